Source: an optimization exercise on an open RTL-to-GDS flow (aim: small area). Production flows keep margins and buffers that such runs may drop. RTL that was checked went through simulation tests only; none was proved equivalent to the original. The runs stand in the order in which they began. Some may have run side by side, so a run need not build on the results above it, and the first need not be the original design. Not every run is shown, and edits may drop behaviour that the tests do not exercise. No functional check of the RTL was part of runs 6 to 8. In runs 6 to 15 the design's own scripts or RTL, not TritonCTS, make the clock network. No driver is modelled on the clock port, so clock power and skew are understated where the tree is cut down; a real chip needs a root buffer or a tree. No activity file was given, so power comes from the tool's default toggle rates.

## design/flow/design.v

```verilog
`timescale 1ns / 1ps
module digital_clock(
    input clk,
    input reset,
    input direction,
    input shift_enable,
    input min_test_enable,
    input hr_test_enable,
    output [7:0] dig,
    output [7:0] ssd
    );
    localparam [3:0] DIV_S_MAX    = 4'd10;   
    localparam [2:0] DIV_R_MAX    = 3'd4;    
    localparam [4:0] DIV_SEC_MAX  = 5'd24;   
    localparam [4:0] DIV_MIN_MAX  = 5'd6;    
    localparam [4:0] DIV_HR_MAX   = 5'd1;    
    reg [3:0] div_s;
    reg [2:0] div_r;
    reg [4:0] div_sec;
    reg clk_s;  
    reg clk_r;  
    reg clk_sec;  
    reg clk_sec_next;
    always @(*) begin
        if (min_test_enable == 1'b1) begin
            clk_sec_next = div_sec[2];
        end
        else if (hr_test_enable == 1'b1) begin
            clk_sec_next = div_sec[0];
        end
        else begin
            clk_sec_next = div_sec[4];
        end
    end
    wire tick_s = div_s[3] & ~clk_s;
    wire tick_r = div_r[2] & ~clk_r;
    wire tick_sec = clk_sec_next & ~clk_sec;
    always @(posedge clk) begin
        if (reset == 1'b1) begin
            div_s <= 4'd0;
            div_r <= 3'd0;
            div_sec <= 5'd0;
            clk_s <= 1'b0;
            clk_r <= 1'b0;
            clk_sec <= 1'b0;
        end
        else begin
            if (div_s < DIV_S_MAX) begin
                div_s <= div_s + 1;
            end
            else begin
                div_s <= 4'd0;
            end
            clk_s <= div_s[3];
            if (div_r < DIV_R_MAX) begin
                div_r <= div_r + 1;
            end
            else begin
                div_r <= 3'd0;
            end
            clk_r <= div_r[2];
            if (min_test_enable == 1'b1) begin
                if (div_sec < DIV_MIN_MAX) begin
                    div_sec <= div_sec + 1;
                end
                else begin
                    div_sec <= 5'd0;
                end
            end
            else if (hr_test_enable == 1'b1) begin
                if (div_sec < DIV_HR_MAX) begin
                    div_sec <= div_sec + 1;
                end
                else begin
                    div_sec <= 5'd0;
                end
            end
            else begin
                if (div_sec < DIV_SEC_MAX) begin
                    div_sec <= div_sec + 1;
                end
                else begin
                    div_sec <= 5'd0;
                end
            end
            clk_sec <= clk_sec_next;
        end
    end
    reg [3:0] current_time[0:19];
    always @(posedge clk) begin
        if (reset == 1'b1) begin
            current_time[0] <= 4'd2;   
            current_time[1] <= 4'd0;
            current_time[2] <= 4'd2;
            current_time[3] <= 4'd4;
            current_time[4] <= 4'd10;  
            current_time[5] <= 4'd0;   
            current_time[6] <= 4'd4;
            current_time[7] <= 4'd10;  
            current_time[8] <= 4'd2;   
            current_time[9] <= 4'd5;
            current_time[10] <= 4'd10;  
            current_time[11] <= 4'd0;   
            current_time[12] <= 4'd0;
            current_time[13] <= 4'd10;  
            current_time[14] <= 4'd0;   
            current_time[15] <= 4'd0;
            current_time[16] <= 4'd10;  
            current_time[17] <= 4'd0;   
            current_time[18] <= 4'd0;
            current_time[19] <= 4'd11;  
        end
        else if (tick_sec) begin
        if (current_time[17] == 4'd5 && current_time[18] == 4'd9) begin
            current_time[17] <= 4'd0;
            current_time[18] <= 4'd0;
            if (current_time[14] == 4'd5 && current_time[15] == 4'd9) begin
                current_time[14] <= 4'd0;
                current_time[15] <= 4'd0;
                if (current_time[11] == 4'd2 && current_time[12] == 4'd3) begin
                    current_time[11] <= 4'd0;
                    current_time[12] <= 4'd0;
                    if (current_time[8] == 4'd3 && current_time[9] == 4'd0) begin
                        current_time[8] <= 4'd0;
                        current_time[9] <= 4'd0;
                        current_time[6] <= current_time[6] + 1;
                    end
                    else if (current_time[8] != 4'd3 && current_time[9] == 4'd9) begin
                        current_time[8] <= current_time[8] + 1;
                        current_time[9] <= 4'd0;
                    end
                    else begin
                        current_time[9] <= current_time[9] + 1;
                    end
                end
                else if (current_time[11] != 4'd2 && current_time[12] == 4'd9) begin
                    current_time[11] <= current_time[11] + 1;
                    current_time[12] <= 4'd0;
                end
                else begin
                    current_time[12] <= current_time[12] + 1;
                end
            end
            else if (current_time[14] != 4'd5 && current_time[15] == 4'd9) begin
                current_time[14] <= current_time[14] + 1;
                current_time[15] <= 4'd0;
            end
            else begin
                current_time[15] <= current_time[15] + 1;
            end
        end
        else if (current_time[17] != 4'd5 && current_time[18] == 4'd9) begin
                current_time[17] <= current_time[17] + 1;
                current_time[18] <= 4'd0;
        end
        else begin
            current_time[18] <= current_time[18] + 1;
        end
        end
    end
    reg [4:0] address[0:19];
    integer k;
    always @(posedge clk) begin
        if (reset == 1'b1) begin
            for (k = 0; k < 20; k = k + 1) begin
                address[k] <= k[4:0];
            end
        end
        else if (tick_s) begin
        if(direction == 1'b0 && shift_enable == 1'b1) begin
            address[0] <= address[19];
            address[1] <= address[0];
            address[2] <= address[1];
            address[3] <= address[2];
            address[4] <= address[3];
            address[5] <= address[4];
            address[6] <= address[5];
            address[7] <= address[6];
            address[8] <= address[7];
            address[9] <= address[8];
            address[10] <= address[9];
            address[11] <= address[10];
            address[12] <= address[11];
            address[13] <= address[12];
            address[14] <= address[13];
            address[15] <= address[14];
            address[16] <= address[15];
            address[17] <= address[16];
            address[18] <= address[17];
            address[19] <= address[18];
        end
        else if (direction == 1'b1 && shift_enable == 1'b1) begin
            address[0] <= address[1];
            address[1] <= address[2];
            address[2] <= address[3];
            address[3] <= address[4];
            address[4] <= address[5];
            address[5] <= address[6];
            address[6] <= address[7];
            address[7] <= address[8];
            address[8] <= address[9];
            address[9] <= address[10];
            address[10] <= address[11];
            address[11] <= address[12];
            address[12] <= address[13];
            address[13] <= address[14];
            address[14] <= address[15];
            address[15] <= address[16];
            address[16] <= address[17];
            address[17] <= address[18];
            address[18] <= address[19];
            address[19] <= address[0];
        end
        end
    end
    function [7:0] ssd_lut;
        input [3:0] bcd;
        begin
            case (bcd)
                4'd0: ssd_lut = 8'b0000001_1;
                4'd1: ssd_lut = 8'b1001111_1;
                4'd2: ssd_lut = 8'b0010010_1;
                4'd3: ssd_lut = 8'b0000110_1;
                4'd4: ssd_lut = 8'b1001100_1;
                4'd5: ssd_lut = 8'b0100100_1;
                4'd6: ssd_lut = 8'b0100000_1;
                4'd7: ssd_lut = 8'b0001111_1;
                4'd8: ssd_lut = 8'b0000000_1;
                4'd9: ssd_lut = 8'b0000100_1;
                4'd10: ssd_lut = 8'b1111110_1;
                default: ssd_lut = 8'b1111111_1;
            endcase
        end
    endfunction
    function [3:0] time_at;
        input [4:0] a;
        begin
            if (a < 5'd20) begin
                time_at = current_time[a];
            end
            else begin
                time_at = 4'd0;
            end
        end
    endfunction
    reg [7:0] memory[0:7];
    always @(*) begin
        memory[0] = ssd_lut(time_at(address[0]));
        memory[1] = ssd_lut(time_at(address[1]));
        memory[2] = ssd_lut(time_at(address[2]));
        memory[3] = ssd_lut(time_at(address[3]));
        memory[4] = ssd_lut(time_at(address[4]));
        memory[5] = ssd_lut(time_at(address[5]));
        memory[6] = ssd_lut(time_at(address[6]));
        memory[7] = ssd_lut(time_at(address[7]));
    end
    reg [2:0] position;
    always @(posedge clk) begin
        if (reset == 1'b1) begin
            position <= 3'b000;
        end
        else if (tick_r) begin
        if (position == 3'b111) begin  
            position <= 3'b000;
        end 
        else begin
            position <= position + 1;
        end
        end
    end
    reg [7:0] ssd_current;
    reg [7:0] dig_r;
    always @(*) begin
        case(position)
            3'b000: begin
                dig_r = 8'b0111_1111;
                ssd_current = memory[0];
            end
            3'b001: begin
                dig_r = 8'b1011_1111;
                ssd_current = memory[1];
            end
            3'b010: begin
                dig_r = 8'b1101_1111;
                ssd_current = memory[2];
            end
            3'b011: begin
                dig_r = 8'b1110_1111;
                ssd_current = memory[3];
            end
            3'b100: begin
                dig_r = 8'b1111_0111;
                ssd_current = memory[4];
            end
            3'b101: begin
                dig_r = 8'b1111_1011;
                ssd_current = memory[5];
            end
            3'b110: begin
                dig_r = 8'b1111_1101;
                ssd_current = memory[6];
            end
            3'b111: begin
                dig_r = 8'b1111_1110;
                ssd_current = memory[7];
            end
            default: begin
                dig_r = 8'b0111_1111;
                ssd_current = 8'b1111111_1;
            end
        endcase
    end
    assign dig = dig_r;
    assign ssd = ssd_current;
endmodule
```

## design/flow/run.sh

```bash
#!/bin/bash
# synth_recipe.tcl (not shown) runs the flow's synth.tcl, then flattens the netlist and writes it again
# the make line also repeats each setting of config.mk as NAME=value (left out here)
make -C /OpenROAD-flow-scripts/flow DESIGN_CONFIG=/design/flow/config.mk WORK_HOME=/design/flow/orfs CLKGATE_MAP_FILE= SYNTH_SCRIPT=/design/flow/synth_recipe.tcl finish
```

## design/flow/config.mk

```make
export PLATFORM = sky130hd
export DESIGN_NAME = digital_clock
export DESIGN_NICKNAME = digital_clock
export VERILOG_FILES = /design/flow/design.v
export SDC_FILE = /design/flow/constraint.sdc
export NUM_CORES = 4
export LEC_CHECK = 0
export CAP_MARGIN = 20
export CORE_MARGIN = 2
export CORE_UTILIZATION = 40
export SLEW_MARGIN = 20
```

## design/flow/constraint.sdc

```tcl
create_clock -name core_clock -period 10.0 [get_ports {clk}]
set_input_delay 2.0000 -clock core_clock [delete_from_list [all_inputs] [get_ports {clk}]]
set_output_delay 2.0000 -clock core_clock [all_outputs]
set_load 0.01 [all_outputs]
```

==> metrics.cfg, run 1 <==
[status]
outcome=complete, no violations

[timing]
setup_slack_ps=3356
setup_viol=0
worst_slew_pin_slew_ps=1053
skew_ps=26.53
min_period_ps=6644
slew-limit-headroom_pct=29.81
hold_violations=0
period_share_pct=66.44
fin_tns_setup_ps=0
slew_viol_final=0
rsz0062_at_grt=false
max_freq_mhz=150.5
timing.hold.ws_ps=429.3

[yosys]
syn_nets=1775
netlist_area_um2=13020
yosys.area.top_type=dfxtp_1
synthFlopType=dfxtp_1
async_flop_share_pct=0
ys.warnings.count=4
synth_edf_count=0
synth.avg_cell_area_um2=7.683
ys_types=97
syn_inst=1695
synth.area.top_cells=dfxtp_1 (24%), ha_1 (7.1%), a21oi_1 (4.7%)
ys_seq_area_share_pct=23.67
synth-seq-cells=154
synth_top_cell_area_share_pct=23.67

[setup_path]
worst-path-max-fanout=21
crit_start=address[7][2]
r2r_setup_slack_ps=6870
cp_top_family=compound AO/OA/AOI/OAI gates
critPathCaptureType=output pin
crit_top_cell=inv_1
critPathKind=reg2out
cp-start-kind=flop
worstPathRequired_ps=8000
path_cells=inv_1 -> and3_1 -> nor3b_1 -> o41ai_2 -> inv_1 -> ha_1 -> a221oi_1 -> nor4_1 -> a41oi_1 -> clkdlybuf4s50_1
critPathSlowestCell=o41ai_2
r2r_start=current_time[18][0]
arrival_ps=4640
cp_num_buf_inv=3
slowest_delay_ps=940

[global_routing]
grt.total_usage_pct=25.73
grt_overflow=0
antenna_found_initial=0
grt_pass1_vias=11602
grt_max_degree=98
grt_pass1_wl_um=67630

[die]
io_pins=22
dieHeight_um=184.4
core_region_area_um2=32290
die-area_um2=34020
initial_utilization_pct=40.33
die_w_um=184.4
fp-row-count=66

[place]
gp_congestion=0.9469
placed_area_um2=13080
dp_cells=1987
dp_slack_ps=3851
post-dp-hpwl_um=28530
io_buffers=20

[cts]
tritoncts=done
holdBufCountCts=0
clk-insertion-delay-late_ps=450
cts.repair.resized=0
clockRootBuffer=clkbuf_16
post_cts_buffers=0
cts.sinks=154
cts_htree_levels=4
clock_path_buffers=2
cts_buffers=17
clkTransAtPathRegs_ps=70

[detailed_routing]
drtIter0Drc=1478
vias=12824
firstDrtPassIters=6
wirelength_um=44010
drc=0
vias_per_cell=6.361
wire_per_inst_um=21.83
ant_nets=0

[pwr]
p_per_area_nw_per_um2=94.40
irDropWorstVdd_mv=0.1100
power_leakage_nw=4.718
total_power_mw=1.285

[cells_and_area]
instances_no_fill=2016
syn_to_final_growth_pct=4.506
num-nets-final=1644
design_area_um2=13610
final_core_util_pct=42.15
antenna_cells=0
drive_gt1_share_pct=6.798

[worst_hold_path]
hp-class=reg2reg
min_from=div_r[0]

[job]
drv_cap=0

power by group:
group / leakage, nW / switching (mW) / internal, mW
sequential: 1.24 / 0.0100 / 0.618
clock: 0.248 / 0.274 / 0.313
combinational: 3.23 / 0.0458 / 0.0239
total: 4.72 / 0.330 / 0.955
Yosys cell counts, drive strengths merged (9+ instances only):
library cell / number
nand2: 139
a21oi: 123
a31oi: 28
and3b: 11
a211oi: 11
o211ai: 14
a32oi: 10
nand4: 20
a2111oi: 11
xnor2: 15
a221oi: 14
o21ai: 63
a22oi: 19
nand3b: 20
and2: 18
o22ai: 47
nor3: 34
mux2: 21
nor2: 148
mux2i: 50
xor2: 13
nand2b: 24
clkbuf: 112
and3: 20
nor2b: 48
nor3b: 22
ha: 74
dfxtp: 154
o221ai: 70
inv: 55
a211o: 47
a22o: 9
nand3: 36
buf: 68
sequential cells by signal, indices dropped and copies added (netlist names):
| register | count |
|---|---|
| current_time | 36 |
| div_s | 4 |
| clk_sec | 1 |
| address | 100 |
| clk_s | 1 |
| div_r | 3 |
| div_sec | 5 |
| position | 3 |
| clk_r | 1 |
cell families (layout without fill, tap and decap cells):
logic type	count (synthesis)	count (layout)	share of synthesized area, %
AND/OR/NAND/NOR	593	593	24.14
AO/OA/AOI/OAI	538	538	29.68
buffers and inverters	235	114	7.648
flip-flops	154	154	23.67
adder cells (fa/ha/maj)	74	74	7.110
multiplexers	72	72	5.832
XOR/XNOR	28	28	1.883
other	1	1	0.02880
layer usage:
metal / track usage [%] / vias to the layer above / share of wire, %
met1: 34.34 / 6121 / 43
met3: 5.533 / 129 / 8.9
met4: 11.58 / 0 / 4.7
met2: 39.68 / 540 / 44
met5: 0 / - / 0
li1: - / 6034 / -
path summary, 6_finish.rpt:
kind / endpoint / cells past startpoint
setup / recovery: ssd[3] / 10
hold / removal: div_r[0] / 1
hold reg to reg: div_r[0] / 1
setup reg to reg: current_time[8][1] / 8
cell type report:
class | instances | area [µm²]
Multi-Input combinational cell | 1306 | 8989
Timing Repair Buffer | 30 | 270.3
Fill cell | 3212 | 18680
Sequential cell | 154 | 3083
Clock buffer | 18 | 429.2
Inverter | 55 | 206.4
Clock inverter | 11 | 78.83
Tap cell | 442 | 553.0
placed cells by master (no fill, tap or decap), drive strengths merged, types with 8 or more instances in the layout:
| cell type | netlist | final |
|---|---|---|
| dfxtp | 154 | 154 |
| nor2 | 148 | 148 |
| nand2 | 139 | 139 |
| a21oi | 123 | 123 |
| ha | 74 | 74 |
| o221ai | 70 | 70 |
| o21ai | 63 | 63 |
| inv | 55 | 56 |
| mux2i | 50 | 50 |
| nor2b | 48 | 48 |
| o22ai | 47 | 47 |
| a211o | 47 | 47 |
| nand3 | 36 | 36 |
| nor3 | 34 | 34 |
| a31oi | 28 | 28 |
| nand2b | 24 | 24 |
| nor3b | 22 | 22 |
| mux2 | 21 | 21 |
| nand3b | 20 | 20 |
| and3 | 20 | 20 |
| nand4 | 20 | 20 |
| a22oi | 19 | 19 |
| clkdlybuf4s50 | 0 | 18 |
| clkbuf | 112 | 18 |
| and2 | 18 | 18 |
| xnor2 | 15 | 15 |
| o211ai | 14 | 14 |
| a221oi | 14 | 14 |
| xor2 | 13 | 13 |
| buf | 68 | 12 |
| and3b | 11 | 11 |
| a211oi | 11 | 11 |
| a2111oi | 11 | 11 |
| a32oi | 10 | 10 |
| a22o | 9 | 9 |
| or3 | 8 | 8 |
| nor4 | 8 | 8 |
| or2 | 8 | 8 |
| clkinv | 0 | 8 |
==> run 2: changes to the inputs <==
==> design/flow/design.v (replaced) <==
`timescale 1ns / 1ps
module digital_clock(
    input clk,
    input reset,
    input direction,
    input shift_enable,
    input min_test_enable,
    input hr_test_enable,
    output [7:0] dig,
    output [7:0] ssd
    );
    reg [3:0] div_s;
    wire tick_s = div_s[3] & ~div_s[1] & ~div_s[0];
    reg [2:0] div_r;
    wire tick_r = div_r[2];
    reg [4:0] div_sec;
    reg clk_sec;
    wire sec_bit = min_test_enable ? div_sec[2] : hr_test_enable ? div_sec[0] : div_sec[4];
    wire sec_wrap = min_test_enable ? (div_sec[4] | div_sec[3] | (div_sec[2] & div_sec[1])) :
                    hr_test_enable ? (|div_sec) : (div_sec[4] & div_sec[3]);
    wire tick_sec = sec_bit & ~clk_sec;
    always @(posedge clk) begin
        if (reset) begin
            div_s <= 4'd0;
            div_r <= 3'd0;
            div_sec <= 5'd0;
            clk_sec <= 1'b0;
        end
        else begin
            div_s <= (div_s[3] & div_s[1]) ? 4'd0 : div_s + 4'd1;
            div_r <= div_r[2] ? 3'd0 : div_r + 3'd1;
            div_sec <= sec_wrap ? 5'd0 : div_sec + 5'd1;
            clk_sec <= sec_bit;
        end
    end
    reg [3:0] s0, m0, h0, d0, mo;
    reg [2:0] s1, m1;
    reg [1:0] h1, d1;
    wire s0_9 = s0[3] & s0[0];
    wire s1_5 = s1[2] & s1[0];
    wire m0_9 = m0[3] & m0[0];
    wire m1_5 = m1[2] & m1[0];
    wire h0_9 = h0[3] & h0[0];
    wire h_23 = h1[1] & h0[1] & h0[0];
    wire d0_9 = d0[3] & d0[0];
    wire d_30 = d1[1] & d1[0];
    wire c_s0 = tick_sec & s0_9;
    wire c_s1 = c_s0 & s1_5;
    wire c_m0 = c_s1 & m0_9;
    wire c_m1 = c_m0 & m1_5;
    wire c_h  = c_m1 & (h_23 | h0_9);
    always @(posedge clk) begin
        if (reset) begin
            s0 <= 4'd0; s1 <= 3'd0;
            m0 <= 4'd0; m1 <= 3'd0;
            h0 <= 4'd0; h1 <= 2'd0;
            d0 <= 4'd5; d1 <= 2'd2;
            mo <= 4'd4;
        end
        else begin
            if (tick_sec) s0 <= s0_9 ? 4'd0 : s0 + 4'd1;
            if (c_s0) s1 <= s1_5 ? 3'd0 : s1 + 3'd1;
            if (c_s1) m0 <= m0_9 ? 4'd0 : m0 + 4'd1;
            if (c_m0) m1 <= m1_5 ? 3'd0 : m1 + 3'd1;
            if (c_m1) h0 <= (h0_9 | h_23) ? 4'd0 : h0 + 4'd1;
            if (c_h)  h1 <= h_23 ? 2'd0 : h1 + 2'd1;
            if (c_m1 & h_23) begin
                if (d_30) begin
                    d1 <= 2'd0;
                    d0 <= 4'd0;
                    mo <= mo + 4'd1;
                end
                else if (d0_9) begin
                    d1 <= d1 + 2'd1;
                    d0 <= 4'd0;
                end
                else begin
                    d0 <= d0 + 4'd1;
                end
            end
        end
    end
    reg [4:0] off;
    reg [2:0] pos;
    always @(posedge clk) begin
        if (reset) begin
            off <= 5'd0;
            pos <= 3'd0;
        end
        else begin
            if (tick_s & shift_enable) begin
                if (direction)
                    off <= (off == 5'd19) ? 5'd0 : off + 5'd1;
                else
                    off <= (off == 5'd0) ? 5'd19 : off - 5'd1;
            end
            if (tick_r) pos <= pos + 3'd1;
        end
    end
    wire [4:0] idx = off + {2'b00, pos};
    reg [3:0] code;
    always @(*) begin
        case (idx)
            5'd0, 5'd20: code = 4'd2;
            5'd1, 5'd21: code = 4'd0;
            5'd2, 5'd22: code = 4'd2;
            5'd3, 5'd23: code = 4'd4;
            5'd4, 5'd24: code = 4'd10;
            5'd5, 5'd25: code = 4'd0;
            5'd6, 5'd26: code = mo;
            5'd7:  code = 4'd10;
            5'd8:  code = {2'b00, d1};
            5'd9:  code = d0;
            5'd10: code = 4'd10;
            5'd11: code = {2'b00, h1};
            5'd12: code = h0;
            5'd13: code = 4'd10;
            5'd14: code = {1'b0, m1};
            5'd15: code = m0;
            5'd16: code = 4'd10;
            5'd17: code = {1'b0, s1};
            5'd18: code = s0;
            default: code = 4'd11;
        endcase
    end
    reg [7:0] seg;
    always @(*) begin
        case (code)
            4'd0: seg = 8'b0000001_1;
            4'd1: seg = 8'b1001111_1;
            4'd2: seg = 8'b0010010_1;
            4'd3: seg = 8'b0000110_1;
            4'd4: seg = 8'b1001100_1;
            4'd5: seg = 8'b0100100_1;
            4'd6: seg = 8'b0100000_1;
            4'd7: seg = 8'b0001111_1;
            4'd8: seg = 8'b0000000_1;
            4'd9: seg = 8'b0000100_1;
            4'd10: seg = 8'b1111110_1;
            default: seg = 8'b1111111_1;
        endcase
    end
    assign ssd = seg;
    assign dig = ~(8'b1000_0000 >> pos);
endmodule
==> metrics.cfg, run 2 <==
[die]
die-area_um2=9269  ; -73%
core_region_area_um2=8217  ; -75%
fp-row-count=33  ; -50%
io_pins=22  ; unchanged
dieHeight_um=96.28  ; -48%
initial_utilization_pct=41.45  ; +1.1 points
die_w_um=96.28  ; -48%

[timing]
min_period_ps=6171  ; -472.9 ps
skew_ps=13.28  ; -13.25 ps
worst_slew_pin_slew_ps=948.2  ; -104.7 ps
setup_slack_ps=3829  ; +472.9 ps
timing.hold.ws_ps=435.6  ; +6.305 ps
fin_tns_setup_ps=0  ; unchanged
slew-limit-headroom_pct=36.58  ; +6.8 points
period_share_pct=61.71  ; -4.7 points
slew_viol_final=0  ; unchanged
setup_viol=0  ; unchanged
hold_violations=0  ; unchanged
rsz0062_at_grt=false
max_freq_mhz=162.0  ; +7.7%

[status]
outcome=complete, no violations

[detailed_routing]
ant_nets=0  ; unchanged
firstDrtPassIters=4  ; -2
vias_per_cell=5.494  ; -14%
drc=0  ; unchanged
wirelength_um=7206  ; -84%
wire_per_inst_um=13.86  ; -37%
drtIter0Drc=201  ; -86%
vias=2857  ; -78%

[yosys]
yosys.area.top_type=dfxtp_1
synth.area.top_cells=dfxtp_1 (30%), ha_1 (9.6%), nand2_1 (4.4%)
yosysMostFrequentCell=dfxtp_1
ys.warnings.count=1  ; -3
syn_nets=438  ; -75%
syn_inst=405  ; -76%
ys_seq_area_share_pct=29.98  ; +6.3 points
async_flop_share_pct=0  ; unchanged
synth-seq-cells=51  ; -67%
synthFlopType=dfxtp_1
synth_edf_count=0  ; unchanged
netlist_area_um2=3406  ; -74%
synth_common_cells=dfxtp_1 (51), nand2_1 (40), nor2_1 (32), a21oi_1 (27), ha_1 (26)
synth.avg_cell_area_um2=8.409  ; +9.5%
ys_types=74  ; -24%
synth_top_cell_area_share_pct=29.98  ; +6.3 points

[setup_path]
critPathSlowestCell=xor2_1
r2r_setup_slack_ps=7690  ; +820 ps
slowest_delay_ps=780  ; -160 ps
cp_top_family=simple AND/OR/NAND/NOR gates
arrival_ps=4170  ; -470 ps
cp_num_buf_inv=1  ; -2
cp-start-kind=flop
worstPathRequired_ps=8000  ; about the same
critPathKind=reg2out
worst-path-max-fanout=12  ; -43%
path_cells=ha_1 -> fa_1 -> xor2_1 -> nor4_2 -> or2_2 -> a2111oi_4 -> nand4b_1 -> nand3_1 -> clkdlybuf4s50_1
critPathCaptureType=output pin

[cts]
clk-insertion-delay-late_ps=320  ; -130 ps
clock_path_buffers=2  ; unchanged
clockRootBuffer=clkbuf_8
holdBufCountCts=0  ; unchanged
cts_buffers=5  ; -12
cts.repair.resized=0  ; unchanged
tritoncts=done
post_cts_buffers=0  ; unchanged
cts.sinks=51  ; -67%
cts_htree_levels=2  ; -2
clkTransAtPathRegs_ps=110  ; +40 ps

[global_routing]
grt_pass1_wl_um=12340  ; -82%
antenna_found_initial=0  ; unchanged
grt_overflow=0  ; unchanged
grt.total_usage_pct=16.60  ; -9.1 points
grt_max_degree=50  ; -49%
grt_pass1_vias=2596  ; -78%

[cells_and_area]
drive_gt1_share_pct=7.711  ; +0.91 points
mostFrequentLayoutCells=dfxtp_1 (51), nand2_1 (40), nor2_1 (32), a21oi_1 (27), ha_1 (26)
design_area_um2=3731  ; -73%
num-nets-final=447  ; -73%
antenna_cells=0  ; unchanged
layout_commonest_cell=dfxtp_1
syn_to_final_growth_pct=9.552
reg_top3=div_sec (5), off (5)

[place]
gp_congestion=0.8760  ; -7.5%
dp_slack_ps=4215  ; +363.9 ps
io_buffers=20  ; unchanged
placed_area_um2=3637  ; -72%
post-dp-hpwl_um=5282  ; -81%

[pwr]
clock_power_share_pct=34.3  ; -11 points
p_per_area_nw_per_um2=100.8  ; +6.8%
irDropWorstVdd_mv=0.05606  ; -49%
pwr-share-seq_pct=56.3  ; +7.4 points
p_int_uw=275.3  ; -71%
netSwitchingPower_uw=100.8  ; -69%
switching_share_pct=26.80  ; +1.1 points
p_comb_share_pct=9.4  ; +4.0 points
power_leakage_nw=1.346  ; -71%

[job]
drv_cap=0  ; unchanged

[worst_hold_path]
hp-class=reg2reg

[run 2: logic make-up after synthesis]
group / synth area share [%]
DFF: 29.98
AOI/OAI and AO/OA: 22.85
buffers and inverters: 4.813
other: 0.1101
muxes: 3.013
and+or+nand+nor: 23.73
adders and majority gates: 10.14
xor gates and xnor gates: 5.364
[run 2: through the flow]
| step | power (mW) | instances | util (%) |
|---|---|---|---|
| 2_1_floorplan | 0.2401 | 405 | - |
| 3_3_place_gp | 0.2514 | 512 | 44.27 |
| 3_5_place_dp | 0.2521 | 512 | 44.27 |
| 4_1_cts | 0.3806 | 520 | 45.41 |
| 5_1_grt | 0.3943 | 520 | 45.41 |
| 6_report | 0.3761 | 520 | 45.41 |
[run 2: per-layer routing]
metal	wire length (µm)	GRT usage [%]	vias up	part of all wire, %
met2	3292	27.26	49	46
met4	145	4.881	0	2.0
met5	0	0	-	0
li1	-	-	1478	-
met3	232	2.662	12	3.2
met1	3536	22.33	1318	49
[run 2: power groups by stage]
stage	Combinational, mW	Sequential, mW	Clock (mW)
2_1_floorplan	0.0252	0.215	0
3_3_place_gp	0.0351	0.216	0
3_5_place_dp	0.0357	0.216	0
4_1_cts	0.0358	0.212	0.133
5_1_grt	0.0401	0.213	0.142
6_report	0.0355	0.212	0.129
[run 2: cell type report]
class                      count  area (µm²)
sequential                    51        1021
timing repair buffer          21       207.7
clock inverter                 3       25.02
fill                         818        4486
clock buffer                   5       68.82
inverter                      15       56.30
tap                          105       131.4
multi-input combinational    320        2221
[run 2: path summary, 6_finish.rpt]
kind              start       end  cells after the start
min reg2reg    div_r[0]  div_r[0]                      1
max reg2reg  div_sec[4]     mo[3]                      7
min            div_r[0]  div_r[0]                      1
max              off[0]    ssd[7]                      9
[run 2: worst reg2reg max path: cells and delay by family (launching register included)]
family | cells | cell delay [ps]
mux | 1 | 120
flops | 1 | 430
simple gates | 4 | 1040
compound gates | 2 | 670
==> run 3: changes to the inputs <==
==> design/flow/flow/run.sh (new file) <==
#!/bin/bash
# Own layout flow: the standard ORFS flow, with
#  - synthesis mapped by an area-oriented ABC script (flow/synth.tcl, flow/area.abc); the
#    registers come from the same dfflibmap step as the standard synthesis,
#  - the smallest buffer for the port buffers,
#  - clock tree synthesis without dummy loads.
set -euo pipefail
W=$(pwd)
export MY_ABC_SCRIPT=$W/flow/area.abc
bash standard.sh \
  SYNTH_SCRIPT=$W/flow/synth.tcl \
  BUFFER_PORTS_ARGS="-buffer_cell sky130_fd_sc_hd__buf_1" \
  CTS_ARGS="-sink_clustering_enable -repair_clock_nets -dont_use_dummy_load -buf_list \"sky130_fd_sc_hd__clkbuf_4 sky130_fd_sc_hd__clkbuf_8\"" \
  finish > $W/flow_make.log 2>&1
==> design/flow/flow/area.abc (new file) <==
strash
&get -n
&deepsyn -I 5 -T 20
&put
dch -f
amap
topo
==> design/flow/flow/synth.tcl (new file) <==
proc synth {args} { yosys synth -nofsm -noshare {*}$args }
proc extract_fa {args} { }
proc abc {args} {
  set out {}
  set skip 0
  foreach a $args {
    if {$skip} { set skip 0; continue }
    if {$a eq "-script" || $a eq "-D" || $a eq "-constr"} { set skip 1; continue }
    lappend out $a
  }
  yosys abc -script $::env(MY_ABC_SCRIPT) {*}$out
}
source $::env(SCRIPTS_DIR)/synth.tcl
# left out here: clear keep_hierarchy, flatten, clean up, hide names made inside functions, write 1_2_yosys.v
==> design/flow/standard.sh (new file) <==
#!/bin/bash
# synth_recipe.tcl (not shown) runs the flow's synth.tcl, then flattens the netlist and writes it again
# the make line also repeats each setting of config.mk as NAME=value (left out here)
make -C /OpenROAD-flow-scripts/flow DESIGN_CONFIG=/design/flow/config.mk WORK_HOME=/design/flow/orfs CLKGATE_MAP_FILE= SYNTH_SCRIPT=/design/flow/synth_recipe.tcl "${@:-finish}"
removed: design/flow/run.sh
==> metrics.cfg, run 3 <==
[yosys]
syn_nets=341  ; -22%
yosys.area.top_type=dfxtp_1
yosys.area_share.xor_xnor_pct=0  ; -5.4 points
synth_top_family_by_area=simple AND/OR/NAND/NOR gates
yosys.area_share.adder_pct=0  ; -10 points
yosysMostFrequentCell=nor2_1
ys_types=34  ; -54%
ys_seq_area_share_pct=42.28  ; +12 points
synth_compound_area_share_pct=23.83  ; +0.98 points
synth.area.top_cells=dfxtp_1 (42%), nor2_1 (12%), clkinv_1 (7.3%)
synthFlopType=dfxtp_1
synth_edf_count=0  ; unchanged
ys.warnings.count=1  ; unchanged
synth.area.mux_share_pct=0  ; -3.0 points
synth-seq-cells=51  ; unchanged
synth.avg_cell_area_um2=7.208  ; -14%
syn_inst=335  ; -17%
netlist_area_um2=2415  ; -29%
synth_common_cells=nor2_1 (76), dfxtp_1 (51), clkinv_1 (47), nand2_1 (24), o21ai_0 (23)
synthSimpleGateAreaFrac_pct=26.11  ; +2.4 points
synth_top_cell_area_share_pct=42.28  ; +12 points
async_flop_share_pct=0  ; unchanged

[place]
io_buffers=20  ; unchanged
post-dp-hpwl_um=4226  ; -20%
gp_congestion=0.8705  ; -0.63%

[status]
stop_error=[ERROR STA-0564] clock_tree_synthesis positional arguments not supported.
outcome=did not finish
lastStage=4_1_cts

[die]
dieHeight_um=81.70  ; -15%
fp-row-count=28  ; -15%
io_pins=22  ; unchanged
die_w_um=81.70  ; -15%
initial_utilization_pct=41.03  ; -0.42 points

-- run 3: cells by family after synthesis --
kind of cell / Yosys count
DFF: 51
and+or+nand+nor: 147
AOI/OAI and AO/OA: 88
buffers and inverters: 48
other: 1
-- run 3: how the worst max path moves through the flow --
stage                       from     end  slack (ps)  cells after the start
after floorplan           pos[1]  ssd[4]        3950                     21
after global placement    pos[1]  ssd[4]        3590                     22
after detailed placement  pos[1]  ssd[4]        3380                     22
-- run 3: through the flow --
step	util (%)	power [mW]	area (µm²)	instances	setup slack, ps
detailed placement	43.90	0.3034	2584	430	3384
global placement	43.90	0.3022	2584	430	3594
floorplan	-	0.2827	2415	335	3951
-- run 3: power groups by stage --
stage	Sequential, mW	Clock (mW)	Combinational, mW
after floorplan	0.227	0	0.0557
after global placement	0.229	0	0.0733
after detailed placement	0.229	0	0.0743
==> run 4: changes to the inputs <==
--- a/design/flow/flow/run.sh
+++ b/design/flow/flow/run.sh
@@ -12,3 +12,3 @@
   BUFFER_PORTS_ARGS="-buffer_cell sky130_fd_sc_hd__buf_1" \
-  CTS_ARGS="-sink_clustering_enable -repair_clock_nets -dont_use_dummy_load -buf_list \"sky130_fd_sc_hd__clkbuf_4 sky130_fd_sc_hd__clkbuf_8\"" \
+  CTS_ARGS="-sink_clustering_enable -repair_clock_nets -dont_use_dummy_load -buf_list {sky130_fd_sc_hd__clkbuf_4 sky130_fd_sc_hd__clkbuf_8}" \
   finish > $W/flow_make.log 2>&1
==> metrics.cfg, run 4 <==
[yosys]
yosys.area.top_type=dfxtp_1
synth.avg_cell_area_um2=7.208  ; unchanged
synth_top_cell_area_share_pct=42.28  ; unchanged
yosysMostFrequentCell=nor2_1
synth-seq-cells=51  ; unchanged
synth_compound_area_share_pct=23.83  ; unchanged
synth_top_family_by_area=simple AND/OR/NAND/NOR gates
synthFlopType=dfxtp_1
synth.area.mux_share_pct=0  ; unchanged
yosys.area_share.adder_pct=0  ; unchanged
synth_common_cells=nor2_1 (76), dfxtp_1 (51), clkinv_1 (47), nand2_1 (24), o21ai_0 (23)
syn_inst=335  ; unchanged
async_flop_share_pct=0  ; unchanged
ys.warnings.count=1  ; unchanged
yosys.area_share.xor_xnor_pct=0  ; unchanged
synthSimpleGateAreaFrac_pct=26.11  ; unchanged
ys_types=34  ; unchanged
synth_edf_count=0  ; unchanged
syn_nets=341  ; unchanged
ys_seq_area_share_pct=42.28  ; unchanged
synth.area.top_cells=dfxtp_1 (42%), nor2_1 (12%), clkinv_1 (7.3%)
netlist_area_um2=2415  ; unchanged

[worst_hold_path]
holdPathStages=1
hp-class=reg2reg

[setup_path]
critPathCaptureType=output pin
r2r_setup_slack_ps=6650
worst-path-max-fanout=9
worstPathRequired_ps=8000
reg2reg_depth=21
path_cells=clkinv_1 -> o22ai_1 -> nor3_1 -> a21oi_1 -> o21ai_0 -> nor2b_1 -> nor2_1 -> nor2_1 -> o21ai_0 -> o21ai_0 -> nor2_1 -> clkinv_1 -> a32o_1 -> o21a_1 -> nor3_1 -> clkinv_1 -> a2111oi_0 -> nor2_1 -> a21oi_1 -> nor2_1 -> or2_0 -> buf_1
critPathSlowestCell=a2111oi_0
critPathKind=reg2out
cp_num_buf_inv=4
cp_top_family=compound AO/OA/AOI/OAI gates
crit_top_cell=nor2_1
slowest_delay_ps=740
cp-start-kind=flop
crit_cells=22
arrival_ps=5050

[pwr]
p_per_area_nw_per_um2=152.4
power_leakage_nw=0.8553
switching_share_pct=29.00
irDropWorstVdd_mv=0.06789
p_comb_share_pct=18.3
clock_power_share_pct=26.2
pwr-share-seq_pct=55.5
p_int_uw=287.1
netSwitchingPower_uw=117.2

[cts]
clk-insertion-delay-late_ps=300
clockRootBuffer=clkbuf_8
cts_htree_levels=2
tritoncts=done
holdBufCountCts=0
clock_path_buffers=2
cts_buffers=5
post_cts_buffers=0
clkTransAtPathRegs_ps=80
cts.sinks=51
cts.repair.resized=0

[detailed_routing]
firstDrtPassIters=6
wirelength_um=5370
vias_per_cell=5.294
drc=0
drtIter0Drc=156
ant_nets=0
vias=2303
wire_per_inst_um=12.34

[place]
gp_congestion=0.8705  ; unchanged
post-dp-hpwl_um=4226  ; unchanged
placed_area_um2=2584  ; unchanged
io_buffers=20  ; unchanged

[global_routing]
grt.total_usage_pct=17.82
grt_pass1_wl_um=9190
grt_pass1_vias=2081
grt_max_degree=23
grt_overflow=0
antenna_found_initial=0

[timing]
period_share_pct=70.53
fin_tns_setup_ps=0
min_period_ps=7053
hold_violations=0
worst_slew_pin_slew_ps=932.1
setup_viol=0
slew_viol_final=0
max_freq_mhz=141.8
slew-limit-headroom_pct=36.26
skew_ps=12.02
rsz0062_at_grt=false

[job]
drv_cap=0

[die]
io_pins=22  ; unchanged
die-area_um2=6675
core_region_area_um2=5886
dieHeight_um=81.70  ; unchanged
die_w_um=81.70  ; unchanged
initial_utilization_pct=41.03  ; unchanged
fp-row-count=28  ; unchanged

[cells_and_area]
reg_top3=div_sec (5), off (5)
num-nets-final=368
mostFrequentLayoutCells=nor2_1 (76), dfxtp_1 (51), clkinv_1 (47), nand2_1 (24), o21ai_0 (23)
antenna_cells=0
design_area_um2=2653
layout_commonest_cell=nor2_1
drive_gt1_share_pct=1.667
syn_to_final_growth_pct=9.844

[status]
outcome=complete, no violations

==> run 4: path summary, 6_finish.rpt <==
path,startpoint,to
setup reg to reg,div_sec[4],mo[3]
setup / recovery,pos[1],ssd[4]
hold reg to reg,div_s[0],div_s[0]
hold / removal,div_s[0],div_s[0]
==> run 4: power groups by stage <==
| stage | logic (mW) | registers [mW] | clock network [mW] |
|---|---|---|---|
| global route | 0.0859 | 0.226 | 0.117 |
| CTS | 0.0745 | 0.224 | 0.110 |
| global placement | 0.0733 | 0.229 | 0 |
| finish | 0.0742 | 0.224 | 0.106 |
| floorplan | 0.0557 | 0.227 | 0 |
| detailed placement | 0.0743 | 0.229 | 0 |
==> run 4: cell type report <==
| class | instances | area [µm²] |
|---|---|---|
| well taps | 75 | 93.84 |
| repair buffers | 21 | 82.58 |
| fillers | 622 | 3233 |
| flip-flops and latches | 51 | 1021 |
| inverters | 47 | 176.4 |
| multi-input cells | 236 | 1210 |
| clock buffers | 5 | 68.82 |
==> run 4: cells by family (layout without fill, tap and decap cells) <==
family	count (synthesis)	in the layout
buffers and inverters	48	73
DFF	51	51
other	1	1
and+or+nand+nor	147	147
AOI/OAI and AO/OA	88	88
==> run 4: metal layers <==
metal,vias to the layer above,part of all wire (%),global-route usage [%]
met1,1040,49,23.66
met5,-,0,0
li1,1228,-,-
met2,31,47,29.43
met4,0,0.97,5.000
met3,4,3.7,3.626
==> run 4: metrics by stage <==
stage          total power, mW  cells  hold WS [ps]  worst slack [ps]  utilization (%)
6_report                0.4043    435         437.1              2947            45.07
2_1_floorplan           0.2827    335         403.8              3951                -
4_1_cts                 0.4092    435         439.2              3035            45.07
5_1_grt                 0.4288    435         454.5              2299            45.07
3_3_place_gp            0.3022    430         421.5              3594            43.90
3_5_place_dp            0.3034    430         425.5              3384            43.90
==> run 5: changes to the inputs <==
--- a/design/flow/flow/run.sh
+++ b/design/flow/flow/run.sh
@@ -12,3 +12,3 @@
   BUFFER_PORTS_ARGS="-buffer_cell sky130_fd_sc_hd__buf_1" \
-  CTS_ARGS="-sink_clustering_enable -repair_clock_nets -dont_use_dummy_load -buf_list {sky130_fd_sc_hd__clkbuf_4 sky130_fd_sc_hd__clkbuf_8}" \
+  CTS_ARGS="-sink_clustering_enable -repair_clock_nets -dont_use_dummy_load -sink_clustering_size 30 -sink_clustering_max_diameter 300 -buf_list {sky130_fd_sc_hd__clkbuf_4 sky130_fd_sc_hd__clkbuf_8 sky130_fd_sc_hd__clkbuf_16}" \
   finish > $W/flow_make.log 2>&1
==> metrics.cfg, run 5 <==
[yosys]
yosysMostFrequentCell=nor2_1
synth-seq-cells=51  ; unchanged
netlist_area_um2=2415  ; unchanged
ys_seq_area_share_pct=42.28  ; unchanged
synth.area.top_cells=dfxtp_1 (42%), nor2_1 (12%), clkinv_1 (7.3%)
synth_edf_count=0  ; unchanged
synth_common_cells=nor2_1 (76), dfxtp_1 (51), clkinv_1 (47), nand2_1 (24), o21ai_0 (23)
synth.avg_cell_area_um2=7.208  ; unchanged
ys.warnings.count=1  ; unchanged
yosys.area.top_type=dfxtp_1
async_flop_share_pct=0  ; unchanged
synthFlopType=dfxtp_1
syn_nets=341  ; unchanged
ys_types=34  ; unchanged
syn_inst=335  ; unchanged
synth_top_cell_area_share_pct=42.28  ; unchanged

[cts]
cts_htree_levels=2  ; unchanged
clk-insertion-delay-late_ps=300  ; about the same
clockRootBuffer=clkbuf_8
tritoncts=done
holdBufCountCts=0  ; unchanged
cts.sinks=51  ; unchanged
clkTransAtPathRegs_ps=80  ; about the same
cts.repair.resized=0  ; unchanged
clock_path_buffers=2  ; unchanged
cts_buffers=5  ; unchanged
post_cts_buffers=0  ; unchanged

[cells_and_area]
mostFrequentLayoutCells=nor2_1 (76), dfxtp_1 (51), clkinv_1 (47), nand2_1 (24), o21ai_0 (23)
drive_gt1_share_pct=1.667  ; unchanged
instances_no_fill=435  ; unchanged
num-nets-final=368  ; unchanged
syn_to_final_growth_pct=9.844  ; unchanged
antenna_cells=0  ; unchanged
reg_top3=div_sec (5), off (5)
layout_commonest_cell=nor2_1

[setup_path]
reg2reg_depth=21  ; unchanged
r2r-end=mo[3]
worstPathRequired_ps=8000  ; about the same
critPathKind=reg2out
r2r_setup_slack_ps=6650  ; about the same
arrival_ps=5050  ; about the same
crit_start=pos[1]
r2r_start=div_sec[4]
worst-path-max-fanout=9  ; unchanged
endpoint=ssd[4]
cp-start-kind=flop
critPathCaptureType=output pin

[timing]
worst_slew_pin_slew_ps=932.1  ; unchanged
setup_viol=0  ; unchanged
max_freq_mhz=141.8  ; unchanged
rsz0062_at_grt=false
slew-limit-headroom_pct=36.26  ; unchanged
skew_ps=12.02  ; unchanged
min_period_ps=7053  ; unchanged
slew_viol_final=0  ; unchanged
hold_violations=0  ; unchanged
fin_tns_setup_ps=0  ; unchanged
period_share_pct=70.53  ; unchanged
timing.hold.ws_ps=437.1  ; unchanged

[place]
dp_cells=430  ; unchanged
post-dp-hpwl_um=4226  ; unchanged
io_buffers=20  ; unchanged
gp_congestion=0.8705  ; unchanged

[die]
initial_utilization_pct=41.03  ; unchanged
fp-row-count=28  ; unchanged
die_w_um=81.70  ; unchanged
die-area_um2=6675  ; unchanged
core_region_area_um2=5886  ; unchanged
io_pins=22  ; unchanged
dieHeight_um=81.70  ; unchanged

[pwr]
irDropWorstVdd_mv=0.06789  ; unchanged
p_per_area_nw_per_um2=152.4  ; unchanged
power_leakage_nw=0.8553  ; unchanged

[global_routing]
grt_pass1_wl_um=9190  ; unchanged
grt_overflow=0  ; unchanged
use_met1_pct=23.66  ; unchanged
grt_use_met2_pct=29.43  ; unchanged
grt_busiest_layer=met2
grt.total_usage_pct=17.82  ; unchanged
antenna_found_initial=0  ; unchanged
grt_pass1_vias=2081  ; unchanged
gr-usage-met3_pct=3.626  ; unchanged
grt_max_degree=23  ; unchanged

[detailed_routing]
wirelength_um=5370  ; unchanged
firstDrtPassIters=6  ; unchanged
vias=2303  ; unchanged
ant_nets=0  ; unchanged
drc=0  ; unchanged
wire_per_inst_um=12.34  ; unchanged
drtIter0Drc=156  ; unchanged
vias_per_cell=5.294  ; unchanged

[job]
drv_cap=0  ; unchanged

[worst_hold_path]
hp-class=reg2reg
holdPathStages=1  ; unchanged

[status]
outcome=complete, no violations

## run 5: cell counts after synthesis
Identical to the previous run, type by type.
## run 5: how the worst min path moves through the flow
stage | start | endpoint | slack [ps]
final | div_s[0] | div_s[0] | 440
after global routing | div_s[0] | div_s[0] | 450
after CTS | div_s[0] | div_s[0] | 440
after detailed placement | div_s[0] | div_s[0] | 430
after global placement | div_s[0] | div_s[0] | 420
after floorplan | div_s[0] | div_s[0] | 400
## run 5: cell families (layout without fill, tap and decap cells)
kind of cell	count (synthesis)	count (layout)	synth area share (%)
and+or+nand+nor	147	147	26.11
AOI/OAI and AO/OA	88	88	23.84
DFF	51	51	42.28
buffers and inverters	48	73	7.617
other	1	1	0.1553
## run 5: layout make-up
class                           count  area (µm²)
Clock buffer                        5       68.82
Multi-Input combinational cell    236        1210
Inverter                           47       176.4
Tap cell                           75       93.84
Timing Repair Buffer               21       82.58
Fill cell                         622        3233
Sequential cell                    51        1021
## run 5: power by group
group          leakage (nW)  switching [mW]  internal [mW]  total [mW]
clock network        0.0359          0.0606         0.0452       0.106
registers             0.414         0.00852          0.216       0.224
logic                 0.405          0.0481         0.0261      0.0742
total                 0.855           0.117          0.287       0.404
## run 5: stage by stage
| step | util [%] | total power [mW] | instance area, µm² | worst slack, ps |
|---|---|---|---|---|
| CTS | 45.07 | 0.4092 | 2653 | 3035 |
| finish | 45.07 | 0.4043 | 2653 | 2947 |
| detailed placement | 43.90 | 0.3034 | 2584 | 3384 |
| global placement | 43.90 | 0.3022 | 2584 | 3594 |
| global route | 45.07 | 0.4288 | 2653 | 2299 |
| floorplan | - | 0.2827 | 2415 | 3951 |
## run 5: worst max-delay path: stages (launching register included)
cell and delay, ps:
dfxtp_1 470, clkinv_1 200, o22ai_1 370, nor3_1 110, a21oi_1 200, o21ai_0 130
nor2b_1 160, nor2_1 120, nor2_1 70, o21ai_0 70, o21ai_0 130, nor2_1 200
clkinv_1 140, a32o_1 290, o21a_1 100, nor3_1 430, clkinv_1 130, a2111oi_0 740
nor2_1 140, a21oi_1 200, nor2_1 70, or2_0 190, buf_1 120
## run 5: metal layers
metal | wire length (µm) | vias up
li1 | - | 1228
met1 | 2613 | 1040
met2 | 2507 | 31
met3 | 198 | 4
met4 | 52 | 0
met5 | 0 | -
==> run 6: changes to the inputs <==
--- a/design/flow/design.v
+++ b/design/flow/design.v
@@ -12,5 +12,15 @@
     reg [3:0] div_s;
-    wire tick_s = div_s[3] & ~div_s[1] & ~div_s[0];
+    wire tick_s = div_s[3] & div_s[1];
+    wire div_s_in = div_s[3] ? div_s[2] : ~div_s[2] & ~(div_s[1] & div_s[0]);
     reg [2:0] div_r;
     wire tick_r = div_r[2];
+    always @(posedge clk) begin
+        if (reset) begin
+            div_s <= 4'd0;
+            div_r <= 3'd0;
+        end else begin
+            div_s <= {div_s[2:0], div_s_in};
+            div_r <= {div_r[1] & ~div_r[0], div_r[0], ~div_r[2] & ~div_r[1]};
+        end
+    end
     reg [4:0] div_sec;
@@ -23,10 +33,5 @@
         if (reset) begin
-            div_s <= 4'd0;
-            div_r <= 3'd0;
             div_sec <= 5'd0;
             clk_sec <= 1'b0;
-        end
-        else begin
-            div_s <= (div_s[3] & div_s[1]) ? 4'd0 : div_s + 4'd1;
-            div_r <= div_r[2] ? 3'd0 : div_r + 3'd1;
+        end else begin
             div_sec <= sec_wrap ? 5'd0 : div_sec + 5'd1;
@@ -86,3 +91,3 @@
         if (reset) begin
-            off <= 5'd0;
+            off <= 5'd1;
             pos <= 3'd0;
@@ -92,3 +97,3 @@
                 if (direction)
-                    off <= (off == 5'd19) ? 5'd0 : off + 5'd1;
+                    off <= (off[4] & off[1] & off[0]) ? 5'd0 : off + 5'd1;
                 else
@@ -99,46 +104,54 @@
     end
-    wire [4:0] idx = off + {2'b00, pos};
-    reg [3:0] code;
+    wire [4:0] t = off + {2'b00, pos};
+    reg [3:0] c;
     always @(*) begin
-        case (idx)
-            5'd0, 5'd20: code = 4'd2;
-            5'd1, 5'd21: code = 4'd0;
-            5'd2, 5'd22: code = 4'd2;
-            5'd3, 5'd23: code = 4'd4;
-            5'd4, 5'd24: code = 4'd10;
-            5'd5, 5'd25: code = 4'd0;
-            5'd6, 5'd26: code = mo;
-            5'd7:  code = 4'd10;
-            5'd8:  code = {2'b00, d1};
-            5'd9:  code = d0;
-            5'd10: code = 4'd10;
-            5'd11: code = {2'b00, h1};
-            5'd12: code = h0;
-            5'd13: code = 4'd10;
-            5'd14: code = {1'b0, m1};
-            5'd15: code = m0;
-            5'd16: code = 4'd10;
-            5'd17: code = {1'b0, s1};
-            5'd18: code = s0;
-            default: code = 4'd11;
+        case (t)
+            5'd0: c = 4'd11;
+            5'd1: c = 4'd2;
+            5'd2: c = 4'd0;
+            5'd3: c = 4'd2;
+            5'd4: c = 4'd4;
+            5'd5: c = 4'd10;
+            5'd6: c = 4'd0;
+            5'd7: c = mo;
+            5'd8: c = 4'd10;
+            5'd9: c = {2'b00, d1};
+            5'd10: c = d0;
+            5'd11: c = 4'd10;
+            5'd12: c = {2'b00, h1};
+            5'd13: c = h0;
+            5'd14: c = 4'd10;
+            5'd15: c = {1'b0, m1};
+            5'd16: c = m0;
+            5'd17: c = 4'd10;
+            5'd18: c = {1'b0, s1};
+            5'd19: c = s0;
+            5'd20: c = 4'd11;
+            5'd21: c = 4'd2;
+            5'd22: c = 4'd0;
+            5'd23: c = 4'd2;
+            5'd24: c = 4'd4;
+            5'd25: c = 4'd10;
+            5'd26: c = 4'd0;
+            default: c = 4'bxxxx;
         endcase
     end
-    reg [7:0] seg;
+    reg [6:0] seg;
     always @(*) begin
-        case (code)
-            4'd0: seg = 8'b0000001_1;
-            4'd1: seg = 8'b1001111_1;
-            4'd2: seg = 8'b0010010_1;
-            4'd3: seg = 8'b0000110_1;
-            4'd4: seg = 8'b1001100_1;
-            4'd5: seg = 8'b0100100_1;
-            4'd6: seg = 8'b0100000_1;
-            4'd7: seg = 8'b0001111_1;
-            4'd8: seg = 8'b0000000_1;
-            4'd9: seg = 8'b0000100_1;
-            4'd10: seg = 8'b1111110_1;
-            default: seg = 8'b1111111_1;
+        case (c)
+            4'd0: seg = 7'b0000001;
+            4'd1: seg = 7'b1001111;
+            4'd2: seg = 7'b0010010;
+            4'd3: seg = 7'b0000110;
+            4'd4: seg = 7'b1001100;
+            4'd5: seg = 7'b0100100;
+            4'd6: seg = 7'b0100000;
+            4'd7: seg = 7'b0001111;
+            4'd8: seg = 7'b0000000;
+            4'd9: seg = 7'b0000100;
+            4'd10: seg = 7'b1111110;
+            default: seg = 7'b1111111;
         endcase
     end
-    assign ssd = seg;
+    assign ssd = {seg, 1'b1};
     assign dig = ~(8'b1000_0000 >> pos);
==> design/flow/flow/run.sh (replaced) <==
#!/bin/bash
# Own layout flow: the standard ORFS flow (standard.sh), with
#  - synthesis mapped by an area-oriented ABC script (flow/synth.tcl, flow/area.abc); the
#    registers come from the same dfflibmap step as the standard synthesis,
#  - the smallest buffer for the port buffers,
#  - one clock buffer driving all register clock pins in place of a clock tree (flow/cts_hook.tcl).
# The make output goes to flow_make.log; ORFS keeps each step's log under orfs/logs/.
set -euo pipefail
W=$(pwd)
export MY_ABC_SCRIPT=$W/flow/area.abc
export MY_CLK_BUF=sky130_fd_sc_hd__buf_8
export MY_CLK_GROUPS=3
export MY_CLK_PORT=clk
bash standard.sh \
  SYNTH_SCRIPT=$W/flow/synth.tcl \
  BUFFER_PORTS_ARGS="-buffer_cell sky130_fd_sc_hd__buf_1" \
  PRE_CTS_TCL=$W/flow/cts_hook.tcl \
  finish > $W/flow_make.log 2>&1
==> design/flow/flow/area.abc (replaced) <==
strash
 &get -n
 &deepsyn -J 100
 &put
 dch -f
 amap
 topo
==> design/flow/flow/cts_hook.tcl (new file) <==
# Sourced by ORFS's cts.tcl before clock_tree_synthesis (PRE_CTS_TCL). The design has few
# registers, so in place of a buffer tree the register clock pins are split by position into
# MY_CLK_GROUPS groups (k-means on their locations), and each group gets one clock buffer of type
# MY_CLK_BUF at its centre. The clock port drives only those buffers, so every register gets its
# clock through exactly one buffer.
proc clock_tree_synthesis {args} {
  set db [ord::get_db]
  set block [ord::get_db_block]
  set master [$db findMaster $::env(MY_CLK_BUF)]
  set clknet [$block findNet $::env(MY_CLK_PORT)]
  set k $::env(MY_CLK_GROUPS)
  set pins {}
  foreach it [$clknet getITerms] {
    set loc [[$it getInst] getLocation]
    lappend pins [list $it [lindex $loc 0] [lindex $loc 1]]
  }
  set n [llength $pins]
  # k-means, started from pins spread through the list sorted by x
  set sorted [lsort -integer -index 1 $pins]
  set cent {}
  for {set g 0} {$g < $k} {incr g} {
    set p [lindex $sorted [expr {int(($g + 0.5) * $n / $k)}]]
    lappend cent [list [lindex $p 1] [lindex $p 2]]
  }
  for {set iter 0} {$iter < 50} {incr iter} {
    set assign {}
    foreach p $pins {
      set best 0
      set bd -1
      for {set g 0} {$g < $k} {incr g} {
        set dx [expr {[lindex $p 1] - [lindex $cent $g 0]}]
        set dy [expr {[lindex $p 2] - [lindex $cent $g 1]}]
        set d [expr {abs($dx) + abs($dy)}]
        if {$bd < 0 || $d < $bd} { set bd $d; set best $g }
      }
      lappend assign $best
    }
    set newc {}
    for {set g 0} {$g < $k} {incr g} {
      set sx 0; set sy 0; set c 0
      foreach p $pins a $assign {
        if {$a == $g} { incr sx [lindex $p 1]; incr sy [lindex $p 2]; incr c }
      }
      if {$c > 0} {
        lappend newc [list [expr {$sx / $c}] [expr {$sy / $c}]]
      } else {
        lappend newc [lindex $cent $g]
      }
    }
    if {$newc eq $cent} break
    set cent $newc
  }
  for {set g 0} {$g < $k} {incr g} {
    set inst [odb::dbInst_create $block $master clkbuf_$g]
    set net [odb::dbNet_create $block clknet_$g]
    $net setSigType CLOCK
    set c 0
    foreach p $pins a $assign {
      if {$a == $g} {
        set it [lindex $p 0]
        $it disconnect
        $it connect $net
        incr c
      }
    }
    [$inst findITerm A] connect $clknet
    [$inst findITerm X] connect $net
    $inst setLocation [lindex $cent $g 0] [lindex $cent $g 1]
    $inst setPlacementStatus PLACED
    puts "clock_tree_synthesis (own flow): group $g, $c clock pins on $::env(MY_CLK_BUF)"
  }
  set_propagated_clock [all_clocks]
}
==> metrics.cfg, run 6 <==
[pwr]
power_leakage_nw=0.8498  ; -0.65%
p_per_area_nw_per_um2=139.3  ; -8.6%
irDropWorstVdd_mv=0.09428  ; +39%

[setup_path]
r2r-end=mo[3]
r2r_setup_slack_ps=5860  ; -790 ps
worst-path-max-fanout=7  ; -2
reg2reg_depth=21  ; unchanged
cp-start-kind=flop
critPathSlowestCell=dfxtp_1
slowest_delay_ps=430  ; -310 ps
crit_top_cell=nor2_1
arrival_ps=4840  ; -210 ps
critPathCaptureType=output pin
critPathKind=reg2out
worstPathRequired_ps=8000  ; about the same
r2r_start=div_sec[0]

[status]
outcome=complete, no violations

[detailed_routing]
wire_per_inst_um=12.20  ; -1.2%
drtIter0Drc=172  ; +10%
vias=2390  ; +3.8%
ant_nets=0  ; unchanged
wirelength_um=5550  ; +3.4%
vias_per_cell=5.253  ; -0.78%
drc=0  ; unchanged
firstDrtPassIters=4  ; -2

[die]
die-area_um2=6875  ; +3.0%
dieHeight_um=82.92  ; +1.5%
die_w_um=82.92  ; +1.5%
io_pins=22  ; unchanged
core_region_area_um2=5956  ; +1.2%
fp-row-count=28  ; unchanged
initial_utilization_pct=41.83  ; +0.80 points

[yosys]
synth-seq-cells=51  ; unchanged
ys_types=33  ; -2.9%
synth_top_family_by_area=simple AND/OR/NAND/NOR gates
synthSimpleGateAreaFrac_pct=28.98  ; +2.9 points
yosys.area_share.adder_pct=0  ; unchanged
ys.warnings.count=1  ; unchanged
yosys.area_share.xor_xnor_pct=0  ; unchanged
syn_inst=357  ; +6.6%
netlist_area_um2=2491  ; +3.2%
synth_common_cells=nor2_1 (80), clkinv_1 (57), dfxtp_1 (51), nand2_1 (32), nor3_1 (25)
synth_edf_count=0  ; unchanged
ys_seq_area_share_pct=40.98  ; -1.3 points
yosysMostFrequentCell=nor2_1
synthFlopType=dfxtp_1
synth.avg_cell_area_um2=6.978  ; -3.2%
yosys.area.top_type=dfxtp_1
synth.area.mux_share_pct=0  ; unchanged
async_flop_share_pct=0  ; unchanged
synth_top_cell_area_share_pct=40.98  ; -1.3 points
synth.area.top_cells=dfxtp_1 (41%), nor2_1 (12%), clkinv_1 (8.6%)
synth_compound_area_share_pct=20.99  ; -2.8 points
syn_nets=363  ; +6.5%

[timing]
setup_viol=0  ; unchanged
worst_slew_pin_slew_ps=547.4  ; -384.7 ps
slew-limit-headroom_pct=63.51  ; +27 points
slew_viol_final=0  ; unchanged
period_share_pct=68.36  ; -2.2 points
hold_violations=0  ; unchanged
skew_ps=30.29  ; +18.27 ps
min_period_ps=6836  ; -216.8 ps
rsz0062_at_grt=false
max_freq_mhz=146.3  ; +3.2%
fin_tns_setup_ps=0  ; unchanged

[place]
post-dp-hpwl_um=4299  ; +1.7%
dp_cells=452  ; +5.1%
gp_congestion=0.9035  ; +3.8%
io_buffers=20  ; unchanged

[global_routing]
gr-usage-met3_pct=1.590  ; -2.0 points
grt_pass1_wl_um=9639  ; +4.9%
grt_use_met2_pct=25.15  ; -4.3 points
grt_busiest_layer=met2
grt_overflow=0  ; unchanged
use_met1_pct=23.47  ; -0.19 points
grt_max_degree=23  ; unchanged
grt_pass1_vias=2087  ; +0.29%
grt.total_usage_pct=15.65  ; -2.2 points
antenna_found_initial=0  ; unchanged

[cells_and_area]
drive_gt1_share_pct=1.053  ; -0.61 points
syn_to_final_growth_pct=8.588
reg_top3=div_sec (5), off (5)
instances_no_fill=455  ; +4.6%
layout_commonest_cell=nor2_1
n_fill_cell=624  ; +0.32%
mostFrequentLayoutCells=nor2_1 (80), clkinv_1 (57), dfxtp_1 (51), nand2_1 (32), nor3_1 (25)
antenna_cells=0  ; unchanged
multiInputGateArea_um2=1249  ; +3.2%
seqCellArea_um2=1021  ; unchanged
num-nets-final=388  ; +5.4%

[worst_hold_path]
min_from=div_r[1]
holdPathStages=1  ; unchanged
hp-class=reg2reg
holdPathEnd=div_r[0]

[cts]
holdBufCountCts=0  ; unchanged
post_cts_buffers=0  ; unchanged
clkTransAtPathRegs_ps=120  ; +40 ps
cts.repair.resized=0  ; unchanged
clk-insertion-delay-late_ps=140  ; -160 ps

[job]
drv_cap=0  ; unchanged

run 6: cell types whose count changed in the layout (fill, tap and decap cells not counted), moves of 4 or more:
cell / change
o22ai_1: -8
clkbuf_8: -5
nand2_1: +8
or3_1: +4
clkinv_1: +10
nor2_1: +4
o221ai_1: +4
a22oi_1: -4
nor3_1: +5
a211oi_1: +5
run 6: through the flow:
stage                     power (mW)  utilization, %  hold WS [ps]  setup slack [ps]  instance area [µm²]
after detailed placement      0.2948           44.66         411.8              3419                 2660
after global routing          0.3989           45.42         461.6              2534                 2705
after floorplan               0.2723               -         382.9              3942                 2491
final                         0.3768           45.42         423.9              3164                 2705
after global placement        0.2948           44.66         393.4              3489                 2660
after CTS                     0.3812           45.42         425.5              3195                 2705
run 6: layer usage:
| layer | wire (µm) | share of wire [%] |
|---|---|---|
| met4 | 61 | 1.1 |
| met2 | 2388 | 43 |
| met5 | 0 | 0 |
| met3 | 243 | 4.4 |
| met1 | 2857 | 51 |
run 6: logic make-up (layout without fill, tap and decap cells):
kind of cell,after synthesis,in the layout
simple gates,168,168
flops,51,51
buf+inv,58,81
other cells,1,1
compound gates,79,79
run 6: layout make-up:
cell class | count | share of cell area, %
Multi-Input combinational cell | 248 | 46.16
Sequential cell | 51 | 37.74
Tap cell | 75 | 3.469
Inverter | 57 | 7.909
Timing Repair Buffer | 21 | 3.053
Buffer | 3 | 1.665
run 6: critical path: cells and delay by family (launching register included):
kind | cells | cell delay (ps)
AOI/OAI and AO/OA | 9 | 1840
buffers and inverters | 5 | 770
DFF | 1 | 430
and+or+nand+nor | 11 | 1660
run 6: power by group:
part           internal, mW  total, mW  switching [mW]  leakage [nW]
sequential            0.209      0.214         0.00521         0.414
combinational        0.0250     0.0771          0.0521         0.413
clock                0.0343     0.0858          0.0515        0.0223
run 6: worst max-delay path by stage:
stage                start  endpoint  cells past startpoint
global route        pos[0]    ssd[2]                     25
floorplan           pos[1]    ssd[2]                     21
finish              pos[0]    ssd[2]                     25
detailed placement  pos[0]    ssd[2]                     25
CTS                 pos[0]    ssd[2]                     25
global placement    pos[0]    ssd[2]                     25
==> run 7: changes to the inputs <==
--- a/design/flow/flow/run.sh
+++ b/design/flow/flow/run.sh
@@ -10,4 +10,4 @@
 export MY_ABC_SCRIPT=$W/flow/area.abc
-export MY_CLK_BUF=sky130_fd_sc_hd__buf_8
-export MY_CLK_GROUPS=3
+export MY_CLK_BUF=sky130_fd_sc_hd__clkbuf_16
+export MY_CLK_GROUPS=2
 export MY_CLK_PORT=clk
==> metrics.cfg, run 7 <==
[status]
outcome=complete, no violations

[setup_path]
cp-start-kind=flop
critPathSlowestCell=dfxtp_1
worstPathRequired_ps=8000  ; about the same
arrival_ps=4890  ; +50 ps
worst-path-max-fanout=7  ; unchanged
reg2reg_depth=21  ; unchanged
r2r_setup_slack_ps=5880  ; +20 ps
critPathKind=reg2out
slowest_delay_ps=430  ; about the same
r2r_start=div_sec[0]
crit_top_cell=nor2_1
cp_num_buf_inv=5  ; unchanged
critPathCaptureType=output pin
r2r-end=mo[3]
cp_top_family=compound AO/OA/AOI/OAI gates

[global_routing]
grt_pass1_wl_um=9563  ; -0.79%
grt_max_degree=30  ; +30%
grt_pass1_vias=2065  ; -1.1%
antenna_found_initial=0  ; unchanged
grt_overflow=0  ; unchanged
grt.total_usage_pct=15.57  ; -0.083 points

[yosys]
syn_nets=363  ; unchanged
yosysMostFrequentCell=nor2_1
synth-seq-cells=51  ; unchanged
async_flop_share_pct=0  ; unchanged
netlist_area_um2=2491  ; unchanged
ys.warnings.count=1  ; unchanged
yosys.area.top_type=dfxtp_1
ys_types=33  ; unchanged
ys_seq_area_share_pct=40.98  ; unchanged
synthFlopType=dfxtp_1
synth_common_cells=nor2_1 (80), clkinv_1 (57), dfxtp_1 (51), nand2_1 (32), nor3_1 (25)
synth.area.top_cells=dfxtp_1 (41%), nor2_1 (12%), clkinv_1 (8.6%)
syn_inst=357  ; unchanged
synth_top_cell_area_share_pct=40.98  ; unchanged
synth_edf_count=0  ; unchanged
synth.avg_cell_area_um2=6.978  ; unchanged

[pwr]
irDropWorstVdd_mv=0.1048  ; +11%
p_per_area_nw_per_um2=140.6  ; +0.91%
switching_share_pct=28.98  ; +0.094 points
netSwitchingPower_uw=110.4  ; +1.4%
p_int_uw=270.6  ; +0.97%
pwr-share-seq_pct=56.1  ; -0.7 points
clock_power_share_pct=23.6  ; +0.8 points
p_comb_share_pct=20.3  ; -0.2 points
power_leakage_nw=0.8522  ; +0.28%

[detailed_routing]
ant_nets=0  ; unchanged
drc=0  ; unchanged
vias_per_cell=5.308  ; +1.1%
wirelength_um=5515  ; -0.63%
vias=2410  ; +0.84%
wire_per_inst_um=12.15  ; -0.41%
firstDrtPassIters=4  ; unchanged
drtIter0Drc=190  ; +10%

[worst_hold_path]
holdPathStages=1  ; unchanged
holdPathEnd=div_r[0]
hp-class=reg2reg
min_from=div_r[1]

[cells_and_area]
instances_no_fill=454  ; -0.22%
syn_to_final_growth_pct=8.790
num-nets-final=387  ; -0.26%
layout_commonest_cell=nor2_1
mostFrequentLayoutCells=nor2_1 (80), clkinv_1 (57), dfxtp_1 (51), nand2_1 (32), nor3_1 (25)
design_area_um2=2710  ; +0.19%
antenna_cells=0  ; unchanged
reg_top3=div_sec (5), off (5)
drive_gt1_share_pct=0.7916  ; -0.26 points
n_fill_cell=623  ; -0.16%

[timing]
timing.hold.ws_ps=423.4  ; -0.5200 ps
fin_tns_setup_ps=0  ; unchanged
min_period_ps=6895  ; +58.52 ps
hold_violations=0  ; unchanged
rsz0062_at_grt=false
period_share_pct=68.95  ; +0.59 points
max_freq_mhz=145.0  ; -0.85%
slew-limit-headroom_pct=65.12  ; +1.6 points
setup_viol=0  ; unchanged
slew_viol_final=0  ; unchanged
skew_ps=17.71  ; -12.58 ps
worst_slew_pin_slew_ps=510.0  ; -37.34 ps

[die]
initial_utilization_pct=41.83  ; unchanged
core_region_area_um2=5956  ; unchanged
fp-row-count=28  ; unchanged
dieHeight_um=82.92  ; unchanged
io_pins=22  ; unchanged
die_w_um=82.92  ; unchanged
die-area_um2=6875  ; unchanged

[place]
placed_area_um2=2660  ; unchanged
post-dp-hpwl_um=4299  ; unchanged
gp_congestion=0.9035  ; unchanged
io_buffers=20  ; unchanged
dp_cells=452  ; unchanged

[cts]
cts.repair.resized=0  ; unchanged
holdBufCountCts=0  ; unchanged
clkTransAtPathRegs_ps=110  ; about the same
clk-insertion-delay-late_ps=170  ; +30 ps
post_cts_buffers=0  ; unchanged

[job]
drv_cap=0  ; unchanged

[run 7: cell counts after synthesis]
No cell type changed its count.
[run 7: routing by layer]
metal | wire length (µm) | track usage, % | vias to the layer above
li1 | - | - | 1291
met1 | 2857 | 23.71 | 1062
met2 | 2370 | 25.00 | 49
met3 | 227 | 1.193 | 8
met4 | 59 | 1.192 | 0
met5 | 0 | 0 | -
[run 7: stage by stage]
step                      power, mW  utilization (%)  worst slack [ps]
after floorplan              0.2723                -              3942
after global placement       0.2948            44.66              3489
after detailed placement     0.2948            44.66              3419
after CTS                    0.3847            45.50              3175
after global routing         0.4027            45.50              2517
final                        0.3809            45.50              3105
[run 7: worst register-to-register path, cell delays in order, from the launching register on]
cell and delay, ps:
dfxtp_1 370, clkinv_1 100, a31oi_1 130, o21ai_0 130, nor2_1 210, nand2_1 180
nor2_1 160, nand2_1 110, nor2_1 240, nand2_1 170, nor2_1 150, nand2_1 100
nor2_1 120, and2_0 220, nand2_1 100, nor2_1 190, clkinv_1 140, nor3_1 210
clkinv_1 180, nor3_1 370, nand2_1 140, a221oi_1 280
[run 7: layout make-up]
| class | count | area, µm² | area share [%] |
|---|---|---|---|
| Tap cell | 75 | 93.84 | 3.463 |
| Timing Repair Buffer | 21 | 82.58 | 3.047 |
| Inverter | 57 | 214.0 | 7.895 |
| Buffer | 2 | 50.05 | 1.847 |
| Multi-Input combinational cell | 248 | 1249 | 46.08 |
| Sequential cell | 51 | 1021 | 37.67 |
[run 7: kinds of logic (layout without fill, tap and decap cells)]
logic type / Yosys count / count (layout) / synth area share [%]
compound gates: 79 / 79 / 21.00
buf+inv: 58 / 80 / 8.890
flops: 51 / 51 / 40.98
other cells: 1 / 1 / 0.1505
simple gates: 168 / 168 / 28.98
[run 7: power groups by stage]
stage          logic, mW  registers (mW)  clock network (mW)
2_1_floorplan     0.0552           0.217                   0
3_3_place_gp      0.0765           0.218                   0
3_5_place_dp      0.0765           0.218                   0
4_1_cts           0.0769           0.214              0.0941
5_1_grt           0.0879           0.215               0.100
6_report          0.0773           0.214              0.0899
[run 7: how the worst max path moves through the flow]
stage | from | cells past startpoint | end
3_5_place_dp | pos[0] | 25 | ssd[2]
3_3_place_gp | pos[0] | 25 | ssd[2]
4_1_cts | pos[0] | 25 | ssd[2]
6_report | pos[0] | 25 | ssd[2]
5_1_grt | pos[0] | 25 | ssd[2]
2_1_floorplan | pos[1] | 21 | ssd[2]
==> run 8: changes to the inputs <==
--- a/design/flow/flow/run.sh
+++ b/design/flow/flow/run.sh
@@ -10,3 +10,3 @@
 export MY_ABC_SCRIPT=$W/flow/area.abc
-export MY_CLK_BUF=sky130_fd_sc_hd__clkbuf_16
+export MY_CLK_BUF=sky130_fd_sc_hd__buf_12
 export MY_CLK_GROUPS=2
==> metrics.cfg, run 8 <==
[yosys]
synthFlopType=dfxtp_1
synth.area.top_cells=dfxtp_1 (41%), nor2_1 (12%), clkinv_1 (8.6%)
yosys.area.top_type=dfxtp_1
syn_inst=357  ; unchanged
synth.avg_cell_area_um2=6.978  ; unchanged
ys_seq_area_share_pct=40.98  ; unchanged
synth_edf_count=0  ; unchanged
yosysMostFrequentCell=nor2_1
ys_types=33  ; unchanged
ys.warnings.count=1  ; unchanged
synth-seq-cells=51  ; unchanged
netlist_area_um2=2491  ; unchanged
synth_top_cell_area_share_pct=40.98  ; unchanged
synth_common_cells=nor2_1 (80), clkinv_1 (57), dfxtp_1 (51), nand2_1 (32), nor3_1 (25)
async_flop_share_pct=0  ; unchanged
syn_nets=363  ; unchanged

[detailed_routing]
vias=2404  ; -0.25%
firstDrtPassIters=5  ; +1
drc=0  ; unchanged
wire_per_inst_um=12.16  ; +0.13%
ant_nets=0  ; unchanged
vias_per_cell=5.295  ; -0.25%
drtIter0Drc=170  ; -11%
wirelength_um=5522  ; +0.13%

[timing]
skew_ps=16.18  ; -1.536 ps
period_share_pct=68.27  ; -0.68 points
fin_tns_setup_ps=0  ; unchanged
max_freq_mhz=146.5  ; +0.99%
setup_viol=0  ; unchanged
hold_violations=0  ; unchanged
min_period_ps=6827  ; -67.75 ps
slew-limit-headroom_pct=63.47  ; -1.6 points
rsz0062_at_grt=false
slew_viol_final=0  ; unchanged
worst_slew_pin_slew_ps=547.9  ; +37.90 ps

[cells_and_area]
multiInputGateArea_um2=1249  ; unchanged
syn_to_final_growth_pct=8.388
design_area_um2=2700  ; -0.37%
instances_no_fill=454  ; unchanged
layout_commonest_cell=nor2_1
reg_top3=div_sec (5), off (5)
n_fill_cell=625  ; +0.32%
antenna_cells=0  ; unchanged
mostFrequentLayoutCells=nor2_1 (80), clkinv_1 (57), dfxtp_1 (51), nand2_1 (32), nor3_1 (25)
drive_gt1_share_pct=0.7916  ; unchanged
seqCellArea_um2=1021  ; unchanged
num-nets-final=387  ; unchanged

[cts]
cts.repair.resized=0  ; unchanged
clkTransAtPathRegs_ps=110  ; about the same
holdBufCountCts=0  ; unchanged
post_cts_buffers=0  ; unchanged
clk-insertion-delay-late_ps=140  ; -30 ps

[global_routing]
grt_pass1_wl_um=9563  ; unchanged
grt.total_usage_pct=15.57  ; unchanged
antenna_found_initial=0  ; unchanged
grt_max_degree=30  ; unchanged
grt_pass1_vias=2065  ; unchanged
grt_overflow=0  ; unchanged

[place]
dp_cells=452  ; unchanged
post-dp-hpwl_um=4299  ; unchanged
io_buffers=20  ; unchanged
gp_congestion=0.9035  ; unchanged
placed_area_um2=2660  ; unchanged

[pwr]
p_per_area_nw_per_um2=139.2  ; -0.97%
power_leakage_nw=0.8463  ; -0.69%
irDropWorstVdd_mv=0.1036  ; -1.2%

[setup_path]
arrival_ps=4830  ; -60 ps
worstPathRequired_ps=8000  ; about the same
critPathCaptureType=output pin
critPathKind=reg2out
worst-path-max-fanout=7  ; unchanged
cp-start-kind=flop

[die]
initial_utilization_pct=41.83  ; unchanged
core_region_area_um2=5956  ; unchanged
fp-row-count=28  ; unchanged
io_pins=22  ; unchanged
die_w_um=82.92  ; unchanged
dieHeight_um=82.92  ; unchanged
die-area_um2=6875  ; unchanged

[status]
outcome=complete, no violations

[job]
drv_cap=0  ; unchanged

[worst_hold_path]
hp-class=reg2reg

==> run 8: cell counts after synthesis <==
No cell type changed its count.
==> run 8: path summary, 6_finish.rpt <==
path | startpoint | end | slack (ps) | depth (start not counted)
min | div_r[1] | div_r[0] | 420 | 1
max reg2reg | div_sec[0] | mo[3] | 5890 | 21
max | pos[0] | ssd[2] | 3170 | 25
min reg2reg | div_r[1] | div_r[0] | 420 | 1
==> run 8: per-stage QoR <==
| stage | utilization (%) | hold slack (ps) | setup slack, ps | power (mW) |
|---|---|---|---|---|
| final | 45.34 | 422.7 | 3173 | 0.3759 |
| after global routing | 45.34 | 461.2 | 2538 | 0.3981 |
| after CTS | 45.34 | 425.1 | 3198 | 0.3803 |
| after detailed placement | 44.66 | 411.8 | 3419 | 0.2948 |
| after global placement | 44.66 | 393.4 | 3489 | 0.2948 |
| after floorplan | - | 382.9 | 3942 | 0.2723 |
==> run 8: logic make-up after synthesis <==
| group | count (synthesis) | synth area share (%) |
|---|---|---|
| and+or+nand+nor | 168 | 28.98 |
| AOI/OAI and AO/OA | 79 | 21.00 |
| buffers and inverters | 58 | 8.890 |
| DFF | 51 | 40.98 |
| other | 1 | 0.1505 |
==> run 8: layout make-up <==
| class | count | area share [%] |
|---|---|---|
| flip-flops and latches | 51 | 37.81 |
| repair buffers | 21 | 3.058 |
| inverters | 57 | 7.924 |
| plain buffers | 2 | 1.483 |
| multi-input cells | 248 | 46.25 |
| well taps | 75 | 3.475 |
==> run 8: worst max-delay path, cell delays in order (launching register included) <==
cell	delay, ps
dfxtp_1	430
clkinv_1	210
nor2_1	250
o22ai_1	150
nand2_1	120
clkinv_1	70
nor2_1	190
clkinv_1	140
o21ai_0	270
nor2_1	70
a21oi_1	210
clkinv_1	190
nor2_1	230
o21ai_0	110
o21ai_0	120
or3_1	220
or3_1	180
nor2_1	70
a2111oi_0	390
o211ai_1	240
nor2_1	170
nor2_1	50
a21oi_1	200
nor2_1	100
o21ai_0	160
buf_1	160
==> run 8: power by group <==
group	leakage, nW	switching, mW	total (mW)	internal (mW)
combinational	0.413	0.0523	0.0773	0.0250
sequential	0.414	0.00522	0.214	0.209
clock	0.0188	0.0521	0.0847	0.0326
==> run 8: routing by layer <==
layer  share of wire [%]  global-route usage, %  vias to the layer above
met1                  51                  23.71                     1060
met5                   0                      0                        -
met3                 4.2                  1.193                        6
met2                  44                  25.00                       52
met4                0.91                  1.192                        0
li1                    -                      -                     1286
==> run 9: changes to the inputs <==
==> design/flow/design.v (replaced) <==
`timescale 1ns / 1ps
module digital_clock(
    input clk,
    input reset,
    input direction,
    input shift_enable,
    input min_test_enable,
    input hr_test_enable,
    output [7:0] dig,
    output [7:0] ssd
    );
    reg [3:0] div_s_q;
    wire [3:0] div_s = div_s_q ^ 4'd0;
    wire [3:0] div_s_n;
    reg [2:0] div_r_q;
    wire [2:0] div_r = div_r_q ^ 3'd0;
    wire [2:0] div_r_n;
    reg [4:0] div_sec_q;
    wire [4:0] div_sec = div_sec_q ^ 5'd0;
    wire [4:0] div_sec_n;
    reg [0:0] clk_sec_q;
    wire [0:0] clk_sec = clk_sec_q ^ 1'd0;
    wire [0:0] clk_sec_n;
    reg [3:0] s0_q;
    wire [3:0] s0 = s0_q ^ 4'd0;
    wire [3:0] s0_n;
    reg [2:0] s1_q;
    wire [2:0] s1 = s1_q ^ 3'd0;
    wire [2:0] s1_n;
    reg [3:0] m0_q;
    wire [3:0] m0 = m0_q ^ 4'd0;
    wire [3:0] m0_n;
    reg [2:0] m1_q;
    wire [2:0] m1 = m1_q ^ 3'd0;
    wire [2:0] m1_n;
    reg [3:0] h0_q;
    wire [3:0] h0 = h0_q ^ 4'd0;
    wire [3:0] h0_n;
    reg [1:0] h1_q;
    wire [1:0] h1 = h1_q ^ 2'd0;
    wire [1:0] h1_n;
    reg [3:0] d0_q;
    wire [3:0] d0 = d0_q ^ 4'd0;
    wire [3:0] d0_n;
    reg [1:0] d1_q;
    wire [1:0] d1 = d1_q ^ 2'd0;
    wire [1:0] d1_n;
    reg [3:0] mo_q;
    wire [3:0] mo = mo_q ^ 4'd0;
    wire [3:0] mo_n;
    reg [4:0] off_q;
    wire [4:0] off = off_q ^ 5'd0;
    wire [4:0] off_n;
    reg [2:0] pos_q;
    wire [2:0] pos = pos_q ^ 3'd0;
    wire [2:0] pos_n;
    wire tick_s = div_s[3] & div_s[1];
    assign div_s_n = {div_s[2:0], div_s[3] ? div_s[2] : ~div_s[2] & ~(div_s[1] & div_s[0])};
    wire tick_r = div_r[2];
    assign div_r_n = {div_r[1] & ~div_r[0], div_r[0], ~div_r[2] & ~div_r[1]};
    wire sec_bit = min_test_enable ? div_sec[2] : hr_test_enable ? div_sec[0] : div_sec[4];
    wire sec_wrap = min_test_enable ? (div_sec[4] | div_sec[3] | (div_sec[2] & div_sec[1])) :
                    hr_test_enable ? (|div_sec) : (div_sec[4] & div_sec[3]);
    wire tick_sec = sec_bit & ~clk_sec;
    assign div_sec_n = sec_wrap ? 5'd0 : div_sec + 5'd1;
    assign clk_sec_n = sec_bit;
    wire s0_9 = s0[3] & s0[0];
    wire s1_5 = s1[2] & s1[0];
    wire m0_9 = m0[3] & m0[0];
    wire m1_5 = m1[2] & m1[0];
    wire h0_9 = h0[3] & h0[0];
    wire h_23 = h1[1] & h0[1] & h0[0];
    wire d0_9 = d0[3] & d0[0];
    wire d_30 = d1[1] & d1[0];
    wire c_s0 = tick_sec & s0_9;
    wire c_s1 = c_s0 & s1_5;
    wire c_m0 = c_s1 & m0_9;
    wire c_m1 = c_m0 & m1_5;
    wire c_d  = c_m1 & h_23;
    assign s0_n = tick_sec ? (s0_9 ? 4'd0 : s0 + 4'd1) : s0;
    assign s1_n = c_s0 ? (s1_5 ? 3'd0 : s1 + 3'd1) : s1;
    assign m0_n = c_s1 ? (m0_9 ? 4'd0 : m0 + 4'd1) : m0;
    assign m1_n = c_m0 ? (m1_5 ? 3'd0 : m1 + 3'd1) : m1;
    assign h0_n = c_m1 ? ((h0_9 | h_23) ? 4'd0 : h0 + 4'd1) : h0;
    assign h1_n = (c_m1 & (h_23 | h0_9)) ? (h_23 ? 2'd0 : h1 + 2'd1) : h1;
    assign d0_n = c_d ? ((d_30 | d0_9) ? 4'd0 : d0 + 4'd1) : d0;
    assign d1_n = c_d ? (d_30 ? 2'd0 : d0_9 ? d1 + 2'd1 : d1) : d1;
    assign mo_n = (c_d & d_30) ? mo + 4'd1 : mo;
    wire sh = tick_s & shift_enable;
    assign off_n = ~sh ? off :
                   direction ? ((off[4] & off[1] & off[0]) ? 5'd0 : off + 5'd1) :
                               ((off == 5'd0) ? 5'd19 : off - 5'd1);
    assign pos_n = tick_r ? pos + 3'd1 : pos;
    always @(posedge clk) begin
        div_s_q <= reset ? 4'd0 : div_s_n ^ 4'd0;
        div_r_q <= reset ? 3'd0 : div_r_n ^ 3'd0;
        div_sec_q <= reset ? 5'd0 : div_sec_n ^ 5'd0;
        clk_sec_q <= clk_sec_n ^ 1'd0;
        s0_q <= reset ? 4'd0 : s0_n ^ 4'd0;
        s1_q <= reset ? 3'd0 : s1_n ^ 3'd0;
        m0_q <= reset ? 4'd0 : m0_n ^ 4'd0;
        m1_q <= reset ? 3'd0 : m1_n ^ 3'd0;
        h0_q <= reset ? 4'd0 : h0_n ^ 4'd0;
        h1_q <= reset ? 2'd0 : h1_n ^ 2'd0;
        d0_q <= reset ? 4'd5 : d0_n ^ 4'd0;
        d1_q <= reset ? 2'd2 : d1_n ^ 2'd0;
        mo_q <= reset ? 4'd4 : mo_n ^ 4'd0;
        off_q <= reset ? 5'd1 : off_n ^ 5'd0;
        pos_q <= reset ? 3'd0 : pos_n ^ 3'd0;
    end
    wire [4:0] t = off + {2'b00, pos};
    reg [3:0] c;
    always @(*) begin
        case (t)
            5'd0: c = 4'd11;
            5'd1: c = 4'd2;
            5'd2: c = 4'd0;
            5'd3: c = 4'd2;
            5'd4: c = 4'd4;
            5'd5: c = 4'd10;
            5'd6: c = 4'd0;
            5'd7: c = mo;
            5'd8: c = 4'd10;
            5'd9: c = {2'b00, d1};
            5'd10: c = d0;
            5'd11: c = 4'd10;
            5'd12: c = {2'b00, h1};
            5'd13: c = h0;
            5'd14: c = 4'd10;
            5'd15: c = {1'b0, m1};
            5'd16: c = m0;
            5'd17: c = 4'd10;
            5'd18: c = {1'b0, s1};
            5'd19: c = s0;
            5'd20: c = 4'd11;
            5'd21: c = 4'd2;
            5'd22: c = 4'd0;
            5'd23: c = 4'd2;
            5'd24: c = 4'd4;
            5'd25: c = 4'd10;
            5'd26: c = 4'd0;
            default: c = 4'bxxxx;
        endcase
    end
    reg [6:0] seg;
    always @(*) begin
        case (c)
            4'd0: seg = 7'b0000001;
            4'd1: seg = 7'b1001111;
            4'd2: seg = 7'b0010010;
            4'd3: seg = 7'b0000110;
            4'd4: seg = 7'b1001100;
            4'd5: seg = 7'b0100100;
            4'd6: seg = 7'b0100000;
            4'd7: seg = 7'b0001111;
            4'd8: seg = 7'b0000000;
            4'd9: seg = 7'b0000100;
            4'd10: seg = 7'b1111110;
            default: seg = 7'b1111111;
        endcase
    end
    assign ssd = {seg, 1'b1};
    assign dig = ~(8'b1000_0000 >> pos);
endmodule
==> design/flow/flow/run.sh (replaced) <==
#!/bin/bash
# Own layout flow: the standard ORFS flow (standard.sh), with
#  - synthesis mapped for area (flow/synth.tcl): no adder-cell extraction, and the final ABC
#    mapping tried with each flow/abc_*.abc script, keeping the smallest; the registers come
#    from the same dfflibmap step as the standard synthesis,
#  - the smallest buffer (buf_1) for the port buffers,
set -euo pipefail
W=$(pwd)
export MY_ABC_SCRIPTS="$W/flow/abc_amap.abc $W/flow/abc_deep1.abc"
export MY_CLK_OPTIONS="3:sky130_fd_sc_hd__buf_6 2:sky130_fd_sc_hd__buf_12 4:sky130_fd_sc_hd__buf_6 3:sky130_fd_sc_hd__buf_8 2:sky130_fd_sc_hd__clkbuf_16 4:sky130_fd_sc_hd__buf_8 4:sky130_fd_sc_hd__clkbuf_16"
export MY_CLK_SLEW_NS=0.100
export MY_CLK_PORT=clk
bash standard.sh \
  SYNTH_SCRIPT=$W/flow/synth.tcl \
  BUFFER_PORTS_ARGS="-buffer_cell sky130_fd_sc_hd__buf_1" \
  PRE_CTS_TCL=$W/flow/cts_hook.tcl \
  finish > $W/flow_make.log 2>&1
==> design/flow/flow/abc_amap.abc (new file) <==
strash
 dch -f
 amap
 topo
==> design/flow/flow/abc_deep1.abc (new file) <==
strash
 &get -n
 &deepsyn -J 100
 &put
 dch -f
 amap
 topo
==> design/flow/flow/cts_hook.tcl (replaced) <==

proc my_clk_kmeans {pins k} {
  set n [llength $pins]
  set sorted [lsort -integer -index 1 $pins]
  set cent {}
  for {set g 0} {$g < $k} {incr g} {
    set p [lindex $sorted [expr {int(($g + 0.5) * $n / $k)}]]
    lappend cent [list [lindex $p 1] [lindex $p 2]]
  }
  set assign {}
  for {set iter 0} {$iter < 100} {incr iter} {
    set assign {}
    foreach p $pins {
      set best 0
      set bd -1
      for {set g 0} {$g < $k} {incr g} {
        set d [expr {abs([lindex $p 1] - [lindex $cent $g 0]) + abs([lindex $p 2] - [lindex $cent $g 1])}]
        if {$bd < 0 || $d < $bd} { set bd $d; set best $g }
      }
      lappend assign $best
    }
    set newc {}
    for {set g 0} {$g < $k} {incr g} {
      set sx 0; set sy 0; set c 0
      foreach p $pins a $assign {
        if {$a == $g} { incr sx [lindex $p 1]; incr sy [lindex $p 2]; incr c }
      }
      if {$c > 0} {
        lappend newc [list [expr {$sx / $c}] [expr {$sy / $c}]]
      } else {
        lappend newc [lindex $cent $g]
      }
    }
    if {$newc eq $cent} break
    set cent $newc
  }
  return [list $assign $cent]
}

proc clock_tree_synthesis {args} {
  set db [ord::get_db]
  set block [ord::get_db_block]
  set clknet [$block findNet $::env(MY_CLK_PORT)]
  set pins {}
  foreach it [$clknet getITerms] {
    set loc [[$it getInst] getLocation]
    lappend pins [list $it [lindex $loc 0] [lindex $loc 1]]
  }
  set limit $::env(MY_CLK_SLEW_NS)
  set opts $::env(MY_CLK_OPTIONS)
  set nopt [llength $opts]
  set_propagated_clock [all_clocks]
  for {set o 0} {$o < $nopt} {incr o} {
    lassign [split [lindex $opts $o] :] k cell
    set master [$db findMaster $cell]
    lassign [my_clk_kmeans $pins $k] assign cent
    set insts {}
    set nets {}
    for {set g 0} {$g < $k} {incr g} {
      set inst [odb::dbInst_create $block $master clkbuf_$g]
      set net [odb::dbNet_create $block clknet_$g]
      $net setSigType CLOCK
      foreach p $pins a $assign {
        if {$a == $g} {
          set it [lindex $p 0]
          $it disconnect
          $it connect $net
        }
      }
      [$inst findITerm A] connect $clknet
      [$inst findITerm X] connect $net
      $inst setLocation [lindex $cent $g 0] [lindex $cent $g 1]
      $inst setPlacementStatus PLACED
      lappend insts $inst
      lappend nets $net
    }
    estimate_parasitics -placement
    set worst 0.0
    foreach net $nets {
      foreach pin [get_pins -of_objects [get_nets [$net getName]]] {
        set s [get_property $pin slew_max]
        if {$s > $worst} { set worst $s }
      }
    }
    puts "clock_tree_synthesis (own flow): $k x $cell, worst clock-pin slew $worst (limit $limit)"
    if {$worst <= $limit || $o == $nopt - 1} {
      for {set g 0} {$g < $k} {incr g} {
        set c 0
        foreach a $assign { if {$a == $g} { incr c } }
        puts "clock_tree_synthesis (own flow): group $g, $c clock pins on $cell"
      }
      return
    }
    # undo and try the next option
    foreach p $pins {
      set it [lindex $p 0]
      $it disconnect
      $it connect $clknet
    }
    foreach inst $insts { odb::dbInst_destroy $inst }
    foreach net $nets { odb::dbNet_destroy $net }
  }
}
--- a/design/flow/flow/synth.tcl
+++ b/design/flow/flow/synth.tcl
@@ -1,3 +1,18 @@
+# The standard synthesis script (synth_recipe.tcl), with two changes to the cell mapping:
+#  - no half/full adder extraction (the adder cells are larger than the plain gates here),
+#  - the final ABC mapping is run with each script in MY_ABC_SCRIPTS, and the smallest result
+#    (by Yosys's cell area) is kept.
+# The registers come from the same dfflibmap step as the standard synthesis; ABC does not
+# touch them.
 proc synth {args} { yosys synth -nofsm -noshare {*}$args }
 proc extract_fa {args} { }
+proc my_cell_area {tag} {
+  set f [file join $::env(OBJECTS_DIR) abc_try_$tag.txt]
+  yosys tee -q -o $f stat -liberty [lindex $::env(LIB_FILES) 0]
+  set fh [open $f r]
+  set txt [read $fh]
+  close $fh
+  if {[regexp {Chip area for module[^:]*:\s*([0-9.]+)} $txt -> a]} { return $a }
+  return 1e18
+}
 proc abc {args} {
@@ -10,3 +25,19 @@
   }
-  yosys abc -script $::env(MY_ABC_SCRIPT) {*}$out
+  yosys design -save my_pre_abc
+  set best 1e18
+  set i 0
+  foreach s $::env(MY_ABC_SCRIPTS) {
+    if {$i > 0} { yosys design -load my_pre_abc }
+    yosys abc -script $s {*}$out
+    yosys opt_clean
+    set a [my_cell_area $i]
+    puts "ABC script $s: area $a"
+    if {$a < $best} {
+      set best $a
+      yosys design -save my_best_abc
+    }
+    incr i
+  }
+  yosys design -load my_best_abc
+  puts "ABC: kept area $best"
 }
removed: design/flow/flow/area.abc
==> metrics.cfg, run 9 <==
[status]
outcome=complete, no violations

[setup_path]
r2r_start=div_sec_q[2]
path_cells=clkinv_1 -> nor2b_1 -> o22ai_1 -> a21oi_1 -> clkinv_1 -> o21ai_0 -> nor2_1 -> a21oi_1 -> nand2_1 -> o211ai_1 -> o22ai_1 -> a2111oi_0 -> nand2_1 -> nor2_1 -> o21ai_0 -> o21a_1 -> or2_0 -> buf_1
crit_start=pos_q[0]
r2r-end=mo_q[3]
reg2reg_depth=21  ; unchanged
endpoint=ssd[3]
critPathKind=reg2out
worstPathRequired_ps=8000  ; about the same
cp-start-kind=flop
worst-path-max-fanout=9  ; +2
critPathCaptureType=output pin
critPathSlowestCell=a2111oi_0
arrival_ps=4240  ; -590 ps
slowest_delay_ps=670  ; +240 ps
r2r_setup_slack_ps=6450  ; +560 ps

[cells_and_area]
syn_to_final_growth_pct=11.41
design_area_um2=2700  ; unchanged
mostFrequentLayoutCells=nor2_1 (73), dfxtp_1 (51), clkinv_1 (48), nand2_1 (33), o21ai_0 (25)
reg_top3=div_sec_q (5), off_q (5)
antenna_cells=0  ; unchanged
drive_gt1_share_pct=1.626  ; +0.83 points
layout_commonest_cell=nor2_1
num-nets-final=377  ; -2.6%

[timing]
hold_violations=0  ; unchanged
worst_slew_pin_slew_ps=818.8  ; +270.9 ps
rsz0062_at_grt=false
min_period_ps=6243  ; -583.9 ps
fin_tns_setup_ps=0  ; unchanged
slew-limit-headroom_pct=44.00  ; -19 points
setup_viol=0  ; unchanged
setup_slack_ps=3757  ; +583.9 ps
slew_viol_final=0  ; unchanged
skew_ps=26.53  ; +10.36 ps
period_share_pct=62.43  ; -5.8 points
max_freq_mhz=160.2  ; +9.4%

[cts]
cts.repair.resized=0  ; unchanged
clk-insertion-delay-late_ps=140  ; about the same
holdBufCountCts=0  ; unchanged
clkTransAtPathRegs_ps=80  ; -30 ps
post_cts_buffers=0  ; unchanged

[yosys]
syn_nets=350  ; -3.6%
async_flop_share_pct=0  ; unchanged
synth-seq-cells=51  ; unchanged
synth.avg_cell_area_um2=7.045  ; +0.96%
ys_types=31  ; -6.1%
ys.warnings.count=1  ; unchanged
ys_seq_area_share_pct=42.13  ; +1.1 points
synth.area.top_cells=dfxtp_1 (42%), nor2_1 (11%), clkinv_1 (7.4%)
synth_edf_count=0  ; unchanged
syn_inst=344  ; -3.6%
synth_top_cell_area_share_pct=42.13  ; +1.1 points
synth_common_cells=nor2_1 (73), dfxtp_1 (51), clkinv_1 (48), nand2_1 (33), o21ai_0 (25)
synthFlopType=dfxtp_1
netlist_area_um2=2424  ; -2.7%
yosysMostFrequentCell=nor2_1
yosys.area.top_type=dfxtp_1

[place]
post-dp-hpwl_um=4046  ; -5.9%
dp_slack_ps=4007  ; +587.9 ps
placed_area_um2=2600  ; -2.3%
gp_congestion=0.8721  ; -3.5%
io_buffers=20  ; unchanged

[die]
die-area_um2=6698  ; -2.6%
core_region_area_um2=5886  ; -1.2%
dieHeight_um=81.84  ; -1.3%
fp-row-count=28  ; unchanged
io_pins=22  ; unchanged
die_w_um=81.84  ; -1.3%
initial_utilization_pct=41.18  ; -0.65 points

[detailed_routing]
drc=0  ; unchanged
drtIter0Drc=138  ; -19%
vias_per_cell=5.261  ; -0.64%
vias=2336  ; -2.8%
wire_per_inst_um=11.82  ; -2.8%
ant_nets=0  ; unchanged
wirelength_um=5248  ; -5.0%
firstDrtPassIters=4  ; -1

[pwr]
irDropWorstVdd_mv=0.1313  ; +27%
power_leakage_nw=0.8916  ; +5.4%
p_per_area_nw_per_um2=133.4  ; -4.1%

[global_routing]
grt_overflow=0  ; unchanged
grt_pass1_vias=1931  ; -6.5%
antenna_found_initial=0  ; unchanged
grt.total_usage_pct=15.75  ; +0.19 points
grt_pass1_wl_um=8756  ; -8.4%
grt_max_degree=22  ; -27%

[worst_hold_path]
holdPathStages=1  ; unchanged
min_from=div_r_q[1]
hp-class=reg2reg

[job]
drv_cap=0  ; unchanged

==> run 9: changes by cell type after synthesis, sizes merged, moves of 6 or more <==
cell,change
nor3,-11
clkinv,-9
a21oi,+7
nor2,-7
nor2b,+7
o22ai,+6
==> run 9: cell families (layout without fill, tap and decap cells) <==
| family | after synthesis | in the layout | share of synthesized area [%] |
|---|---|---|---|
| flip-flops | 51 | 51 | 42.13 |
| buffers and inverters | 49 | 74 | 7.744 |
| other | 1 | 1 | 0.1547 |
| AND/OR/NAND/NOR | 157 | 157 | 28.14 |
| AO/OA/AOI/OAI | 86 | 86 | 21.84 |
==> run 9: final cells by class <==
class	count	area [µm²]
Tap cell	75	93.84
Inverter	48	180.2
Fill cell	607	3186
Multi-Input combinational cell	244	1215
Buffer	4	100.1
Timing Repair Buffer	22	90.09
Sequential cell	51	1021
==> run 9: where the power goes <==
group	leakage, nW	switching (mW)	internal, mW
logic	0.429	0.0172	0.00931
registers	0.414	0.00268	0.208
clock network	0.0493	0.0520	0.0714
==> run 9: worst max-delay path, delay by kind of cell (launching register included) <==
kind	cells	cell delay (ps)
AOI/OAI and AO/OA	9	2100
buffers and inverters	3	470
DFF	1	480
and+or+nand+nor	6	1060
==> run 9: through the flow <==
stage	power, mW	utilization [%]	hold WS [ps]	std cells
final	0.3603	45.88	414.5	444
after global placement	0.2410	44.18	387.8	440
after CTS	0.3633	45.88	417.2	444
after floorplan	0.2325	-	382.9	344
after detailed placement	0.2414	44.18	405.4	440
after global routing	0.3753	45.88	430.7	444
==> run 9: worst min path at each step <==
stage,end,slack [ps]
6_report,div_r_q[0],410
5_1_grt,div_r_q[0],430
4_1_cts,div_r_q[0],420
3_5_place_dp,div_r_q[0],410
3_3_place_gp,div_r_q[0],390
2_1_floorplan,div_r_q[0],380
==> run 9: layer usage <==
metal  vias to the layer above  track usage [%]  routed length (µm)
li1                       1242                -                   -
met1                      1036            22.65                2628
met2                        50            26.26                2324
met3                         8            1.099                 194
met4                         0            2.500                  99
met5                         -                0                   0
==> run 10: changes to the inputs <==
--- a/design/flow/flow/run.sh
+++ b/design/flow/flow/run.sh
@@ -9,4 +9,4 @@
 export MY_ABC_SCRIPTS="$W/flow/abc_amap.abc $W/flow/abc_deep1.abc"
-export MY_CLK_OPTIONS="3:sky130_fd_sc_hd__buf_6 2:sky130_fd_sc_hd__buf_12 4:sky130_fd_sc_hd__buf_6 3:sky130_fd_sc_hd__buf_8 2:sky130_fd_sc_hd__clkbuf_16 4:sky130_fd_sc_hd__buf_8 4:sky130_fd_sc_hd__clkbuf_16"
-export MY_CLK_SLEW_NS=0.100
+export MY_CLK_CELLS="sky130_fd_sc_hd__buf_4 sky130_fd_sc_hd__buf_6 sky130_fd_sc_hd__buf_8 sky130_fd_sc_hd__buf_12 sky130_fd_sc_hd__clkbuf_16 sky130_fd_sc_hd__buf_16"
+export MY_CLK_SLEW_NS=0.115
 export MY_CLK_PORT=clk
==> design/flow/flow/cts_hook.tcl (replaced) <==

proc my_clk_kmeans {pins k} {
  set n [llength $pins]
  set sorted [lsort -integer -index 1 $pins]
  set cent {}
  for {set g 0} {$g < $k} {incr g} {
    set p [lindex $sorted [expr {int(($g + 0.5) * $n / $k)}]]
    lappend cent [list [lindex $p 1] [lindex $p 2]]
  }
  set assign {}
  for {set iter 0} {$iter < 100} {incr iter} {
    set assign {}
    foreach p $pins {
      set best 0
      set bd -1
      for {set g 0} {$g < $k} {incr g} {
        set d [expr {abs([lindex $p 1] - [lindex $cent $g 0]) + abs([lindex $p 2] - [lindex $cent $g 1])}]
        if {$bd < 0 || $d < $bd} { set bd $d; set best $g }
      }
      lappend assign $best
    }
    set newc {}
    for {set g 0} {$g < $k} {incr g} {
      set sx 0; set sy 0; set c 0
      foreach p $pins a $assign {
        if {$a == $g} { incr sx [lindex $p 1]; incr sy [lindex $p 2]; incr c }
      }
      if {$c > 0} {
        lappend newc [list [expr {$sx / $c}] [expr {$sy / $c}]]
      } else {
        lappend newc [lindex $cent $g]
      }
    }
    if {$newc eq $cent} break
    set cent $newc
  }
  return [list $assign $cent]
}

proc my_clk_build {block clknet pins k master} {
  lassign [my_clk_kmeans $pins $k] assign cent
  set insts {}
  set nets {}
  for {set g 0} {$g < $k} {incr g} {
    set inst [odb::dbInst_create $block $master clkbuf_$g]
    set net [odb::dbNet_create $block clknet_$g]
    $net setSigType CLOCK
    foreach p $pins a $assign {
      if {$a == $g} {
        set it [lindex $p 0]
        $it disconnect
        $it connect $net
      }
    }
    [$inst findITerm A] connect $clknet
    [$inst findITerm X] connect $net
    $inst setLocation [lindex $cent $g 0] [lindex $cent $g 1]
    $inst setPlacementStatus PLACED
    lappend insts $inst
    lappend nets $net
  }
  return [list $insts $nets $assign]
}

proc my_clk_undo {clknet pins insts nets} {
  foreach p $pins {
    set it [lindex $p 0]
    $it disconnect
    $it connect $clknet
  }
  foreach inst $insts { odb::dbInst_destroy $inst }
  foreach net $nets { odb::dbNet_destroy $net }
}

proc my_clk_worst {net} {
  estimate_parasitics -placement
  set worst 0.0
  foreach pin [get_pins -of_objects [get_nets [$net getName]]] {
    set s [get_property $pin slew_max]
    if {$s > $worst} { set worst $s }
  }
  return $worst
}

proc clock_tree_synthesis {args} {
  set db [ord::get_db]
  set block [ord::get_db_block]
  set clknet [$block findNet $::env(MY_CLK_PORT)]
  set pins {}
  foreach it [$clknet getITerms] {
    set loc [[$it getInst] getLocation]
    lappend pins [list $it [lindex $loc 0] [lindex $loc 1]]
  }
  set limit $::env(MY_CLK_SLEW_NS)
  set masters {}
  foreach c $::env(MY_CLK_CELLS) { lappend masters [$db findMaster $c] }
  set nm [llength $masters]
  set_propagated_clock [all_clocks]
  set best_area -1
  set best {}
  for {set k 1} {$k <= 4} {incr k} {
    lassign [my_clk_build $block $clknet $pins $k [lindex $masters 0]] insts nets assign
    set area 0
    set cells {}
    set ok 1
    foreach inst $insts net $nets {
      for {set m 0} {$m < $nm} {incr m} {
        set master [lindex $masters $m]
        $inst swapMaster $master
        set w [my_clk_worst $net]
        if {$w <= $limit} break
      }
      if {$w > $limit} { set ok 0 }
      set area [expr {$area + [$master getWidth] * [$master getHeight]}]
      lappend cells [$master getName]
      puts "clock_tree_synthesis (own flow): k $k, [$net getName]: [$master getName], slew $w"
    }
    my_clk_undo $clknet $pins $insts $nets
    if {$ok && ($best_area < 0 || $area < $best_area)} {
      set best_area $area
      set best [list $k $cells]
    }
  }
  if {$best_area < 0} {
    error "clock_tree_synthesis (own flow): no option meets the clock slew limit"
  }
  lassign $best k cells
  lassign [my_clk_build $block $clknet $pins $k [lindex $masters 0]] insts nets assign
  foreach inst $insts net $nets cell $cells {
    $inst swapMaster [$db findMaster $cell]
    set c [llength [$net getITerms]]
    puts "clock_tree_synthesis (own flow): kept [$net getName]: $cell, [expr {$c - 1}] clock pins, slew [my_clk_worst $net]"
  }
}
==> metrics.cfg, run 10 <==
[timing]
slew-limit-headroom_pct=43.06  ; -0.94 points
skew_ps=7.632  ; -18.90 ps
worst_slew_pin_slew_ps=832.6  ; +13.76 ps
slew_viol_final=0  ; unchanged
max_freq_mhz=159.7  ; -0.30%
setup_viol=0  ; unchanged
timing.hold.ws_ps=418.2  ; +3.610 ps
rsz0062_at_grt=false
min_period_ps=6262  ; +18.55 ps
period_share_pct=62.62  ; +0.19 points
hold_violations=0  ; unchanged
fin_tns_setup_ps=0  ; unchanged

[die]
io_pins=22  ; unchanged
initial_utilization_pct=41.18  ; unchanged
die_w_um=81.84  ; unchanged
dieHeight_um=81.84  ; unchanged
core_region_area_um2=5886  ; unchanged
die-area_um2=6698  ; unchanged
fp-row-count=28  ; unchanged

[yosys]
synth.area.mux_share_pct=0  ; unchanged
synthSimpleGateAreaFrac_pct=28.14  ; unchanged
syn_inst=344  ; unchanged
yosys.area.top_type=dfxtp_1
synth_common_cells=nor2_1 (73), dfxtp_1 (51), clkinv_1 (48), nand2_1 (33), o21ai_0 (25)
async_flop_share_pct=0  ; unchanged
syn_nets=350  ; unchanged
synth_top_cell_area_share_pct=42.13  ; unchanged
yosys.area_share.xor_xnor_pct=0  ; unchanged
yosys.area_share.adder_pct=0  ; unchanged
synth_compound_area_share_pct=21.84  ; unchanged
synthFlopType=dfxtp_1
ys_seq_area_share_pct=42.13  ; unchanged
netlist_area_um2=2424  ; unchanged
synth.area.top_cells=dfxtp_1 (42%), nor2_1 (11%), clkinv_1 (7.4%)
ys.warnings.count=1  ; unchanged
yosysMostFrequentCell=nor2_1
synth_edf_count=0  ; unchanged
ys_types=31  ; unchanged
synth-seq-cells=51  ; unchanged
synth.avg_cell_area_um2=7.045  ; unchanged
synth_top_family_by_area=simple AND/OR/NAND/NOR gates

[detailed_routing]
drtIter0Drc=162  ; +17%
routed.top_layer=met4
drc=0  ; unchanged
m1WireLength_um=2656  ; +1.1%
wl_met3_um=166  ; -14%
ant_nets=0  ; unchanged
wire_per_inst_um=11.83  ; +0.11%
vias=2314  ; -0.94%
wl_met2_um=2339  ; +0.65%
firstDrtPassIters=4  ; unchanged
wirelength_um=5254  ; +0.11%
vias_per_cell=5.212  ; -0.94%

[cells_and_area]
drive_gt1_share_pct=1.626  ; unchanged
mostFrequentLayoutCells=nor2_1 (73), dfxtp_1 (51), clkinv_1 (48), nand2_1 (33), o21ai_0 (25)
multiInputGateArea_um2=1215  ; unchanged
num-nets-final=377  ; unchanged
syn_to_final_growth_pct=8.983
seqCellArea_um2=1021  ; unchanged
n_fill_cell=613  ; +0.99%
layout_commonest_cell=nor2_1
antenna_cells=0  ; unchanged
reg_top3=div_sec_q (5), off_q (5)

[setup_path]
worstPathRequired_ps=8000  ; about the same
critPathCaptureType=output pin
arrival_ps=4260  ; +20 ps
cp-start-kind=flop
critPathKind=reg2out
path_cells=clkinv_1 -> nor2b_1 -> o22ai_1 -> a21oi_1 -> clkinv_1 -> o21ai_0 -> nor2_1 -> a21oi_1 -> nand2_1 -> o211ai_1 -> o22ai_1 -> a2111oi_0 -> nand2_1 -> nor2_1 -> o21ai_0 -> o21a_1 -> or2_0 -> buf_1
slowest_delay_ps=680  ; about the same
cp_num_buf_inv=3  ; unchanged
critPathSlowestCell=a2111oi_0
cp_top_family=compound AO/OA/AOI/OAI gates
worst-path-max-fanout=9  ; unchanged

[global_routing]
grt_pass1_wl_um=8756  ; unchanged
grt_overflow=0  ; unchanged
antenna_found_initial=0  ; unchanged
grt_max_degree=22  ; unchanged
grt.total_usage_pct=15.71  ; -0.046 points
grt_pass1_vias=1935  ; +0.21%

[place]
post-dp-hpwl_um=4046  ; unchanged
gp_congestion=0.8721  ; unchanged
io_buffers=20  ; unchanged

[cts]
post_cts_buffers=0  ; unchanged
holdBufCountCts=0  ; unchanged
cts.repair.resized=0  ; unchanged
clk-insertion-delay-late_ps=130  ; about the same
clkTransAtPathRegs_ps=110  ; +30 ps

[pwr]
p_per_area_nw_per_um2=120.9  ; -9.4%
power_leakage_nw=0.8654  ; -2.9%
irDropWorstVdd_mv=0.09850  ; -25%

[job]
drv_cap=0  ; unchanged

[status]
outcome=complete, no violations

[worst_hold_path]
hp-class=reg2reg

==> run 10: cell families (layout without fill, tap and decap cells) <==
kind of cell | after synthesis | after routing
other cells | 1 | 1
buf+inv | 49 | 74
compound gates | 86 | 86
flops | 51 | 51
simple gates | 157 | 157
==> run 10: worst paths after layout <==
check / from / to / slack, ps / cells past startpoint
setup reg to reg: div_sec_q[2] / mo_q[3] / 6480 / 21
setup / recovery: pos_q[0] / ssd[3] / 3740 / 18
hold / removal: div_r_q[1] / div_r_q[0] / 420 / 1
hold reg to reg: div_r_q[1] / div_r_q[0] / 420 / 1
==> run 10: stage by stage <==
stage	power (mW)	std cells	setup WS (ps)	util (%)	cell area [µm²]
after detailed placement	0.2414	440	4007	44.18	2600
after CTS	0.3219	444	3804	44.88	2641
after global routing	0.3326	444	3139	44.88	2641
after global placement	0.2410	440	4241	44.18	2600
final	0.3193	444	3738	44.88	2641
after floorplan	0.2325	344	4332	-	2424
==> run 10: layout make-up <==
class | instances | area share (%)
Multi-Input combinational cell | 244 | 46.00
Sequential cell | 51 | 38.65
Inverter | 48 | 6.821
Tap cell | 75 | 3.553
Timing Repair Buffer | 22 | 3.411
Buffer | 4 | 1.563
==> run 10: power by group <==
group / internal, mW / switching, mW
clock: 0.0300 / 0.0526
combinational: 0.00931 / 0.0173
sequential: 0.207 / 0.00268
==> run 10: metal layers <==
layer	global-route usage, %	up-vias
li1	-	1238
met1	22.65	1033
met2	26.18	36
met3	1.099	7
met4	2.333	0
met5	0	-
==> run 11: changes to the inputs <==
--- a/design/flow/config.mk
+++ b/design/flow/config.mk
@@ -9,3 +9,4 @@
 export CORE_MARGIN = 2
-export CORE_UTILIZATION = 40
+export CORE_UTILIZATION = 60
+export PLACE_DENSITY = 0.75
 export SLEW_MARGIN = 20
==> metrics.cfg, run 11 <==
[status]
outcome=complete, no violations

[timing]
worst_slew_pin_slew_ps=807.6  ; -24.98 ps
period_share_pct=62.01  ; -0.61 points
slew-limit-headroom_pct=44.77  ; +1.7 points
slew_viol_final=0  ; unchanged
setup_viol=0  ; unchanged
hold_violations=0  ; unchanged
fin_tns_setup_ps=0  ; unchanged
rsz0062_at_grt=false
skew_ps=11.55  ; +3.916 ps
max_freq_mhz=161.3  ; +0.99%
min_period_ps=6201  ; -61.27 ps

[yosys]
synthFlopType=dfxtp_1
synth.area.top_cells=dfxtp_1 (42%), nor2_1 (11%), clkinv_1 (7.4%)
netlist_area_um2=2424  ; unchanged
yosysMostFrequentCell=nor2_1
synth-seq-cells=51  ; unchanged
syn_nets=350  ; unchanged
yosys.area.top_type=dfxtp_1
async_flop_share_pct=0  ; unchanged
synth_common_cells=nor2_1 (73), dfxtp_1 (51), clkinv_1 (48), nand2_1 (33), o21ai_0 (25)
synth.avg_cell_area_um2=7.045  ; unchanged
ys_seq_area_share_pct=42.13  ; unchanged
synth_edf_count=0  ; unchanged
syn_inst=344  ; unchanged
ys_types=31  ; unchanged
synth_top_cell_area_share_pct=42.13  ; unchanged
ys.warnings.count=1  ; unchanged

[cts]
post_cts_buffers=0  ; unchanged
cts.repair.resized=0  ; unchanged
holdBufCountCts=0  ; unchanged
clkTransAtPathRegs_ps=110  ; about the same
clk-insertion-delay-late_ps=130  ; about the same

[cells_and_area]
reg_top3=div_sec_q (5), off_q (5)
n_fill_cell=364  ; -41%
syn_to_final_growth_pct=7.537
antenna_cells=0  ; unchanged
layout_commonest_cell=nor2_1
seqCellArea_um2=1021  ; unchanged
mostFrequentLayoutCells=nor2_1 (73), dfxtp_1 (51), clkinv_1 (48), nand2_1 (33), o21ai_0 (25)
num-nets-final=376  ; -0.27%
drive_gt1_share_pct=1.359  ; -0.27 points
multiInputGateArea_um2=1215  ; unchanged

[setup_path]
cp_top_family=compound AO/OA/AOI/OAI gates
worst-path-max-fanout=9  ; unchanged
slowest_delay_ps=660  ; -20 ps
crit_top_cell=nor2_1
critPathKind=reg2out
critPathCaptureType=output pin
worstPathRequired_ps=8000  ; about the same
critPathSlowestCell=a2111oi_0
arrival_ps=4200  ; -60 ps
cp_num_buf_inv=3  ; unchanged
cp-start-kind=flop
path_cells=clkinv_1 -> a22oi_1 -> nor2_1 -> a21oi_1 -> clkinv_1 -> o21ai_0 -> nor2_1 -> a21oi_1 -> nand2_1 -> o211ai_1 -> o22ai_1 -> a2111oi_0 -> nand2_1 -> nor2_1 -> o21ai_0 -> o21a_1 -> or2_0 -> buf_1

[detailed_routing]
drtIter0Drc=113  ; -30%
firstDrtPassIters=4  ; unchanged
vias_per_cell=5.612  ; +7.7%
wire_per_inst_um=12.17  ; +2.8%
vias=2346  ; +1.4%
drc=0  ; unchanged
wirelength_um=5086  ; -3.2%
ant_nets=0  ; unchanged

[global_routing]
grt_overflow=0  ; unchanged
grt_max_degree=22  ; unchanged
antenna_found_initial=0  ; unchanged
grt_pass1_wl_um=8562  ; -2.2%
grt.total_usage_pct=23.22  ; +7.5 points
grt_pass1_vias=1953  ; +0.93%

[pwr]
irDropWorstVdd_mv=0.1147  ; +16%
total_power_uw=311.6  ; -2.4%
p_per_area_nw_per_um2=119.6  ; -1.1%
power_leakage_nw=0.8619  ; -0.41%

[die]
die_w_um=67.56  ; -17%
die-area_um2=4564  ; -32%
io_pins=22  ; unchanged
dieHeight_um=67.56  ; -17%
initial_utilization_pct=61.47  ; +20 points
fp-row-count=23  ; -18%
core_region_area_um2=3943  ; -33%

[place]
gp_congestion=0.8922  ; +2.3%
post-dp-hpwl_um=3907  ; -3.4%
io_buffers=20  ; unchanged

[worst_hold_path]
hp-class=reg2reg

[job]
drv_cap=0  ; unchanged

run 11: cell families (layout without fill, tap and decap cells):
family,after synthesis,after routing,synth area share (%)
other,1,1,0.1547
buffers and inverters,49,73,7.744
flip-flops,51,51,42.13
AND/OR/NAND/NOR,157,157,28.14
AO/OA/AOI/OAI,86,86,21.84
run 11: worst paths after layout:
check,from,to,slack (ps),cells past startpoint
max,pos_q[2],ssd[3],3800,18
min,div_r_q[1],div_r_q[0],410,1
max reg2reg,div_sec_q[2],mo_q[3],6380,21
min reg2reg,div_r_q[1],div_r_q[0],410,1
run 11: power by group:
| part | internal [mW] | switching [mW] | leakage [nW] |
|---|---|---|---|
| registers | 0.207 | 0.00276 | 0.414 |
| logic | 0.00930 | 0.0169 | 0.429 |
| clock network | 0.0276 | 0.0476 | 0.0195 |
run 11: cell type report:
type	instances	share of cell area [%]
multi-input combinational	244	46.62
sequential	51	39.17
inverter	48	6.913
timing repair buffer	22	3.457
tap	50	2.400
buffer	3	1.440
run 11: per-layer routing:
layer,track usage [%],wire [µm],vias to the layer above
li1,-,-,1224
met1,32.37,2473,1067
met2,40.44,2346,48
met3,1.333,196,7
met4,3.061,70,0
met5,0,0,-
run 11: worst register-to-register path, stage by stage (launching register included):
cell and delay (ps):
dfxtp_1 380, nor2_1 60, a311oi_1 260, nor2b_1 200
nand2_1 120, clkinv_1 80, nand2_1 120, nor3_1 250
nand2_1 110, nor2b_1 250, nand2_1 130, nor2_1 190
nand2_1 130, clkinv_1 70, nand2_1 80, nor2_1 230
nand3_1 190, nor2_1 200, nand2_1 100, nor2_1 180
o21ai_0 110, a21oi_1 130
run 11: stage by stage:
stage | setup WS (ps) | hold WS [ps] | instance area (µm²) | std cells | util [%]
after floorplan | 4332 | 382.9 | 2424 | 344 | -
after global placement | 4243 | 398.2 | 2569 | 415 | 65.15
after detailed placement | 4051 | 396.6 | 2569 | 415 | 65.15
after CTS | 3841 | 410.5 | 2606 | 418 | 66.11
after global routing | 3340 | 419.6 | 2606 | 418 | 66.11
final | 3799 | 414.9 | 2606 | 418 | 66.11
==> run 12: changes to the inputs <==
--- a/design/flow/flow/run.sh
+++ b/design/flow/flow/run.sh
@@ -3,3 +3,4 @@
 #  - synthesis mapped for area (flow/synth.tcl): no adder-cell extraction, and the final ABC
-#    mapping tried with each flow/abc_*.abc script, keeping the smallest; the registers come
+#    mapping tried with each flow/abc_*.abc script (amap alone, and deepsyn runs with several
+#    settings before amap), keeping the smallest; the registers come
 #    from the same dfflibmap step as the standard synthesis,
@@ -8,3 +9,3 @@
 W=$(pwd)
-export MY_ABC_SCRIPTS="$W/flow/abc_amap.abc $W/flow/abc_deep1.abc"
+export MY_ABC_SCRIPTS="$(ls $W/flow/abc_*.abc | tr "\n" " ")"
 export MY_CLK_CELLS="sky130_fd_sc_hd__buf_4 sky130_fd_sc_hd__buf_6 sky130_fd_sc_hd__buf_8 sky130_fd_sc_hd__buf_12 sky130_fd_sc_hd__clkbuf_16 sky130_fd_sc_hd__buf_16"
==> design/flow/flow/abc_01_amap.abc (new file) <==
strash
 dch -f
 amap
 topo
==> design/flow/flow/abc_02_deep.abc (new file) <==
strash
 &get -n
 &deepsyn -J 100
 &put
 dch -f
 amap
 topo
==> design/flow/flow/abc_03_deep_amapf.abc (new file) <==
strash
 &get -n
 &deepsyn -J 100
 &put
 dch -f
 amap -F 50 -A 50
 topo
==> design/flow/flow/abc_04_deep_dchp.abc (new file) <==
strash
 &get -n
 &deepsyn -J 100
 &put
 dch -f -p
 amap
 topo
==> design/flow/flow/abc_05_deep_s1.abc (new file) <==
strash
 &get -n
 &deepsyn -J 200 -S 1
 &put
 dch -f
 amap
 topo
==> design/flow/flow/abc_06_deep_s2.abc (new file) <==
strash
 &get -n
 &deepsyn -J 200 -S 2
 &put
 dch -f
 amap
 topo
==> design/flow/flow/abc_07_deep_s3.abc (new file) <==
strash
 &get -n
 &deepsyn -J 200 -S 3
 &put
 dch -f
 amap
 topo
==> design/flow/flow/abc_08_deep_s4.abc (new file) <==
strash
 &get -n
 &deepsyn -J 200 -S 4
 &put
 dch -f
 amap
 topo
==> design/flow/flow/abc_09_deep_s5.abc (new file) <==
strash
 &get -n
 &deepsyn -J 200 -S 5
 &put
 dch -f
 amap
 topo
==> design/flow/flow/abc_10_deep_long.abc (new file) <==
strash
 &get -n
 &deepsyn -J 1000
 &put
 dch -f
 amap
 topo
removed: design/flow/flow/abc_amap.abc
removed: design/flow/flow/abc_deep1.abc
==> metrics.cfg, run 12 <==
[worst_hold_path]
min_from=div_r_q[1]
hp-class=reg2reg

[setup_path]
r2r_setup_slack_ps=6440  ; +60 ps
crit_top_cell=clkinv_1
crit_cells=20  ; +2
cp_top_family=compound AO/OA/AOI/OAI gates
r2r_start=div_sec_q[2]
worstPathRequired_ps=8000  ; about the same
critPathCaptureType=output pin
arrival_ps=4850  ; +650 ps
endpoint=ssd[6]
slowest_delay_ps=730  ; +70 ps
worst-path-max-fanout=9  ; unchanged
cp_num_buf_inv=6  ; +3
reg2reg_depth=20  ; -4.8%
path_cells=clkinv_1 -> nor2_1 -> nor2_1 -> a21oi_1 -> o21ai_0 -> clkinv_1 -> nor2_1 -> o32ai_1 -> clkinv_1 -> nand3_1 -> o22ai_1 -> a2111oi_1 -> clkinv_1 -> nor2b_1 -> nor2_1 -> clkinv_1 -> o211ai_1 -> or2_0 -> o21ai_0 -> buf_1
critPathKind=reg2out
cp-start-kind=flop
r2r-end=mo_q[3]
crit_start=pos_q[0]
critPathSlowestCell=a2111oi_1

[detailed_routing]
drc=0  ; unchanged
drtIter0Drc=121  ; +7.1%
vias=2277  ; -2.9%
vias_per_cell=5.664  ; +0.92%
wire_per_inst_um=12.25  ; +0.67%
wirelength_um=4924  ; -3.2%
firstDrtPassIters=4  ; unchanged
ant_nets=0  ; unchanged

[yosys]
ys_types=31  ; unchanged
synth.area.top_cells=dfxtp_1 (43%), nor2_1 (11%), clkinv_1 (7.0%)
ys.warnings.count=1  ; unchanged
yosys.area_share.adder_pct=0  ; unchanged
netlist_area_um2=2396  ; -1.1%
ys_seq_area_share_pct=42.61  ; +0.48 points
synth_top_cell_area_share_pct=42.61  ; +0.48 points
synth_edf_count=0  ; unchanged
syn_nets=337  ; -3.7%
synth_common_cells=nor2_1 (72), dfxtp_1 (51), clkinv_1 (45), o21ai_0 (30), nand2_1 (23)
yosys.area.top_type=dfxtp_1
syn_inst=331  ; -3.8%
yosys.area_share.xor_xnor_pct=0  ; unchanged
async_flop_share_pct=0  ; unchanged
synth_top_family_by_area=simple AND/OR/NAND/NOR gates
synth.avg_cell_area_um2=7.239  ; +2.7%
synthFlopType=dfxtp_1
synthSimpleGateAreaFrac_pct=27.57  ; -0.56 points
synth.area.mux_share_pct=0  ; unchanged
synth_compound_area_share_pct=22.30  ; +0.46 points
yosysMostFrequentCell=nor2_1
synth-seq-cells=51  ; unchanged

[pwr]
power_leakage_nw=0.8698  ; +0.92%
irDropWorstVdd_mv=0.09855  ; -14%
total_power_uw=306.5  ; -1.6%
p_per_area_nw_per_um2=119.3  ; -0.26%

[cells_and_area]
mostFrequentLayoutCells=nor2_1 (72), dfxtp_1 (51), clkinv_1 (45), o21ai_0 (30), nand2_1 (23)
layout_commonest_cell=nor2_1
antenna_cells=0  ; unchanged
syn_to_final_growth_pct=7.258
num-nets-final=362  ; -3.7%
drive_gt1_share_pct=1.130  ; -0.23 points
reg_top3=div_sec_q (5), off_q (5)

[cts]
holdBufCountCts=0  ; unchanged
post_cts_buffers=0  ; unchanged
clk-insertion-delay-late_ps=130  ; about the same
clkTransAtPathRegs_ps=110  ; about the same
cts.repair.resized=0  ; unchanged

[timing]
slew_viol_final=0  ; unchanged
slew-limit-headroom_pct=39.13  ; -5.6 points
worst_slew_pin_slew_ps=910.8  ; +103.2 ps
max_freq_mhz=146.1  ; -9.4%
setup_viol=0  ; unchanged
rsz0062_at_grt=false
period_share_pct=68.47  ; +6.5 points
skew_ps=10.23  ; -1.317 ps
hold_violations=0  ; unchanged
fin_tns_setup_ps=0  ; unchanged
min_period_ps=6847  ; +646.1 ps

[status]
outcome=complete, no violations

[die]
dieHeight_um=67.20  ; -0.53%
die_w_um=67.20  ; -0.53%
initial_utilization_pct=64.00  ; +2.5 points
io_pins=22  ; unchanged
fp-row-count=22  ; -4.3%
die-area_um2=4515  ; -1.1%
core_region_area_um2=3744  ; -5.0%

[global_routing]
antenna_found_initial=0  ; unchanged
grt_max_degree=24  ; +9.1%
grt_pass1_wl_um=8749  ; +2.2%
grt_pass1_vias=1989  ; +1.8%
grt_overflow=0  ; unchanged
grt.total_usage_pct=23.84  ; +0.61 points

[place]
gp_congestion=0.8923  ; about the same
io_buffers=20  ; unchanged
post-dp-hpwl_um=3781  ; -3.2%

[job]
drv_cap=0  ; unchanged

## run 12: area by class of cell
cell class	instances	area, µm²
Multi-Input combinational cell	234	1200
Fill cell	338	1174
Sequential cell	51	1021
Inverter	45	168.9
Timing Repair Buffer	21	82.58
Tap cell	48	60.06
Buffer	3	37.54
## run 12: cell families (layout without fill, tap and decap cells)
kind of cell           Yosys count  count (layout)
AOI/OAI and AO/OA               83              83
buffers and inverters           46              69
other                            1               1
and+or+nand+nor                150             150
DFF                             51              51
## run 12: metal layers
layer / vias up / wire [µm] / GRT usage [%]
li1: 1204 / - / -
met1: 1025 / 2613 / 35.25
met2: 43 / 2089 / 40.22
met3: 5 / 173 / 1.333
met4: 0 / 48 / 1.531
met5: - / 0 / 0
## run 12: how the worst min path moves through the flow
stage	to	slack, ps	cells after the start
floorplan	div_r_q[0]	380	1
global placement	div_r_q[0]	390	1
detailed placement	div_r_q[0]	400	1
CTS	div_r_q[0]	410	1
global route	div_r_q[0]	420	1
finish	div_r_q[0]	410	1
## run 12: metrics by stage
stage | setup slack (ps) | utilization, % | instance area, µm² | std cells | hold slack (ps)
floorplan | 3926 | - | 2396 | 331 | 382.9
global placement | 3468 | 67.61 | 2531 | 399 | 394.2
detailed placement | 3237 | 67.61 | 2531 | 399 | 396.0
CTS | 3032 | 68.62 | 2569 | 402 | 411.3
global route | 2586 | 68.65 | 2570 | 402 | 420.2
finish | 3153 | 68.65 | 2570 | 402 | 410.7
## run 12: worst reg2reg max path: cells and delay by family (launching register included)
family | cells | cell delay, ps
DFF | 1 | 370
buffers and inverters | 1 | 80
and+or+nand+nor | 16 | 2560
AOI/OAI and AO/OA | 3 | 500
## run 12: power breakdown
part / internal (mW) / switching [mW] / leakage [nW]
clock: 0.0276 / 0.0483 / 0.0195
sequential: 0.207 / 0.00262 / 0.414
combinational: 0.00718 / 0.0137 / 0.437
total: 0.242 / 0.0646 / 0.870
==> run 13: changes to the inputs <==
==> design/flow/flow/run.sh (replaced) <==
#!/bin/bash
# Own layout flow: the standard ORFS flow (standard.sh), with
#  - synthesis mapped for area (flow/synth.tcl): no adder-cell extraction, and the final ABC
#    mapping tried several ways (amap alone, and ABC's deepsyn and a mapping for each seed:map
#    pair in MY_ABC_TRIES), keeping the smallest; the registers come from
#    the same dfflibmap step as the standard synthesis,
#  - the smallest buffer (buf_1) for the port buffers,
set -euo pipefail
W=$(pwd)
export MY_ABC_TRIES="$(for s in $(seq 0 35); do printf '%s:0 ' $s; done; for s in $(seq 0 9); do printf '%s:1 ' $s; done)"
export MY_ABC_MAPS="amap,amap -F 50 -A 50"
export MY_ABC_DEEPSYN_J=200
export MY_CLK_CELLS="sky130_fd_sc_hd__buf_4 sky130_fd_sc_hd__buf_6 sky130_fd_sc_hd__buf_8 sky130_fd_sc_hd__buf_12 sky130_fd_sc_hd__clkbuf_16 sky130_fd_sc_hd__buf_16"
export MY_CLK_SLEW_NS=0.115
export MY_CLK_PORT=clk
bash standard.sh \
  SYNTH_SCRIPT=$W/flow/synth.tcl \
  BUFFER_PORTS_ARGS="-buffer_cell sky130_fd_sc_hd__buf_1" \
  PRE_CTS_TCL=$W/flow/cts_hook.tcl \
  finish > $W/flow_make.log 2>&1
--- a/design/flow/flow/synth.tcl
+++ b/design/flow/flow/synth.tcl
@@ -1,5 +1,7 @@
 # The standard synthesis script (synth_recipe.tcl), with two changes to the cell mapping:
-#  - no half/full adder extraction (the adder cells are larger than the plain gates here),
-#  - the final ABC mapping is run with each script in MY_ABC_SCRIPTS, and the smallest result
-#    (by Yosys's cell area) is kept.
+#  - no half/full adder extraction (the adder cells are larger than plain gates here),
+#  - the final ABC mapping is tried several ways and the smallest result (by Yosys's cell area)
+#    is kept: a plain "dch; amap" mapping, and ABC's &deepsyn AIG optimisation followed by a
+#    mapping command, for each "seed:map" pair in MY_ABC_TRIES (map indexes the comma-separated
+#    MY_ABC_MAPS). Every try is deterministic, so the flow always gives the same netlist.
 # The registers come from the same dfflibmap step as the standard synthesis; ABC does not
@@ -17,2 +19,9 @@
 }
+proc my_abc_script {tag lines} {
+  set f [file join $::env(OBJECTS_DIR) abc_$tag.abc]
+  set fh [open $f w]
+  puts $fh [join $lines "\n"]
+  close $fh
+  return $f
+}
 proc abc {args} {
@@ -25,2 +34,8 @@
   }
+  set scripts [list [my_abc_script plain {strash "dch -f" amap topo}]]
+  set maps [split $::env(MY_ABC_MAPS) ","]
+  foreach try $::env(MY_ABC_TRIES) {
+    lassign [split $try :] s m
+    lappend scripts [my_abc_script deep_s${s}_m$m [list strash "&get -n" "&deepsyn -J $::env(MY_ABC_DEEPSYN_J) -S $s" "&put" "dch -f" [lindex $maps $m] topo]]
+  }
   yosys design -save my_pre_abc
@@ -28,3 +43,3 @@
   set i 0
-  foreach s $::env(MY_ABC_SCRIPTS) {
+  foreach s $scripts {
     if {$i > 0} { yosys design -load my_pre_abc }
@@ -33,3 +48,3 @@
     set a [my_cell_area $i]
-    puts "ABC script $s: area $a"
+    puts "ABC script [file tail $s]: area $a"
     if {$a < $best} {
removed: design/flow/flow/abc_01_amap.abc
removed: design/flow/flow/abc_02_deep.abc
removed: design/flow/flow/abc_03_deep_amapf.abc
removed: design/flow/flow/abc_04_deep_dchp.abc
removed: design/flow/flow/abc_05_deep_s1.abc
removed: design/flow/flow/abc_06_deep_s2.abc
removed: design/flow/flow/abc_07_deep_s3.abc
removed: design/flow/flow/abc_08_deep_s4.abc
removed: design/flow/flow/abc_09_deep_s5.abc
removed: design/flow/flow/abc_10_deep_long.abc
==> metrics.cfg, run 13 <==
[timing]
setup_viol=0  ; unchanged
skew_ps=7.410  ; -2.822 ps
fin_tns_setup_ps=0  ; unchanged
hold_violations=0  ; unchanged
slew-limit-headroom_pct=44.36  ; +5.2 points
min_period_ps=6406  ; -440.5 ps
period_share_pct=64.06  ; -4.4 points
slew_viol_final=0  ; unchanged
rsz0062_at_grt=false
setup_slack_ps=3594  ; +440.5 ps
worst_slew_pin_slew_ps=832.1  ; -78.67 ps
max_freq_mhz=156.1  ; +6.9%

[setup_path]
r2r-end=mo_q[3]
worstPathRequired_ps=8000  ; about the same
cp-start-kind=flop
r2r_setup_slack_ps=6050  ; -390 ps
reg2reg_depth=20  ; unchanged
critPathCaptureType=output pin
critPathKind=reg2out
r2r_start=div_sec_q[0]
worst-path-max-fanout=11  ; +2
arrival_ps=4410  ; -440 ps
crit_start=pos_q[1]

[detailed_routing]
ant_nets=0  ; unchanged
drc=0  ; unchanged
firstDrtPassIters=5  ; +1
vias_per_cell=5.733  ; +1.2%
wirelength_um=4919  ; -0.10%
wire_per_inst_um=12.61  ; +3.0%
vias=2236  ; -1.8%
drtIter0Drc=106  ; -12%

[yosys]
ys_types=32  ; +3.2%
syn_nets=325  ; -3.6%
synthFlopType=dfxtp_1
ys.warnings.count=1  ; unchanged
synth.avg_cell_area_um2=7.468  ; +3.2%
synth.area.top_cells=dfxtp_1 (43%), clkinv_1 (7.2%), o21ai_0 (7.1%)
ys_seq_area_share_pct=42.86  ; +0.25 points
async_flop_share_pct=0  ; unchanged
yosysMostFrequentCell=dfxtp_1
netlist_area_um2=2382  ; -0.57%
synth_edf_count=0  ; unchanged
yosys.area.top_type=dfxtp_1
synth_common_cells=dfxtp_1 (51), clkinv_1 (46), nor2_1 (44), o21ai_0 (34), nor3_1 (26)
synth-seq-cells=51  ; unchanged
syn_inst=319  ; -3.6%
synth_top_cell_area_share_pct=42.86  ; +0.25 points

[cells_and_area]
syn_to_final_growth_pct=7.248  ; about the same
final_core_util_pct=68.25  ; -0.40 points
antenna_cells=0  ; unchanged
design_area_um2=2555  ; -0.58%
reg_top3=div_sec_q (5), off_q (5)
layout_commonest_cell=dfxtp_1
drive_gt1_share_pct=1.170  ; +0.040 points
mostFrequentLayoutCells=dfxtp_1 (51), clkinv_1 (46), nor2_1 (44), o21ai_0 (34), nor3_1 (26)
num-nets-final=350  ; -3.3%

[cts]
holdBufCountCts=0  ; unchanged
cts.repair.resized=0  ; unchanged
clk-insertion-delay-late_ps=130  ; about the same
post_cts_buffers=0  ; unchanged
clkTransAtPathRegs_ps=100  ; about the same

[worst_hold_path]
hp-class=reg2reg
min_from=div_r_q[0]
holdPathEnd=div_r_q[1]
holdPathStages=2  ; +1

[global_routing]
grt_pass1_vias=1856  ; -6.7%
antenna_found_initial=0  ; unchanged
grt_overflow=0  ; unchanged
grt_max_degree=31  ; +29%
grt_pass1_wl_um=8390  ; -4.1%
grt.total_usage_pct=23.13  ; -0.71 points

[place]
post-dp-hpwl_um=3686  ; -2.5%
io_buffers=20  ; unchanged
placed_area_um2=2517  ; -0.54%
gp_congestion=0.8631  ; -3.3%
dp_slack_ps=3809  ; +572.1 ps

[die]
initial_utilization_pct=63.64  ; -0.37 points
fp-row-count=22  ; unchanged
dieHeight_um=67.01  ; -0.28%
core_region_area_um2=3744  ; unchanged
die_w_um=67.01  ; -0.28%
die-area_um2=4490  ; -0.55%
io_pins=22  ; unchanged

[pwr]
p_per_area_nw_per_um2=120.9  ; +1.3%
power_leakage_nw=0.8400  ; -3.4%
irDropWorstVdd_mv=0.07787  ; -21%
total_power_uw=308.8  ; +0.74%

[job]
drv_cap=0  ; unchanged

[status]
outcome=complete, no violations

## run 13: worst max path at each step
stage             end  depth (start not counted)  slack [ps]
3_3_place_gp   ssd[6]                         16        4020
3_5_place_dp   ssd[6]                         16        3810
5_1_grt        ssd[6]                         16        3120
4_1_cts        ssd[6]                         16        3630
2_1_floorplan  ssd[6]                         15        4310
6_report       ssd[6]                         16        3590
## run 13: worst max-delay path: stages, from the launching register on
cell and delay (ps):
dfxtp_1 460, clkinv_1 220, o21ai_0 190, o21ai_0 150
a21oi_1 660, nor2_1 110, o32ai_1 750, nor2_1 120
a222oi_1 340, o221ai_1 260, clkinv_1 110, nand2_1 80
or2_0 280, o211ai_1 200, nand2b_1 140, o21ai_0 80
buf_1 130
## run 13: through the flow
| step | cells | hold WS [ps] |
|---|---|---|
| floorplan | 319 | 382.9 |
| finish | 390 | 420.4 |
| global route | 390 | 438.1 |
| global placement | 387 | 400.2 |
| detailed placement | 387 | 407.7 |
| CTS | 390 | 422.6 |
## run 13: layer usage
layer  share of wire [%]  GRT usage (%)  vias to the layer above  wire [µm]
met1                  52          34.66                      998       2557
met2                  42          37.75                       47       2064
met4                0.81          1.786                        0         40
met3                 5.2          1.520                        3        257
li1                    -              -                     1188          -
met5                   0              0                        -          0
## run 13: kinds of logic after synthesis
kind of cell,synth area share [%]
AND/OR/NAND/NOR,24.47
AO/OA/AOI/OAI,24.95
flip-flops,42.86
buffers and inverters,7.563
other,0.1574
## run 13: power by group
group	internal [mW]	switching (mW)
clock network	0.0276	0.0492
registers	0.207	0.00307
logic	0.00745	0.0143
total	0.242	0.0667
## run 13: cell type report
cell class	instances	area (µm²)
fillers	324	1189
multi-input cells	221	1181
flip-flops and latches	51	1021
inverters	46	172.7
repair buffers	21	82.58
well taps	48	60.06
plain buffers	3	37.54
==> run 14: changes to the inputs <==
--- a/design/flow/flow/run.sh
+++ b/design/flow/flow/run.sh
@@ -9,3 +9,3 @@
 W=$(pwd)
-export MY_ABC_TRIES="$(for s in $(seq 0 35); do printf '%s:0 ' $s; done; for s in $(seq 0 9); do printf '%s:1 ' $s; done)"
+export MY_ABC_TRIES="$(for s in $(seq 0 69); do printf '%s:0 ' $s; done; for s in $(seq 0 29); do printf '%s:1 ' $s; done)"
 export MY_ABC_MAPS="amap,amap -F 50 -A 50"
--- a/design/flow/flow/synth.tcl
+++ b/design/flow/flow/synth.tcl
@@ -5,3 +5,5 @@
 #    mapping command, for each "seed:map" pair in MY_ABC_TRIES (map indexes the comma-separated
-#    MY_ABC_MAPS). Every try is deterministic, so the flow always gives the same netlist.
+#    MY_ABC_MAPS). The tries run in parallel, NUM_CORES at a time, each in its own Yosys
+#    process on a copy of the design; every try is deterministic, so the flow always gives
+#    the same netlist.
 # The registers come from the same dfflibmap step as the standard synthesis; ABC does not
@@ -40,18 +42,46 @@
   }
+  # Each try runs in its own Yosys process on a copy of the design (NUM_CORES at a time) and
+  # reports its area; the best try is then run again here (every try is deterministic).
+  set dir [file join $::env(OBJECTS_DIR) abc_tries]
+  file mkdir $dir
   yosys design -save my_pre_abc
-  set best 1e18
+  yosys write_rtlil [file join $dir pre_abc.il]
+  set lib [lindex $::env(LIB_FILES) 0]
+  set jobs [open [file join $dir jobs.txt] w]
   set i 0
   foreach s $scripts {
-    if {$i > 0} { yosys design -load my_pre_abc }
-    yosys abc -script $s {*}$out
-    yosys opt_clean
-    set a [my_cell_area $i]
-    puts "ABC script [file tail $s]: area $a"
-    if {$a < $best} {
-      set best $a
-      yosys design -save my_best_abc
-    }
+    set ys [file join $dir try_$i.ys]
+    set fh [open $ys w]
+    puts $fh "read_rtlil [file join $dir pre_abc.il]"
+    puts $fh "abc -script $s $out"
+    puts $fh "opt_clean"
+    puts $fh "tee -q -o [file join $dir area_$i.txt] stat -liberty $lib"
+    close $fh
+    puts $jobs $ys
     incr i
   }
-  yosys design -load my_best_abc
+  close $jobs
+  if {[info exists ::env(YOSYS_EXE)] && [file executable $::env(YOSYS_EXE)]} {
+    set yosys_bin $::env(YOSYS_EXE)
+  } else {
+    set yosys_bin [info nameofexecutable]
+  }
+  exec bash -c "xargs -P $::env(NUM_CORES) -I @ $yosys_bin -q -l @.log -s @ < [file join $dir jobs.txt] > [file join $dir xargs.log] 2>&1 || true"
+  set best 1e18
+  set best_i 0
+  for {set i 0} {$i < [llength $scripts]} {incr i} {
+    set a 1e18
+    set f [file join $dir area_$i.txt]
+    if {[file exists $f]} {
+      set fh [open $f r]
+      set txt [read $fh]
+      close $fh
+      regexp {Chip area for module[^:]*:\s*([0-9.]+)} $txt -> a
+    }
+    puts "ABC script [file tail [lindex $scripts $i]]: area $a"
+    if {$a < $best} { set best $a; set best_i $i }
+  }
+  yosys abc -script [lindex $scripts $best_i] {*}$out
+  yosys opt_clean
+  set best [my_cell_area kept]
   puts "ABC: kept area $best"
==> metrics.cfg, run 14 <==
[cells_and_area]
instances_no_fill=390  ; unchanged
final_core_util_pct=68.25  ; unchanged
syn_to_final_growth_pct=7.248  ; unchanged
drive_gt1_share_pct=1.170  ; unchanged
num-nets-final=350  ; unchanged
seqCellArea_um2=1021  ; unchanged
n_fill_cell=324  ; unchanged
mostFrequentLayoutCells=dfxtp_1 (51), clkinv_1 (46), nor2_1 (44), o21ai_0 (34), nor3_1 (26)
reg_top3=div_sec_q (5), off_q (5)
multiInputGateArea_um2=1181  ; unchanged
layout_commonest_cell=dfxtp_1
antenna_cells=0  ; unchanged

[yosys]
syn_nets=325  ; unchanged
synth_edf_count=0  ; unchanged
async_flop_share_pct=0  ; unchanged
synthFlopType=dfxtp_1
syn_inst=319  ; unchanged
synth_common_cells=dfxtp_1 (51), clkinv_1 (46), nor2_1 (44), o21ai_0 (34), nor3_1 (26)
ys_seq_area_share_pct=42.86  ; unchanged
synth.avg_cell_area_um2=7.468  ; unchanged
yosysMostFrequentCell=dfxtp_1
synth_top_cell_area_share_pct=42.86  ; unchanged
synth.area.top_cells=dfxtp_1 (43%), clkinv_1 (7.2%), o21ai_0 (7.1%)
ys_types=32  ; unchanged
ys.warnings.count=1  ; unchanged
yosys.area.top_type=dfxtp_1
synth-seq-cells=51  ; unchanged
netlist_area_um2=2382  ; unchanged

[setup_path]
crit_start=pos_q[1]
critPathSlowestCell=o32ai_1
path_cells=clkinv_1 -> o21ai_0 -> o21ai_0 -> a21oi_1 -> nor2_1 -> o32ai_1 -> nor2_1 -> a222oi_1 -> o221ai_1 -> clkinv_1 -> nand2_1 -> or2_0 -> o211ai_1 -> nand2b_1 -> o21ai_0 -> buf_1
worst-path-max-fanout=11  ; unchanged
reg2reg_depth=20  ; unchanged
cp_num_buf_inv=3  ; unchanged
worstPathRequired_ps=8000  ; about the same
critPathCaptureType=output pin
crit_top_cell=o21ai_0
r2r_setup_slack_ps=6050  ; about the same
cp-start-kind=flop
crit_cells=16  ; unchanged
critPathKind=reg2out
arrival_ps=4410  ; about the same
r2r-end=mo_q[3]
cp_top_family=compound AO/OA/AOI/OAI gates
r2r_start=div_sec_q[0]
slowest_delay_ps=750  ; about the same
endpoint=ssd[6]

[pwr]
power_leakage_nw=0.8400  ; unchanged
p_per_area_nw_per_um2=120.9  ; unchanged
total_power_uw=308.8  ; unchanged
irDropWorstVdd_mv=0.07787  ; unchanged

[cts]
clkTransAtPathRegs_ps=100  ; about the same
cts.repair.resized=0  ; unchanged
post_cts_buffers=0  ; unchanged
clk-insertion-delay-late_ps=130  ; about the same
holdBufCountCts=0  ; unchanged

[timing]
slew_viol_final=0  ; unchanged
rsz0062_at_grt=false
setup_slack_ps=3594  ; unchanged
slew-limit-headroom_pct=44.36  ; unchanged
setup_viol=0  ; unchanged
period_share_pct=64.06  ; unchanged
worst_slew_pin_slew_ps=832.1  ; unchanged
skew_ps=7.410  ; unchanged
hold_violations=0  ; unchanged
fin_tns_setup_ps=0  ; unchanged
max_freq_mhz=156.1  ; unchanged
min_period_ps=6406  ; unchanged

[die]
die_w_um=67.01  ; unchanged
fp-row-count=22  ; unchanged
initial_utilization_pct=63.64  ; unchanged
core_region_area_um2=3744  ; unchanged
dieHeight_um=67.01  ; unchanged
io_pins=22  ; unchanged
die-area_um2=4490  ; unchanged

[global_routing]
grt_pass1_wl_um=8390  ; unchanged
grt_max_degree=31  ; unchanged
grt.total_usage_pct=23.13  ; unchanged
grt_overflow=0  ; unchanged
antenna_found_initial=0  ; unchanged
grt_pass1_vias=1856  ; unchanged

[detailed_routing]
wire_per_inst_um=12.61  ; unchanged
wirelength_um=4919  ; unchanged
drtIter0Drc=106  ; unchanged
vias=2236  ; unchanged
ant_nets=0  ; unchanged
firstDrtPassIters=5  ; unchanged
drc=0  ; unchanged
vias_per_cell=5.733  ; unchanged

[place]
post-dp-hpwl_um=3686  ; unchanged
gp_congestion=0.8631  ; unchanged
io_buffers=20  ; unchanged
dp_slack_ps=3809  ; unchanged
dp_cells=387  ; unchanged

[worst_hold_path]
hp-class=reg2reg
min_from=div_r_q[0]

[status]
outcome=complete, no violations

[job]
drv_cap=0  ; unchanged

run 14: worst min-delay path by stage:
| stage | to | slack (ps) | depth (start not counted) |
|---|---|---|---|
| 6_report | div_r_q[1] | 420 | 2 |
| 5_1_grt | div_r_q[1] | 440 | 2 |
| 4_1_cts | div_r_q[1] | 420 | 2 |
| 3_5_place_dp | div_r_q[1] | 410 | 2 |
| 3_3_place_gp | div_r_q[0] | 400 | 1 |
| 2_1_floorplan | div_r_q[0] | 380 | 1 |
run 14: metrics by stage:
step | area (µm²) | hold slack [ps]
finish | 2555 | 420.4
CTS | 2555 | 422.6
global placement | 2517 | 400.2
detailed placement | 2517 | 407.7
global route | 2555 | 438.1
floorplan | 2382 | 382.9
run 14: metal layers:
metal | share of wire, % | up-vias | global-route usage [%]
li1 | - | 1188 | -
met1 | 52 | 998 | 34.66
met2 | 42 | 47 | 37.75
met3 | 5.2 | 3 | 1.520
met4 | 0.81 | 0 | 1.786
met5 | 0 | - | 0
run 14: final cells by class:
type	count	share of cell area (%)
multi-input combinational	221	46.23
sequential	51	39.96
inverter	46	6.758
timing repair buffer	21	3.232
tap	48	2.351
buffer	3	1.469
run 14: cell families (layout without fill, tap and decap cells):
| group | count (synthesis) | count (layout) | synth area share, % |
|---|---|---|---|
| buffers and inverters | 47 | 70 | 7.563 |
| other | 1 | 1 | 0.1574 |
| AND/OR/NAND/NOR | 127 | 127 | 24.47 |
| AO/OA/AOI/OAI | 93 | 93 | 24.95 |
| flip-flops | 51 | 51 | 42.86 |
run 14: power by group:
part           leakage [nW]  switching (mW)  internal, mW
clock network        0.0195          0.0492        0.0276
logic                 0.407          0.0143       0.00745
registers             0.414         0.00307         0.207
run 14: worst reg2reg max path, cell delays in order (launching register included):
cell and delay (ps):
dfxtp_1 400, clkinv_1 140, nand2_1 80, o21ai_0 100, nor2_1 130, and2_0 230
nand2_1 110, nor2_1 140, clkinv_1 110, nor2_1 230, and3_1 330, nand2_1 110
nor2_1 290, and2_0 240, nand2_1 140, nor2_1 180, and3_1 300, and2_0 210
and3_1 220, o21ai_0 80, a21oi_1 120
==> run 15: changes to the inputs <==
--- a/design/flow/flow/synth.tcl
+++ b/design/flow/flow/synth.tcl
@@ -3,3 +3,3 @@
 #  - the final ABC mapping is tried several ways and the smallest result (by Yosys's cell area)
-#    is kept: a plain "dch; amap" mapping, and ABC's &deepsyn AIG optimisation followed by a
+#    (after the tie-cell and pass-through buffer steps that follow it) is kept: a plain "dch; amap" mapping, and ABC's &deepsyn AIG optimisation followed by a
 #    mapping command, for each "seed:map" pair in MY_ABC_TRIES (map indexes the comma-separated
@@ -57,2 +57,9 @@
     puts $fh "opt_clean"
+    # the steps ORFS's synthesis runs after the mapping, so the area compared is the final one
+    puts $fh "splitnets"
+    puts $fh "opt_clean -purge"
+    puts $fh "hilomap -singleton -hicell $::env(TIEHI_CELL_AND_PORT) -locell $::env(TIELO_CELL_AND_PORT)"
+    if {$::env(SYNTH_INSBUF)} {
+      puts $fh "insbuf -buf $::env(MIN_BUF_CELL_AND_PORTS)"
+    }
     puts $fh "tee -q -o [file join $dir area_$i.txt] stat -liberty $lib"
==> metrics.cfg, run 15 <==
[detailed_routing]
ant_nets=0  ; unchanged
drc=0  ; unchanged
firstDrtPassIters=5  ; unchanged
vias_per_cell=5.733  ; unchanged
wire_per_inst_um=12.61  ; unchanged
wirelength_um=4919  ; unchanged
drtIter0Drc=106  ; unchanged
vias=2236  ; unchanged

[cts]
holdBufCountCts=0  ; unchanged
clk-insertion-delay-late_ps=130  ; about the same
cts.repair.resized=0  ; unchanged
clkTransAtPathRegs_ps=100  ; about the same
post_cts_buffers=0  ; unchanged

[yosys]
synth_common_cells=dfxtp_1 (51), clkinv_1 (46), nor2_1 (44), o21ai_0 (34), nor3_1 (26)
synth.area.top_cells=dfxtp_1 (43%), clkinv_1 (7.2%), o21ai_0 (7.1%)
async_flop_share_pct=0  ; unchanged
synthFlopType=dfxtp_1
synth-seq-cells=51  ; unchanged
ys.warnings.count=1  ; unchanged
netlist_area_um2=2382  ; unchanged
ys_seq_area_share_pct=42.86  ; unchanged
yosys.area.top_type=dfxtp_1
syn_nets=325  ; unchanged
synth.avg_cell_area_um2=7.468  ; unchanged
ys_types=32  ; unchanged
synth_top_cell_area_share_pct=42.86  ; unchanged
yosysMostFrequentCell=dfxtp_1
synth_edf_count=0  ; unchanged
syn_inst=319  ; unchanged

[worst_hold_path]
min_from=div_r_q[0]
holdPathStages=2  ; unchanged
holdPathEnd=div_r_q[1]
hp-class=reg2reg

[cells_and_area]
seqCellArea_um2=1021  ; unchanged
syn_to_final_growth_pct=7.248  ; unchanged
n_fill_cell=324  ; unchanged
instances_no_fill=390  ; unchanged
antenna_cells=0  ; unchanged
num-nets-final=350  ; unchanged
layout_commonest_cell=dfxtp_1
design_area_um2=2555  ; unchanged
multiInputGateArea_um2=1181  ; unchanged
drive_gt1_share_pct=1.170  ; unchanged
reg_top3=div_sec_q (5), off_q (5)
mostFrequentLayoutCells=dfxtp_1 (51), clkinv_1 (46), nor2_1 (44), o21ai_0 (34), nor3_1 (26)
final_core_util_pct=68.25  ; unchanged

[timing]
period_share_pct=64.06  ; unchanged
min_period_ps=6406  ; unchanged
slew_viol_final=0  ; unchanged
slew-limit-headroom_pct=44.36  ; unchanged
setup_slack_ps=3594  ; unchanged
max_freq_mhz=156.1  ; unchanged
worst_slew_pin_slew_ps=832.1  ; unchanged
skew_ps=7.410  ; unchanged
fin_tns_setup_ps=0  ; unchanged
rsz0062_at_grt=false
hold_violations=0  ; unchanged
timing.hold.ws_ps=420.4  ; unchanged
setup_viol=0  ; unchanged

[pwr]
power_leakage_nw=0.8400  ; unchanged
irDropWorstVdd_mv=0.07787  ; unchanged
total_power_uw=308.8  ; unchanged
p_per_area_nw_per_um2=120.9  ; unchanged

[global_routing]
grt_overflow=0  ; unchanged
grt_max_degree=31  ; unchanged
antenna_found_initial=0  ; unchanged
grt_pass1_vias=1856  ; unchanged
grt_pass1_wl_um=8390  ; unchanged
grt.total_usage_pct=23.13  ; unchanged

[place]
dp_cells=387  ; unchanged
gp_congestion=0.8631  ; unchanged
placed_area_um2=2517  ; unchanged
dp_slack_ps=3809  ; unchanged
post-dp-hpwl_um=3686  ; unchanged
io_buffers=20  ; unchanged

[setup_path]
arrival_ps=4410  ; about the same
cp-start-kind=flop
critPathCaptureType=output pin
worstPathRequired_ps=8000  ; about the same
reg2reg_depth=20  ; unchanged
critPathKind=reg2out
r2r_start=div_sec_q[0]
r2r-end=mo_q[3]
worst-path-max-fanout=11  ; unchanged
r2r_setup_slack_ps=6050  ; about the same

[die]
initial_utilization_pct=63.64  ; unchanged
die_w_um=67.01  ; unchanged
fp-row-count=22  ; unchanged
dieHeight_um=67.01  ; unchanged
die-area_um2=4490  ; unchanged
io_pins=22  ; unchanged
core_region_area_um2=3744  ; unchanged

[status]
outcome=complete, no violations

[job]
drv_cap=0  ; unchanged

## run 15: per-layer routing
layer	track usage, %	wire length (µm)	up-vias
met5	0	0	-
met4	1.786	40	0
met3	1.520	257	3
met2	37.75	2064	47
met1	34.66	2557	998
li1	-	-	1188
## run 15: logic make-up after synthesis
logic type / after synthesis / share of synthesized area, %
other: 1 / 0.1574
buffers and inverters: 47 / 7.563
and+or+nand+nor: 127 / 24.47
DFF: 51 / 42.86
AOI/OAI and AO/OA: 93 / 24.95
## run 15: worst max-delay path, cell delays in order, from the launching register on
cell and delay, ps:
dfxtp_1 460, clkinv_1 220, o21ai_0 190, o21ai_0 150, a21oi_1 660, nor2_1 110, o32ai_1 750, nor2_1 120
a222oi_1 340, o221ai_1 260, clkinv_1 110, nand2_1 80, or2_0 280, o211ai_1 200, nand2b_1 140, o21ai_0 80
buf_1 130
## run 15: cell type report
class	instances	area share, %
plain buffers	3	1.469
inverters	46	6.758
multi-input cells	221	46.23
flip-flops and latches	51	39.96
well taps	48	2.351
repair buffers	21	3.232
## run 15: worst max path at each step
stage / slack [ps] / startpoint / to
after detailed placement: 3810 / pos_q[1] / ssd[6]
after floorplan: 4310 / pos_q[1] / ssd[6]
after global placement: 4020 / pos_q[1] / ssd[6]
final: 3590 / pos_q[1] / ssd[6]
after CTS: 3630 / pos_q[1] / ssd[6]
after global routing: 3120 / pos_q[1] / ssd[6]
## run 15: where the power goes
group | switching (mW) | internal, mW
Sequential | 0.00307 | 0.207
Combinational | 0.0143 | 0.00745
Clock | 0.0492 | 0.0276
Total | 0.0667 | 0.242

==> re-timing with driven ports <==
In the flow no input, the clock included, has a driving cell. The finished layouts below were timed again as built, in two steps.
Step 1 (the two cells are an assumption about what drives the block):
set clk [get_ports {clk}]
set_driving_cell -lib_cell sky130_fd_sc_hd__clkbuf_16 $clk
set_driving_cell -lib_cell sky130_fd_sc_hd__buf_2 [delete_from_list [all_inputs] $clk]
Step 2 times the ports against the registers' clock, not the clock port: input delays grow and output delays shrink by t, the midpoint of the rising clock arrivals with the driver on.
Three values: no drivers, after step 1, after step 2; two values: the first two.
run	t, ns	setup WS [ns]	hold WS [ns]	worst slew at a driven data input, ns
run 1	0.485	3.356 / 3.303 / 3.788	0.429 / 0.429 / 0.429	0.04
run 2	0.341	3.829 / 3.799 / 4.140	0.436 / 0.436 / 0.436	0.03
run 4	0.321	2.947 / 2.919 / 3.240	0.437 / 0.437 / 0.437	0.03
run 5	0.321	2.947 / 2.919 / 3.240	0.437 / 0.437 / 0.437	0.03
run 6	0.185	3.164 / 3.104 / 3.289	0.424 / 0.424 / 0.424	0.03
run 7	0.204	3.105 / 3.060 / 3.264	0.423 / 0.423 / 0.423	0.03
run 8	0.182	3.173 / 3.124 / 3.306	0.423 / 0.423 / 0.423	0.03
run 9	0.204	3.757 / 3.683 / 3.887	0.415 / 0.415 / 0.415	0.03
run 10	0.188	3.738 / 3.679 / 3.867	0.418 / 0.418 / 0.418	0.03
run 11	0.179	3.799 / 3.747 / 3.926	0.415 / 0.415 / 0.415	0.04
run 12	0.178	3.153 / 3.102 / 3.280	0.411 / 0.411 / 0.411	0.03
run 13	0.180	3.594 / 3.540 / 3.721	0.420 / 0.420 / 0.420	0.03
run 14	0.180	3.594 / 3.540 / 3.721	0.420 / 0.420 / 0.420	0.03
run 15	0.180	3.594 / 3.540 / 3.721	0.420 / 0.420 / 0.420	0.03
After both steps every run listed still meets setup and hold.
